What follows belongs to an exercise in optimizing a design on an open flow for small area, a short achievable clock period and few clock cycles; a production flow would make more cautious choices.
Where RTL was checked, it was by simulation tests only, not by an equivalence proof against the original.
Runs are listed by start time; runs that overlapped did not see each other's results, and the first one shown may already differ from the original design.
Not every run is shown, and edits may drop behaviour that the tests do not exercise.
The RTL of runs 2 to 6, 9, 11, 13, 15, 16 and 18 to 22 was laid out without a check of its function.
No activity file was given, so power comes from the tool's default toggle rates.

--- design.v ---
/*verilator lint_off MULTITOP*/
module std_div_pipe #(
    parameter WIDTH = 32
) (
    input                    reset,
    input                    clk,
    input                    go,
    input        [WIDTH-1:0] left,
    input        [WIDTH-1:0] right,
    output logic [WIDTH-1:0] out_remainder,
    output logic [WIDTH-1:0] out_quotient,
    output logic             done
);
  logic [WIDTH-1:0] dividend;
  logic [(WIDTH-1)*2:0] divisor;
  logic [WIDTH-1:0] quotient;
  logic [WIDTH-1:0] quotient_msk;
  logic start, running, finished, dividend_is_zero;
  assign start = go && !running;
  assign finished = quotient_msk == 0 && running;
  assign dividend_is_zero = start && left == 0;
  always_ff @(posedge clk) begin
    if (finished || dividend_is_zero)
      done <= 1;
    else
      done <= 0;
  end
  always_ff @(posedge clk) begin
    if (reset || finished || dividend_is_zero)
      running <= 0;
    else if (start)
      running <= 1;
    else
      running <= running;
  end
  always_ff @(posedge clk) begin
    if (dividend_is_zero || start) begin
      out_quotient <= 0;
      out_remainder <= 0;
    end else if (finished) begin
      out_quotient <= quotient;
      out_remainder <= dividend;
    end else begin
      out_quotient <= out_quotient;
      out_remainder <= out_remainder;
    end
  end
  always_ff @(posedge clk) begin
    if (start)
      quotient_msk <= 1 << WIDTH - 1;
    else if (running)
      quotient_msk <= quotient_msk >> 1;
    else
      quotient_msk <= quotient_msk;
  end
  always_ff @(posedge clk) begin
    if (start)
      quotient <= 0;
    else if (divisor <= dividend)
      quotient <= quotient | quotient_msk;
    else
      quotient <= quotient;
  end
  always_ff @(posedge clk) begin
    if (start)
      dividend <= left;
    else if (divisor <= dividend)
      dividend <= dividend - divisor;
    else
      dividend <= dividend;
  end
  always_ff @(posedge clk) begin
    if (start) begin
      divisor <= right << WIDTH - 1;
    end else if (finished) begin
      divisor <= 0;
    end else begin
      divisor <= divisor >> 1;
    end
  end
endmodule
/*verilator lint_off WIDTH*/
module std_sdiv_pipe #(
    parameter WIDTH = 32
) (
    input                           reset,
    input                           clk,
    input                           go,
    input  logic signed [WIDTH-1:0] left,
    input  logic signed [WIDTH-1:0] right,
    output logic signed [WIDTH-1:0] out_quotient,
    output logic signed [WIDTH-1:0] out_remainder,
    output logic                    done
);
  logic signed [WIDTH-1:0] left_abs, right_abs, comp_out_q, comp_out_r, right_save, out_rem_intermediate;
  logic different_signs, left_sign, right_sign;
  always_ff @(posedge clk) begin
    if (go) begin
      right_save <= right_abs;
      left_sign <= left[WIDTH-1];
      right_sign <= right[WIDTH-1];
    end else begin
      left_sign <= left_sign;
      right_save <= right_save;
      right_sign <= right_sign;
    end
  end
  assign right_abs = right[WIDTH-1] ? -right : right;
  assign left_abs = left[WIDTH-1] ? -left : left;
  assign different_signs = left_sign ^ right_sign;
  assign out_quotient = different_signs ? -comp_out_q : comp_out_q;
  assign out_rem_intermediate = different_signs & |comp_out_r ? $signed(right_save - comp_out_r) : comp_out_r;
  assign out_remainder = right_sign ? -out_rem_intermediate : out_rem_intermediate;
  std_div_pipe #(
    .WIDTH(WIDTH)
  ) comp (
    .reset(reset),
    .clk(clk),
    .done(done),
    .go(go),
    .left(left_abs),
    .right(right_abs),
    .out_quotient(comp_out_q),
    .out_remainder(comp_out_r)
  );
endmodule
--- run.sh ---
#!/bin/bash
# synth_recipe.tcl (not shown) runs the flow's synth.tcl, then flattens the netlist and writes it again
# the make line also repeats each setting of config.mk as NAME=value (left out here)
make -C /OpenROAD-flow-scripts/flow DESIGN_CONFIG=/design/flow/config.mk WORK_HOME=/design/flow/orfs CLKGATE_MAP_FILE= SYNTH_SCRIPT=/design/flow/synth_recipe.tcl finish
--- config.mk ---
export PLATFORM = sky130hd
export DESIGN_NAME = std_sdiv_pipe
export DESIGN_NICKNAME = std_sdiv_pipe
export VERILOG_FILES = /design/flow/design.v
export SDC_FILE = /design/flow/constraint.sdc
export NUM_CORES = 4
export LEC_CHECK = 0
export CAP_MARGIN = 20
export CORE_MARGIN = 2
export CORE_UTILIZATION = 40
export PLACE_DENSITY = 0.6
export SLEW_MARGIN = 20
--- constraint.sdc ---
create_clock -name core_clock -period 6.0 [get_ports {clk}]
set_input_delay 1.2000 -clock core_clock [delete_from_list [all_inputs] [get_ports {clk}]]
set_output_delay 1.2000 -clock core_clock [all_outputs]
set_load 0.01 [all_outputs]
==> results of run 1 <==
-- critical path, cell delays in order (launching register included) --
cell and delay (ns):
dfxtp_1 0.41, inv_1 0.07, ha_2 0.40, o21a_1 0.16, o31a_1 0.27, o21ai_1 0.11
o211ai_1 0.35, buf_4 0.24, mux2i_1 0.09, o31ai_1 0.38, a21oi_1 0.17, o21ai_1 0.39
buf_4 0.20, o21ai_0 0.10, xor2_1 0.17, clkdlybuf4s50_1 0.55
-- metal layers --
layer	track usage (%)	routed length (um)	up-vias
li1	-	-	7433
met1	30.6	23100	7141
met2	36.9	23100	345
met3	2.86	2420	86
met4	7.24	1570	0
met5	0	0	-
-- path summary, 6_finish.rpt --
kind,startpoint,endpoint,slack [ns]
hold / removal,comp.divisor[52]$_DFF_P_,comp.divisor[51]$_DFF_P_,0.45
setup / recovery,comp.out_remainder[2]$_SDFFE_PP0P_,out_remainder[20],0.20
hold reg to reg,comp.divisor[52]$_DFF_P_,comp.divisor[51]$_DFF_P_,0.45
setup reg to reg,comp.dividend[19]$_DFFE_PP_,comp.dividend[23]$_DFFE_PP_,2.09
-- synth_stat cells, types with 7 or more instances --
cell type | n | area (um2)
inv_1 | 130 | 488
a211oi_1 | 11 | 82.6
a21boi_0 | 8 | 60.1
xor2_1 | 60 | 526
nand2_1 | 316 | 1190
a21oi_1 | 200 | 1000
buf_1 | 9 | 33.8
nand2b_1 | 46 | 288
a31oi_1 | 12 | 75.1
nor2_1 | 134 | 503
o211ai_1 | 13 | 97.6
o31ai_1 | 32 | 240
clkbuf_1 | 80 | 300
nor2b_1 | 13 | 81.3
nor3_1 | 65 | 325
nand3_1 | 49 | 245
o21ai_1 | 11 | 55.1
a22o_1 | 8 | 70.1
o21bai_1 | 9 | 67.6
edfxtp_1 | 66 | 1980
o21a_1 | 26 | 195
or4_1 | 12 | 90.1
or3_1 | 26 | 163
and2_1 | 7 | 43.8
nor4_1 | 34 | 213
xnor2_1 | 95 | 832
dfxtp_1 | 193 | 3860
and3_1 | 11 | 68.8
nand4_1 | 18 | 113
ha_1 | 99 | 1240
o21ai_0 | 126 | 631
a21o_1 | 36 | 270
-- final cells by class --
type / count / area, um2
fillers: 3995 / 21400
multi-input cells: 1578 / 9940
flip-flops and latches: 259 / 5850
repair buffers: 162 / 1560
clock buffers: 36 / 771
well taps: 532 / 666
inverters: 131 / 492
clock inverters: 16 / 171
-- registers in the layout, summed over array words and instances (netlist names) --
register	count
right_sign	1
comp.dividend	32
comp.divisor	63
comp.quotient	32
comp.quotient_msk	32
comp.done	1
right_save	32
comp.running	1
left_sign	1
comp.out_quotient	32
comp.out_remainder	32
-- power breakdown --
part | switching, uW | total (uW) | internal [uW]
Sequential | 124 | 2090 | 1960
Combinational | 1490 | 2550 | 1060
Clock | 712 | 1750 | 1040
-- kinds of logic after synthesis --
group / after synthesis / synth area share, %
AND/OR/NAND/NOR: 756 / 21.4
AO/OA/AOI/OAI: 560 / 21.2
flip-flops: 259 / 35.4
buffers and inverters: 233 / 5.66
XOR/XNOR: 155 / 8.22
adder cells (fa/ha/maj): 101 / 7.74
multiplexers: 6 / 0.363
-- metrics by stage --
| step | std cells | worst slack, ns |
|---|---|---|
| after floorplan | 2070 | 1.33 |
| final | 2714 | 0.199 |
| after global placement | 2656 | 0.415 |
| after global routing | 2714 | 0.0370 |
| after CTS | 2708 | 0.0174 |
| after detailed placement | 2656 | 0.330 |
-- what timing repair did --
item	4_1_cts	5_1_grt
buffers inserted	0	6
hold endpoints to repair	0	0
pin swaps	1	7
endpoints found under the setup margin	12	17
resized for setup	8	39
==> impl_metrics.json, run 1 <==
{
  "status": "complete, no violations",
  "initial_core_util_pct": 40.5,
  "drt.antenna.violating_nets": 0,
  "htree_num_levels": 1,
  "layout_common_cells": "nand2_1, a21oi_1, dfxtp_1, nor2_1, inv_1",
  "powerDensity_nw_per_um2": 328,
  "dp_hpwl_um": 37800,
  "first_global_vias": 14300,
  "via_per_inst": 5.53,
  "core_um2": 40800,
  "syn_avg_cell_area_um2": 7.98,
  "design.die.area_um2": 43000,
  "final_common_cell": "nand2_1",
  "place_area_um2": 18300,
  "hp-class": "reg2reg",
  "synth_nets": 2238,
  "diodes": 0,
  "hold_viol": 0,
  "grt_start_max_net_pins": 101,
  "total_power_uw": 6390,
  "slew_headroom_pct": 29.7,
  "setup_viol": 0,
  "synth-seq-area-share_pct": 35.4,
  "routed_wl_um": 50200,
  "die_w_um": 207,
  "synth-edff-count": 66,
  "rr_worst_depth": 12,
  "vias": 15000,
  "drc": 0,
  "syn_inst": 2070,
  "synth-seq-cells": 259,
  "utilization_pct": 47.6,
  "rows": 74,
  "ys.flop_type": "dfxtp_1",
  "worstSkewPairLatency_ns": 0.55,
  "cp_max_fo": 6,
  "hold_slack_ns": 0.452,
  "cp-start-kind": "register",
  "p_leak_uw": 0.00742,
  "clk_pin_slew_ns": 0.06,
  "yosysWarnings": 2,
  "synth_area_um2": 16500,
  "drive_gt1_share_pct": 6.55,
  "gr-total-overflow": 0,
  "final_max_slew_viol_count": 0,
  "cts_root_buf": "clkbuf_16",
  "numPortBuffers": 131,
  "drt-wirelength-per-cell_um": 18.5,
  "cts_buffer_depth": 3,
  "ctsHoldBuffers": 0,
  "cp-end-kind": "output pin",
  "area.growth.synth_to_final_pct": 17.7,
  "arrival_ns": 4.60,
  "finalInstanceArea_um2": 19400,
  "post-route-period-util_pct": 96.7,
  "gp_congestion": 0.928,
  "dieHeight_um": 207,
  "post-route-min-period_ns": 5.80,
  "clock.fmax_mhz": 172,
  "yosysUniqueCellTypes": 84,
  "cts.sinks": 259,
  "hold_depth": 2,
  "io_pins": 132,
  "setup_tns_ns": 0,
  "numCtsBuffers": 28,
  "ir_worst_vdd_mv": 0.212,
  "drtIter0Drc": 793,
  "cts_tree": "yes",
  "synthArstFlopShare_pct": 0,
  "first_pass_iters": 6,
  "worstPathRequired_ns": 4.80,
  "track_usage_pct": 22.4,
  "fin_nets": 2328,
  "worstMarginPinSlew_ns": 1.05,
  "worstSetupPathType": "reg2out",
  "grt_pass1_wl_um": 78800,
  "maxCapViolCount": 0,
  "rsz0062_at_grt": "false",
  "finalClockSkew_ns": 0.00813,
  "antenna_found_initial": 0
}
Testbench counts, summed over its fixed seeds: cycles 52,758.
==> inputs of run 2 (changes only) <==
==> design.v (replaced) <==
module std_sdiv_pipe #(
    parameter WIDTH = 32
) (
    input                           reset,
    input                           clk,
    input                           go,
    input  logic signed [WIDTH-1:0] left,
    input  logic signed [WIDTH-1:0] right,
    output logic signed [WIDTH-1:0] out_quotient,
    output logic signed [WIDTH-1:0] out_remainder,
    output logic                    done
);
  function automatic [5:0] clz32(input [31:0] x);
    logic [15:0] v1; logic [15:0]      c1;
    logic [7:0]  v2; logic [7:0][1:0]  c2;
    logic [3:0]  v4; logic [3:0][2:0]  c4;
    logic [1:0]  v8; logic [1:0][3:0]  c8;
    logic        v16; logic [4:0]      c16;
    integer i;
    begin
      for (i = 0; i < 16; i = i + 1) begin
        v1[i] = x[2*i+1] | x[2*i];
        c1[i] = ~x[2*i+1];
      end
      for (i = 0; i < 8; i = i + 1) begin
        v2[i] = v1[2*i+1] | v1[2*i];
        c2[i] = v1[2*i+1] ? {1'b0, c1[2*i+1]} : {1'b1, c1[2*i]};
      end
      for (i = 0; i < 4; i = i + 1) begin
        v4[i] = v2[2*i+1] | v2[2*i];
        c4[i] = v2[2*i+1] ? {1'b0, c2[2*i+1]} : {1'b1, c2[2*i]};
      end
      for (i = 0; i < 2; i = i + 1) begin
        v8[i] = v4[2*i+1] | v4[2*i];
        c8[i] = v4[2*i+1] ? {1'b0, c4[2*i+1]} : {1'b1, c4[2*i]};
      end
      v16 = v8[1] | v8[0];
      c16 = v8[1] ? {1'b0, c8[1]} : {1'b1, c8[0]};
      clz32 = v16 ? {1'b0, c16} : 6'd32;
    end
  endfunction
  logic        busy, align;
  logic [31:0] P, D, Q;
  logic [4:0]  cnt;
  logic        s, ls;
  wire start = go & ~busy;
  wire [31:0] abs_l = left[31] ? -left : left;
  wire [31:0] abs_r = right[31] ? -right : right;
  wire        l_nz = |left;
  wire        r_nz = |right;
  wire [5:0] clz_p = clz32(P);
  wire [5:0] clz_d = clz32(D);
  wire [5:0] sh = clz_d - clz_p;
  wire       sh_pos = ~sh[5] & (sh != 0);
  wire [31:0] d_al = D << sh[4:0];
  wire        iter = busy & (~align | ~sh_pos);
  wire        last = align | (cnt == 0);
  wire [32:0] diff = {1'b0, P} - {1'b0, D};
  wire        ge = ~diff[32];
  wire [32:0] diff2 = {1'b0, P} - {D, 1'b0};
  wire        eq_d = (P == D);
  wire        eq_0 = (P == 0);
  wire [31:0] p_ge = (last & s & ~eq_d) ? diff2[31:0] : diff[31:0];
  wire [31:0] p_lt = (last & s & ~eq_0) ? diff[31:0] : P;
  always_ff @(posedge clk) begin
    if (reset) begin
      busy <= 1'b0;
      done <= 1'b0;
    end else if (start) begin
      P <= abs_l;
      D <= abs_r;
      Q <= {32{l_nz & ~r_nz}};
      s <= left[31] ^ right[31];
      ls <= left[31];
      busy <= l_nz & r_nz;
      align <= 1'b1;
      done <= ~(l_nz & r_nz);
    end else if (busy) begin
      if (align & sh_pos) begin
        D <= d_al;
        cnt <= sh[4:0];
        align <= 1'b0;
        done <= 1'b0;
      end else begin
        P <= ge ? p_ge : p_lt;
        Q <= {Q[30:0], ge};
        D <= {1'b0, D[31:1]};
        cnt <= cnt - 5'd1;
        align <= 1'b0;
        busy <= ~last;
        done <= last;
      end
    end else begin
      done <= 1'b0;
    end
  end
  assign out_quotient = s ? -Q : Q;
  assign out_remainder = ls ? -P : P;
endmodule
==> impl_metrics.json, run 2 <==
{
  "grt_start_max_net_pins": 57,
  "yosysTopAreaCell": "edfxtp_1",
  "synth_most_common_cell": "nand2_1",
  "yosysTopAreaCellShare_pct": 24.2,
  "setup_tns_ns": 0,
  "synth-seq-area-share_pct": 24.5,
  "critical_path.cell_chain": "nor4_1 -> and2_1 -> nand4_1 -> a311oi_1 -> nor3_1 -> nor3_1 -> o311ai_0 -> a2111oi_0 -> buf_4 -> fa_2 -> nor2_1 -> nand2_1 -> o31ai_1 -> nor3_2 -> o21bai_1 -> a21oi_4 -> buf_4",
  "final_common_cell": "nand2_1",
  "synth-seq-cells": 106,
  "numPortBuffers": 131,
  "path_depth": 17,
  "dp_hpwl_um": 34400,
  "core_um2": 31600,
  "gr-total-overflow": 0,
  "cp-end-kind": "register",
  "maxCapViolCount": 0,
  "gp_congestion": 0.961,
  "cpLargestDelayFamily": "simple AND/OR/NAND/NOR gates",
  "status": "complete, no violations",
  "design.die.area_um2": 33700,
  "worstSetupPathType": "reg2reg",
  "routed_wl_um": 44500,
  "ctsHoldBuffers": 0,
  "yosysUniqueCellTypes": 74,
  "drt-wirelength-per-cell_um": 21.1,
  "place_area_um2": 14600,
  "area.growth.synth_to_final_pct": 16.0,
  "vias": 12900,
  "post_cts_buffers": 0,
  "synth_area_um2": 12900,
  "hold_viol": 0,
  "utilization_pct": 47.2,
  "drc": 0,
  "arrival_ns": 5.40,
  "stdcell_count": 2110,
  "cp-start-kind": "register",
  "fin_nets": 1845,
  "synthArstFlopShare_pct": 0,
  "worstPathRequired_ns": 6.01,
  "syn_inst": 1612,
  "final_max_slew_viol_count": 0,
  "n_fill_cell": 3117,
  "grt_pass1_wl_um": 68900,
  "numCtsBuffers": 9,
  "synthTopCellsByArea": "edfxtp_1, xnor2_1, ha_1",
  "via_per_inst": 6.14,
  "rsz0062_at_grt": "false",
  "largestRegisters": "D (32), P (32), Q (32)",
  "synth-edff-count": 104,
  "drt.antenna.violating_nets": 0,
  "drtIter0Drc": 1199,
  "hp-class": "reg2reg",
  "first_pass_iters": 5,
  "ir_worst_vdd_mv": 0.233,
  "clock.fmax_mhz": 186,
  "diodes": 0,
  "track_usage_pct": 26.2,
  "p_leak_uw": 0.00572,
  "rr_worst_depth": 17,
  "cts_buffer_depth": 2,
  "cts_tree": "yes",
  "setup_viol": 0,
  "layout_common_cells": "nand2_1, clkdlybuf4s50_1, o21ai_0, nor2_1, xnor2_1",
  "cts_resized": 0,
  "slew_headroom_pct": 25.1,
  "io_pins": 132,
  "clk_pin_slew_ns": 0.10,
  "cpPeakStageDelay_ns": 0.68,
  "post-route-min-period_ns": 5.39,
  "cp_slowest_cell": "fa_2",
  "synth_nets": 1754,
  "dp_cells": 2094,
  "finalClockSkew_ns": 0.0174,
  "yosysWarnings": 1,
  "rows": 65,
  "hold_depth": 2,
  "worstSkewPairLatency_ns": 0.38,
  "die_w_um": 183,
  "antenna_found_initial": 0,
  "seq_area_um2": 3160,
  "dieHeight_um": 183,
  "worstMarginPinSlew_ns": 1.11,
  "drive_gt1_share_pct": 6.09,
  "cts.sinks": 106,
  "multi_input_area_um2": 9160,
  "path_buf_inv": 2,
  "cts_root_buf": "clkbuf_16",
  "synth_common_cells": "nand2_1, o21ai_0, nor2_1",
  "initial_core_util_pct": 40.7,
  "htree_num_levels": 3,
  "syn_avg_cell_area_um2": 7.99,
  "powerDensity_nw_per_um2": 368,
  "post-route-period-util_pct": 89.8,
  "finalInstanceArea_um2": 14900,
  "ys.flop_type": "edfxtp_1",
  "first_global_vias": 12300,
  "r2r_slack_ns": 0.61,
  "cp_max_fo": 31
}
-- run 2: logic make-up after synthesis --
| group | count (synthesis) | share of synthesized area [%] |
|---|---|---|
| AND/OR/NAND/NOR | 565 | 20.7 |
| AO/OA/AOI/OAI | 476 | 24.5 |
| XOR/XNOR | 177 | 12.0 |
| buffers and inverters | 153 | 4.85 |
| flip-flops | 106 | 24.5 |
| adder cells (fa/ha/maj) | 75 | 7.46 |
| multiplexers | 60 | 5.97 |
-- run 2: layout make-up --
type                    count  share of cell area, %
repair buffers            158                   10.2
inverters                  75                   1.88
clock buffers               9                   1.51
well taps                 402                   3.37
flip-flops and latches    106                   21.2
multi-input cells        1353                   61.3
clock inverters             7                  0.594
-- run 2: layer usage --
layer / vias to the layer above / share of wire [%] / GRT usage, %
li1: 6161 / - / -
met2: 531 / 46 / 42.4
met4: 0 / 2.4 / 7.58
met5: - / 0 / 0
met3: 68 / 7.6 / 4.56
met1: 6185 / 44 / 35.9
-- run 2: per-stage QoR --
step	worst slack [ns]	hold slack, ns	total power [uW]
after floorplan	0.414	0.473	3660
after global placement	0.756	0.496	4760
after detailed placement	0.667	0.502	4750
after CTS	0.623	0.514	5430
after global routing	0.0811	0.559	5860
final	0.614	0.511	5500
-- run 2: worst register-to-register path, delay by kind of cell, from the launching register on --
kind / cells / cell delay [ns]
flops: 1 / 0.52
fa+ha+maj: 1 / 0.68
compound gates: 6 / 1.54
buf+inv: 2 / 0.65
simple gates: 8 / 1.63
-- run 2: worst paths after layout --
path,start,end
hold / removal,busy$_SDFF_PP0_,busy$_SDFF_PP0_
setup reg to reg,D[10]$_DFFE_PP_,P[29]$_DFFE_PP_
setup / recovery,D[10]$_DFFE_PP_,P[29]$_DFFE_PP_
hold reg to reg,busy$_SDFF_PP0_,busy$_SDFF_PP0_
-- run 2: power breakdown --
part	switching (uW)	internal, uW	total, uW
combinational	2130	1480	3620
sequential	206	1010	1220
clock	362	306	667
total	2700	2800	5500
==> inputs of run 3 (changes only) <==
==> design.v (replaced) <==
module sdiv_sub32 (
    input  logic [31:0] a,
    input  logic [31:0] b,
    output logic [31:0] diff,
    output logic        ge
);
  logic [32:0] g [0:6];
  logic [32:0] p [0:6];
  logic [31:0] x;
  assign x = a ^ ~b;
  assign g[0][0] = 1'b1;
  assign p[0][0] = 1'b0;
  genvar i, l;
  generate
    for (i = 0; i < 32; i = i + 1) begin : gen_gp
      assign g[0][i+1] = a[i] & ~b[i];
      assign p[0][i+1] = x[i];
    end
    for (l = 0; l < 6; l = l + 1) begin : gen_lvl
      for (i = 0; i < 33; i = i + 1) begin : gen_node
        if (((i >> l) & 1) == 1) begin : gen_op
          localparam integer J = ((i >> l) << l) - 1;
          assign g[l+1][i] = g[l][i] | (p[l][i] & g[l][J]);
          assign p[l+1][i] = p[l][i] & p[l][J];
        end else begin : gen_pass
          assign g[l+1][i] = g[l][i];
          assign p[l+1][i] = p[l][i];
        end
      end
    end
    for (i = 0; i < 32; i = i + 1) begin : gen_sum
      assign diff[i] = x[i] ^ g[6][i];
    end
  endgenerate
  assign ge = g[6][32];
endmodule
module std_sdiv_pipe #(
    parameter WIDTH = 32
) (
    input                           reset,
    input                           clk,
    input                           go,
    input  logic signed [WIDTH-1:0] left,
    input  logic signed [WIDTH-1:0] right,
    output logic signed [WIDTH-1:0] out_quotient,
    output logic signed [WIDTH-1:0] out_remainder,
    output logic                    done
);
  function automatic [5:0] clz32(input [31:0] x);
    logic [15:0] v1; logic [15:0]      c1;
    logic [7:0]  v2; logic [7:0][1:0]  c2;
    logic [3:0]  v4; logic [3:0][2:0]  c4;
    logic [1:0]  v8; logic [1:0][3:0]  c8;
    logic        v16; logic [4:0]      c16;
    integer i;
    begin
      for (i = 0; i < 16; i = i + 1) begin
        v1[i] = x[2*i+1] | x[2*i];
        c1[i] = ~x[2*i+1];
      end
      for (i = 0; i < 8; i = i + 1) begin
        v2[i] = v1[2*i+1] | v1[2*i];
        c2[i] = v1[2*i+1] ? {1'b0, c1[2*i+1]} : {1'b1, c1[2*i]};
      end
      for (i = 0; i < 4; i = i + 1) begin
        v4[i] = v2[2*i+1] | v2[2*i];
        c4[i] = v2[2*i+1] ? {1'b0, c2[2*i+1]} : {1'b1, c2[2*i]};
      end
      for (i = 0; i < 2; i = i + 1) begin
        v8[i] = v4[2*i+1] | v4[2*i];
        c8[i] = v4[2*i+1] ? {1'b0, c4[2*i+1]} : {1'b1, c4[2*i]};
      end
      v16 = v8[1] | v8[0];
      c16 = v8[1] ? {1'b0, c8[1]} : {1'b1, c8[0]};
      clz32 = v16 ? {1'b0, c16} : 6'd32;
    end
  endfunction
  localparam logic [1:0] IDLE = 2'd0, ALIGN = 2'd1, ITER = 2'd2, FIX = 2'd3;
  logic [1:0]  phase;
  logic [31:0] P, D, Q;
  logic [4:0]  cnt;
  logic        last;
  logic        s, ls;
  wire start = go & (phase == IDLE);
  wire [31:0] abs_l = left[31] ? -left : left;
  wire [31:0] abs_r = right[31] ? -right : right;
  wire        l_nz = |left;
  wire        r_nz = |right;
  wire [5:0]  sh = clz32(D) - clz32(P);
  wire        sh_pos = ~sh[5] & (sh[4:0] != 5'd0);
  wire [31:0] diff;
  wire        ge;
  sdiv_sub32 u_sub (.a(P), .b(D), .diff(diff), .ge(ge));
  wire        p_zero = (P == 32'd0);
  always_ff @(posedge clk) begin
    if (reset) begin
      phase <= IDLE;
      done <= 1'b0;
    end else begin
      done <= 1'b0;
      case (phase)
        IDLE: if (go) begin
          if (l_nz & r_nz) phase <= ALIGN;
          else done <= 1'b1;
        end
        ALIGN: phase <= ITER;
        ITER: if (last) begin
          if (s) phase <= FIX;
          else begin
            phase <= IDLE;
            done <= 1'b1;
          end
        end
        FIX: begin
          phase <= IDLE;
          done <= 1'b1;
        end
      endcase
    end
  end
  always_ff @(posedge clk) begin
    case (phase)
      IDLE: if (go) begin
        P <= abs_l;
        D <= abs_r;
        Q <= {32{l_nz & ~r_nz}};
        s <= left[31] ^ right[31];
        ls <= left[31];
      end
      ALIGN: begin
        if (sh_pos) D <= D << sh[4:0];
        cnt <= sh_pos ? sh[4:0] : 5'd0;
        last <= ~sh_pos;
      end
      ITER: begin
        if (ge) P <= diff;
        Q <= {Q[30:0], ge};
        if (!last) D <= {1'b0, D[31:1]};
        cnt <= cnt - 5'd1;
        last <= (cnt == 5'd1);
      end
      FIX: begin
        P <= p_zero ? 32'd0 : diff;
      end
    endcase
  end
  assign out_quotient = s ? -Q : Q;
  assign out_remainder = ls ? -P : P;
endmodule
==> impl_metrics.json, run 3 <==
{
  "status": "complete, no violations",
  "yosysUniqueCellTypes": 73,
  "worstMarginPinSlew_ns": 0.968,
  "ctsHoldBuffers": 0,
  "dieHeight_um": 169,
  "synth_most_common_cell": "nand2_1",
  "cts_buffer_depth": 2,
  "layout_common_cells": "clkdlybuf4s50_1, nand2_1, edfxtp_1, inv_1, xnor2_1",
  "grtUsageMet3_pct": 2.88,
  "cts_root_buf": "clkbuf_16",
  "yosys.area_share.adder_pct": 6.38,
  "post_cts_buffers": 0,
  "yosys.area_share.simple_pct": 15.8,
  "gp_congestion": 0.925,
  "routed_wl_um": 32900,
  "io_pins": 132,
  "hold_viol": 0,
  "rows": 60,
  "initial_core_util_pct": 40.6,
  "grt_pass1_wl_um": 51300,
  "yosysTopAreaCell": "edfxtp_1",
  "final_common_cell": "clkdlybuf4s50_1",
  "synth-edff-count": 104,
  "top_usage_layer": "met2",
  "synth_common_cells": "nand2_1, edfxtp_1, inv_1",
  "worstSetupPathType": "reg2reg",
  "post-route-min-period_ns": 5.25,
  "finalClockSkew_ns": 0.0136,
  "clock.fmax_mhz": 190,
  "gr-total-overflow": 0,
  "arrival_ns": 5.33,
  "largestRegisters": "D (32), P (32), Q (32)",
  "drt-wirelength-per-cell_um": 19.4,
  "synthTopCellsByArea": "edfxtp_1, xnor2_1, ha_1",
  "post-route-period-util_pct": 87.6,
  "synth_nets": 1372,
  "syn_avg_cell_area_um2": 8.70,
  "diodes": 0,
  "cp_max_fo": 25,
  "cp-start-kind": "register",
  "rsz0062_at_grt": "false",
  "antenna_found_initial": 0,
  "min_from": "phase[1]$_SDFFE_PP0P_",
  "grt_start_max_net_pins": 62,
  "synth_xor_area_share_pct": 11.6,
  "worstPathRequired_ns": 6.08,
  "htree_num_levels": 3,
  "cts.sinks": 107,
  "synth_area_um2": 10900,
  "drtIter0Drc": 857,
  "core_um2": 26900,
  "design.die.area_um2": 28600,
  "dp_hpwl_um": 25000,
  "fin_nets": 1468,
  "drt.antenna.violating_nets": 0,
  "synthArstFlopShare_pct": 0,
  "area.growth.synth_to_final_pct": 18.0,
  "ys.flop_type": "edfxtp_1",
  "clk_pin_slew_ns": 0.08,
  "setup_tns_ns": 0,
  "synth-seq-cells": 107,
  "via_per_inst": 5.92,
  "utilization_pct": 47.9,
  "met1_usage_pct": 29.5,
  "r2r-start": "D[21]$_DFFE_PP_",
  "syn_inst": 1253,
  "first_pass_iters": 6,
  "maxCapViolCount": 0,
  "synth-seq-area-share_pct": 29.2,
  "startpoint": "D[21]$_DFFE_PP_",
  "yosysWarnings": 4,
  "cp-end-kind": "register",
  "slew_headroom_pct": 35.5,
  "setup_viol": 0,
  "synth_top_family_by_area": "compound AO/OA/AOI/OAI gates",
  "grt_use_met2_pct": 38.7,
  "synth.mux.area_fraction_pct": 8.11,
  "cts_tree": "yes",
  "drive_gt1_share_pct": 7.09,
  "first_global_vias": 9538,
  "vias": 10000,
  "synth_compound_area_share_pct": 23.1,
  "numPortBuffers": 131,
  "worstSkewPairLatency_ns": 0.36,
  "numCtsBuffers": 9,
  "drc": 0,
  "die_w_um": 169,
  "track_usage_pct": 22.6,
  "yosysTopAreaCellShare_pct": 28.6,
  "hp-class": "reg2reg",
  "cts_resized": 0,
  "final_max_slew_viol_count": 0
}
-- run 3: critical path, stage by stage, from the launching register on --
cell	delay, ns
edfxtp_1	0.50
nor4_1	0.52
and4_1	0.29
nand3_1	0.17
nor2b_1	0.26
o311ai_0	0.20
o41ai_1	0.17
inv_1	0.15
fa_1	0.77
buf_4	0.36
o21ai_0	0.17
o21ai_0	0.41
o21ai_0	0.14
mux4_2	0.50
a221oi_1	0.27
a21oi_1	0.07
-- run 3: final cells by class --
cell class                      instances  area (um2)
Clock inverter                          6        57.6
Fill cell                            2632       14000
Sequential cell                       107        3180
Timing Repair Buffer                  152        1470
Multi-Input combinational cell        979        7120
Clock buffer                           10         229
Tap cell                              341         427
Inverter                              100         375
-- run 3: cells by family (layout without fill, tap and decap cells) --
group | after synthesis | after routing
AO/OA/AOI/OAI | 376 | 376
AND/OR/NAND/NOR | 347 | 347
buffers and inverters | 167 | 268
XOR/XNOR | 144 | 144
flip-flops | 107 | 107
multiplexers | 60 | 60
adder cells (fa/ha/maj) | 52 | 52
-- run 3: per-layer routing --
| layer | wire length (um) | vias up |
|---|---|---|
| li1 | - | 4875 |
| met1 | 14500 | 4764 |
| met2 | 15800 | 340 |
| met3 | 1600 | 59 |
| met4 | 1010 | 0 |
| met5 | 0 | - |
-- run 3: per-stage QoR --
step	area, um2	worst slack (ns)	instances	hold slack (ns)
global route	12900	0.370	1695	0.613
detailed placement	12600	0.732	1679	0.553
floorplan	10900	0.378	1253	0.512
global placement	12600	0.919	1679	0.559
CTS	12900	0.708	1695	0.565
finish	12900	0.747	1695	0.558
-- run 3: path summary, 6_finish.rpt --
path	to	slack, ns	cells past startpoint
worst min register to register	phase[1]$_SDFFE_PP0P_	0.56	2
worst min-delay path	phase[1]$_SDFFE_PP0P_	0.56	2
worst max-delay path	D[25]$_DFFE_PP_	0.75	15
worst max register to register	D[25]$_DFFE_PP_	0.75	15
Power of run 3 is left out: the tool's default activity adds up to more than one toggle a clock period on the data nets, which glitch-free logic cannot reach.
==> inputs of run 4 (changes only) <==
--- a/design.v
+++ b/design.v
@@ -1,6 +1,7 @@
 module sdiv_sub32 (
     input  logic [31:0] a,
     input  logic [31:0] b,
+    input  logic        cin,
     output logic [31:0] diff,
     output logic        ge
 );
@@ -8,7 +9,7 @@
   logic [32:0] p [0:6];
   logic [31:0] x;
   assign x = a ^ ~b;
-  assign g[0][0] = 1'b1;
+  assign g[0][0] = cin;
   assign p[0][0] = 1'b0;
   genvar i, l;
   generate
@@ -79,18 +80,18 @@
   logic [1:0]  phase;
   logic [31:0] P, D, Q;
   logic [4:0]  cnt;
-  logic        last;
+  logic        last, cin;
   logic        s, ls;
-  wire start = go & (phase == IDLE);
   wire [31:0] abs_l = left[31] ? -left : left;
   wire [31:0] abs_r = right[31] ? -right : right;
   wire        l_nz = |left;
   wire        r_nz = |right;
   wire [5:0]  sh = clz32(D) - clz32(P);
   wire        sh_pos = ~sh[5] & (sh[4:0] != 5'd0);
+  wire [4:0]  sh_amt = sh_pos ? sh[4:0] : 5'd0;
   wire [31:0] diff;
   wire        ge;
-  sdiv_sub32 u_sub (.a(P), .b(D), .diff(diff), .ge(ge));
+  sdiv_sub32 u_sub (.a(P), .b(D), .cin(cin), .diff(diff), .ge(ge));
   wire        p_zero = (P == 32'd0);
   always_ff @(posedge clk) begin
     if (reset) begin
@@ -105,7 +106,7 @@
         end
         ALIGN: phase <= ITER;
         ITER: if (last) begin
-          if (s) phase <= FIX;
+          if (ls | s) phase <= FIX;
           else begin
             phase <= IDLE;
             done <= 1'b1;
@@ -121,29 +122,32 @@
   always_ff @(posedge clk) begin
     case (phase)
       IDLE: if (go) begin
-        P <= abs_l;
+        P <= r_nz ? abs_l : left;
         D <= abs_r;
         Q <= {32{l_nz & ~r_nz}};
         s <= left[31] ^ right[31];
         ls <= left[31];
       end
       ALIGN: begin
-        if (sh_pos) D <= D << sh[4:0];
-        cnt <= sh_pos ? sh[4:0] : 5'd0;
+        D <= D << sh_amt;
+        cnt <= sh_amt;
         last <= ~sh_pos;
+        cin <= 1'b1;
       end
       ITER: begin
         if (ge) P <= diff;
         Q <= {Q[30:0], ge};
         if (!last) D <= {1'b0, D[31:1]};
+        else if (!s) D <= 32'd0;
         cnt <= cnt - 5'd1;
         last <= (cnt == 5'd1);
+        cin <= ~(last & ls);
       end
       FIX: begin
-        P <= p_zero ? 32'd0 : diff;
+        P <= (s & p_zero) ? 32'd0 : (ls ? ~diff : diff);
       end
     endcase
   end
   assign out_quotient = s ? -Q : Q;
-  assign out_remainder = ls ? -P : P;
+  assign out_remainder = P;
 endmodule
==> impl_metrics.json, run 4 <==
{
  "cpPeakStageDelay_ns": 0.49,
  "cts_tree": "yes",
  "synth_common_cells": "nand2_1, a21oi_1, nor2_1",
  "drt-wirelength-per-cell_um": 21.0,
  "core_um2": 27000,
  "first_global_vias": 10500,
  "worstSkewPairLatency_ns": 0.37,
  "synth-seq-cells": 108,
  "critical_path.cell_chain": "inv_1 -> o211ai_1 -> a311oi_1 -> nor3_1 -> nor3_1 -> o311ai_0 -> a311oi_1 -> nor3_1 -> o311ai_0 -> a2111oi_2 -> ha_1 -> nand2b_1 -> a21oi_1 -> o22ai_2 -> xor3_2 -> buf_4 -> nor2_1 -> buf_4 -> a221oi_1 -> a31oi_1 -> o21ai_0 -> o32a_1",
  "first_pass_iters": 6,
  "gp_congestion": 0.972,
  "drt.antenna.violating_nets": 0,
  "worstMarginPinSlew_ns": 1.05,
  "status": "complete, no violations",
  "synth_area_um2": 11100,
  "drc": 0,
  "antenna_found_initial": 0,
  "finalClockSkew_ns": 0.0106,
  "syn_avg_cell_area_um2": 8.05,
  "slew_headroom_pct": 29.4,
  "hp-class": "reg2reg",
  "yosysTopAreaCell": "edfxtp_1",
  "htree_num_levels": 3,
  "initial_core_util_pct": 40.9,
  "synth-seq-area-share_pct": 29.1,
  "layout_common_cells": "nand2_1, clkdlybuf4s50_1, a21oi_1, nor2_1, edfxtp_1",
  "setup_tns_ns": 0,
  "r2r-end": "D[28]$_DFFE_PP_",
  "drtIter0Drc": 1136,
  "cts_root_buf": "clkbuf_16",
  "cts.sinks": 108,
  "r2r-start": "D[4]$_DFFE_PP_",
  "largestRegisters": "D (32), P (32), Q (32)",
  "design.die.area_um2": 29000,
  "grt_pass1_wl_um": 59900,
  "holdPathEnd": "phase[1]$_SDFFE_PP0P_",
  "routed_wl_um": 38400,
  "cts_buffer_depth": 2,
  "rr_worst_depth": 22,
  "diodes": 0,
  "cp_max_fo": 20,
  "arrival_ns": 5.80,
  "synthTopCellsByArea": "edfxtp_1, a21oi_1, xnor2_1",
  "yosysUniqueCellTypes": 80,
  "synth-edff-count": 105,
  "post-route-min-period_ns": 5.68,
  "fin_nets": 1602,
  "ys.flop_type": "edfxtp_1",
  "cp-start-kind": "register",
  "synthArstFlopShare_pct": 0,
  "n_fill_cell": 2718,
  "yosysWarnings": 4,
  "gr-total-overflow": 0,
  "crit_path_frequent_cell": "nor3_1",
  "maxCapViolCount": 0,
  "min_from": "phase[1]$_SDFFE_PP0P_",
  "rows": 60,
  "post-route-period-util_pct": 94.6,
  "syn_inst": 1373,
  "dieHeight_um": 170,
  "synth_most_common_cell": "nand2_1",
  "numPortBuffers": 131,
  "die_w_um": 170,
  "worstPathRequired_ns": 6.12,
  "grt_start_max_net_pins": 53,
  "final_max_slew_viol_count": 0,
  "track_usage_pct": 26.4,
  "synth_nets": 1492,
  "via_per_inst": 6.10,
  "hold_depth": 2,
  "final_common_cell": "nand2_1",
  "numCtsBuffers": 9,
  "r2r_slack_ns": 0.32,
  "cp-end-kind": "register",
  "yosysTopAreaCellShare_pct": 28.5,
  "cp_slowest_cell": "edfxtp_1",
  "clock.fmax_mhz": 176,
  "hold_viol": 0,
  "worstSetupPathType": "reg2reg",
  "drive_gt1_share_pct": 7.33,
  "ctsHoldBuffers": 0,
  "area.growth.synth_to_final_pct": 19.6,
  "io_pins": 132,
  "clk_pin_slew_ns": 0.08,
  "setup_viol": 0,
  "rsz0062_at_grt": "false",
  "dp_hpwl_um": 29800,
  "vias": 11200
}
-- run 4: layout make-up --
type | instances | area (um2) | area share, %
sequential | 108 | 3210 | 24.3
timing repair buffer | 182 | 1730 | 13.1
clock buffer | 9 | 225 | 1.70
inverter | 94 | 353 | 2.67
tap | 341 | 427 | 3.23
multi-input combinational | 1088 | 7210 | 54.5
clock inverter | 7 | 66.3 | 0.501
-- run 4: timing repair --
item,in CTS,in global routing
setup endpoints to repair,0,30
hold endpoints to repair,0,0
resized for setup,0,7
buffers inserted,0,0
-- run 4: metrics by stage --
step | std cells | hold slack [ns] | setup slack [ns] | utilization (%) | instance area, um2
after floorplan | 1373 | 0.533 | 0.137 | - | 11100
after global placement | 1812 | 0.567 | 0.198 | 47.7 | 12900
after detailed placement | 1812 | 0.574 | 0.0382 | 47.7 | 12900
after CTS | 1828 | 0.586 | 0.0279 | 48.7 | 13200
after global routing | 1829 | 0.609 | 0.0143 | 48.9 | 13200
final | 1829 | 0.590 | 0.323 | 48.9 | 13200
-- run 4: cell families after synthesis --
logic type	synth area share (%)
compound gates	27.2
xor+xnor	9.86
fa+ha+maj	6.36
buf+inv	6.34
flops	29.1
mux	2.84
simple gates	18.4
-- run 4: layer usage --
metal  GRT usage (%)  vias to the layer above  wire length [um]
met2            43.8                      441             18400
met1            35.9                     5303             16700
met3            3.14                       84              2170
li1                -                     5331                 -
met4            8.51                        0              1140
met5               0                        -                 0
-- run 4: worst max path at each step --
stage | cells past startpoint | startpoint | to | slack [ns]
2_1_floorplan | 14 | D[12]$_DFFE_PP_ | P[0]$_DFFE_PP_ | 0.14
3_3_place_gp | 21 | D[4]$_DFFE_PP_ | D[31]$_DFFE_PP_ | 0.20
3_5_place_dp | 21 | D[4]$_DFFE_PP_ | D[31]$_DFFE_PP_ | 0.04
4_1_cts | 21 | D[4]$_DFFE_PP_ | D[31]$_DFFE_PP_ | 0.03
5_1_grt | 22 | D[4]$_DFFE_PP_ | D[28]$_DFFE_PP_ | 0.01
6_report | 22 | D[4]$_DFFE_PP_ | D[28]$_DFFE_PP_ | 0.32
-- run 4: worst max-delay path, delay by kind of cell, from the launching register on --
family | cells | cell delay (ns)
DFF | 1 | 0.49
buffers and inverters | 3 | 0.68
xor gates and xnor gates | 1 | 0.47
adders and majority gates | 1 | 0.31
and+or+nand+nor | 5 | 0.50
AOI/OAI and AO/OA | 12 | 2.96
Power of run 4 is left out for the same reason.
==> inputs of run 5 (changes only) <==
--- a/config.mk
+++ b/config.mk
@@ -9,4 +9,5 @@
 export CORE_MARGIN = 2
 export CORE_UTILIZATION = 40
 export PLACE_DENSITY = 0.6
+export SETUP_SLACK_MARGIN = 2.0
 export SLEW_MARGIN = 20
==> impl_metrics.json, run 5 <==
{
  "r2r-end": "D[28]$_DFFE_PP_",
  "synth-edff-count": 105,
  "drtIter0Drc": 1457,
  "clk_pin_slew_ns": 0.09,
  "endpoint": "D[28]$_DFFE_PP_",
  "rr_worst_depth": 19,
  "multi_input_area_um2": 8670,
  "clock.fmax_mhz": 194,
  "worstSkewPairLatency_ns": 0.38,
  "first_global_vias": 11500,
  "r2r_slack_ns": 0.85,
  "hold_viol": 0,
  "syn_avg_cell_area_um2": 8.05,
  "drt-wirelength-per-cell_um": 22.5,
  "post-route-period-util_pct": 85.9,
  "setup_viol": 0,
  "routed_wl_um": 44700,
  "finalClockSkew_ns": 0.0100,
  "slew_headroom_pct": 25.2,
  "synth_area_um2": 11100,
  "synth-seq-cells": 108,
  "cts_tree": "yes",
  "die_w_um": 170,
  "maxCapViolCount": 0,
  "design.die.area_um2": 29000,
  "syn_inst": 1373,
  "cts_buffer_depth": 2,
  "path_buf_inv": 5,
  "dp_worst_setup_slack_ns": 0.241,
  "synth-seq-area-share_pct": 29.1,
  "yosysUniqueCellTypes": 80,
  "cts_root_buf": "clkbuf_16",
  "worst_slack_ns": 0.847,
  "cpLargestDelayFamily": "simple AND/OR/NAND/NOR gates",
  "utilization_pct": 60.5,
  "finalInstanceArea_um2": 16400,
  "antenna_found_initial": 1,
  "cp_max_fo": 6,
  "first_pass_iters": 6,
  "grt_pass1_wl_um": 64500,
  "yosysWarnings": 4,
  "gr-total-overflow": 0,
  "crit_path_frequent_cell": "buf_6",
  "seq_area_um2": 3210,
  "hp-class": "reg2reg",
  "critical_path.cell_chain": "nor4_1 -> nand4_1 -> nor4_1 -> a21oi_1 -> ha_2 -> nand2b_1 -> a21oi_2 -> o22ai_4 -> buf_6 -> buf_6 -> xnor3_2 -> buf_6 -> clkbuf_16 -> a22oi_2 -> nand2_1 -> a31oi_1 -> buf_4 -> o21ai_0 -> o32a_1",
  "numPortBuffers": 131,
  "rows": 60,
  "final_max_slew_viol_count": 0,
  "dieHeight_um": 170,
  "grt_start_max_net_pins": 53,
  "diodes": 0,
  "cpPeakStageDelay_ns": 0.60,
  "cp-start-kind": "register",
  "via_per_inst": 6.27,
  "vias": 12500,
  "yosysTopAreaCell": "edfxtp_1",
  "worstSetupPathType": "reg2reg",
  "cp-end-kind": "register",
  "drc": 0,
  "track_usage_pct": 28.4,
  "ys.flop_type": "edfxtp_1",
  "layout_common_cells": "buf_4, nand2_1, a21oi_1, edfxtp_1, clkdlybuf4s50_1",
  "worstPathRequired_ns": 6.14,
  "final_common_cell": "buf_4",
  "cts.sinks": 108,
  "startpoint": "D[31]$_DFFE_PP_",
  "largestRegisters": "D (32), P (32), Q (32)",
  "n_fill_cell": 2277,
  "synth_common_cells": "nand2_1, a21oi_1, nor2_1",
  "setup_tns_ns": 0,
  "synthArstFlopShare_pct": 0,
  "cp_slowest_cell": "nor4_1",
  "status": "complete, no violations",
  "fin_nets": 1763,
  "synthTopCellsByArea": "edfxtp_1, a21oi_1, xnor2_1",
  "worstMarginPinSlew_ns": 1.12,
  "place_area_um2": 13000,
  "gp_congestion": 0.987,
  "yosysTopAreaCellShare_pct": 28.5,
  "path_depth": 19,
  "drive_gt1_share_pct": 28.5,
  "dp_hpwl_um": 29600,
  "initial_core_util_pct": 40.9,
  "htree_num_levels": 3,
  "rsz0062_at_grt": "true",
  "numCtsBuffers": 9,
  "area.growth.synth_to_final_pct": 47.9,
  "synth_nets": 1492,
  "synth_most_common_cell": "nand2_1",
  "drt.antenna.violating_nets": 0,
  "post-route-min-period_ns": 5.15,
  "io_pins": 132,
  "core_um2": 27000,
  "arrival_ns": 5.29,
  "r2r-start": "D[31]$_DFFE_PP_"
}
## run 5: changes by cell type in the layout (fill, tap and decap cells not counted), moves of 17 or more
cell	previous run	this run
buf_4	49	140
buf_6	0	40
clkdlybuf4s50_1	131	102
o21ai_0	98	69
a21oi_1	128	108
nand2_1	142	125
## run 5: metal layers
layer,wire length [um],track usage (%),vias up
met1,17900,36.8,5955
met5,0,0,-
met3,3560,4.53,181
met4,2370,11.1,0
met2,20900,47.6,687
li1,-,-,5660
## run 5: per-stage QoR
stage	std cells	hold slack, ns
floorplan	1373	0.533
global placement	1809	0.566
detailed placement	1809	0.574
CTS	1928	0.586
global route	1990	0.640
finish	1990	0.597
## run 5: cell families after synthesis
group,after synthesis,share of synthesized area [%]
buffers and inverters,177,6.34
adders and majority gates,52,6.36
AOI/OAI and AO/OA,458,27.2
muxes,31,2.84
DFF,108,29.1
xor gates and xnor gates,121,9.86
and+or+nand+nor,426,18.4
## run 5: layout make-up
| class | count | area share, % |
|---|---|---|
| timing repair buffer | 341 | 20.6 |
| clock inverter | 7 | 0.574 |
| tap | 341 | 2.61 |
| inverter | 94 | 2.16 |
| clock buffer | 9 | 1.38 |
| sequential | 108 | 19.6 |
| multi-input combinational | 1090 | 53.0 |
## run 5: how the worst min path moves through the flow
| stage | start | to | slack (ns) | cells past startpoint |
|---|---|---|---|---|
| after floorplan | phase[1]$_SDFFE_PP0P_ | phase[1]$_SDFFE_PP0P_ | 0.53 | 2 |
| after global placement | phase[0]$_SDFFE_PP0P_ | phase[0]$_SDFFE_PP0P_ | 0.57 | 2 |
| after detailed placement | phase[0]$_SDFFE_PP0P_ | phase[0]$_SDFFE_PP0P_ | 0.57 | 2 |
| after CTS | phase[0]$_SDFFE_PP0P_ | phase[0]$_SDFFE_PP0P_ | 0.59 | 2 |
| after global routing | phase[1]$_SDFFE_PP0P_ | phase[1]$_SDFFE_PP0P_ | 0.64 | 2 |
| final | phase[0]$_SDFFE_PP0P_ | phase[0]$_SDFFE_PP0P_ | 0.60 | 2 |
## run 5: worst register-to-register path, delay by kind of cell (launching register included)
kind            cells  cell delay, ns
compound gates      7            1.31
fa+ha+maj           1            0.23
flops               1            0.59
buf+inv             5            0.75
xor+xnor            1            0.29
simple gates        5            1.76
## run 5: repair_timing
item / in CTS / in global routing
pin swaps: 87 / 93
buffers inserted: 99 / 57
cloned: 4 / 5
hold buffers: 0 / 0
setup endpoints to repair: 154 / 152
gates resized for setup: 245 / 176
Power of run 5 is left out for the same reason.
==> inputs of run 6 (changes only) <==
--- a/design.v
+++ b/design.v
@@ -86,9 +86,8 @@
   wire [31:0] abs_r = right[31] ? -right : right;
   wire        l_nz = |left;
   wire        r_nz = |right;
+  wire        sgn = left[31] ^ right[31];
   wire [5:0]  sh = clz32(D) - clz32(P);
-  wire        sh_pos = ~sh[5] & (sh[4:0] != 5'd0);
-  wire [4:0]  sh_amt = sh_pos ? sh[4:0] : 5'd0;
   wire [31:0] diff;
   wire        ge;
   sdiv_sub32 u_sub (.a(P), .b(D), .cin(cin), .diff(diff), .ge(ge));
@@ -104,7 +103,12 @@
           if (l_nz & r_nz) phase <= ALIGN;
           else done <= 1'b1;
         end
-        ALIGN: phase <= ITER;
+        ALIGN: if (!sh[5]) phase <= ITER;
+        else if (ls | s) phase <= FIX;
+        else begin
+          phase <= IDLE;
+          done <= 1'b1;
+        end
         ITER: if (last) begin
           if (ls | s) phase <= FIX;
           else begin
@@ -124,15 +128,17 @@
       IDLE: if (go) begin
         P <= r_nz ? abs_l : left;
         D <= abs_r;
-        Q <= {32{l_nz & ~r_nz}};
-        s <= left[31] ^ right[31];
+        Q <= (l_nz & ~r_nz) ? (sgn ? 32'd1 : 32'hffffffff) : 32'd0;
+        s <= sgn;
         ls <= left[31];
+        cin <= 1'b1;
       end
       ALIGN: begin
-        D <= D << sh_amt;
-        cnt <= sh_amt;
-        last <= ~sh_pos;
-        cin <= 1'b1;
+        if (!sh[5]) D <= D << sh[4:0];
+        else if (!s) D <= 32'd0;
+        cnt <= sh[4:0];
+        last <= (sh[4:0] == 5'd0);
+        cin <= ~(sh[5] & ls);
       end
       ITER: begin
         if (ge) P <= diff;
@@ -145,9 +151,10 @@
       end
       FIX: begin
         P <= (s & p_zero) ? 32'd0 : (ls ? ~diff : diff);
+        if (s) Q <= -Q;
       end
     endcase
   end
-  assign out_quotient = s ? -Q : Q;
+  assign out_quotient = Q;
   assign out_remainder = P;
 endmodule
--- a/config.mk
+++ b/config.mk
@@ -9,5 +9,4 @@
 export CORE_MARGIN = 2
 export CORE_UTILIZATION = 40
 export PLACE_DENSITY = 0.6
-export SETUP_SLACK_MARGIN = 2.0
 export SLEW_MARGIN = 20
==> impl_metrics.json, run 6 <==
{
  "status": "complete, no violations",
  "setup_tns_ns": 0,
  "first_global_vias": 10500,
  "arrival_ns": 5.40,
  "final_common_cell": "nand2_1",
  "drc": 0,
  "post-route-period-util_pct": 87.9,
  "cts_root_buf": "clkbuf_16",
  "r2r_slack_ns": 0.72,
  "layout_common_cells": "nand2_1, clkdlybuf4s50_1, edfxtp_1, o21ai_0, nor2_1",
  "drt.antenna.violating_nets": 0,
  "final_max_slew_viol_count": 0,
  "design.die.area_um2": 30100,
  "rsz0062_at_grt": "false",
  "dp_hpwl_um": 27600,
  "synth-seq-cells": 108,
  "post_cts_buffers": 0,
  "post-route-min-period_ns": 5.28,
  "synthTopCellsByArea": "edfxtp_1, nand2_1, mux2i_1",
  "track_usage_pct": 24.7,
  "synth-edff-count": 105,
  "cts.sinks": 108,
  "core_um2": 28500,
  "holdPathEnd": "phase[0]$_SDFFE_PP0P_",
  "drtIter0Drc": 1145,
  "antenna_found_initial": 0,
  "hold_viol": 0,
  "largestRegisters": "D (32), P (32), Q (32)",
  "worstSetupPathType": "reg2reg",
  "synth_common_cells": "nand2_1, edfxtp_1, o21ai_0",
  "cp-end-kind": "register",
  "rr_worst_depth": 19,
  "numPortBuffers": 131,
  "syn_inst": 1352,
  "yosysTopAreaCellShare_pct": 27.5,
  "ys.flop_type": "edfxtp_1",
  "drive_gt1_share_pct": 8.36,
  "synthArstFlopShare_pct": 0,
  "gr-total-overflow": 0,
  "startpoint": "D[26]$_DFFE_PP_",
  "vias": 11000,
  "cts_resized": 0,
  "grt_pass1_wl_um": 59500,
  "clk_pin_slew_ns": 0.09,
  "setup_viol": 0,
  "synth_area_um2": 11500,
  "dieHeight_um": 173,
  "yosysWarnings": 4,
  "fin_nets": 1551,
  "initial_core_util_pct": 40.3,
  "r2r-start": "D[26]$_DFFE_PP_",
  "htree_num_levels": 3,
  "io_pins": 132,
  "diodes": 0,
  "cp-start-kind": "register",
  "die_w_um": 173,
  "total_power_uw": 6940,
  "via_per_inst": 6.06,
  "routed_wl_um": 37600,
  "syn_avg_cell_area_um2": 8.49,
  "drt-wirelength-per-cell_um": 20.7,
  "worstMarginPinSlew_ns": 0.973,
  "cts_tree": "yes",
  "powerDensity_nw_per_um2": 514,
  "min_from": "phase[0]$_SDFFE_PP0P_",
  "p_leak_uw": 0.00523,
  "gp_congestion": 0.908,
  "ctsHoldBuffers": 0,
  "slew_headroom_pct": 34.9,
  "hp-class": "reg2reg",
  "utilization_pct": 47.5,
  "first_pass_iters": 9,
  "synth-seq-area-share_pct": 28.0,
  "yosysTopAreaCell": "edfxtp_1",
  "hold_depth": 2,
  "numCtsBuffers": 9,
  "area.growth.synth_to_final_pct": 17.7,
  "synth_nets": 1472,
  "cts_buffer_depth": 2,
  "finalClockSkew_ns": 0.0134,
  "maxCapViolCount": 0,
  "synth_most_common_cell": "nand2_1",
  "clock.fmax_mhz": 190,
  "hold_slack_ns": 0.610,
  "cp_max_fo": 37,
  "grt_start_max_net_pins": 54,
  "yosysUniqueCellTypes": 71,
  "rows": 62,
  "r2r-end": "D[30]$_DFFE_PP_",
  "ir_worst_vdd_mv": 0.353,
  "worstPathRequired_ns": 6.12,
  "worstSkewPairLatency_ns": 0.38
}
## run 6: cell types whose count changed after synthesis, sizes merged, moves of 24 or more
cell | before | now
and3 | 5 | 29
nand2 | 145 | 173
inv | 94 | 62
nor2 | 114 | 88
a21oi | 129 | 62
o31ai | 37 | 13
mux2i | 28 | 63
## run 6: per-layer routing
metal,global-route usage [%],vias up,share of wire [%],routed length (um)
met3,3.99,50,7.0,2640
met5,0,-,0,0
met2,40.8,476,47,17700
met4,7.17,0,2.5,930
li1,-,5239,-,-
met1,33.6,5270,44,16400
## run 6: worst max-delay path by stage
stage                     cells after the start  slack (ns)              end
after floorplan                              13        0.50   P[0]$_DFFE_PP_
final                                        19        0.72  D[30]$_DFFE_PP_
after CTS                                    19        0.74  D[30]$_DFFE_PP_
after global routing                         19        0.18  D[30]$_DFFE_PP_
after detailed placement                     19        0.79  D[30]$_DFFE_PP_
after global placement                       19        0.79  D[30]$_DFFE_PP_
## run 6: cell type report
| type | count | area, um2 |
|---|---|---|
| clock buffers | 9 | 225 |
| fillers | 2763 | 15000 |
| clock inverters | 7 | 91.3 |
| well taps | 384 | 480 |
| repair buffers | 164 | 1560 |
| multi-input cells | 1086 | 7710 |
| inverters | 62 | 233 |
| flip-flops and latches | 108 | 3210 |
## run 6: critical path, stage by stage, from the launching register on
cell      delay (ns)
edfxtp_1        0.36
buf_4           0.18
nor4_1          0.77
nand3_1         0.26
nor2_1          0.22
o21a_1          0.20
o311ai_0        0.14
nand2_1         0.14
inv_1           0.07
fa_1            0.53
buf_4           0.42
mux2_2          0.39
nand2_1         0.06
o21ai_0         0.12
mux2i_1         0.33
mux2i_1         0.16
mux2i_1         0.15
mux2i_1         0.08
a222oi_1        0.28
mux2i_1         0.11
## run 6: report_power, final
| group | leakage [uW] | internal (uW) | switching, uW |
|---|---|---|---|
| sequential | 0.00107 | 1130 | 392 |
| clock | 0.000152 | 304 | 357 |
| combinational | 0.00400 | 2030 | 2730 |
| total | 0.00523 | 3470 | 3470 |
## run 6: metrics by stage
stage	worst slack (ns)	std cells	area, um2
after floorplan	0.495	1352	11500
after CTS	0.743	1820	13500
after detailed placement	0.786	1804	13200
final	0.725	1820	13500
after global routing	0.184	1820	13500
after global placement	0.794	1804	13200
## run 6: cells by family after synthesis
kind of cell    synth area share [%]
flops                           28.0
compound gates                  20.5
xor+xnor                        8.00
fa+ha+maj                       6.23
buf+inv                         5.48
mux                             9.80
simple gates                    22.0
==> inputs of run 7 (changes only) <==
--- a/design.v
+++ b/design.v
@@ -92,6 +92,7 @@
   wire        ge;
   sdiv_sub32 u_sub (.a(P), .b(D), .cin(cin), .diff(diff), .ge(ge));
   wire        p_zero = (P == 32'd0);
+  wire        skip = sh[5] | (s & ~ge);
   always_ff @(posedge clk) begin
     if (reset) begin
       phase <= IDLE;
@@ -103,7 +104,7 @@
           if (l_nz & r_nz) phase <= ALIGN;
           else done <= 1'b1;
         end
-        ALIGN: if (!sh[5]) phase <= ITER;
+        ALIGN: if (!skip) phase <= ITER;
         else if (ls | s) phase <= FIX;
         else begin
           phase <= IDLE;
@@ -136,13 +137,15 @@
       ALIGN: begin
         if (!sh[5]) D <= D << sh[4:0];
         else if (!s) D <= 32'd0;
+        if (s & ge) P <= diff;
+        Q <= {32{s & ~skip}};
         cnt <= sh[4:0];
         last <= (sh[4:0] == 5'd0);
-        cin <= ~(sh[5] & ls);
+        cin <= ~(skip & ls);
       end
       ITER: begin
         if (ge) P <= diff;
-        Q <= {Q[30:0], ge};
+        Q <= {Q[30:0], ge ^ s};
         if (!last) D <= {1'b0, D[31:1]};
         else if (!s) D <= 32'd0;
         cnt <= cnt - 5'd1;
@@ -151,7 +154,6 @@
       end
       FIX: begin
         P <= (s & p_zero) ? 32'd0 : (ls ? ~diff : diff);
-        if (s) Q <= -Q;
       end
     endcase
   end
==> impl_metrics.json, run 7 <==
{
  "drt.antenna.violating_nets": 0,
  "post_cts_buffers": 0,
  "gr-total-overflow": 0,
  "min_from": "phase[0]$_SDFFE_PP0P_",
  "rr_worst_depth": 18,
  "synth-edff-count": 105,
  "synth_most_common_cell": "nand2_1",
  "crit_path_frequent_cell": "nand2_1",
  "r2r-start": "P[8]$_DFFE_PP_",
  "utilization_pct": 47.8,
  "layout_common_cells": "nand2_1, clkdlybuf4s50_1, a21oi_1, edfxtp_1, nor2_1",
  "maxCapViolCount": 0,
  "first_global_vias": 9810,
  "syn_inst": 1293,
  "worstSkewPairLatency_ns": 0.37,
  "via_per_inst": 6.02,
  "clock.fmax_mhz": 178,
  "cp-start-kind": "register",
  "htree_num_levels": 3,
  "core_um2": 26800,
  "numPortBuffers": 131,
  "cts_buffer_depth": 2,
  "finalInstanceArea_um2": 12800,
  "initial_core_util_pct": 40.5,
  "first_pass_iters": 6,
  "yosysUniqueCellTypes": 74,
  "ctsHoldBuffers": 0,
  "synth-seq-cells": 108,
  "track_usage_pct": 23.3,
  "design.die.area_um2": 28400,
  "vias": 10300,
  "io_pins": 132,
  "arrival_ns": 5.71,
  "largestRegisters": "D (32), P (32), Q (32)",
  "cpLargestDelayFamily": "compound AO/OA/AOI/OAI gates",
  "setup_tns_ns": 0,
  "routed_wl_um": 33400,
  "die_w_um": 169,
  "critical_path.cell_chain": "nor4_1 -> nand2_1 -> nor4_1 -> o21ai_0 -> a211oi_1 -> nor3_1 -> nor3_1 -> o311ai_0 -> fa_2 -> buf_4 -> mux4_2 -> nand2_1 -> nand2_1 -> o21ai_0 -> a211oi_1 -> a31o_1 -> a222oi_1 -> o21ai_1",
  "dp_hpwl_um": 24600,
  "finalClockSkew_ns": 0.0131,
  "antenna_found_initial": 0,
  "cts_root_buf": "clkbuf_16",
  "numCtsBuffers": 9,
  "grt_pass1_wl_um": 53400,
  "synth_common_cells": "nand2_1, a21oi_1, edfxtp_1",
  "cts.sinks": 108,
  "area.growth.synth_to_final_pct": 18.0,
  "syn_avg_cell_area_um2": 8.39,
  "cp_max_fo": 18,
  "hold_depth": 2,
  "synth-seq-area-share_pct": 29.6,
  "diodes": 0,
  "drt-wirelength-per-cell_um": 19.6,
  "synth_nets": 1413,
  "place_area_um2": 12500,
  "holdPathEnd": "phase[0]$_SDFFE_PP0P_",
  "rsz0062_at_grt": "false",
  "post-route-min-period_ns": 5.60,
  "final_common_cell": "nand2_1",
  "path_buf_inv": 1,
  "post-route-period-util_pct": 93.4,
  "synthArstFlopShare_pct": 0,
  "worstMarginPinSlew_ns": 1.03,
  "status": "complete, no violations",
  "ys.flop_type": "edfxtp_1",
  "cp_slowest_cell": "fa_2",
  "synth_area_um2": 10800,
  "worstSetupPathType": "reg2reg",
  "worstPathRequired_ns": 6.11,
  "gp_congestion": 0.967,
  "clk_pin_slew_ns": 0.09,
  "cpPeakStageDelay_ns": 0.92,
  "drive_gt1_share_pct": 8.49,
  "setup_viol": 0,
  "hold_viol": 0,
  "dieHeight_um": 169,
  "hp-class": "reg2reg",
  "final_max_slew_viol_count": 0,
  "yosysWarnings": 4,
  "drtIter0Drc": 917,
  "drc": 0,
  "n_fill_cell": 2592,
  "grt_start_max_net_pins": 68,
  "cp-end-kind": "register",
  "r2r-end": "D[28]$_DFFE_PP_",
  "cts_tree": "yes",
  "yosysTopAreaCell": "edfxtp_1",
  "fin_nets": 1482,
  "rows": 60,
  "slew_headroom_pct": 31.6,
  "r2r_slack_ns": 0.40,
  "synthTopCellsByArea": "edfxtp_1, a21oi_1, ha_1",
  "yosysTopAreaCellShare_pct": 29.1
}
-- run 7: changes by cell type in the layout (fill, tap and decap cells not counted), sizes merged, moves of 12 or more --
cell / change
a21oi: +55
nand2: -40
a22oi: -27
a211oi: +26
and3: -25
mux2i: -23
a221oi: -22
o221ai: -20
xor2: -20
o31ai: +18
a222oi: +16
o21ai: +15
nor2: +13
nor2b: -12
-- run 7: worst max path at each step --
stage,start,to,slack (ns),depth (start not counted)
after floorplan,D[13]$_DFFE_PP_,P[0]$_DFFE_PP_,0.36,17
after global placement,D[7]$_DFFE_PP_,D[28]$_DFFE_PP_,0.55,18
after detailed placement,D[6]$_DFFE_PP_,D[28]$_DFFE_PP_,0.39,18
after CTS,D[6]$_DFFE_PP_,D[28]$_DFFE_PP_,0.37,18
after global routing,P[12]$_DFFE_PP_,D[30]$_DFFE_PP_,0.02,19
final,P[8]$_DFFE_PP_,D[28]$_DFFE_PP_,0.40,18
-- run 7: metrics by stage --
step | cells | hold WS [ns] | worst slack [ns]
5_1_grt | 1708 | 0.630 | 0.0240
3_5_place_dp | 1692 | 0.571 | 0.387
6_report | 1708 | 0.591 | 0.396
3_3_place_gp | 1692 | 0.558 | 0.555
4_1_cts | 1708 | 0.590 | 0.369
2_1_floorplan | 1293 | 0.516 | 0.364
-- run 7: routing by layer --
metal,global-route usage (%),vias to the layer above,share of wire (%)
met4,6.22,0,2.0
met2,38.6,326,48
li1,-,4947,-
met1,32.2,4962,45
met3,2.99,52,5.4
met5,0,-,0
-- run 7: area by class of cell --
| class | count | area [um2] | share of cell area (%) |
|---|---|---|---|
| clock buffer | 9 | 225 | 1.76 |
| clock inverter | 7 | 83.8 | 0.655 |
| inverter | 62 | 233 | 1.82 |
| multi-input combinational | 1011 | 7010 | 54.8 |
| sequential | 108 | 3210 | 25.1 |
| tap | 341 | 427 | 3.33 |
| timing repair buffer | 170 | 1600 | 12.5 |
-- run 7: logic make-up after synthesis --
kind of cell | Yosys count | share of synthesized area (%)
flip-flops | 108 | 29.6
AO/OA/AOI/OAI | 399 | 23.6
adder cells (fa/ha/maj) | 53 | 6.60
buffers and inverters | 174 | 6.30
XOR/XNOR | 90 | 7.27
AND/OR/NAND/NOR | 404 | 18.0
multiplexers | 65 | 8.61
-- run 7: tightest hold or removal path, stage by stage (launching register included) --
cell and delay [ns]:
dfxtp_1 0.36, nor2_1 0.12, a211oi_1 0.06
-- run 7: what timing repair did --
item                                   4_1_cts  5_1_grt
endpoints found under the hold margin        0        0
setup endpoints to repair                    0        3
resized for setup                            0        1
Testbench counts for the RTL of run 7, summed over its fixed seeds: cycles 12,688.
Power of run 7 is left out: the tool's default activity adds up to more than one toggle a clock period on the data nets, which glitch-free logic cannot reach.
==> inputs of run 8 (changes only) <==
--- a/config.mk
+++ b/config.mk
@@ -5,6 +5,7 @@
 export SDC_FILE = /design/flow/constraint.sdc
 export NUM_CORES = 4
 export LEC_CHECK = 0
+export ABC_AREA = 1
 export CAP_MARGIN = 20
 export CORE_MARGIN = 2
 export CORE_UTILIZATION = 40
==> impl_metrics.json, run 8 <==
{
  "status": "complete, no violations",
  "numPortBuffers": 131,
  "setup_tns_ns": 0,
  "die_w_um": 180,
  "antenna_found_initial": 1,
  "multi_input_area_um2": 8040,
  "syn_avg_cell_area_um2": 6.04,
  "syn_inst": 2047,
  "synth-seq-area-share_pct": 26.0,
  "largestRegisters": "D (32), P (32), Q (32)",
  "drtIter0Drc": 1340,
  "hold_viol": 0,
  "n_fill_cell": 3228,
  "design.die.area_um2": 32400,
  "r2r-end": "D[30]$_DFFE_PP_",
  "cts_tree": "yes",
  "slew_headroom_pct": 36.9,
  "yosysTopAreaCellShare_pct": 25.5,
  "r2r_slack_ns": 1.68,
  "cp-start-kind": "register",
  "ys.flop_type": "edfxtp_1",
  "post-route-min-period_ns": 4.32,
  "track_usage_pct": 27.7,
  "htree_num_levels": 3,
  "first_pass_iters": 6,
  "synth_most_common_cell": "nand2_1",
  "drt.antenna.violating_nets": 0,
  "gp_congestion": 1.04,
  "layout_common_cells": "nand2_1, nand3_1, inv_1, nor2_1, clkdlybuf4s50_1",
  "area.growth.synth_to_final_pct": 15.3,
  "numCtsBuffers": 9,
  "cp-end-kind": "register",
  "yosysTopAreaCell": "edfxtp_1",
  "cts_buffer_depth": 2,
  "synth_common_cells": "nand2_1, nand3_1, inv_1",
  "final_common_cell": "nand2_1",
  "grt_start_max_net_pins": 48,
  "yosysUniqueCellTypes": 46,
  "core_um2": 30500,
  "cp_max_fo": 34,
  "holdPathEnd": "phase[1]$_SDFFE_PP0P_",
  "worstSetupPathType": "reg2reg",
  "worstMarginPinSlew_ns": 0.922,
  "routed_wl_um": 45700,
  "worstSkewPairLatency_ns": 0.38,
  "min_from": "phase[1]$_SDFFE_PP0P_",
  "io_pins": 132,
  "synth_nets": 2167,
  "via_per_inst": 5.59,
  "hp-class": "reg2reg",
  "clock.fmax_mhz": 231,
  "first_global_vias": 13000,
  "initial_core_util_pct": 40.6,
  "arrival_ns": 4.43,
  "clk_pin_slew_ns": 0.10,
  "cts_root_buf": "clkbuf_16",
  "setup_viol": 0,
  "dp_cells": 2501,
  "yosysWarnings": 4,
  "synthArstFlopShare_pct": 0,
  "stdcell_count": 2517,
  "drc": 0,
  "ctsHoldBuffers": 0,
  "worstPathRequired_ns": 6.11,
  "hold_depth": 2,
  "fin_nets": 2236,
  "synth_area_um2": 12400,
  "finalClockSkew_ns": 0.0189,
  "hold_slack_ns": 0.547,
  "final_max_slew_viol_count": 0,
  "seq_area_um2": 3210,
  "cts.sinks": 108,
  "diodes": 0,
  "synth-edff-count": 105,
  "synth-seq-cells": 108,
  "gr-total-overflow": 0,
  "rows": 64,
  "cts_resized": 0,
  "rr_worst_depth": 17,
  "dp_hpwl_um": 34300,
  "drt-wirelength-per-cell_um": 18.1,
  "maxCapViolCount": 0,
  "drive_gt1_share_pct": 4.34,
  "vias": 14100,
  "utilization_pct": 46.8,
  "post_cts_buffers": 0,
  "grt_pass1_wl_um": 72600,
  "synthTopCellsByArea": "edfxtp_1, nand2_1, nand3_1",
  "r2r-start": "D[2]$_DFFE_PP_",
  "rsz0062_at_grt": "false",
  "dieHeight_um": 180,
  "post-route-period-util_pct": 72.1
}
run 8: per-layer routing:
metal  share of wire [%]  global-route usage, %  wire length, um
met5                   0                      0                0
met4                 2.9                   8.94             1310
met3                 7.9                   4.76             3600
met2                  46                   45.8            21000
met1                  43                   36.9            19700
run 8: logic make-up after synthesis:
logic type               share of synthesized area, %
AND/OR/NAND/NOR                                  43.5
AO/OA/AOI/OAI                                    13.5
buffers and inverters                            9.33
flip-flops                                       26.0
adder cells (fa/ha/maj)                          5.78
XOR/XNOR                                         1.91
run 8: layout make-up:
class | count | area share (%)
clock buffer | 9 | 1.58
multi-input combinational | 1651 | 56.4
sequential | 108 | 22.5
timing repair buffer | 153 | 10.3
clock inverter | 7 | 0.640
inverter | 193 | 5.08
tap | 396 | 3.47
run 8: through the flow:
step | instance area (um2) | setup WS, ns
after floorplan | 12400 | 1.51
after global placement | 14000 | 1.73
after detailed placement | 14000 | 1.79
after CTS | 14300 | 1.76
after global routing | 14300 | 1.37
final | 14300 | 1.68
run 8: worst max path at each step:
stage,start,to,slack (ns),cells past startpoint
2_1_floorplan,D[0]$_DFFE_PP_,P[0]$_DFFE_PP_,1.51,16
3_3_place_gp,D[25]$_DFFE_PP_,D[30]$_DFFE_PP_,1.73,21
3_5_place_dp,D[25]$_DFFE_PP_,D[30]$_DFFE_PP_,1.79,21
4_1_cts,D[25]$_DFFE_PP_,D[30]$_DFFE_PP_,1.76,21
5_1_grt,D[25]$_DFFE_PP_,D[30]$_DFFE_PP_,1.37,18
6_report,D[2]$_DFFE_PP_,D[30]$_DFFE_PP_,1.68,17
run 8: worst max-delay path, stage by stage, from the launching register on:
cell and delay (ns):
edfxtp_1 0.53, nor2_1 0.23, o21ai_0 0.13, nand2_1 0.07, o211ai_1 0.12, a2111oi_0 0.81, fa_1 0.40, xnor2_2 0.13
buf_4 0.33, inv_2 0.31, nand3_1 0.15, nand2_1 0.10, o21ai_0 0.34, nand2_1 0.09, nand2_1 0.09, nand2_1 0.05
nand3_1 0.08, a21oi_1 0.08
Power of run 8 is left out for the same reason.
==> inputs of run 9 (changes only) <==
--- a/design.v
+++ b/design.v
@@ -87,7 +87,20 @@
   wire        l_nz = |left;
   wire        r_nz = |right;
   wire        sgn = left[31] ^ right[31];
-  wire [5:0]  sh = clz32(D) - clz32(P);
+  function automatic ones_below(input [31:0] x);
+    integer i;
+    begin
+      ones_below = 1'b1;
+      for (i = 0; i < 31; i = i + 1)
+        if (x[i+1] & ~x[i]) ones_below = 1'b0;
+    end
+  endfunction
+  wire [31:0] l_x = left ^ {32{left[31]}};
+  wire [31:0] r_x = right ^ {32{right[31]}};
+  logic [5:0] cl, cr;
+  logic       zl, zr;
+  wire [6:0]  sh7 = {1'b0, cr} - {1'b0, cl} + {6'd0, zl} - {6'd0, zr};
+  wire [5:0]  sh = sh7[5:0];
   wire [31:0] diff;
   wire        ge;
   sdiv_sub32 u_sub (.a(P), .b(D), .cin(cin), .diff(diff), .ge(ge));
@@ -133,6 +146,10 @@
         s <= sgn;
         ls <= left[31];
         cin <= 1'b1;
+        cl <= clz32(l_x);
+        cr <= clz32(r_x);
+        zl <= left[31] & ones_below(l_x);
+        zr <= right[31] & ones_below(r_x);
       end
       ALIGN: begin
         if (!sh[5]) D <= D << sh[4:0];
==> impl_metrics.json, run 9 <==
{
  "status": "complete, no violations",
  "drtIter0Drc": 1482,
  "path_depth": 15,
  "track_usage_pct": 28.6,
  "maxCapViolCount": 0,
  "ctsHoldBuffers": 0,
  "rsz0062_at_grt": "false",
  "post-route-period-util_pct": 70.3,
  "initial_core_util_pct": 40.6,
  "worst_slack_ns": 1.78,
  "finalClockSkew_ns": 0.0167,
  "clk_pin_slew_ns": 0.07,
  "cpPeakStageDelay_ns": 0.65,
  "synth_most_common_cell": "nand2_1",
  "synthTopCellsByArea": "edfxtp_1, nand2_1, nand3_1",
  "cts_tree": "yes",
  "worstPathRequired_ns": 6.17,
  "synth-seq-area-share_pct": 25.2,
  "ys.flop_type": "edfxtp_1",
  "diodes": 0,
  "clock.fmax_mhz": 237,
  "synthArstFlopShare_pct": 0,
  "seq_area_um2": 3630,
  "cp-end-kind": "register",
  "first_pass_iters": 6,
  "multi_input_area_um2": 9380,
  "antenna_found_initial": 0,
  "cp_max_fo": 23,
  "gp_congestion": 0.942,
  "via_per_inst": 5.52,
  "synth-seq-cells": 122,
  "syn_avg_cell_area_um2": 6.26,
  "synth_area_um2": 14400,
  "vias": 15700,
  "cpLargestDelayFamily": "simple AND/OR/NAND/NOR gates",
  "drt-wirelength-per-cell_um": 19.1,
  "syn_inst": 2306,
  "grt_start_max_net_pins": 74,
  "hold_depth": 2,
  "numPortBuffers": 131,
  "core_um2": 35600,
  "synth-edff-count": 119,
  "cts.sinks": 122,
  "post_cts_buffers": 0,
  "numCtsBuffers": 17,
  "setup_tns_ns": 0,
  "final_common_cell": "nand2_1",
  "rr_worst_depth": 15,
  "critical_path.cell_chain": "fa_1 -> fa_1 -> ha_1 -> inv_1 -> fa_1 -> nor2_1 -> nor2_1 -> nand3_1 -> nand2_2 -> nor2_2 -> nand2_1 -> nand3_1 -> nand2_1 -> nand2_1 -> o21ai_0",
  "drc": 0,
  "cp_slowest_cell": "nor2_2",
  "routed_wl_um": 54400,
  "dieHeight_um": 194,
  "layout_common_cells": "nand2_1, nand3_1, inv_1, nor2_1, clkdlybuf4s50_1",
  "synth_nets": 2435,
  "hold_viol": 0,
  "area.growth.synth_to_final_pct": 14.5,
  "hp-class": "reg2reg",
  "worstSetupPathType": "reg2reg",
  "cp-start-kind": "register",
  "setup_viol": 0,
  "io_pins": 132,
  "post-route-min-period_ns": 4.22,
  "drive_gt1_share_pct": 5.45,
  "worstSkewPairLatency_ns": 0.46,
  "dp_worst_setup_slack_ns": 1.88,
  "first_global_vias": 14600,
  "htree_num_levels": 4,
  "worstMarginPinSlew_ns": 1.06,
  "cts_buffer_depth": 2,
  "final_max_slew_viol_count": 0,
  "rows": 69,
  "die_w_um": 194,
  "yosysTopAreaCellShare_pct": 24.7,
  "design.die.area_um2": 37600,
  "fin_nets": 2501,
  "n_fill_cell": 3778,
  "arrival_ns": 4.39,
  "cts_resized": 0,
  "dp_hpwl_um": 41200,
  "gr-total-overflow": 0,
  "drt.antenna.violating_nets": 0,
  "largestRegisters": "D (32), P (32), Q (32)",
  "cts_root_buf": "clkbuf_16",
  "yosysTopAreaCell": "edfxtp_1",
  "hold_slack_ns": 0.537,
  "yosysUniqueCellTypes": 62,
  "slew_headroom_pct": 29.4,
  "path_buf_inv": 1,
  "yosysWarnings": 4,
  "synth_common_cells": "nand2_1, nand3_1, inv_1",
  "grt_pass1_wl_um": 84500
}
-- run 9: changes by cell type in the layout (fill, tap and decap cells not counted), moves of 20 or more --
| cell | before | now |
|---|---|---|
| nand2_1 | 719 | 845 |
| a21oi_1 | 126 | 95 |
| xor2_1 | 18 | 38 |
| xnor2_1 | 8 | 34 |
| nand3_1 | 276 | 230 |
| inv_1 | 181 | 225 |
-- run 9: cell families after synthesis --
| kind of cell | count (synthesis) | synth area share, % |
|---|---|---|
| muxes | 2 | 0.139 |
| and+or+nand+nor | 1370 | 40.2 |
| adders and majority gates | 62 | 5.84 |
| buffers and inverters | 347 | 10.0 |
| AOI/OAI and AO/OA | 315 | 12.4 |
| DFF | 122 | 25.2 |
| xor gates and xnor gates | 88 | 6.17 |
-- run 9: per-stage QoR --
stage	util, %	cells	cell area [um2]
floorplan	-	2306	14400
global placement	44.9	2814	16000
detailed placement	44.9	2814	16000
CTS	46.5	2846	16500
global route	46.5	2846	16500
finish	46.5	2846	16500
-- run 9: worst paths after layout --
check	start	end	slack [ns]
hold / removal	phase[1]$_SDFFE_PP0P_	phase[1]$_SDFFE_PP0P_	0.54
setup / recovery	cr[0]$_SDFFCE_PP0P_	D[16]$_DFFE_PP_	1.78
hold reg to reg	phase[1]$_SDFFE_PP0P_	phase[1]$_SDFFE_PP0P_	0.54
setup reg to reg	cr[0]$_SDFFCE_PP0P_	D[16]$_DFFE_PP_	1.78
-- run 9: layout make-up --
cell class,instances,area share [%]
clock buffer,18,2.59
clock inverter,14,0.832
inverter,242,5.50
multi-input combinational,1837,56.7
sequential,122,22.0
tap,461,3.49
timing repair buffer,152,8.90
-- run 9: metal layers --
| layer | GRT usage (%) | vias up | wire length (um) | share of wire (%) |
|---|---|---|---|---|
| li1 | - | 7702 | - | - |
| met3 | 4.45 | 96 | 4080 | 7.5 |
| met4 | 10.3 | 0 | 1780 | 3.3 |
| met5 | 0 | - | 0 | 0 |
| met2 | 44.8 | 654 | 23900 | 44 |
| met1 | 39.9 | 7251 | 24600 | 45 |
-- run 9: worst min-delay path, stage by stage, from the launching register on --
cell     delay, ns
dfxtp_1       0.36
nand2_1       0.08
a21oi_1       0.05
Power of run 9 is not shown: the default activity estimate is doubtful for this run.
==> inputs of run 10 (changes only) <==
--- a/design.v
+++ b/design.v
@@ -87,20 +87,7 @@
   wire        l_nz = |left;
   wire        r_nz = |right;
   wire        sgn = left[31] ^ right[31];
-  function automatic ones_below(input [31:0] x);
-    integer i;
-    begin
-      ones_below = 1'b1;
-      for (i = 0; i < 31; i = i + 1)
-        if (x[i+1] & ~x[i]) ones_below = 1'b0;
-    end
-  endfunction
-  wire [31:0] l_x = left ^ {32{left[31]}};
-  wire [31:0] r_x = right ^ {32{right[31]}};
-  logic [5:0] cl, cr;
-  logic       zl, zr;
-  wire [6:0]  sh7 = {1'b0, cr} - {1'b0, cl} + {6'd0, zl} - {6'd0, zr};
-  wire [5:0]  sh = sh7[5:0];
+  wire [5:0]  sh = clz32(D) - clz32(P);
   wire [31:0] diff;
   wire        ge;
   sdiv_sub32 u_sub (.a(P), .b(D), .cin(cin), .diff(diff), .ge(ge));
@@ -146,10 +133,6 @@
         s <= sgn;
         ls <= left[31];
         cin <= 1'b1;
-        cl <= clz32(l_x);
-        cr <= clz32(r_x);
-        zl <= left[31] & ones_below(l_x);
-        zr <= right[31] & ones_below(r_x);
       end
       ALIGN: begin
         if (!sh[5]) D <= D << sh[4:0];
--- a/config.mk
+++ b/config.mk
@@ -8,6 +8,6 @@
 export ABC_AREA = 1
 export CAP_MARGIN = 20
 export CORE_MARGIN = 2
-export CORE_UTILIZATION = 40
-export PLACE_DENSITY = 0.6
+export CORE_UTILIZATION = 65
+export PLACE_DENSITY = 0.75
 export SLEW_MARGIN = 20
==> impl_metrics.json, run 10 <==
{
  "critical_path.cell_chain": "inv_2 -> nand2_1 -> nor2_1 -> nand2_1 -> a21oi_1 -> o21ai_0 -> nand3_1 -> ha_1 -> inv_1 -> fa_1 -> xnor2_2 -> buf_4 -> inv_2 -> nand3_1 -> nand3_1 -> o21ai_0 -> o21ai_0 -> nand3_1 -> a21oi_1",
  "clk_pin_slew_ns": 0.08,
  "cpPeakStageDelay_ns": 0.57,
  "crit_path_frequent_cell": "nand3_1",
  "drt.antenna.violating_nets": 0,
  "cts_resized": 0,
  "cpLargestDelayFamily": "compound AO/OA/AOI/OAI gates",
  "dieHeight_um": 142,
  "post_cts_buffers": 0,
  "first_pass_iters": 7,
  "status": "complete, no violations",
  "yosysTopAreaCell": "edfxtp_1",
  "first_global_vias": 12900,
  "finalInstanceArea_um2": 14100,
  "drtIter0Drc": 2094,
  "initial_core_util_pct": 66.1,
  "cts_root_buf": "clkbuf_16",
  "dp_hpwl_um": 31200,
  "largestRegisters": "D (32), P (32), Q (32)",
  "rows": 50,
  "layout_common_cells": "nand2_1, nand3_1, inv_1, nor2_1, clkdlybuf4s50_1",
  "synth_most_common_cell": "nand2_1",
  "place_area_um2": 13700,
  "grt_pass1_wl_um": 66400,
  "post-route-period-util_pct": 78.0,
  "rsz0062_at_grt": "false",
  "numCtsBuffers": 9,
  "io_pins": 132,
  "arrival_ns": 4.91,
  "cts_tree": "yes",
  "synth_nets": 2167,
  "ctsHoldBuffers": 0,
  "syn_inst": 2047,
  "drt-wirelength-per-cell_um": 18.0,
  "cp-start-kind": "register",
  "synthTopCellsByArea": "edfxtp_1, nand2_1, nand3_1",
  "design.die.area_um2": 20200,
  "syn_avg_cell_area_um2": 6.04,
  "synth-seq-cells": 108,
  "htree_num_levels": 3,
  "slew_headroom_pct": 27.5,
  "synth_area_um2": 12400,
  "track_usage_pct": 41.5,
  "synth_common_cells": "nand2_1, nand3_1, inv_1",
  "cp_max_fo": 34,
  "worstMarginPinSlew_ns": 1.09,
  "cts.sinks": 108,
  "vias": 14800,
  "worstPathRequired_ns": 6.23,
  "drc": 0,
  "synthArstFlopShare_pct": 0,
  "ys.flop_type": "edfxtp_1",
  "die_w_um": 142,
  "final_common_cell": "nand2_1",
  "seq_area_um2": 3210,
  "synth-seq-area-share_pct": 26.0,
  "hold_viol": 0,
  "cts_buffer_depth": 2,
  "clock.fmax_mhz": 214,
  "finalClockSkew_ns": 0.0131,
  "cp-end-kind": "register",
  "yosysTopAreaCellShare_pct": 25.5,
  "drive_gt1_share_pct": 4.34,
  "setup_viol": 0,
  "gr-total-overflow": 0,
  "yosysWarnings": 4,
  "cp_slowest_cell": "edfxtp_1",
  "worstSetupPathType": "reg2reg",
  "final_max_slew_viol_count": 0,
  "antenna_found_initial": 3,
  "post-route-min-period_ns": 4.68,
  "grt_start_max_net_pins": 66,
  "worstSkewPairLatency_ns": 0.38,
  "n_fill_cell": 1554,
  "path_buf_inv": 4,
  "via_per_inst": 6.28,
  "fin_nets": 2236,
  "numPortBuffers": 131,
  "routed_wl_um": 42500,
  "area.growth.synth_to_final_pct": 13.6,
  "hp-class": "reg2reg",
  "gp_congestion": 1.09,
  "maxCapViolCount": 0,
  "multi_input_area_um2": 8040,
  "synth-edff-count": 105,
  "yosysUniqueCellTypes": 46,
  "setup_tns_ns": 0,
  "core_um2": 18700
}
==> run 10: cell types whose count changed after synthesis, sizes merged, moves of 9 or more <==
cell | previous run | this run
o211ai | 27 | 10
buf | 59 | 45
edfxtp | 119 | 105
a21oi | 97 | 127
xnor2 | 48 | 9
o21ai | 137 | 117
inv | 237 | 192
nand3b | 14 | 5
nor2 | 191 | 177
nand3 | 234 | 277
xor2 | 40 | 18
nand2 | 854 | 733
==> run 10: path summary, 6_finish.rpt <==
path | startpoint | end | slack (ns) | cells past startpoint
min | phase[1]$_SDFFE_PP0P_ | phase[1]$_SDFFE_PP0P_ | 0.56 | 2
max | D[9]$_DFFE_PP_ | D[10]$_DFFE_PP_ | 1.32 | 19
min reg2reg | phase[1]$_SDFFE_PP0P_ | phase[1]$_SDFFE_PP0P_ | 0.56 | 2
max reg2reg | D[9]$_DFFE_PP_ | D[10]$_DFFE_PP_ | 1.32 | 19
==> run 10: worst reg2reg max path, delay by kind of cell, from the launching register on <==
kind / cells / cell delay (ns)
fa+ha+maj: 2 / 0.61
flops: 1 / 0.57
buf+inv: 4 / 0.97
compound gates: 5 / 1.21
xor+xnor: 1 / 0.16
simple gates: 7 / 1.01
==> run 10: logic make-up (layout without fill, tap and decap cells) <==
logic type	Yosys count	count (layout)	share of synthesized area, %
adders and majority gates	53	53	5.78
and+or+nand+nor	1268	1268	43.5
DFF	108	108	26.0
xor gates and xnor gates	27	27	1.91
AOI/OAI and AO/OA	303	303	13.5
other	0	1	0
buffers and inverters	288	362	9.33
==> run 10: metal layers <==
layer  GRT usage, %  share of wire [%]  up-vias
met3           11.6                 14      183
li1               -                  -     6938
met2           63.8                 43     1064
met5              0              0.026        -
met1           56.2                 39     6617
met4           15.0                4.3        2
==> run 10: per-stage QoR <==
step	utilization [%]	cells	worst slack (ns)	hold WS [ns]
floorplan	-	2047	1.51	0.486
global placement	73.5	2339	1.81	0.524
detailed placement	73.5	2339	1.60	0.547
CTS	75.2	2355	1.58	0.562
global route	75.2	2355	1.05	0.596
finish	75.2	2356	1.32	0.562
==> run 10: cell type report <==
class / count / share of cell area [%]
clock inverters: 7 / 0.614
clock buffers: 9 / 1.60
multi-input cells: 1651 / 57.2
diodes: 1 / 0.0178
well taps: 234 / 2.08
inverters: 193 / 5.15
flip-flops and latches: 108 / 22.9
repair buffers: 153 / 10.5
Testbench counts for the RTL of run 10, summed over its fixed seeds: cycles 12,688.
Power of run 10 is not shown: default switching activity piles up to over one toggle a cycle in this logic, so the estimate is an artifact.
==> inputs of run 11 (changes only) <==
--- a/design.v
+++ b/design.v
@@ -77,17 +77,31 @@
     end
   endfunction
   localparam logic [1:0] IDLE = 2'd0, ALIGN = 2'd1, ITER = 2'd2, FIX = 2'd3;
+  function automatic [31:0] shl_fill(input [31:0] x, input [4:0] amt, input f);
+    logic [31:0] y;
+    begin
+      y = x;
+      if (amt[0]) y = {y[30:0], f};
+      if (amt[1]) y = {y[29:0], {2{f}}};
+      if (amt[2]) y = {y[27:0], {4{f}}};
+      if (amt[3]) y = {y[23:0], {8{f}}};
+      if (amt[4]) y = {y[15:0], {16{f}}};
+      shl_fill = y;
+    end
+  endfunction
   logic [1:0]  phase;
   logic [31:0] P, D, Q;
   logic [4:0]  cnt;
   logic        last, cin;
   logic        s, ls;
+  wire        rs = s ^ ls;
   wire [31:0] abs_l = left[31] ? -left : left;
-  wire [31:0] abs_r = right[31] ? -right : right;
+  wire [31:0] r_x = right ^ {32{right[31]}};
   wire        l_nz = |left;
   wire        r_nz = |right;
   wire        sgn = left[31] ^ right[31];
-  wire [5:0]  sh = clz32(D) - clz32(P);
+  wire [5:0]  clz_d = clz32(D);
+  wire [5:0]  sh = (clz_d[5] ? 6'd31 : clz_d) - clz32(P);
   wire [31:0] diff;
   wire        ge;
   sdiv_sub32 u_sub (.a(P), .b(D), .cin(cin), .diff(diff), .ge(ge));
@@ -128,20 +142,20 @@
     case (phase)
       IDLE: if (go) begin
         P <= r_nz ? abs_l : left;
-        D <= abs_r;
+        D <= r_x;
         Q <= (l_nz & ~r_nz) ? (sgn ? 32'd1 : 32'hffffffff) : 32'd0;
         s <= sgn;
         ls <= left[31];
-        cin <= 1'b1;
+        cin <= ~right[31];
       end
       ALIGN: begin
-        if (!sh[5]) D <= D << sh[4:0];
+        if (!sh[5]) D <= shl_fill(D, sh[4:0], rs);
         else if (!s) D <= 32'd0;
         if (s & ge) P <= diff;
         Q <= {32{s & ~skip}};
         cnt <= sh[4:0];
         last <= (sh[4:0] == 5'd0);
-        cin <= ~(skip & ls);
+        cin <= ~(skip | rs);
       end
       ITER: begin
         if (ge) P <= diff;
@@ -150,10 +164,10 @@
         else if (!s) D <= 32'd0;
         cnt <= cnt - 5'd1;
         last <= (cnt == 5'd1);
-        cin <= ~(last & ls);
+        cin <= ~(last | rs);
       end
       FIX: begin
-        P <= (s & p_zero) ? 32'd0 : (ls ? ~diff : diff);
+        if (!(s & p_zero)) P <= ls ? ~diff : diff;
       end
     endcase
   end
--- a/config.mk
+++ b/config.mk
@@ -8,6 +8,6 @@
 export ABC_AREA = 1
 export CAP_MARGIN = 20
 export CORE_MARGIN = 2
-export CORE_UTILIZATION = 65
-export PLACE_DENSITY = 0.75
+export CORE_UTILIZATION = 40
+export PLACE_DENSITY = 0.6
 export SLEW_MARGIN = 20
==> impl_metrics.json, run 11 <==
{
  "dieHeight_um": 178,
  "synth_most_common_cell": "nand2_1",
  "cts_buffer_depth": 2,
  "arrival_ns": 5.12,
  "yosysWarnings": 4,
  "yosysTopAreaCellShare_pct": 26.0,
  "cp_max_fo": 33,
  "core_um2": 29700,
  "syn_avg_cell_area_um2": 6.01,
  "final_common_cell": "nand2_1",
  "layout_common_cells": "nand2_1, nand3_1, inv_1, nor2_1, clkdlybuf4s50_1",
  "post-route-min-period_ns": 4.90,
  "synth-seq-area-share_pct": 26.5,
  "design.die.area_um2": 31700,
  "io_pins": 132,
  "numPortBuffers": 131,
  "htree_num_levels": 3,
  "hold_viol": 0,
  "die_w_um": 178,
  "cp-start-kind": "register",
  "rows": 63,
  "worstMarginPinSlew_ns": 1.02,
  "cts.sinks": 108,
  "drt.antenna.violating_nets": 0,
  "worstSkewPairLatency_ns": 0.38,
  "grt_pass1_wl_um": 68800,
  "drtIter0Drc": 1331,
  "yosysTopAreaCell": "edfxtp_1",
  "post_cts_buffers": 0,
  "slew_headroom_pct": 31.7,
  "syn_inst": 2019,
  "first_global_vias": 12700,
  "via_per_inst": 5.48,
  "drc": 0,
  "yosysUniqueCellTypes": 47,
  "antenna_found_initial": 1,
  "maxCapViolCount": 0,
  "cts_root_buf": "clkbuf_16",
  "initial_core_util_pct": 40.8,
  "worstSetupPathType": "reg2reg",
  "numCtsBuffers": 9,
  "gp_congestion": 0.980,
  "synthArstFlopShare_pct": 0,
  "clock.fmax_mhz": 204,
  "setup_viol": 0,
  "ys.flop_type": "edfxtp_1",
  "vias": 13600,
  "first_pass_iters": 6,
  "n_fill_cell": 3126,
  "cts_resized": 0,
  "largestRegisters": "D (32), P (32), Q (32)",
  "synth_common_cells": "nand2_1, nand3_1, inv_1",
  "cts_tree": "yes",
  "synth_area_um2": 12100,
  "final_max_slew_viol_count": 0,
  "ctsHoldBuffers": 0,
  "finalClockSkew_ns": 0.0117,
  "clk_pin_slew_ns": 0.09,
  "rsz0062_at_grt": "false",
  "cp-end-kind": "register",
  "synth_nets": 2140,
  "drive_gt1_share_pct": 3.49,
  "setup_tns_ns": 0,
  "status": "complete, no violations",
  "routed_wl_um": 43600,
  "dp_hpwl_um": 32000,
  "area.growth.synth_to_final_pct": 16.2,
  "drt-wirelength-per-cell_um": 17.6,
  "fin_nets": 2210,
  "gr-total-overflow": 0,
  "synth-seq-cells": 108,
  "worstPathRequired_ns": 6.22,
  "post-route-period-util_pct": 81.6,
  "track_usage_pct": 27.7,
  "grt_start_max_net_pins": 46,
  "synthTopCellsByArea": "edfxtp_1, nand2_1, nand3_1",
  "synth-edff-count": 105,
  "hp-class": "reg2reg"
}
-- run 11: cell count changes after synthesis, moves of 13 or more --
| cell | previous run | this run |
|---|---|---|
| clkbuf_1 | 50 | 63 |
| nor3_1 | 37 | 24 |
| o21ai_0 | 104 | 73 |
| nor2_1 | 163 | 143 |
| nand2_1 | 719 | 767 |
| nand3_1 | 276 | 303 |
| nand4_1 | 26 | 11 |
-- run 11: final timing paths --
check	start	endpoint	slack, ns	cells past startpoint
max	D[27]$_DFFE_PP_	D[13]$_DFFE_PP_	1.10	22
min	phase[1]$_SDFFE_PP0P_	phase[1]$_SDFFE_PP0P_	0.56	2
max reg2reg	D[27]$_DFFE_PP_	D[13]$_DFFE_PP_	1.10	22
min reg2reg	phase[1]$_SDFFE_PP0P_	phase[1]$_SDFFE_PP0P_	0.56	2
-- run 11: layer usage --
metal	GRT usage [%]	vias to the layer above	share of wire, %
met5	0	-	0
met4	9.32	0	3.0
met3	3.84	78	6.9
met2	44.7	512	46
met1	38.0	6250	44
li1	-	6783	-
-- run 11: worst max-delay path, cell delays in order, from the launching register on --
cell	delay [ns]
edfxtp_1	0.54
inv_1	0.20
nand2_1	0.10
nor3_1	0.26
inv_1	0.08
nor2_1	0.14
nand2_1	0.13
inv_1	0.12
nor2_1	0.05
a22oi_1	0.20
ha_1	0.19
inv_1	0.07
fa_1	0.54
clkinv_1	0.81
nand3_1	0.43
nand3_1	0.13
nand2_1	0.10
nand2_1	0.07
nand3_1	0.16
nand2_1	0.08
nand2_1	0.09
nand3_1	0.06
a21oi_1	0.18
-- run 11: cells by family (layout without fill, tap and decap cells) --
group / Yosys count / after routing / synth area share, %
and+or+nand+nor: 1281 / 1281 / 44.2
buffers and inverters: 290 / 365 / 9.39
AOI/OAI and AO/OA: 256 / 256 / 11.7
DFF: 108 / 108 / 26.5
adders and majority gates: 54 / 54 / 6.00
xor gates and xnor gates: 30 / 30 / 2.23
other: 0 / 1 / 0
-- run 11: final cells by class --
cell class / count / area (um2) / share of cell area, %
Clock buffer: 9 / 225 / 1.60
Timing Repair Buffer: 158 / 1510 / 10.7
Inverter: 191 / 717 / 5.09
Sequential cell: 108 / 3210 / 22.8
Tap cell: 390 / 488 / 3.46
Clock inverter: 7 / 111 / 0.790
Antenna cell: 1 / 2.50 / 0.0178
Multi-Input combinational cell: 1621 / 7830 / 55.5
-- run 11: stage by stage --
| stage | cells | setup WS (ns) | utilization (%) | hold WS [ns] | instance area (um2) |
|---|---|---|---|---|---|
| after floorplan | 2019 | 0.623 | - | 0.486 | 12100 |
| after global placement | 2468 | 1.40 | 46.3 | 0.530 | 13800 |
| after detailed placement | 2468 | 1.37 | 46.3 | 0.538 | 13800 |
| after CTS | 2484 | 1.36 | 47.4 | 0.554 | 14100 |
| after global routing | 2484 | 0.566 | 47.4 | 0.596 | 14100 |
| final | 2485 | 1.10 | 47.4 | 0.563 | 14100 |
Power of run 11 is left out for the same reason.
==> inputs of run 12 (changes only) <==
--- a/design.v
+++ b/design.v
@@ -77,31 +77,17 @@
     end
   endfunction
   localparam logic [1:0] IDLE = 2'd0, ALIGN = 2'd1, ITER = 2'd2, FIX = 2'd3;
-  function automatic [31:0] shl_fill(input [31:0] x, input [4:0] amt, input f);
-    logic [31:0] y;
-    begin
-      y = x;
-      if (amt[0]) y = {y[30:0], f};
-      if (amt[1]) y = {y[29:0], {2{f}}};
-      if (amt[2]) y = {y[27:0], {4{f}}};
-      if (amt[3]) y = {y[23:0], {8{f}}};
-      if (amt[4]) y = {y[15:0], {16{f}}};
-      shl_fill = y;
-    end
-  endfunction
   logic [1:0]  phase;
   logic [31:0] P, D, Q;
   logic [4:0]  cnt;
   logic        last, cin;
   logic        s, ls;
-  wire        rs = s ^ ls;
   wire [31:0] abs_l = left[31] ? -left : left;
-  wire [31:0] r_x = right ^ {32{right[31]}};
+  wire [31:0] abs_r = right[31] ? -right : right;
   wire        l_nz = |left;
   wire        r_nz = |right;
   wire        sgn = left[31] ^ right[31];
-  wire [5:0]  clz_d = clz32(D);
-  wire [5:0]  sh = (clz_d[5] ? 6'd31 : clz_d) - clz32(P);
+  wire [5:0]  sh = clz32(D) - clz32(P);
   wire [31:0] diff;
   wire        ge;
   sdiv_sub32 u_sub (.a(P), .b(D), .cin(cin), .diff(diff), .ge(ge));
@@ -142,20 +128,20 @@
     case (phase)
       IDLE: if (go) begin
         P <= r_nz ? abs_l : left;
-        D <= r_x;
+        D <= abs_r;
         Q <= (l_nz & ~r_nz) ? (sgn ? 32'd1 : 32'hffffffff) : 32'd0;
         s <= sgn;
         ls <= left[31];
-        cin <= ~right[31];
+        cin <= 1'b1;
       end
       ALIGN: begin
-        if (!sh[5]) D <= shl_fill(D, sh[4:0], rs);
+        if (!sh[5]) D <= D << sh[4:0];
         else if (!s) D <= 32'd0;
         if (s & ge) P <= diff;
         Q <= {32{s & ~skip}};
         cnt <= sh[4:0];
         last <= (sh[4:0] == 5'd0);
-        cin <= ~(skip | rs);
+        cin <= ~(skip & ls);
       end
       ITER: begin
         if (ge) P <= diff;
@@ -164,10 +150,10 @@
         else if (!s) D <= 32'd0;
         cnt <= cnt - 5'd1;
         last <= (cnt == 5'd1);
-        cin <= ~(last | rs);
+        cin <= ~(last & ls);
       end
       FIX: begin
-        if (!(s & p_zero)) P <= ls ? ~diff : diff;
+        P <= (s & p_zero) ? 32'd0 : (ls ? ~diff : diff);
       end
     endcase
   end
--- a/config.mk
+++ b/config.mk
@@ -10,4 +10,5 @@
 export CORE_MARGIN = 2
 export CORE_UTILIZATION = 40
 export PLACE_DENSITY = 0.6
+export SETUP_SLACK_MARGIN = 1.0
 export SLEW_MARGIN = 20
==> impl_metrics.json, run 12 <==
{
  "status": "complete, no violations",
  "layout_common_cells": "nand2_1, nand3_1, inv_1, nor2_1, clkdlybuf4s50_1",
  "synth_common_cells": "nand2_1, nand3_1, inv_1",
  "grt_pass1_wl_um": 72600,
  "yosysWarnings": 4,
  "worstSkewPairLatency_ns": 0.38,
  "track_usage_pct": 27.7,
  "diodes": 0,
  "hold_depth": 2,
  "synth-seq-cells": 108,
  "min_from": "phase[1]$_SDFFE_PP0P_",
  "synth_nets": 2167,
  "yosysTopAreaCell": "edfxtp_1",
  "rsz0062_at_grt": "false",
  "via_per_inst": 5.59,
  "r2r_slack_ns": 1.68,
  "cp-start-kind": "register",
  "ys.flop_type": "edfxtp_1",
  "drt-wirelength-per-cell_um": 18.1,
  "syn_inst": 2047,
  "numCtsBuffers": 9,
  "area.growth.synth_to_final_pct": 15.3,
  "yosysTopAreaCellShare_pct": 25.5,
  "yosysUniqueCellTypes": 46,
  "synth-seq-area-share_pct": 26.0,
  "core_um2": 30500,
  "finalClockSkew_ns": 0.0189,
  "htree_num_levels": 3,
  "dp_hpwl_um": 34300,
  "design.die.area_um2": 32400,
  "cts_tree": "yes",
  "die_w_um": 180,
  "holdPathEnd": "phase[1]$_SDFFE_PP0P_",
  "cp_max_fo": 34,
  "numPortBuffers": 131,
  "setup_tns_ns": 0,
  "cts_root_buf": "clkbuf_16",
  "first_pass_iters": 6,
  "rows": 64,
  "worstMarginPinSlew_ns": 0.922,
  "gr-total-overflow": 0,
  "drc": 0,
  "hold_viol": 0,
  "synthArstFlopShare_pct": 0,
  "rr_worst_depth": 17,
  "syn_avg_cell_area_um2": 6.04,
  "routed_wl_um": 45700,
  "gp_congestion": 1.04,
  "synth-edff-count": 105,
  "synthTopCellsByArea": "edfxtp_1, nand2_1, nand3_1",
  "post_cts_buffers": 0,
  "post-route-period-util_pct": 72.1,
  "largestRegisters": "D (32), P (32), Q (32)",
  "clk_pin_slew_ns": 0.10,
  "antenna_found_initial": 1,
  "setup_viol": 0,
  "cts.sinks": 108,
  "clock.fmax_mhz": 231,
  "fin_nets": 2236,
  "worstSetupPathType": "reg2reg",
  "maxCapViolCount": 0,
  "initial_core_util_pct": 40.6,
  "drtIter0Drc": 1340,
  "r2r-end": "D[30]$_DFFE_PP_",
  "vias": 14100,
  "cp-end-kind": "register",
  "arrival_ns": 4.43,
  "r2r-start": "D[2]$_DFFE_PP_",
  "worstPathRequired_ns": 6.11,
  "synth_most_common_cell": "nand2_1",
  "drive_gt1_share_pct": 4.34,
  "slew_headroom_pct": 36.9,
  "final_max_slew_viol_count": 0,
  "io_pins": 132,
  "cts_resized": 0,
  "dieHeight_um": 180,
  "grt_start_max_net_pins": 48,
  "ctsHoldBuffers": 0,
  "synth_area_um2": 12400,
  "first_global_vias": 13000,
  "drt.antenna.violating_nets": 0,
  "cts_buffer_depth": 2,
  "post-route-min-period_ns": 4.32,
  "final_common_cell": "nand2_1",
  "hp-class": "reg2reg"
}
## run 12: logic make-up (layout without fill, tap and decap cells)
family | Yosys count | in the layout | share of synthesized area [%]
and+or+nand+nor | 1268 | 1268 | 43.5
AOI/OAI and AO/OA | 303 | 303 | 13.5
buffers and inverters | 288 | 362 | 9.33
DFF | 108 | 108 | 26.0
adders and majority gates | 53 | 53 | 5.78
xor gates and xnor gates | 27 | 27 | 1.91
## run 12: worst max path at each step
stage / start / to / slack (ns)
after detailed placement: D[25]$_DFFE_PP_ / D[30]$_DFFE_PP_ / 1.79
after global routing: D[25]$_DFFE_PP_ / D[30]$_DFFE_PP_ / 1.37
after floorplan: D[0]$_DFFE_PP_ / P[0]$_DFFE_PP_ / 1.51
after global placement: D[25]$_DFFE_PP_ / D[30]$_DFFE_PP_ / 1.73
after CTS: D[25]$_DFFE_PP_ / D[30]$_DFFE_PP_ / 1.76
final: D[2]$_DFFE_PP_ / D[30]$_DFFE_PP_ / 1.68
## run 12: per-stage QoR
step | hold slack, ns | std cells | setup slack, ns | utilization (%) | area (um2)
after floorplan | 0.486 | 2047 | 1.51 | - | 12400
after global placement | 0.521 | 2501 | 1.73 | 45.7 | 14000
after detailed placement | 0.526 | 2501 | 1.79 | 45.7 | 14000
after CTS | 0.539 | 2517 | 1.76 | 46.8 | 14300
after global routing | 0.581 | 2517 | 1.37 | 46.8 | 14300
final | 0.547 | 2517 | 1.68 | 46.8 | 14300
## run 12: layout make-up
class | instances | area [um2]
inverters | 193 | 724
fillers | 3228 | 16200
multi-input cells | 1651 | 8040
clock inverters | 7 | 91.3
repair buffers | 153 | 1480
clock buffers | 9 | 225
flip-flops and latches | 108 | 3210
well taps | 396 | 495
## run 12: critical path, stage by stage, from the launching register on
cell	delay, ns
edfxtp_1	0.53
nor2_1	0.23
o21ai_0	0.13
nand2_1	0.07
o211ai_1	0.12
a2111oi_0	0.81
fa_1	0.40
xnor2_2	0.13
buf_4	0.33
inv_2	0.31
nand3_1	0.15
nand2_1	0.10
o21ai_0	0.34
nand2_1	0.09
nand2_1	0.09
nand2_1	0.05
nand3_1	0.08
a21oi_1	0.08
## run 12: layer usage
layer	global-route usage [%]	up-vias	wire length [um]
li1	-	6922	-
met1	36.9	6527	19700
met2	45.8	546	21000
met3	4.76	78	3600
met4	8.94	0	1310
met5	0	-	0
Testbench counts for the RTL of run 12, summed over its fixed seeds: cycles 12,688.
Power of run 12 is left out for the same reason.
==> inputs of run 13 (changes only) <==
--- a/design.v
+++ b/design.v
@@ -77,17 +77,31 @@
     end
   endfunction
   localparam logic [1:0] IDLE = 2'd0, ALIGN = 2'd1, ITER = 2'd2, FIX = 2'd3;
+  function automatic [31:0] shl_fill(input [31:0] x, input [4:0] amt, input f);
+    logic [31:0] y;
+    begin
+      y = x;
+      if (amt[0]) y = {y[30:0], f};
+      if (amt[1]) y = {y[29:0], {2{f}}};
+      if (amt[2]) y = {y[27:0], {4{f}}};
+      if (amt[3]) y = {y[23:0], {8{f}}};
+      if (amt[4]) y = {y[15:0], {16{f}}};
+      shl_fill = y;
+    end
+  endfunction
   logic [1:0]  phase;
   logic [31:0] P, D, Q;
   logic [4:0]  cnt;
   logic        last, cin;
   logic        s, ls;
+  wire        rs = s ^ ls;
   wire [31:0] abs_l = left[31] ? -left : left;
-  wire [31:0] abs_r = right[31] ? -right : right;
+  wire [31:0] r_x = right ^ {32{right[31]}};
   wire        l_nz = |left;
   wire        r_nz = |right;
   wire        sgn = left[31] ^ right[31];
-  wire [5:0]  sh = clz32(D) - clz32(P);
+  wire [5:0]  clz_d = clz32(D);
+  wire [5:0]  sh = (clz_d[5] ? 6'd31 : clz_d) - clz32(P);
   wire [31:0] diff;
   wire        ge;
   sdiv_sub32 u_sub (.a(P), .b(D), .cin(cin), .diff(diff), .ge(ge));
@@ -128,20 +142,20 @@
     case (phase)
       IDLE: if (go) begin
         P <= r_nz ? abs_l : left;
-        D <= abs_r;
+        D <= r_x;
         Q <= (l_nz & ~r_nz) ? (sgn ? 32'd1 : 32'hffffffff) : 32'd0;
         s <= sgn;
         ls <= left[31];
-        cin <= 1'b1;
+        cin <= ~right[31];
       end
       ALIGN: begin
-        if (!sh[5]) D <= D << sh[4:0];
+        if (!sh[5]) D <= shl_fill(D, sh[4:0], rs);
         else if (!s) D <= 32'd0;
         if (s & ge) P <= diff;
         Q <= {32{s & ~skip}};
         cnt <= sh[4:0];
         last <= (sh[4:0] == 5'd0);
-        cin <= ~(skip & ls);
+        cin <= ~(skip | rs);
       end
       ITER: begin
         if (ge) P <= diff;
@@ -150,10 +164,10 @@
         else if (!s) D <= 32'd0;
         cnt <= cnt - 5'd1;
         last <= (cnt == 5'd1);
-        cin <= ~(last & ls);
+        cin <= ~(last | rs);
       end
       FIX: begin
-        P <= (s & p_zero) ? 32'd0 : (ls ? ~diff : diff);
+        if (!(s & p_zero)) P <= ls ? ~diff : diff;
       end
     endcase
   end
--- a/config.mk
+++ b/config.mk
@@ -10,5 +10,5 @@
 export CORE_MARGIN = 2
 export CORE_UTILIZATION = 40
 export PLACE_DENSITY = 0.6
-export SETUP_SLACK_MARGIN = 1.0
+export SETUP_SLACK_MARGIN = 2.0
 export SLEW_MARGIN = 20
==> impl_metrics.json, run 13 <==
{
  "syn_inst": 2019,
  "endpoint": "D[31]$_DFFE_PP_",
  "worstSetupPathType": "reg2reg",
  "initial_core_util_pct": 40.8,
  "layout_common_cells": "nand2_1, nand3_1, inv_1, nor2_1, clkdlybuf4s50_1",
  "numPortBuffers": 131,
  "drive_gt1_share_pct": 8.33,
  "yosysTopAreaCell": "edfxtp_1",
  "cp-end-kind": "register",
  "design.die.area_um2": 31700,
  "core_um2": 29700,
  "post-route-period-util_pct": 64.9,
  "die_w_um": 178,
  "first_global_vias": 12600,
  "synthArstFlopShare_pct": 0,
  "setup_viol": 0,
  "synth_most_common_cell": "nand2_1",
  "rows": 63,
  "fin_nets": 2264,
  "hold_slack_ns": 0.547,
  "path_buf_inv": 5,
  "r2r-start": "D[21]$_DFFE_PP_",
  "yosysWarnings": 4,
  "hp-class": "reg2reg",
  "r2r_slack_ns": 2.10,
  "worstMarginPinSlew_ns": 0.995,
  "cts.sinks": 108,
  "final_max_slew_viol_count": 0,
  "synth-edff-count": 105,
  "final_common_cell": "nand2_1",
  "diodes": 0,
  "largestRegisters": "D (32), P (32), Q (32)",
  "r2r-end": "D[31]$_DFFE_PP_",
  "ys.flop_type": "edfxtp_1",
  "rr_worst_depth": 22,
  "grt_start_max_net_pins": 82,
  "cts_buffer_depth": 2,
  "post-route-min-period_ns": 3.90,
  "utilization_pct": 49.7,
  "dieHeight_um": 178,
  "cts_root_buf": "clkbuf_16",
  "vias": 14100,
  "cpPeakStageDelay_ns": 0.60,
  "antenna_found_initial": 0,
  "clk_pin_slew_ns": 0.09,
  "cp_max_fo": 8,
  "slew_headroom_pct": 33.5,
  "worstPathRequired_ns": 6.14,
  "cp_slowest_cell": "fa_2",
  "yosysTopAreaCellShare_pct": 26.0,
  "crit_path_frequent_cell": "nand2_1",
  "htree_num_levels": 3,
  "path_depth": 22,
  "gr-total-overflow": 0,
  "numCtsBuffers": 9,
  "cp-start-kind": "register",
  "hold_viol": 0,
  "synth_nets": 2140,
  "setup_tns_ns": 0,
  "cpLargestDelayFamily": "simple AND/OR/NAND/NOR gates",
  "routed_wl_um": 45300,
  "cts_tree": "yes",
  "synth-seq-area-share_pct": 26.5,
  "status": "complete, no violations",
  "clock.fmax_mhz": 257,
  "critical_path.cell_chain": "nor2_1 -> nand2_1 -> o21ai_1 -> nand2_1 -> a21oi_2 -> o21ai_2 -> a22oi_1 -> ha_2 -> inv_2 -> fa_2 -> buf_12 -> buf_4 -> clkinvlp_4 -> buf_4 -> nand3_1 -> nand3_1 -> nand3_1 -> nand2_1 -> o21ai_2 -> nand2_1 -> nand2_1 -> a21oi_1",
  "rsz0062_at_grt": "true",
  "drt.antenna.violating_nets": 0,
  "track_usage_pct": 27.8,
  "syn_avg_cell_area_um2": 6.01,
  "startpoint": "D[21]$_DFFE_PP_",
  "grt_pass1_wl_um": 68800,
  "worstSkewPairLatency_ns": 0.38,
  "synthTopCellsByArea": "edfxtp_1, nand2_1, nand3_1",
  "area.growth.synth_to_final_pct": 21.7,
  "synth_common_cells": "nand2_1, nand3_1, inv_1",
  "arrival_ns": 4.04,
  "io_pins": 132,
  "finalClockSkew_ns": 0.0132,
  "gp_congestion": 0.935,
  "drtIter0Drc": 1456,
  "maxCapViolCount": 0,
  "drc": 0,
  "ctsHoldBuffers": 0,
  "dp_hpwl_um": 31800,
  "synth_area_um2": 12100,
  "synth-seq-cells": 108,
  "via_per_inst": 5.54,
  "first_pass_iters": 6,
  "yosysUniqueCellTypes": 47,
  "drt-wirelength-per-cell_um": 17.9
}
run 13: worst min-delay path by stage:
stage                     cells after the start                   from  slack (ns)               endpoint
final                                         2  phase[1]$_SDFFE_PP0P_        0.55  phase[1]$_SDFFE_PP0P_
after global routing                          2  phase[1]$_SDFFE_PP0P_        0.59  phase[1]$_SDFFE_PP0P_
after CTS                                     2  phase[1]$_SDFFE_PP0P_        0.54  phase[1]$_SDFFE_PP0P_
after detailed placement                      2  phase[1]$_SDFFE_PP0P_        0.53  phase[1]$_SDFFE_PP0P_
after floorplan                               2  phase[1]$_SDFFE_PP0P_        0.49  phase[1]$_SDFFE_PP0P_
after global placement                        2  phase[1]$_SDFFE_PP0P_        0.53  phase[1]$_SDFFE_PP0P_
run 13: kinds of logic (layout without fill, tap and decap cells):
kind of cell / after synthesis / count (layout) / synth area share [%]
AOI/OAI and AO/OA: 256 / 256 / 11.7
and+or+nand+nor: 1281 / 1281 / 44.2
buffers and inverters: 290 / 419 / 9.39
xor gates and xnor gates: 30 / 30 / 2.23
adders and majority gates: 54 / 54 / 6.00
DFF: 108 / 108 / 26.5
run 13: timing repair:
item	in CTS	in global routing
gates cloned	1	4
resized for setup	10	69
buffers inserted	10	38
endpoints found under the setup margin	67	100
pin swaps	0	22
run 13: final cells by class:
cell class	instances	area, um2
Sequential cell	108	3210
Timing Repair inverter	2	12.5
Timing Repair Buffer	210	2030
Fill cell	3100	15000
Multi-Input combinational cell	1621	8000
Inverter	191	724
Clock inverter	7	60.1
Tap cell	390	488
Clock buffer	9	225
run 13: layer usage:
layer  track usage, %  part of all wire [%]  up-vias
li1                 -                     -     6899
met1             38.3                    43     6437
met2             44.6                    46      642
met3             3.79                   7.4       91
met4             9.60                   3.4        0
met5                0                     0        -
run 13: worst min-delay path: cells and delay by family (launching register included):
kind	cells	cell delay (ns)
DFF	1	0.36
and+or+nand+nor	1	0.09
AOI/OAI and AO/OA	1	0.06
run 13: metrics by stage:
step                setup slack [ns]  cells  instance area (um2)
global route                    1.94   2538                14800
CTS                             2.02   2496                14200
finish                          2.10   2538                14800
global placement                1.21   2469                13800
detailed placement              1.16   2469                13800
floorplan                       2.20   2019                12100
Power of run 13 is left out for the same reason.
==> inputs of run 14 (changes only) <==
--- a/design.v
+++ b/design.v
@@ -77,31 +77,17 @@
     end
   endfunction
   localparam logic [1:0] IDLE = 2'd0, ALIGN = 2'd1, ITER = 2'd2, FIX = 2'd3;
-  function automatic [31:0] shl_fill(input [31:0] x, input [4:0] amt, input f);
-    logic [31:0] y;
-    begin
-      y = x;
-      if (amt[0]) y = {y[30:0], f};
-      if (amt[1]) y = {y[29:0], {2{f}}};
-      if (amt[2]) y = {y[27:0], {4{f}}};
-      if (amt[3]) y = {y[23:0], {8{f}}};
-      if (amt[4]) y = {y[15:0], {16{f}}};
-      shl_fill = y;
-    end
-  endfunction
   logic [1:0]  phase;
   logic [31:0] P, D, Q;
   logic [4:0]  cnt;
   logic        last, cin;
   logic        s, ls;
-  wire        rs = s ^ ls;
   wire [31:0] abs_l = left[31] ? -left : left;
-  wire [31:0] r_x = right ^ {32{right[31]}};
+  wire [31:0] abs_r = right[31] ? -right : right;
   wire        l_nz = |left;
   wire        r_nz = |right;
   wire        sgn = left[31] ^ right[31];
-  wire [5:0]  clz_d = clz32(D);
-  wire [5:0]  sh = (clz_d[5] ? 6'd31 : clz_d) - clz32(P);
+  wire [5:0]  sh = clz32(D) - clz32(P);
   wire [31:0] diff;
   wire        ge;
   sdiv_sub32 u_sub (.a(P), .b(D), .cin(cin), .diff(diff), .ge(ge));
@@ -142,20 +128,20 @@
     case (phase)
       IDLE: if (go) begin
         P <= r_nz ? abs_l : left;
-        D <= r_x;
+        D <= abs_r;
         Q <= (l_nz & ~r_nz) ? (sgn ? 32'd1 : 32'hffffffff) : 32'd0;
         s <= sgn;
         ls <= left[31];
-        cin <= ~right[31];
+        cin <= 1'b1;
       end
       ALIGN: begin
-        if (!sh[5]) D <= shl_fill(D, sh[4:0], rs);
+        if (!sh[5]) D <= D << sh[4:0];
         else if (!s) D <= 32'd0;
         if (s & ge) P <= diff;
         Q <= {32{s & ~skip}};
         cnt <= sh[4:0];
         last <= (sh[4:0] == 5'd0);
-        cin <= ~(skip | rs);
+        cin <= ~(skip & ls);
       end
       ITER: begin
         if (ge) P <= diff;
@@ -164,10 +150,10 @@
         else if (!s) D <= 32'd0;
         cnt <= cnt - 5'd1;
         last <= (cnt == 5'd1);
-        cin <= ~(last | rs);
+        cin <= ~(last & ls);
       end
       FIX: begin
-        if (!(s & p_zero)) P <= ls ? ~diff : diff;
+        P <= (s & p_zero) ? 32'd0 : (ls ? ~diff : diff);
       end
     endcase
   end
--- a/config.mk
+++ b/config.mk
@@ -10,5 +10,5 @@
 export CORE_MARGIN = 2
 export CORE_UTILIZATION = 40
 export PLACE_DENSITY = 0.6
-export SETUP_SLACK_MARGIN = 2.0
+export SETUP_SLACK_MARGIN = 2.5
 export SLEW_MARGIN = 20
==> impl_metrics.json, run 14 <==
{
  "cts_tree": "yes",
  "routed_wl_um": 51900,
  "htree_num_levels": 3,
  "drt.antenna.violating_nets": 0,
  "clk_pin_slew_ns": 0.10,
  "worstSkewPairLatency_ns": 0.39,
  "n_fill_cell": 3014,
  "synth_area_um2": 12400,
  "yosysUniqueCellTypes": 46,
  "first_global_vias": 13900,
  "largestRegisters": "D (32), P (32), Q (32)",
  "maxCapViolCount": 0,
  "dp_hpwl_um": 34700,
  "layout_common_cells": "nand2_1, nand3_1, inv_1, buf_4, nor2_1",
  "dieHeight_um": 180,
  "numCtsBuffers": 9,
  "synth-seq-cells": 108,
  "worstSetupPathType": "reg2reg",
  "cts_root_buf": "clkbuf_16",
  "dr_wl_met3_um": 4130,
  "setup_tns_ns": 0,
  "fin_nets": 2391,
  "hp-class": "reg2reg",
  "grt_pass1_wl_um": 77400,
  "setup_viol": 0,
  "vias": 15300,
  "ys.flop_type": "edfxtp_1",
  "area.growth.synth_to_final_pct": 35.7,
  "post-route-min-period_ns": 3.63,
  "syn_inst": 2047,
  "cts.sinks": 108,
  "worstMarginPinSlew_ns": 1.04,
  "grt_start_max_net_pins": 47,
  "synth_top_family_by_area": "simple AND/OR/NAND/NOR gates",
  "via_per_inst": 5.71,
  "yosysWarnings": 4,
  "yosysTopAreaCellShare_pct": 25.5,
  "status": "complete, no violations",
  "final_max_slew_viol_count": 0,
  "gp_congestion": 0.951,
  "core_um2": 30500,
  "final_common_cell": "nand2_1",
  "track_usage_pct": 29.8,
  "rows": 64,
  "synth_nets": 2167,
  "arrival_ns": 3.86,
  "synth_common_cells": "nand2_1, nand3_1, inv_1",
  "drtIter0Drc": 1727,
  "yosys.area_share.adder_pct": 5.78,
  "gr-total-overflow": 0,
  "first_pass_iters": 9,
  "clock.fmax_mhz": 276,
  "synthTopCellsByArea": "edfxtp_1, nand2_1, nand3_1",
  "initial_core_util_pct": 40.6,
  "synth.mux.area_fraction_pct": 0,
  "antenna_found_initial": 0,
  "design.die.area_um2": 32400,
  "io_pins": 132,
  "ctsHoldBuffers": 0,
  "post-route-period-util_pct": 60.5,
  "synth_xor_area_share_pct": 1.91,
  "dr.max_layer_used": "met4",
  "slew_headroom_pct": 30.9,
  "yosysTopAreaCell": "edfxtp_1",
  "drive_gt1_share_pct": 19.5,
  "rsz0062_at_grt": "true",
  "finalClockSkew_ns": 0.0224,
  "cp-start-kind": "register",
  "die_w_um": 180,
  "wl_met1_um": 21300,
  "synthArstFlopShare_pct": 0,
  "cp_max_fo": 8,
  "synth_compound_area_share_pct": 13.5,
  "cts_buffer_depth": 2,
  "drt-wirelength-per-cell_um": 19.4,
  "hold_viol": 0,
  "multi_input_area_um2": 9100,
  "synth-seq-area-share_pct": 26.0,
  "synth_most_common_cell": "nand2_1",
  "numPortBuffers": 131,
  "synth-edff-count": 105,
  "cp-end-kind": "register",
  "syn_avg_cell_area_um2": 6.04,
  "seq_area_um2": 3210,
  "worstPathRequired_ns": 6.23,
  "yosys.area_share.simple_pct": 43.5,
  "drc": 0,
  "wl_met2_um": 24200,
  "diodes": 0
}
-- run 14: changes by cell type after synthesis, moves of 8 or more --
cell / change
nand2_1: -48
o21ai_0: +31
nand3_1: -27
nor2_1: +20
nand4_1: +15
clkbuf_1: -13
nor3_1: +13
o21ai_1: +9
nor2_2: +8
-- run 14: final timing paths --
path	from	end	slack (ns)	cells after the start
worst max-delay path	P[11]$_DFFE_PP_	D[19]$_DFFE_PP_	2.37	19
worst min-delay path	phase[1]$_SDFFE_PP0P_	phase[1]$_SDFFE_PP0P_	0.55	2
worst max register to register	P[11]$_DFFE_PP_	D[19]$_DFFE_PP_	2.37	19
worst min register to register	phase[1]$_SDFFE_PP0P_	phase[1]$_SDFFE_PP0P_	0.55	2
-- run 14: per-layer routing --
| metal | vias up | track usage (%) |
|---|---|---|
| met5 | - | 0 |
| met4 | 0 | 11.6 |
| met3 | 138 | 5.17 |
| met2 | 698 | 49.4 |
| met1 | 7158 | 38.8 |
| li1 | 7266 | - |
-- run 14: cell families (layout without fill, tap and decap cells) --
logic type	Yosys count	count (layout)
fa+ha+maj	53	53
simple gates	1268	1273
flops	108	108
compound gates	303	303
xor+xnor	27	27
buf+inv	288	512
-- run 14: repair_timing --
action	CTS	global route
pin swaps	39	83
buffers inserted	98	44
gates resized for setup	125	189
setup endpoints to repair	116	154
cloned	7	5
-- run 14: final cells by class --
class | count | share of cell area, %
Multi-Input combinational cell | 1656 | 54.2
Sequential cell | 108 | 19.1
Timing Repair Buffer | 303 | 17.3
Inverter | 193 | 4.49
Tap cell | 396 | 2.95
Clock buffer | 9 | 1.34
Clock inverter | 7 | 0.559
-- run 14: worst max-delay path: stages, from the launching register on --
cell and delay (ns):
edfxtp_1 0.46, nor2_1 0.08, nand3_1 0.09, nor2_2 0.06, buf_4 0.13, buf_4 0.13, a221oi_2 0.27, o211ai_1 0.12
buf_4 0.17, fa_2 0.61, inv_4 0.08, buf_12 0.13, buf_16 0.15, nand3_4 0.08, nand3_1 0.11, a21oi_1 0.20
nor2_2 0.05, o21ai_2 0.21, nand3_1 0.14, a21oi_2 0.19
-- run 14: metrics by stage --
stage	util, %	setup WS (ns)	instances	hold WS (ns)	instance area [um2]
3_5_place_dp	45.8	1.64	2502	0.533	14000
3_3_place_gp	45.8	1.51	2502	0.525	14000
2_1_floorplan	-	2.52	2047	0.486	12400
5_1_grt	55.1	2.28	2672	0.576	16800
6_report	55.1	2.37	2672	0.549	16800
4_1_cts	51.2	2.45	2623	0.549	15600
Testbench counts for the RTL of run 14, summed over its fixed seeds: cycles 12,688.
Power of run 14 is left out for the same reason.
==> inputs of run 15 (changes only) <==
--- a/design.v
+++ b/design.v
@@ -31,6 +31,37 @@
     end
     for (i = 0; i < 32; i = i + 1) begin : gen_sum
       assign diff[i] = x[i] ^ g[6][i];
+    end
+  endgenerate
+  assign ge = g[6][32];
+endmodule
+module sdiv_ge32 (
+    input  logic [31:0] a,
+    input  logic [31:0] b,
+    input  logic        cin,
+    output logic        ge
+);
+  logic [32:0] g [0:6];
+  logic [32:0] t [0:6];
+  assign g[0][0] = cin;
+  assign t[0][0] = 1'b0;
+  genvar i, l;
+  generate
+    for (i = 0; i < 32; i = i + 1) begin : gen_gt
+      assign g[0][i+1] = a[i] & ~b[i];
+      assign t[0][i+1] = a[i] | ~b[i];
+    end
+    for (l = 0; l < 6; l = l + 1) begin : gen_lvl
+      for (i = 0; i < 33; i = i + 1) begin : gen_node
+        if (((i >> l) & 1) == 1) begin : gen_op
+          localparam integer J = ((i >> l) << l) - 1;
+          assign g[l+1][i] = g[l][i] | (t[l][i] & g[l][J]);
+          assign t[l+1][i] = t[l][i] & t[l][J];
+        end else begin : gen_pass
+          assign g[l+1][i] = g[l][i];
+          assign t[l+1][i] = t[l][i];
+        end
+      end
     end
   endgenerate
   assign ge = g[6][32];
@@ -77,20 +108,37 @@
     end
   endfunction
   localparam logic [1:0] IDLE = 2'd0, ALIGN = 2'd1, ITER = 2'd2, FIX = 2'd3;
+  function automatic [31:0] shl_fill(input [31:0] x, input [4:0] amt, input f);
+    logic [31:0] y;
+    begin
+      y = x;
+      if (amt[0]) y = {y[30:0], f};
+      if (amt[1]) y = {y[29:0], {2{f}}};
+      if (amt[2]) y = {y[27:0], {4{f}}};
+      if (amt[3]) y = {y[23:0], {8{f}}};
+      if (amt[4]) y = {y[15:0], {16{f}}};
+      shl_fill = y;
+    end
+  endfunction
   logic [1:0]  phase;
   logic [31:0] P, D, Q;
   logic [4:0]  cnt;
-  logic        last, cin;
+  wire         last = (cnt == 5'd0);
+  logic        cin, skp;
   logic        s, ls;
+  wire        rs = s ^ ls;
   wire [31:0] abs_l = left[31] ? -left : left;
-  wire [31:0] abs_r = right[31] ? -right : right;
+  wire [31:0] r_x = right ^ {32{right[31]}};
   wire        l_nz = |left;
   wire        r_nz = |right;
   wire        sgn = left[31] ^ right[31];
-  wire [5:0]  sh = clz32(D) - clz32(P);
+  wire [5:0]  clz_d = clz32(D);
+  wire [5:0]  sh = (clz_d[5] ? 6'd31 : clz_d) - clz32(P);
   wire [31:0] diff;
   wire        ge;
-  sdiv_sub32 u_sub (.a(P), .b(D), .cin(cin), .diff(diff), .ge(ge));
+  wire        ge_unused;
+  sdiv_sub32 u_sub (.a(P), .b(D), .cin(cin), .diff(diff), .ge(ge_unused));
+  sdiv_ge32 u_ge (.a(P), .b(D), .cin(cin), .ge(ge));
   wire        p_zero = (P == 32'd0);
   wire        skip = sh[5] | (s & ~ge);
   always_ff @(posedge clk) begin
@@ -128,20 +176,20 @@
     case (phase)
       IDLE: if (go) begin
         P <= r_nz ? abs_l : left;
-        D <= abs_r;
+        D <= r_x;
         Q <= (l_nz & ~r_nz) ? (sgn ? 32'd1 : 32'hffffffff) : 32'd0;
         s <= sgn;
         ls <= left[31];
-        cin <= 1'b1;
+        cin <= ~right[31];
       end
       ALIGN: begin
-        if (!sh[5]) D <= D << sh[4:0];
+        if (!sh[5]) D <= shl_fill(D, sh[4:0], rs);
         else if (!s) D <= 32'd0;
         if (s & ge) P <= diff;
-        Q <= {32{s & ~skip}};
+        Q <= {32{s}};
+        skp <= skip;
         cnt <= sh[4:0];
-        last <= (sh[4:0] == 5'd0);
-        cin <= ~(skip & ls);
+        cin <= ~(skip | rs);
       end
       ITER: begin
         if (ge) P <= diff;
@@ -149,11 +197,12 @@
         if (!last) D <= {1'b0, D[31:1]};
         else if (!s) D <= 32'd0;
         cnt <= cnt - 5'd1;
-        last <= (cnt == 5'd1);
-        cin <= ~(last & ls);
+        cin <= ~(last | rs);
+        skp <= 1'b0;
       end
       FIX: begin
-        P <= (s & p_zero) ? 32'd0 : (ls ? ~diff : diff);
+        if (!(s & p_zero)) P <= ls ? ~diff : diff;
+        if (skp) Q <= 32'd0;
       end
     endcase
   end
--- a/config.mk
+++ b/config.mk
@@ -10,5 +10,5 @@
 export CORE_MARGIN = 2
 export CORE_UTILIZATION = 40
 export PLACE_DENSITY = 0.6
-export SETUP_SLACK_MARGIN = 2.5
+export SETUP_SLACK_MARGIN = 2.0
 export SLEW_MARGIN = 20
==> impl_metrics.json, run 15 <==
{
  "worstSkewPairLatency_ns": 0.38,
  "antenna_found_initial": 1,
  "yosysTopAreaCellShare_pct": 24.4,
  "cp-start-kind": "register",
  "place_area_um2": 14500,
  "gp_congestion": 0.970,
  "worstSetupPathType": "reg2reg",
  "cp-end-kind": "register",
  "slew_headroom_pct": 30.2,
  "htree_num_levels": 3,
  "first_pass_iters": 7,
  "synth_xor_area_share_pct": 2.63,
  "clock.fmax_mhz": 259,
  "post-route-period-util_pct": 64.3,
  "yosysTopAreaCell": "edfxtp_1",
  "synth_most_common_cell": "nand2_1",
  "clk_pin_slew_ns": 0.09,
  "post-route-min-period_ns": 3.86,
  "ys.flop_type": "edfxtp_1",
  "arrival_ns": 4.01,
  "seq_area_um2": 3210,
  "yosysUniqueCellTypes": 45,
  "synth-edff-count": 105,
  "synthArstFlopShare_pct": 0,
  "grt_pass1_wl_um": 73400,
  "drtIter0Drc": 1625,
  "design.die.area_um2": 33700,
  "cts_tree": "yes",
  "cts_root_buf": "clkbuf_16",
  "dieHeight_um": 184,
  "setup_viol": 0,
  "synth.mux.area_fraction_pct": 0,
  "dp_hpwl_um": 35400,
  "finalInstanceArea_um2": 15400,
  "grt_start_max_net_pins": 71,
  "maxCapViolCount": 0,
  "area.growth.synth_to_final_pct": 19.5,
  "drt.antenna.violating_nets": 0,
  "worstPathRequired_ns": 6.15,
  "syn_avg_cell_area_um2": 6.05,
  "r2r_slack_ns": 2.14,
  "track_usage_pct": 27.6,
  "synth_top_family_by_area": "simple AND/OR/NAND/NOR gates",
  "status": "complete, no violations",
  "drt-wirelength-per-cell_um": 17.9,
  "initial_core_util_pct": 40.8,
  "final_common_cell": "nand2_1",
  "drc": 0,
  "hold_viol": 0,
  "cts_buffer_depth": 2,
  "finalClockSkew_ns": 0.0151,
  "via_per_inst": 5.51,
  "synthTopCellsByArea": "edfxtp_1, nand2_1, nand3_1",
  "synth_compound_area_share_pct": 10.9,
  "rsz0062_at_grt": "true",
  "die_w_um": 184,
  "yosys.area_share.adder_pct": 8.49,
  "yosysWarnings": 7,
  "fin_nets": 2405,
  "hp-class": "reg2reg",
  "stdcell_count": 2661,
  "synth_common_cells": "nand2_1, nand3_1, inv_1",
  "routed_wl_um": 47600,
  "numCtsBuffers": 9,
  "first_global_vias": 13300,
  "largestRegisters": "D (32), P (32), Q (32)",
  "numPortBuffers": 131,
  "synth_nets": 2283,
  "final_max_slew_viol_count": 0,
  "io_pins": 132,
  "drive_gt1_share_pct": 6.46,
  "layout_common_cells": "nand2_1, nand3_1, inv_1, nor2_1, clkdlybuf4s50_1",
  "vias": 14700,
  "setup_tns_ns": 0,
  "synth-seq-area-share_pct": 24.9,
  "worstMarginPinSlew_ns": 1.05,
  "rows": 65,
  "n_fill_cell": 3306,
  "yosys.area_share.simple_pct": 42.4,
  "synth-seq-cells": 108,
  "core_um2": 31600,
  "cts.sinks": 108,
  "syn_inst": 2132,
  "synth_area_um2": 12900,
  "gr-total-overflow": 0,
  "diodes": 0,
  "multi_input_area_um2": 8470,
  "cp_max_fo": 16,
  "dp_cells": 2601
}
## run 15: layout make-up
type / instances / share of cell area, %
timing repair buffer: 195 / 12.3
clock buffer: 9 / 1.46
multi-input combinational: 1666 / 54.9
sequential: 108 / 20.8
inverter: 273 / 6.67
clock inverter: 7 / 0.487
tap: 402 / 3.26
timing repair inverter: 1 / 0.0487
## run 15: critical path: stages (launching register included)
cell,delay [ns]
edfxtp_1,0.44
inv_2,0.11
nand2_1,0.11
nor3_4,0.20
nand4_1,0.16
inv_1,0.10
nand2_1,0.10
nor2_4,0.14
inv_1,0.09
nand4_1,0.10
nand2_1,0.06
inv_1,0.05
ha_2,0.19
fa_2,0.53
clkinvlp_4,0.13
buf_12,0.15
nand3_1,0.11
nand3_1,0.10
nand2_1,0.08
o21ai_1,0.26
nand2_1,0.11
nand3_1,0.11
nand3_1,0.09
nand2_1,0.07
inv_1,0.03
## run 15: layer usage
| layer | track usage, % | part of all wire (%) | up-vias |
|---|---|---|---|
| met2 | 44.8 | 45 | 652 |
| li1 | - | - | 7203 |
| met5 | 0 | 0 | - |
| met1 | 38.3 | 44 | 6719 |
| met3 | 4.02 | 7.8 | 82 |
| met4 | 7.78 | 2.6 | 0 |
## run 15: timing repair
action	in CTS	in global routing
hold buffers	0	0
gates cloned	1	2
endpoints found under the setup margin	34	37
buffers inserted	1	40
gates resized for setup	18	28
pin swaps	1	5
## run 15: kinds of logic (layout without fill, tap and decap cells)
kind of cell | count (synthesis) | after routing
DFF | 108 | 108
adders and majority gates | 84 | 84
xor gates and xnor gates | 37 | 37
AOI/OAI and AO/OA | 254 | 254
and+or+nand+nor | 1290 | 1291
buffers and inverters | 359 | 485
## run 15: per-stage QoR
stage / worst slack, ns / hold WS [ns] / utilization (%)
6_report: 2.14 / 0.546 / 48.7
5_1_grt: 1.94 / 0.580 / 48.7
4_1_cts: 2.00 / 0.539 / 47.2
3_5_place_dp: 1.26 / 0.526 / 46.0
3_3_place_gp: 1.36 / 0.510 / 46.0
2_1_floorplan: 2.33 / 0.482 / -
## run 15: path summary, 6_finish.rpt
check | startpoint | depth (start not counted) | to
setup / recovery | D[30]$_DFFE_PP_ | 24 | D[6]$_DFFE_PP_
hold / removal | phase[1]$_SDFFE_PP0P_ | 2 | phase[1]$_SDFFE_PP0P_
setup reg to reg | D[30]$_DFFE_PP_ | 24 | D[6]$_DFFE_PP_
hold reg to reg | phase[1]$_SDFFE_PP0P_ | 2 | phase[1]$_SDFFE_PP0P_
Power of run 15 is left out for the same reason.
==> inputs of run 16 (changes only) <==
--- a/config.mk
+++ b/config.mk
@@ -10,5 +10,5 @@
 export CORE_MARGIN = 2
 export CORE_UTILIZATION = 40
 export PLACE_DENSITY = 0.6
-export SETUP_SLACK_MARGIN = 2.0
+export SETUP_SLACK_MARGIN = 2.5
 export SLEW_MARGIN = 20
==> impl_metrics.json, run 16 <==
{
  "drt-wirelength-per-cell_um": 19.0,
  "cts_root_buf": "clkbuf_16",
  "hp-class": "reg2reg",
  "place_area_um2": 14600,
  "worstSetupPathType": "reg2reg",
  "synthArstFlopShare_pct": 0,
  "cp-end-kind": "register",
  "setup_tns_ns": 0,
  "finalInstanceArea_um2": 17500,
  "yosysWarnings": 7,
  "yosysTopAreaCellShare_pct": 24.4,
  "finalClockSkew_ns": 0.0169,
  "dieHeight_um": 184,
  "worstSkewPairLatency_ns": 0.38,
  "maxCapViolCount": 0,
  "largestRegisters": "D (32), P (32), Q (32)",
  "drtIter0Drc": 1780,
  "hold_slack_ns": 0.546,
  "via_per_inst": 5.65,
  "cp-start-kind": "register",
  "antenna_found_initial": 0,
  "rsz0062_at_grt": "true",
  "cts_buffer_depth": 2,
  "syn_avg_cell_area_um2": 6.05,
  "core_um2": 31600,
  "cts_tree": "yes",
  "dp_hpwl_um": 35500,
  "diodes": 0,
  "gr-total-overflow": 0,
  "clk_pin_slew_ns": 0.10,
  "syn_inst": 2132,
  "design.die.area_um2": 33700,
  "slew_headroom_pct": 26.2,
  "worstMarginPinSlew_ns": 1.11,
  "rows": 65,
  "die_w_um": 184,
  "drive_gt1_share_pct": 18.6,
  "grt_start_max_net_pins": 71,
  "setup_viol": 0,
  "worstPathRequired_ns": 6.25,
  "final_max_slew_viol_count": 0,
  "cts.sinks": 108,
  "synth_common_cells": "nand2_1, nand3_1, inv_1",
  "layout_common_cells": "nand2_1, inv_1, nand3_1, nor2_1, clkdlybuf4s50_1",
  "utilization_pct": 55.2,
  "io_pins": 132,
  "grt_pass1_wl_um": 77900,
  "first_global_vias": 14100,
  "post-route-period-util_pct": 61.4,
  "synth-seq-area-share_pct": 24.9,
  "track_usage_pct": 29.6,
  "clock.fmax_mhz": 271,
  "synth_nets": 2283,
  "synthTopCellsByArea": "edfxtp_1, nand2_1, nand3_1",
  "final_common_cell": "nand2_1",
  "numCtsBuffers": 9,
  "routed_wl_um": 52500,
  "hold_viol": 0,
  "ctsHoldBuffers": 0,
  "drc": 0,
  "yosysTopAreaCell": "edfxtp_1",
  "synth-seq-cells": 108,
  "status": "complete, no violations",
  "synth-edff-count": 105,
  "yosysUniqueCellTypes": 45,
  "ys.flop_type": "edfxtp_1",
  "synth_most_common_cell": "nand2_1",
  "first_pass_iters": 6,
  "area.growth.synth_to_final_pct": 35.3,
  "initial_core_util_pct": 40.8,
  "fin_nets": 2499,
  "numPortBuffers": 131,
  "synth_area_um2": 12900,
  "drt.antenna.violating_nets": 0,
  "arrival_ns": 3.94,
  "vias": 15600,
  "post-route-min-period_ns": 3.69,
  "htree_num_levels": 3,
  "cp_max_fo": 7,
  "gp_congestion": 0.950
}
## run 16: path summary, 6_finish.rpt
| check | start | endpoint | slack, ns | depth (start not counted) |
|---|---|---|---|---|
| max | D[25]$_DFFE_PP_ | D[29]$_DFFE_PP_ | 2.31 | 22 |
| min | phase[1]$_SDFFE_PP0P_ | phase[1]$_SDFFE_PP0P_ | 0.55 | 2 |
| max reg2reg | D[25]$_DFFE_PP_ | D[29]$_DFFE_PP_ | 2.31 | 22 |
| min reg2reg | phase[1]$_SDFFE_PP0P_ | phase[1]$_SDFFE_PP0P_ | 0.55 | 2 |
## run 16: worst max-delay path, cell delays in order (launching register included)
cell and delay, ns:
edfxtp_1 0.59, inv_1 0.18, nand4_1 0.16, inv_1 0.07, nand2_2 0.09, nor2_4 0.05, inv_2 0.07, nand4_1 0.14
nand2_1 0.11, inv_2 0.05, ha_4 0.15, fa_2 0.58, buf_8 0.17, buf_6 0.12, clkinvlp_4 0.12, buf_8 0.18
nand3_1 0.08, nand3_1 0.12, nand3_2 0.11, nand3_2 0.09, nand3_2 0.08, nand3_2 0.06, a21oi_2 0.16
## run 16: cell families after synthesis
family	count (synthesis)	synth area share [%]
buf+inv	359	10.7
xor+xnor	37	2.63
simple gates	1290	42.4
flops	108	24.9
compound gates	254	10.9
fa+ha+maj	84	8.50
## run 16: area by class of cell
cell class                      instances  area, um2
Tap cell                              402        503
Clock inverter                          7       72.6
Clock buffer                            9        225
Multi-Input combinational cell       1667       9540
Fill cell                            3041      14200
Timing Repair Buffer                  288       2860
Inverter                              273       1030
Timing Repair inverter                  1       7.51
Sequential cell                       108       3210
## run 16: per-layer routing
layer | global-route usage, % | part of all wire (%) | vias up
met4 | 9.57 | 3.8 | 0
met1 | 40.5 | 42 | 7205
li1 | - | - | 7387
met2 | 47.7 | 45 | 832
met3 | 4.75 | 9.5 | 154
met5 | 0 | 0 | -
## run 16: timing repair
| action | in CTS | in global routing |
|---|---|---|
| endpoints found under the setup margin | 59 | 88 |
| gates cloned | 6 | 5 |
| endpoints found under the hold margin | 0 | 0 |
| buffers inserted | 65 | 63 |
| resized for setup | 116 | 187 |
| pin swaps | 46 | 89 |
## run 16: metrics by stage
stage	setup WS, ns	std cells
final	2.31	2755
after detailed placement	1.22	2600
after floorplan	2.55	2132
after global routing	2.20	2755
after global placement	1.24	2600
after CTS	2.34	2687
Power of run 16 is left out for the same reason.
==> inputs of run 17 (changes only) <==
==> design.v: back to that of run 7 <==
--- a/config.mk
+++ b/config.mk
@@ -10,5 +10,5 @@
 export CORE_MARGIN = 2
 export CORE_UTILIZATION = 40
 export PLACE_DENSITY = 0.6
-export SETUP_SLACK_MARGIN = 2.5
+export SETUP_SLACK_MARGIN = 2.0
 export SLEW_MARGIN = 20
==> impl_metrics.json, run 17 <==
{
  "status": "complete, no violations",
  "fin_nets": 2293,
  "yosysTopAreaCellShare_pct": 25.5,
  "maxCapViolCount": 0,
  "diodes": 0,
  "post-route-min-period_ns": 3.81,
  "cp-end-kind": "register",
  "dp_cells": 2503,
  "via_per_inst": 5.57,
  "rsz0062_at_grt": "false",
  "synth_nets": 2167,
  "synth-edff-count": 105,
  "clock.fmax_mhz": 262,
  "layout_common_cells": "nand2_1, nand3_1, inv_1, nor2_1, clkdlybuf4s50_1",
  "dieHeight_um": 180,
  "setup_viol": 0,
  "cts_root_buf": "clkbuf_16",
  "ctsHoldBuffers": 0,
  "htree_num_levels": 3,
  "core_um2": 30500,
  "track_usage_pct": 27.9,
  "final_max_slew_viol_count": 0,
  "worstPathRequired_ns": 6.13,
  "vias": 14300,
  "hold_viol": 0,
  "finalClockSkew_ns": 0.0211,
  "slew_headroom_pct": 32.7,
  "initial_core_util_pct": 40.6,
  "routed_wl_um": 46200,
  "stdcell_count": 2574,
  "synth_most_common_cell": "nand2_1",
  "rows": 64,
  "grt_pass1_wl_um": 72700,
  "drt-wirelength-per-cell_um": 17.9,
  "area.growth.synth_to_final_pct": 20.0,
  "synth-seq-area-share_pct": 26.0,
  "synthArstFlopShare_pct": 0,
  "setup_tns_ns": 0,
  "cp-start-kind": "register",
  "synth_area_um2": 12400,
  "syn_inst": 2047,
  "gp_congestion": 0.987,
  "numPortBuffers": 131,
  "syn_avg_cell_area_um2": 6.04,
  "cts_buffer_depth": 2,
  "ys.flop_type": "edfxtp_1",
  "yosysWarnings": 4,
  "yosysUniqueCellTypes": 46,
  "hp-class": "reg2reg",
  "dp_hpwl_um": 34100,
  "worstMarginPinSlew_ns": 0.999,
  "yosysTopAreaCell": "edfxtp_1",
  "die_w_um": 180,
  "worstSkewPairLatency_ns": 0.38,
  "antenna_found_initial": 0,
  "drc": 0,
  "clk_pin_slew_ns": 0.09,
  "rr_worst_depth": 23,
  "arrival_ns": 3.95,
  "gr-total-overflow": 0,
  "first_pass_iters": 8,
  "hold_depth": 2,
  "n_fill_cell": 3201,
  "post-route-period-util_pct": 63.5,
  "design.die.area_um2": 32400,
  "first_global_vias": 13100,
  "synth-seq-cells": 108,
  "cp_max_fo": 34,
  "synthTopCellsByArea": "edfxtp_1, nand2_1, nand3_1",
  "cts.sinks": 108,
  "worstSetupPathType": "reg2reg",
  "numCtsBuffers": 9,
  "cts_tree": "yes",
  "r2r-start": "D[10]$_DFFE_PP_",
  "drtIter0Drc": 1351,
  "final_common_cell": "nand2_1",
  "io_pins": 132,
  "min_from": "phase[1]$_SDFFE_PP0P_",
  "r2r-end": "D[31]$_DFFE_PP_",
  "largestRegisters": "D (32), P (32), Q (32)",
  "r2r_slack_ns": 2.19,
  "holdPathEnd": "phase[1]$_SDFFE_PP0P_",
  "grt_start_max_net_pins": 74,
  "drt.antenna.violating_nets": 0,
  "drive_gt1_share_pct": 7.76,
  "synth_common_cells": "nand2_1, nand3_1, inv_1"
}
-- run 17: cell count changes after synthesis, moves of 15 or more --
| cell | previous run | this run |
|---|---|---|
| a211oi_1 | 0 | 17 |
| a21oi_1 | 96 | 127 |
| clkbuf_1 | 65 | 50 |
| ha_1 | 78 | 46 |
| inv_1 | 267 | 181 |
| nand3_1 | 345 | 276 |
| nor3_1 | 18 | 37 |
-- run 17: through the flow --
step	hold slack (ns)	setup slack [ns]	util [%]	area, um2
after detailed placement	0.521	1.81	45.8	14000
after global placement	0.512	1.88	45.8	14000
after CTS	0.535	1.97	46.9	14300
after global routing	0.571	2.00	48.7	14900
final	0.534	2.19	48.7	14900
after floorplan	0.486	2.19	-	12400
-- run 17: timing repair --
action                                  in CTS  in global routing
setup buffers                                0                 54
endpoints found under the setup margin      84                 99
gates cloned                                 1                  0
resized for setup                            5                 36
pin swaps                                    0                  6
-- run 17: cell families after synthesis --
kind of cell	count (synthesis)	share of synthesized area (%)
AO/OA/AOI/OAI	303	13.5
XOR/XNOR	27	1.91
adder cells (fa/ha/maj)	53	5.78
buffers and inverters	288	9.33
flip-flops	108	26.0
AND/OR/NAND/NOR	1268	43.5
-- run 17: per-layer routing --
| layer | global-route usage [%] | vias up | routed length, um |
|---|---|---|---|
| li1 | - | 7041 | - |
| met1 | 36.8 | 6605 | 19400 |
| met5 | 0 | - | 0 |
| met3 | 4.84 | 97 | 3840 |
| met2 | 45.6 | 602 | 21300 |
| met4 | 10.8 | 0 | 1570 |
-- run 17: critical path: stages, from the launching register on --
cell and delay, ns:
edfxtp_1 0.49, inv_2 0.13, nand2_1 0.06, nor2_1 0.15, nand2_1 0.17, a21oi_2 0.18, o21ai_0 0.12, nand3_1 0.10
ha_1 0.17, inv_1 0.07, fa_1 0.43, xnor2_2 0.21, buf_8 0.25, inv_6 0.14, nand3_1 0.12, nand2_1 0.09
nand2_1 0.09, nand3_1 0.13, nand2_1 0.09, nand2_1 0.06, nand2_1 0.07, o21ai_0 0.10, nand2_1 0.09, nand2_1 0.05
-- run 17: how the worst max path moves through the flow --
stage,startpoint,depth (start not counted),slack (ns),endpoint
6_report,D[10]$_DFFE_PP_,23,2.19,D[31]$_DFFE_PP_
5_1_grt,D[10]$_DFFE_PP_,23,2.00,D[31]$_DFFE_PP_
4_1_cts,D[0]$_DFFE_PP_,18,1.97,Q[0]$_DFFE_PP_
3_5_place_dp,D[17]$_DFFE_PP_,15,1.81,P[12]$_DFFE_PP_
3_3_place_gp,D[23]$_DFFE_PP_,18,1.88,D[19]$_DFFE_PP_
2_1_floorplan,D[0]$_DFFE_PP_,16,2.19,P[0]$_DFFE_PP_
-- run 17: cell type report --
class / count / area, um2 / share of cell area, %
tap: 396 / 495 / 3.34
inverter: 193 / 737 / 4.96
clock inverter: 7 / 81.3 / 0.548
sequential: 108 / 3210 / 21.6
timing repair buffer: 209 / 1970 / 13.3
clock buffer: 9 / 225 / 1.52
multi-input combinational: 1652 / 8130 / 54.7
Testbench counts for the RTL of run 17, summed over its fixed seeds: cycles 12,688.
Power of run 17 is left out for the same reason.
==> inputs of run 18 (changes only) <==
--- a/design.v
+++ b/design.v
@@ -87,6 +87,19 @@
   wire        l_nz = |left;
   wire        r_nz = |right;
   wire        sgn = left[31] ^ right[31];
+  wire [31:0] l_x = left ^ {32{left[31]}};
+  wire [31:0] r_x = right ^ {32{right[31]}};
+  wire [31:0] u = left[31] ? {l_x[30:0], 1'b1} : l_x;
+  function automatic [31:0] ones_at_or_above(input [31:0] x);
+    integer k;
+    begin
+      ones_at_or_above[31] = x[31];
+      for (k = 30; k >= 0; k = k - 1)
+        ones_at_or_above[k] = ones_at_or_above[k+1] | x[k];
+    end
+  endfunction
+  wire [31:0] u_above = ones_at_or_above(u);
+  wire        lt = |(r_x & ~u_above);
   wire [5:0]  sh = clz32(D) - clz32(P);
   wire [31:0] diff;
   wire        ge;
@@ -101,7 +114,8 @@
       done <= 1'b0;
       case (phase)
         IDLE: if (go) begin
-          if (l_nz & r_nz) phase <= ALIGN;
+          if (l_nz & r_nz & ~lt) phase <= ALIGN;
+          else if (l_nz & r_nz & (left[31] | right[31])) phase <= FIX;
           else done <= 1'b1;
         end
         ALIGN: if (!skip) phase <= ITER;
@@ -128,11 +142,11 @@
     case (phase)
       IDLE: if (go) begin
         P <= r_nz ? abs_l : left;
-        D <= abs_r;
+        D <= (lt & ~sgn) ? 32'd0 : abs_r;
         Q <= (l_nz & ~r_nz) ? (sgn ? 32'd1 : 32'hffffffff) : 32'd0;
         s <= sgn;
         ls <= left[31];
-        cin <= 1'b1;
+        cin <= ~(lt & left[31]);
       end
       ALIGN: begin
         if (!sh[5]) D <= D << sh[4:0];
==> impl_metrics.json, run 18 <==
{
  "post-route-period-util_pct": 72.2,
  "synth-edff-count": 105,
  "synth-seq-cells": 108,
  "synth_common_cells": "nand2_1, o21ai_0, inv_1",
  "layout_common_cells": "nand2_1, inv_1, o21ai_0, buf_4, nor2_1",
  "cpPeakStageDelay_ns": 0.43,
  "arrival_ns": 4.45,
  "drtIter0Drc": 2079,
  "synth-seq-area-share_pct": 26.2,
  "cts_buffer_depth": 2,
  "htree_num_levels": 3,
  "worstMarginPinSlew_ns": 0.996,
  "drive_gt1_share_pct": 23.7,
  "dp_hpwl_um": 36500,
  "cp_slowest_cell": "edfxtp_1",
  "gp_congestion": 0.989,
  "numPortBuffers": 131,
  "startpoint": "P[26]$_DFFE_PP_",
  "status": "complete, no violations",
  "post-route-min-period_ns": 4.33,
  "cp-end-kind": "register",
  "area.growth.synth_to_final_pct": 41.7,
  "dieHeight_um": 179,
  "worstSetupPathType": "reg2reg",
  "first_pass_iters": 7,
  "largestRegisters": "D (32), P (32), Q (32)",
  "grt_pass1_wl_um": 77300,
  "cts.sinks": 108,
  "cp-start-kind": "register",
  "gr-total-overflow": 0,
  "setup_viol": 0,
  "track_usage_pct": 31.7,
  "diodes": 0,
  "hp-class": "reg2reg",
  "dp_worst_setup_slack_ns": 0.758,
  "cts_tree": "yes",
  "synth_area_um2": 12300,
  "syn_inst": 1916,
  "via_per_inst": 5.94,
  "final_max_slew_viol_count": 0,
  "final_common_cell": "nand2_1",
  "initial_core_util_pct": 40.3,
  "synth_nets": 2038,
  "syn_avg_cell_area_um2": 6.41,
  "worstSkewPairLatency_ns": 0.39,
  "drt-wirelength-per-cell_um": 20.9,
  "design.die.area_um2": 32100,
  "clk_pin_slew_ns": 0.09,
  "worstPathRequired_ns": 6.12,
  "yosysTopAreaCell": "edfxtp_1",
  "synthArstFlopShare_pct": 0,
  "yosysUniqueCellTypes": 60,
  "antenna_found_initial": 2,
  "die_w_um": 179,
  "io_pins": 132,
  "cp_max_fo": 10,
  "yosysTopAreaCellShare_pct": 25.7,
  "worst_slack_ns": 1.67,
  "synthTopCellsByArea": "edfxtp_1, nand2_1, o21ai_0",
  "drt.antenna.violating_nets": 0,
  "ys.flop_type": "edfxtp_1",
  "setup_tns_ns": 0,
  "slew_headroom_pct": 33.4,
  "grt_start_max_net_pins": 75,
  "ctsHoldBuffers": 0,
  "vias": 15300,
  "core_um2": 30400,
  "clock.fmax_mhz": 231,
  "critical_path.cell_chain": "nor2_2 -> inv_2 -> nor3_4 -> nand2_2 -> nor2_2 -> nand3_2 -> buf_4 -> a22oi_2 -> ha_4 -> a21oi_2 -> inv_1 -> a31oi_2 -> or2_4 -> nand2_2 -> a21oi_2 -> xnor2_1 -> or2_1 -> nand2_4 -> bufbuf_16 -> a21oi_1 -> a211oi_1 -> o21ai_0 -> o31ai_1",
  "fin_nets": 2294,
  "min_from": "phase[1]$_SDFFE_PP0P_",
  "rows": 64,
  "routed_wl_um": 53900,
  "first_global_vias": 13400,
  "synth_most_common_cell": "nand2_1",
  "maxCapViolCount": 0,
  "cts_root_buf": "clkbuf_16",
  "numCtsBuffers": 9,
  "rsz0062_at_grt": "true",
  "r2r-start": "P[26]$_DFFE_PP_",
  "drc": 0,
  "hold_viol": 0,
  "yosysWarnings": 4,
  "finalClockSkew_ns": 0.0189
}
[run 18: cell count changes after synthesis, moves of 15 or more]
| cell | delta |
|---|---|
| o221ai_1 | +18 |
| nand2_1 | -168 |
| xnor2_1 | +21 |
| clkbuf_1 | +25 |
| o21ai_0 | +114 |
| nand3_1 | -170 |
| o22ai_1 | +29 |
| mux2i_1 | +18 |
| o31ai_1 | +15 |
[run 18: cells by family (layout without fill, tap and decap cells)]
family,count (synthesis),in the layout,share of synthesized area [%]
and+or+nand+nor,905,906,30.7
buffers and inverters,298,558,9.62
adders and majority gates,55,55,6.03
xor gates and xnor gates,54,54,3.85
muxes,18,18,1.47
DFF,108,108,26.2
AOI/OAI and AO/OA,478,478,22.2
[run 18: per-layer routing]
metal	global-route usage [%]	part of all wire, %	up-vias
li1	-	-	7048
met1	43.7	41	7033
met2	48.3	44	998
met3	5.51	9.7	204
met4	14.1	5.4	0
met5	0	0	-
[run 18: area by class of cell]
class / instances / area (um2)
multi-input combinational: 1511 / 9150
clock inverter: 7 / 104
timing repair buffer: 340 / 3400
fill: 2838 / 13000
timing repair inverter: 3 / 27.5
tap: 396 / 495
inverter: 199 / 782
sequential: 108 / 3210
clock buffer: 9 / 225
[run 18: what timing repair did]
| action | CTS | global route |
|---|---|---|
| buffers inserted | 119 | 45 |
| resized for setup | 242 | 225 |
| pin swaps | 63 | 117 |
| gates cloned | 12 | 6 |
| endpoints found under the setup margin | 115 | 124 |
[run 18: critical path, delay by kind of cell, from the launching register on]
family	cells	cell delay, ns
flops	1	0.43
fa+ha+maj	1	0.25
xor+xnor	1	0.16
simple gates	9	1.19
compound gates	8	1.41
buf+inv	4	0.61
[run 18: final timing paths]
kind                                              end  slack, ns  cells after the start
worst max register to register        D[11]$_DFFE_PP_       1.67                     23
worst min register to register  phase[1]$_SDFFE_PP0P_       0.58                      2
worst max-delay path                  D[11]$_DFFE_PP_       1.67                     23
worst min-delay path            phase[1]$_SDFFE_PP0P_       0.58                      2
[run 18: through the flow]
stage | cell area (um2) | hold slack, ns | util (%) | instances
floorplan | 12300 | 0.526 | - | 1916
global placement | 13900 | 0.555 | 45.7 | 2375
detailed placement | 13900 | 0.567 | 45.7 | 2375
CTS | 16100 | 0.576 | 53.0 | 2522
global route | 17400 | 0.638 | 57.2 | 2573
finish | 17400 | 0.584 | 57.2 | 2573
Power of run 18 is left out for the same reason.
==> inputs of run 19 (changes only) <==
--- a/config.mk
+++ b/config.mk
@@ -10,5 +10,5 @@
 export CORE_MARGIN = 2
 export CORE_UTILIZATION = 40
 export PLACE_DENSITY = 0.6
-export SETUP_SLACK_MARGIN = 2.0
+export SETUP_SLACK_MARGIN = 1.8
 export SLEW_MARGIN = 20
==> impl_metrics.json, run 19 <==
{
  "status": "complete, no violations",
  "cts_tree": "yes",
  "clock.fmax_mhz": 227,
  "yosysUniqueCellTypes": 60,
  "synth_area_um2": 12300,
  "cp-start-kind": "register",
  "htree_num_levels": 3,
  "fin_nets": 2235,
  "cp_slowest_cell": "edfxtp_1",
  "arrival_ns": 4.54,
  "post-route-min-period_ns": 4.41,
  "maxCapViolCount": 0,
  "rr_worst_depth": 28,
  "worstMarginPinSlew_ns": 1.10,
  "track_usage_pct": 31.2,
  "syn_inst": 1916,
  "synth_nets": 2038,
  "gr-total-overflow": 0,
  "drt.antenna.violating_nets": 0,
  "diodes": 0,
  "yosysWarnings": 4,
  "first_pass_iters": 6,
  "yosysTopAreaCellShare_pct": 25.7,
  "synth-edff-count": 105,
  "clk_pin_slew_ns": 0.10,
  "gp_congestion": 0.942,
  "dieHeight_um": 179,
  "area.growth.synth_to_final_pct": 30.4,
  "first_global_vias": 13200,
  "slew_headroom_pct": 26.5,
  "numPortBuffers": 131,
  "drt-wirelength-per-cell_um": 20.7,
  "multi_input_area_um2": 8590,
  "cp-end-kind": "register",
  "grt_start_max_net_pins": 75,
  "initial_core_util_pct": 40.3,
  "antenna_found_initial": 0,
  "seq_area_um2": 3210,
  "hold_viol": 0,
  "via_per_inst": 5.83,
  "worstSetupPathType": "reg2reg",
  "setup_viol": 0,
  "routed_wl_um": 51900,
  "final_max_slew_viol_count": 0,
  "min_from": "phase[0]$_SDFFE_PP0P_",
  "synthArstFlopShare_pct": 0,
  "cts_root_buf": "clkbuf_16",
  "drive_gt1_share_pct": 16.2,
  "startpoint": "D[30]$_DFFE_PP_",
  "design.die.area_um2": 32100,
  "rows": 64,
  "vias": 14700,
  "synthTopCellsByArea": "edfxtp_1, nand2_1, o21ai_0",
  "cpPeakStageDelay_ns": 0.41,
  "synth_most_common_cell": "nand2_1",
  "hp-class": "reg2reg",
  "synth_common_cells": "nand2_1, o21ai_0, inv_1",
  "hold_depth": 2,
  "finalClockSkew_ns": 0.0167,
  "drtIter0Drc": 1696,
  "crit_path_frequent_cell": "nor2_4",
  "die_w_um": 179,
  "r2r-start": "D[30]$_DFFE_PP_",
  "n_fill_cell": 3034,
  "ys.flop_type": "edfxtp_1",
  "final_common_cell": "nand2_1",
  "layout_common_cells": "nand2_1, inv_1, o21ai_0, nor2_1, buf_4",
  "cts.sinks": 108,
  "ctsHoldBuffers": 0,
  "yosysTopAreaCell": "edfxtp_1",
  "grt_pass1_wl_um": 76000,
  "cp_max_fo": 4,
  "worstPathRequired_ns": 6.13,
  "numCtsBuffers": 9,
  "drc": 0,
  "syn_avg_cell_area_um2": 6.41,
  "synth-seq-cells": 108,
  "post-route-period-util_pct": 73.5,
  "worstSkewPairLatency_ns": 0.38,
  "cts_buffer_depth": 2,
  "io_pins": 132,
  "synth-seq-area-share_pct": 26.2,
  "core_um2": 30400,
  "largestRegisters": "D (32), P (32), Q (32)",
  "rsz0062_at_grt": "true",
  "setup_tns_ns": 0,
  "dp_hpwl_um": 37300
}
[run 19: cell type report]
type | instances | share of cell area, %
multi-input combinational | 1510 | 53.6
sequential | 108 | 20.1
timing repair buffer | 283 | 16.4
inverter | 199 | 4.90
tap | 396 | 3.09
clock buffer | 9 | 1.41
clock inverter | 7 | 0.461
timing repair inverter | 2 | 0.0781
[run 19: kinds of logic (layout without fill, tap and decap cells)]
family	after synthesis	after routing	synth area share, %
simple gates	905	905	30.7
mux	18	18	1.47
compound gates	478	478	22.2
flops	108	108	26.2
fa+ha+maj	55	55	6.03
buf+inv	298	500	9.62
xor+xnor	54	54	3.85
[run 19: layer usage]
| metal | up-vias | track usage [%] | part of all wire [%] |
|---|---|---|---|
| met5 | - | 0 | 0 |
| met2 | 761 | 49.1 | 45 |
| met1 | 6862 | 43.3 | 42 |
| met4 | 0 | 11.7 | 3.8 |
| li1 | 6898 | - | - |
| met3 | 140 | 4.58 | 9.1 |
[run 19: path summary, 6_finish.rpt]
kind | end | slack (ns)
worst max register to register | Q[0]$_DFFE_PP_ | 1.59
worst min-delay path | phase[0]$_SDFFE_PP0P_ | 0.58
worst min register to register | phase[0]$_SDFFE_PP0P_ | 0.58
worst max-delay path | Q[0]$_DFFE_PP_ | 1.59
[run 19: timing repair]
action,CTS,global route
pin swaps,22,67
gates cloned,4,3
buffers inserted,68,44
resized for setup,89,176
setup endpoints to repair,107,118
[run 19: per-stage QoR]
stage | util [%] | hold slack [ns] | worst slack, ns | std cells | instance area (um2)
4_1_cts | 49.6 | 0.583 | 1.75 | 2467 | 15100
3_5_place_dp | 45.8 | 0.572 | 0.931 | 2379 | 13900
2_1_floorplan | - | 0.526 | 1.81 | 1916 | 12300
5_1_grt | 52.6 | 0.602 | 1.45 | 2514 | 16000
6_report | 52.6 | 0.581 | 1.59 | 2514 | 16000
3_3_place_gp | 45.8 | 0.558 | 0.993 | 2379 | 13900
[run 19: critical path, delay by kind of cell, from the launching register on]
kind | cells | cell delay, ns
and+or+nand+nor | 14 | 1.97
buffers and inverters | 7 | 0.83
AOI/OAI and AO/OA | 5 | 0.63
DFF | 1 | 0.41
adders and majority gates | 1 | 0.20
xor gates and xnor gates | 1 | 0.10
Power of run 19 is left out for the same reason.
==> inputs of run 20 (changes only) <==
--- a/design.v
+++ b/design.v
@@ -115,7 +115,7 @@
       case (phase)
         IDLE: if (go) begin
           if (l_nz & r_nz & ~lt) phase <= ALIGN;
-          else if (l_nz & r_nz & (left[31] | right[31])) phase <= FIX;
+          else if (l_nz & (left[31] | right[31])) phase <= FIX;
           else done <= 1'b1;
         end
         ALIGN: if (!skip) phase <= ITER;
@@ -141,12 +141,12 @@
   always_ff @(posedge clk) begin
     case (phase)
       IDLE: if (go) begin
-        P <= r_nz ? abs_l : left;
+        P <= abs_l;
         D <= (lt & ~sgn) ? 32'd0 : abs_r;
         Q <= (l_nz & ~r_nz) ? (sgn ? 32'd1 : 32'hffffffff) : 32'd0;
         s <= sgn;
         ls <= left[31];
-        cin <= ~(lt & left[31]);
+        cin <= ~((lt | ~r_nz) & left[31]);
       end
       ALIGN: begin
         if (!sh[5]) D <= D << sh[4:0];
@@ -167,7 +167,7 @@
         cin <= ~(last & ls);
       end
       FIX: begin
-        P <= (s & p_zero) ? 32'd0 : (ls ? ~diff : diff);
+        if (!(s & p_zero)) P <= ls ? ~diff : diff;
       end
     endcase
   end
--- a/config.mk
+++ b/config.mk
@@ -10,5 +10,5 @@
 export CORE_MARGIN = 2
 export CORE_UTILIZATION = 40
 export PLACE_DENSITY = 0.6
-export SETUP_SLACK_MARGIN = 1.8
+export SETUP_SLACK_MARGIN = 2.0
 export SLEW_MARGIN = 20
==> impl_metrics.json, run 20 <==
{
  "synthArstFlopShare_pct": 0,
  "ctsHoldBuffers": 0,
  "grt_pass1_wl_um": 79800,
  "final_max_slew_viol_count": 0,
  "worstSetupPathType": "reg2reg",
  "first_pass_iters": 8,
  "status": "complete, no violations",
  "diodes": 0,
  "fin_nets": 2299,
  "rows": 64,
  "via_per_inst": 5.96,
  "stdcell_count": 2578,
  "worstPathRequired_ns": 6.14,
  "gr-total-overflow": 0,
  "drive_gt1_share_pct": 25.1,
  "cts_buffer_depth": 2,
  "largestRegisters": "D (32), P (32), Q (32)",
  "cts_root_buf": "clkbuf_16",
  "routed_wl_um": 55400,
  "syn_inst": 1913,
  "final_common_cell": "nand2_1",
  "synth-edff-count": 105,
  "drt-wirelength-per-cell_um": 21.5,
  "design.die.area_um2": 32800,
  "antenna_found_initial": 2,
  "track_usage_pct": 31.2,
  "dp_hpwl_um": 35500,
  "dieHeight_um": 181,
  "clk_pin_slew_ns": 0.10,
  "post-route-min-period_ns": 4.56,
  "die_w_um": 181,
  "cts.sinks": 108,
  "synth_most_common_cell": "nand2_1",
  "cp_max_fo": 15,
  "yosysWarnings": 4,
  "area.growth.synth_to_final_pct": 41.1,
  "gp_congestion": 0.977,
  "syn_avg_cell_area_um2": 6.56,
  "yosysTopAreaCell": "edfxtp_1",
  "dp_cells": 2360,
  "synth_common_cells": "nand2_1, o21ai_0, inv_1",
  "post-route-period-util_pct": 76.0,
  "yosysUniqueCellTypes": 66,
  "slew_headroom_pct": 29.3,
  "setup_viol": 0,
  "synth_area_um2": 12600,
  "finalClockSkew_ns": 0.0161,
  "drtIter0Drc": 1993,
  "ys.flop_type": "edfxtp_1",
  "synth-seq-cells": 108,
  "worstMarginPinSlew_ns": 1.05,
  "vias": 15400,
  "numPortBuffers": 131,
  "synth_nets": 2035,
  "arrival_ns": 4.70,
  "htree_num_levels": 3,
  "layout_common_cells": "nand2_1, buf_4, inv_1, nor2_1, o21ai_0",
  "drc": 0,
  "synthTopCellsByArea": "edfxtp_1, nand2_1, o21ai_0",
  "grt_start_max_net_pins": 66,
  "initial_core_util_pct": 40.8,
  "worstSkewPairLatency_ns": 0.39,
  "io_pins": 132,
  "hp-class": "reg2reg",
  "clock.fmax_mhz": 219,
  "r2r_slack_ns": 1.44,
  "cp-end-kind": "register",
  "first_global_vias": 13700,
  "cp-start-kind": "register",
  "rsz0062_at_grt": "true",
  "setup_tns_ns": 0,
  "numCtsBuffers": 9,
  "hold_viol": 0,
  "maxCapViolCount": 0,
  "yosysTopAreaCellShare_pct": 25.1,
  "core_um2": 30700,
  "cts_tree": "yes",
  "synth-seq-area-share_pct": 25.6,
  "drt.antenna.violating_nets": 0
}
==> run 20: cell count changes in the layout (fill, tap and decap cells not counted), sizes merged, moves of 9 or more <==
cell / previous run / this run
nor3: 37 / 27
nand2: 554 / 569
nand3: 107 / 98
o22ai: 31 / 16
o221ai: 19 / 35
buf: 149 / 213
a21oi: 117 / 108
==> run 20: layout make-up <==
| cell class | count | area, um2 |
|---|---|---|
| fillers | 2814 | 13000 |
| multi-input cells | 1504 | 9360 |
| repair buffers | 349 | 3480 |
| flip-flops and latches | 108 | 3210 |
| inverters | 198 | 787 |
| well taps | 396 | 495 |
| clock buffers | 9 | 225 |
| clock inverters | 7 | 73.8 |
| repair inverters | 7 | 65.1 |
==> run 20: routing by layer <==
layer / up-vias / global-route usage [%] / routed length [um]
li1: 7041 / - / -
met4: 4 / 12.8 / 2790
met1: 7105 / 42.3 / 22200
met3: 201 / 8.14 / 6400
met5: - / 0 / 24
met2: 1010 / 47.0 / 24000
==> run 20: timing repair <==
item | CTS | global route
endpoints found under the setup margin | 106 | 113
resized for setup | 234 | 229
cloned | 14 | 7
buffers inserted | 137 | 44
pin swaps | 93 | 98
==> run 20: through the flow <==
stage	cell area, um2	hold WS [ns]	worst slack (ns)	utilization [%]
floorplan	12600	0.513	1.80	-
global placement	14100	0.605	0.624	45.9
detailed placement	14100	0.607	0.592	45.9
CTS	16400	0.622	1.74	53.3
global route	17700	0.659	1.35	57.6
finish	17700	0.633	1.44	57.6
==> run 20: cell families (layout without fill, tap and decap cells) <==
logic type / after synthesis / in the layout / share of synthesized area [%]
fa+ha+maj: 55 / 55 / 5.90
flops: 108 / 108 / 25.6
compound gates: 473 / 473 / 23.5
simple gates: 909 / 910 / 30.5
mux: 15 / 15 / 1.20
xor+xnor: 51 / 51 / 3.56
buf+inv: 302 / 570 / 9.79
==> run 20: final timing paths <==
kind         cells past startpoint                   from                    end
min reg2reg                      2  phase[0]$_SDFFE_PP0P_  phase[0]$_SDFFE_PP0P_
min                              2  phase[0]$_SDFFE_PP0P_  phase[0]$_SDFFE_PP0P_
max reg2reg                     23        D[14]$_DFFE_PP_        D[31]$_DFFE_PP_
max                             23        D[14]$_DFFE_PP_        D[31]$_DFFE_PP_
==> run 20: worst max-delay path: stages, from the launching register on <==
cell        delay [ns]
edfxtp_1          0.53
nor2_4            0.19
nand3_2           0.11
nor2_4            0.14
inv_2             0.06
nor2_4            0.11
nand4_1           0.20
inv_2             0.17
buf_6             0.11
buf_6             0.09
buf_6             0.08
buf_6             0.09
a21oi_4           0.07
fa_2              0.46
a21oi_1           0.17
o21ai_0           0.15
xnor2_2           0.33
clkinvlp_4        0.51
nand2_1           0.25
o21ai_1           0.10
o21ai_1           0.12
o21ai_1           0.07
nand2_1           0.13
o31ai_4           0.08
Power of run 20 is left out for the same reason.
==> inputs of run 21 (changes only) <==
--- a/design.v
+++ b/design.v
@@ -80,8 +80,9 @@
   logic [1:0]  phase;
   logic [31:0] P, D, Q;
   logic [4:0]  cnt;
-  logic        last, cin;
-  logic        s, ls;
+  logic        s, ls, skp;
+  wire         last = (cnt == 5'd0);
+  wire         cin = ~((phase == FIX) & ls);
   wire [31:0] abs_l = left[31] ? -left : left;
   wire [31:0] abs_r = right[31] ? -right : right;
   wire        l_nz = |left;
@@ -118,12 +119,7 @@
           else if (l_nz & (left[31] | right[31])) phase <= FIX;
           else done <= 1'b1;
         end
-        ALIGN: if (!skip) phase <= ITER;
-        else if (ls | s) phase <= FIX;
-        else begin
-          phase <= IDLE;
-          done <= 1'b1;
-        end
+        ALIGN: phase <= ITER;
         ITER: if (last) begin
           if (ls | s) phase <= FIX;
           else begin
@@ -146,16 +142,14 @@
         Q <= (l_nz & ~r_nz) ? (sgn ? 32'd1 : 32'hffffffff) : 32'd0;
         s <= sgn;
         ls <= left[31];
-        cin <= ~((lt | ~r_nz) & left[31]);
+        skp <= 1'b0;
       end
       ALIGN: begin
         if (!sh[5]) D <= D << sh[4:0];
-        else if (!s) D <= 32'd0;
         if (s & ge) P <= diff;
-        Q <= {32{s & ~skip}};
-        cnt <= sh[4:0];
-        last <= (sh[4:0] == 5'd0);
-        cin <= ~(skip & ls);
+        Q <= {32{s}};
+        skp <= skip;
+        cnt <= sh[5] ? 5'd0 : sh[4:0];
       end
       ITER: begin
         if (ge) P <= diff;
@@ -163,11 +157,10 @@
         if (!last) D <= {1'b0, D[31:1]};
         else if (!s) D <= 32'd0;
         cnt <= cnt - 5'd1;
-        last <= (cnt == 5'd1);
-        cin <= ~(last & ls);
       end
       FIX: begin
         if (!(s & p_zero)) P <= ls ? ~diff : diff;
+        if (skp) Q <= 32'd0;
       end
     endcase
   end
==> impl_metrics.json, run 21 <==
{
  "status": "complete, no violations",
  "largestRegisters": "D (32), P (32), Q (32)",
  "r2r_slack_ns": 1.83,
  "hold_depth": 3,
  "drtIter0Drc": 1446,
  "rows": 62,
  "grt_start_max_net_pins": 52,
  "numCtsBuffers": 9,
  "syn_inst": 1706,
  "routed_wl_um": 47600,
  "dieHeight_um": 174,
  "maxCapViolCount": 0,
  "via_per_inst": 5.71,
  "ys.flop_type": "edfxtp_1",
  "utilization_pct": 54.4,
  "first_pass_iters": 6,
  "gr-total-overflow": 0,
  "cts_buffer_depth": 2,
  "fin_nets": 2045,
  "io_pins": 132,
  "startpoint": "phase[1]$_SDFFE_PP0P_",
  "worstSetupPathType": "reg2reg",
  "dp_hpwl_um": 35100,
  "hp-class": "reg2reg",
  "drt.antenna.violating_nets": 0,
  "grt_pass1_wl_um": 71400,
  "cts_root_buf": "clkbuf_16",
  "synth_nets": 1827,
  "r2r-end": "P[1]$_DFFE_PP_",
  "synth_common_cells": "nand2_1, inv_1, o21ai_0",
  "gp_congestion": 0.945,
  "drc": 0,
  "yosysTopAreaCell": "edfxtp_1",
  "drive_gt1_share_pct": 19.8,
  "yosysWarnings": 4,
  "diodes": 0,
  "hold_slack_ns": 0.646,
  "min_from": "phase[1]$_SDFFE_PP0P_",
  "yosys.area_share.simple_pct": 28.0,
  "final_max_slew_viol_count": 0,
  "numPortBuffers": 131,
  "synth_compound_area_share_pct": 22.8,
  "synth_most_common_cell": "nand2_1",
  "holdPathEnd": "phase[1]$_SDFFE_PP0P_",
  "synthTopCellsByArea": "edfxtp_1, nand2_1, o21ai_0",
  "post-route-period-util_pct": 69.5,
  "synth_top_family_by_area": "simple AND/OR/NAND/NOR gates",
  "arrival_ns": 4.31,
  "layout_common_cells": "nand2_1, inv_1, o21ai_0, nor2_1, buf_4",
  "yosysUniqueCellTypes": 63,
  "finalClockSkew_ns": 0.0168,
  "area.growth.synth_to_final_pct": 34.6,
  "synth_xor_area_share_pct": 3.20,
  "place_area_um2": 13200,
  "synth_area_um2": 11500,
  "worstMarginPinSlew_ns": 1.04,
  "first_global_vias": 12200,
  "cp-end-kind": "register",
  "slew_headroom_pct": 30.0,
  "die_w_um": 174,
  "yosys.area_share.adder_pct": 6.33,
  "n_fill_cell": 2767,
  "cts.sinks": 107,
  "rsz0062_at_grt": "true",
  "syn_avg_cell_area_um2": 6.74,
  "worstSkewPairLatency_ns": 0.38,
  "cp-start-kind": "register",
  "rr_worst_depth": 26,
  "vias": 13200,
  "yosysTopAreaCellShare_pct": 27.2,
  "r2r-start": "phase[1]$_SDFFE_PP0P_",
  "track_usage_pct": 30.6,
  "setup_viol": 0,
  "hold_viol": 0,
  "cts_tree": "yes",
  "synthArstFlopShare_pct": 0,
  "worstPathRequired_ns": 6.14,
  "synth.mux.area_fraction_pct": 2.26,
  "finalInstanceArea_um2": 15500,
  "synth-seq-cells": 107,
  "ctsHoldBuffers": 0,
  "initial_core_util_pct": 40.4,
  "cp_max_fo": 8,
  "clock.fmax_mhz": 240,
  "drt-wirelength-per-cell_um": 20.6,
  "post-route-min-period_ns": 4.17,
  "final_common_cell": "nand2_1",
  "synth-edff-count": 104,
  "htree_num_levels": 3,
  "setup_tns_ns": 0,
  "design.die.area_um2": 30100,
  "synth-seq-area-share_pct": 27.7,
  "clk_pin_slew_ns": 0.08,
  "core_um2": 28500,
  "antenna_found_initial": 2
}
## run 21: cell type report
class                           instances  area [um2]  area share [%]
Timing Repair inverter                  2        16.3           0.105
Sequential cell                       107        3190            20.6
Clock inverter                          6        48.8           0.315
Multi-Input combinational cell       1318        7950            51.4
Clock buffer                           10         229            1.48
Timing Repair Buffer                  284        2770            17.9
Tap cell                              384         480            3.11
Inverter                              202         797            5.15
## run 21: routing by layer
layer / up-vias / routed length, um / GRT usage, %
met4: 0 / 1340 / 10.1
met2: 648 / 20700 / 46.0
met1: 6202 / 20800 / 43.4
li1: 6281 / - / -
met3: 78 / 4800 / 7.08
met5: - / 0 / 0
## run 21: through the flow
| step | worst slack [ns] | instances |
|---|---|---|
| 2_1_floorplan | 1.86 | 1706 |
| 3_3_place_gp | 0.887 | 2163 |
| 3_5_place_dp | 0.933 | 2163 |
| 4_1_cts | 1.80 | 2288 |
| 5_1_grt | 1.70 | 2313 |
| 6_report | 1.83 | 2313 |
## run 21: worst max-delay path, cell delays in order, from the launching register on
cell and delay (ns):
dfxtp_4 0.36, ha_4 0.15, nand2_4 0.08, fa_2 0.35
a21o_1 0.17, a21oi_2 0.18, o21ai_2 0.09, nand2_1 0.08
nand2_2 0.08, a21oi_4 0.18, o21ai_2 0.08, nand2_1 0.08
nand2_2 0.06, nand2_2 0.06, nand2_2 0.06, nand2_2 0.08
nand2_4 0.06, a21oi_4 0.22, inv_4 0.07, nand3_4 0.07
nand3_2 0.07, a21o_1 0.19, fa_2 0.38, ha_4 0.18
o221ai_4 0.15, a31oi_4 0.13, buf_12 0.24
## run 21: kinds of logic (layout without fill, tap and decap cells)
group,after synthesis,in the layout
simple gates,747,747
flops,107,107
compound gates,449,449
mux,26,26
fa+ha+maj,54,54
buf+inv,281,504
xor+xnor,42,42
## run 21: how the worst max path moves through the flow
stage / slack [ns] / to / depth (start not counted)
finish: 1.83 / P[1]$_DFFE_PP_ / 26
global route: 1.70 / D[30]$_DFFE_PP_ / 25
CTS: 1.80 / P[1]$_DFFE_PP_ / 26
detailed placement: 0.93 / D[16]$_DFFE_PP_ / 19
global placement: 0.89 / D[20]$_DFFE_PP_ / 19
floorplan: 1.86 / P[0]$_DFFE_PP_ / 26
## run 21: timing repair
action	4_1_cts	5_1_grt
gates cloned	9	1
endpoints found under the hold margin	0	0
pin swaps	72	59
buffers inserted	100	24
endpoints found under the setup margin	144	149
gates resized for setup	165	88
Power of run 21 is left out for the same reason.
==> inputs of run 22 (changes only) <==
--- a/design.v
+++ b/design.v
@@ -31,6 +31,37 @@
     end
     for (i = 0; i < 32; i = i + 1) begin : gen_sum
       assign diff[i] = x[i] ^ g[6][i];
+    end
+  endgenerate
+  assign ge = g[6][32];
+endmodule
+module sdiv_ge32 (
+    input  logic [31:0] a,
+    input  logic [31:0] b,
+    input  logic        cin,
+    output logic        ge
+);
+  logic [32:0] g [0:6];
+  logic [32:0] t [0:6];
+  assign g[0][0] = cin;
+  assign t[0][0] = 1'b0;
+  genvar i, l;
+  generate
+    for (i = 0; i < 32; i = i + 1) begin : gen_gt
+      assign g[0][i+1] = a[i] & ~b[i];
+      assign t[0][i+1] = a[i] | ~b[i];
+    end
+    for (l = 0; l < 6; l = l + 1) begin : gen_lvl
+      for (i = 0; i < 33; i = i + 1) begin : gen_node
+        if (((i >> l) & 1) == 1) begin : gen_op
+          localparam integer J = ((i >> l) << l) - 1;
+          assign g[l+1][i] = g[l][i] | (t[l][i] & g[l][J]);
+          assign t[l+1][i] = t[l][i] & t[l][J];
+        end else begin : gen_pass
+          assign g[l+1][i] = g[l][i];
+          assign t[l+1][i] = t[l][i];
+        end
+      end
     end
   endgenerate
   assign ge = g[6][32];
@@ -104,7 +135,9 @@
   wire [5:0]  sh = clz32(D) - clz32(P);
   wire [31:0] diff;
   wire        ge;
-  sdiv_sub32 u_sub (.a(P), .b(D), .cin(cin), .diff(diff), .ge(ge));
+  wire        ge_unused;
+  sdiv_sub32 u_sub (.a(P), .b(D), .cin(cin), .diff(diff), .ge(ge_unused));
+  sdiv_ge32 u_ge (.a(P), .b(D), .cin(cin), .ge(ge));
   wire        p_zero = (P == 32'd0);
   wire        skip = sh[5] | (s & ~ge);
   always_ff @(posedge clk) begin
==> impl_metrics.json, run 22 <==
{
  "status": "complete, no violations",
  "cts_root_buf": "clkbuf_16",
  "crit_path_frequent_cell": "inv_1",
  "dieHeight_um": 180,
  "core_um2": 30500,
  "synthTopCellsByArea": "edfxtp_1, nand2_1, ha_1",
  "synth_top_family_by_area": "simple AND/OR/NAND/NOR gates",
  "fin_nets": 2151,
  "routed_wl_um": 48700,
  "hold_viol": 0,
  "slew_headroom_pct": 25.6,
  "clk_pin_slew_ns": 0.09,
  "synth_area_um2": 12400,
  "holdPathEnd": "phase[1]$_SDFFE_PP0P_",
  "rows": 64,
  "numCtsBuffers": 9,
  "yosys.area_share.adder_pct": 8.95,
  "synth-seq-area-share_pct": 25.7,
  "synth_common_cells": "nand2_1, inv_1, o21ai_0",
  "utilization_pct": 51.8,
  "rsz0062_at_grt": "true",
  "synthArstFlopShare_pct": 0,
  "diodes": 0,
  "cp_slowest_cell": "fa_2",
  "post-route-period-util_pct": 67.2,
  "drtIter0Drc": 1410,
  "yosysTopAreaCell": "edfxtp_1",
  "post-route-min-period_ns": 4.03,
  "drt.antenna.violating_nets": 0,
  "vias": 13600,
  "setup_tns_ns": 0,
  "r2r-start": "P[22]$_DFFE_PP_",
  "worstPathRequired_ns": 6.10,
  "dp_hpwl_um": 36600,
  "hp-class": "reg2reg",
  "synth_most_common_cell": "nand2_1",
  "cts_buffer_depth": 2,
  "first_global_vias": 12500,
  "drt-wirelength-per-cell_um": 20.3,
  "layout_common_cells": "nand2_1, inv_1, o21ai_0, nor2_1, clkdlybuf4s50_1",
  "rr_worst_depth": 24,
  "grt_start_max_net_pins": 58,
  "yosysTopAreaCellShare_pct": 25.2,
  "cts_tree": "yes",
  "gp_congestion": 1.05,
  "synth.mux.area_fraction_pct": 2.02,
  "htree_num_levels": 3,
  "final_max_slew_viol_count": 0,
  "drive_gt1_share_pct": 16.9,
  "synth_nets": 1968,
  "io_pins": 132,
  "track_usage_pct": 29.1,
  "worstSkewPairLatency_ns": 0.38,
  "cp-start-kind": "register",
  "yosysUniqueCellTypes": 69,
  "cp_max_fo": 7,
  "maxCapViolCount": 0,
  "arrival_ns": 4.13,
  "ys.flop_type": "edfxtp_1",
  "numPortBuffers": 131,
  "synth-edff-count": 104,
  "cts.sinks": 107,
  "via_per_inst": 5.67,
  "yosys.area_share.simple_pct": 26.5,
  "setup_viol": 0,
  "min_from": "phase[1]$_SDFFE_PP0P_",
  "r2r-end": "D[14]$_DFFE_PP_",
  "yosysWarnings": 7,
  "first_pass_iters": 5,
  "drc": 0,
  "synth-seq-cells": 107,
  "cpPeakStageDelay_ns": 0.64,
  "worstMarginPinSlew_ns": 1.11,
  "n_fill_cell": 3038,
  "final_common_cell": "nand2_1",
  "initial_core_util_pct": 40.6,
  "clock.fmax_mhz": 248,
  "cp-end-kind": "register",
  "synth_compound_area_share_pct": 22.9,
  "syn_avg_cell_area_um2": 6.82,
  "finalClockSkew_ns": 0.0154,
  "ctsHoldBuffers": 0,
  "antenna_found_initial": 0,
  "grt_pass1_wl_um": 73800,
  "gr-total-overflow": 0,
  "design.die.area_um2": 32400,
  "die_w_um": 180,
  "area.growth.synth_to_final_pct": 27.5,
  "synth_xor_area_share_pct": 3.68,
  "syn_inst": 1816,
  "hold_depth": 2,
  "r2r_slack_ns": 1.97,
  "worstSetupPathType": "reg2reg",
  "critical_path.cell_chain": "nor2_1 -> inv_1 -> nor3_2 -> nand2_1 -> nor2_1 -> inv_2 -> nor2_2 -> inv_1 -> o21ai_2 -> ha_4 -> inv_2 -> fa_2 -> clkinvlp_4 -> buf_12 -> buf_6 -> mux2i_1 -> inv_1 -> nand2_2 -> o21ai_2 -> mux2i_1 -> buf_4 -> o22ai_4 -> nand2_2 -> o31ai_4",
  "largestRegisters": "D (32), P (32), Q (32)"
}
run 22: cell count changes in the layout (fill, tap and decap cells not counted), moves of 8 or more:
cell and change:
o31ai_4 +9, nand2_1 +20, xor2_1 +8, o21ai_0 +13, nand4_1 +8, clkdlybuf4s50_1 +14, o221ai_1 -9, buf_4 -12
buf_6 -8, ha_1 +34, nor2_1 +27, nand2_2 -29, a21oi_1 -8, inv_1 +32
run 22: critical path, delay by kind of cell, from the launching register on:
| kind | cells | cell delay, ns |
|---|---|---|
| compound gates | 4 | 0.40 |
| fa+ha+maj | 2 | 0.79 |
| mux | 2 | 0.28 |
| flops | 1 | 0.44 |
| buf+inv | 9 | 0.98 |
| simple gates | 7 | 0.86 |
run 22: repair_timing:
action	CTS	global route
buffers inserted	52	49
pin swaps	20	54
hold endpoints to repair	0	0
setup endpoints to repair	137	136
gates resized for setup	92	117
gates cloned	2	3
run 22: worst max-delay path by stage:
stage                     from              end  slack [ns]  cells after the start
6_report       P[22]$_DFFE_PP_  D[14]$_DFFE_PP_        1.97                     24
5_1_grt         D[6]$_DFFE_PP_  D[14]$_DFFE_PP_        1.78                     22
4_1_cts        D[27]$_DFFE_PP_  D[25]$_DFFE_PP_        1.94                     20
3_5_place_dp   P[15]$_DFFE_PP_  D[25]$_DFFE_PP_        0.72                     22
3_3_place_gp   P[15]$_DFFE_PP_  D[25]$_DFFE_PP_        0.75                     22
2_1_floorplan  P[15]$_DFFE_PP_  D[25]$_DFFE_PP_        2.03                     24
run 22: cell type report:
| type | count | area, um2 | share of cell area [%] |
|---|---|---|---|
| multi-input combinational | 1385 | 8470 | 53.7 |
| sequential | 107 | 3190 | 20.2 |
| timing repair buffer | 255 | 2370 | 15.0 |
| inverter | 237 | 932 | 5.90 |
| tap | 396 | 495 | 3.14 |
| clock buffer | 9 | 225 | 1.43 |
| clock inverter | 7 | 76.3 | 0.483 |
| timing repair inverter | 4 | 30.0 | 0.190 |
run 22: per-layer routing:
layer / vias up / global-route usage, % / part of all wire [%]
met3: 70 / 4.60 / 8.9
met2: 577 / 43.5 / 43
met5: - / 0 / 0
met1: 6426 / 43.1 / 46
met4: 0 / 8.10 / 2.6
li1: 6524 / - / -
run 22: kinds of logic after synthesis:
group	count (synthesis)
AND/OR/NAND/NOR	767
AO/OA/AOI/OAI	456
buffers and inverters	324
flip-flops	107
adder cells (fa/ha/maj)	85
XOR/XNOR	52
multiplexers	25
run 22: through the flow:
stage | worst slack, ns | instance area, um2 | cells | hold WS [ns]
final | 1.97 | 15800 | 2400 | 0.566
after global routing | 1.78 | 15800 | 2400 | 0.595
after CTS | 1.94 | 15000 | 2347 | 0.566
after detailed placement | 0.717 | 14000 | 2277 | 0.568
after global placement | 0.747 | 14000 | 2277 | 0.554
after floorplan | 2.03 | 12400 | 1816 | 0.513
Power of run 22 is left out for the same reason.
==> inputs of run 23 (changes only) <==
==> design.v: back to that of run 7 <==
==> flow/run.sh (new file) <==
#!/bin/bash
# The standard layout, with the port buffers made of the platform's
# smallest buffer (sky130_fd_sc_hd__buf_1) instead of the cell buffer_ports
# picks by itself. Every port still gets its own buffer.
set -euo pipefail
export BUFFER_PORTS_ARGS="-buffer_cell sky130_fd_sc_hd__buf_1"
bash standard.sh > standard.log 2>&1
==> standard.sh (new file) <==
#!/bin/bash
# synth_recipe.tcl (not shown) runs the flow's synth.tcl, then flattens the netlist and writes it again
# the make line also repeats each setting of config.mk as NAME=value (left out here)
make -C /OpenROAD-flow-scripts/flow DESIGN_CONFIG=/design/flow/config.mk WORK_HOME=/design/flow/orfs CLKGATE_MAP_FILE= SYNTH_SCRIPT=/design/flow/synth_recipe.tcl "${@:-finish}"
removed: run.sh
==> impl_metrics.json, run 23 <==
{
  "status": "complete, no violations",
  "diodes": 0,
  "drc": 0,
  "maxCapViolCount": 0,
  "finalInstanceArea_um2": 14400,
  "drt.antenna.violating_nets": 0,
  "rows": 64,
  "routed_wl_um": 47800,
  "holdPathEnd": "phase[1]$_SDFFE_PP0P_",
  "design.die.area_um2": 32400,
  "synth_nets": 2167,
  "cpLargestDelayFamily": "simple AND/OR/NAND/NOR gates",
  "synth-edff-count": 105,
  "post-route-period-util_pct": 64.7,
  "cts.sinks": 108,
  "worstSkewPairLatency_ns": 0.39,
  "yosysWarnings": 4,
  "fin_nets": 2329,
  "track_usage_pct": 28.3,
  "min_from": "phase[1]$_SDFFE_PP0P_",
  "yosysUniqueCellTypes": 46,
  "drt-wirelength-per-cell_um": 18.3,
  "setup_tns_ns": 0,
  "utilization_pct": 47.3,
  "initial_core_util_pct": 40.6,
  "dp_hpwl_um": 33900,
  "syn_avg_cell_area_um2": 6.04,
  "gp_congestion": 0.966,
  "gr-total-overflow": 0,
  "r2r_slack_ns": 2.12,
  "r2r-start": "D[28]$_DFFE_PP_",
  "first_global_vias": 13200,
  "place_area_um2": 13100,
  "clock.fmax_mhz": 258,
  "slew_headroom_pct": 33.5,
  "cpPeakStageDelay_ns": 0.68,
  "synthTopCellsByArea": "edfxtp_1, nand2_1, nand3_1",
  "synthArstFlopShare_pct": 0,
  "drtIter0Drc": 1594,
  "worstSetupPathType": "reg2reg",
  "syn_inst": 2047,
  "arrival_ns": 4.10,
  "cp_slowest_cell": "fa_2",
  "yosysTopAreaCellShare_pct": 25.5,
  "cts_buffer_depth": 2,
  "cp-end-kind": "register",
  "final_common_cell": "nand2_1",
  "core_um2": 30500,
  "final_max_slew_viol_count": 0,
  "cp-start-kind": "register",
  "vias": 14500,
  "cts_tree": "yes",
  "synth-seq-cells": 108,
  "post-route-min-period_ns": 3.88,
  "die_w_um": 180,
  "hold_slack_ns": 0.545,
  "synth-seq-area-share_pct": 26.0,
  "dieHeight_um": 180,
  "rr_worst_depth": 21,
  "path_buf_inv": 4,
  "worstMarginPinSlew_ns": 0.995,
  "clk_pin_slew_ns": 0.10,
  "ys.flop_type": "edfxtp_1",
  "synth_most_common_cell": "nand2_1",
  "cts_root_buf": "clkbuf_16",
  "hold_depth": 2,
  "first_pass_iters": 7,
  "layout_common_cells": "nand2_1, nand3_1, inv_1, nor2_1, buf_1",
  "grt_pass1_wl_um": 73200,
  "antenna_found_initial": 0,
  "worstPathRequired_ns": 6.22,
  "critical_path.cell_chain": "nor2_1 -> nand2_2 -> nor2_4 -> inv_1 -> a21oi_2 -> a2111oi_2 -> nand3_1 -> ha_2 -> inv_1 -> fa_2 -> clkinvlp_4 -> buf_12 -> nand3_1 -> nand3_1 -> nand2_1 -> nand2_1 -> nand2_1 -> nor2_1 -> o21ai_1 -> nand3_1 -> a21oi_1",
  "grt_start_max_net_pins": 74,
  "hold_viol": 0,
  "io_pins": 132,
  "synth_common_cells": "nand2_1, nand3_1, inv_1",
  "finalClockSkew_ns": 0.0188,
  "htree_num_levels": 3,
  "largestRegisters": "D (32), P (32), Q (32)",
  "r2r-end": "D[17]$_DFFE_PP_",
  "cp_max_fo": 7,
  "numPortBuffers": 131,
  "ctsHoldBuffers": 0,
  "rsz0062_at_grt": "true",
  "drive_gt1_share_pct": 10.1,
  "area.growth.synth_to_final_pct": 16.6,
  "numCtsBuffers": 9,
  "setup_viol": 0,
  "via_per_inst": 5.57,
  "yosysTopAreaCell": "edfxtp_1",
  "crit_path_frequent_cell": "nand3_1",
  "hp-class": "reg2reg",
  "synth_area_um2": 12400
}
run 23: through the flow:
| stage | std cells | setup slack (ns) |
|---|---|---|
| 6_report | 2610 | 2.12 |
| 4_1_cts | 2535 | 2.00 |
| 5_1_grt | 2610 | 1.91 |
| 3_5_place_dp | 2499 | 1.24 |
| 2_1_floorplan | 2047 | 2.19 |
| 3_3_place_gp | 2499 | 1.26 |
run 23: repair_timing:
action	4_1_cts	5_1_grt
resized for setup	14	52
pin swaps	0	17
hold endpoints to repair	0	0
setup buffers	18	71
endpoints found under the setup margin	96	99
gates cloned	2	3
run 23: cells by family after synthesis:
logic type / after synthesis / synth area share, %
compound gates: 303 / 13.5
xor+xnor: 27 / 1.91
fa+ha+maj: 53 / 5.78
buf+inv: 288 / 9.33
flops: 108 / 26.0
simple gates: 1268 / 43.5
run 23: layout make-up:
class / count / area, um2
Clock buffer: 9 / 225
Clock inverter: 7 / 91.3
Fill cell: 3251 / 16100
Inverter: 193 / 737
Multi-Input combinational cell: 1652 / 8210
Sequential cell: 108 / 3210
Tap cell: 396 / 495
Timing Repair Buffer: 243 / 1450
Timing Repair inverter: 2 / 15.0
run 23: how the worst max path moves through the flow:
stage                      end            start  cells after the start  slack, ns
3_3_place_gp   D[15]$_DFFE_PP_  D[24]$_DFFE_PP_                     22       1.26
6_report       D[17]$_DFFE_PP_  D[28]$_DFFE_PP_                     21       2.12
4_1_cts        D[14]$_DFFE_PP_  D[21]$_DFFE_PP_                     18       2.00
5_1_grt        D[22]$_DFFE_PP_  D[10]$_DFFE_PP_                     22       1.91
3_5_place_dp   D[14]$_DFFE_PP_  D[15]$_DFFE_PP_                     15       1.24
2_1_floorplan   P[0]$_DFFE_PP_   D[0]$_DFFE_PP_                     16       2.19
run 23: worst register-to-register path, stage by stage (launching register included):
cell and delay, ns:
edfxtp_1 0.52, nor2_1 0.16, nand2_2 0.12, nor2_4 0.13
inv_1 0.10, a21oi_2 0.16, a2111oi_2 0.06, nand3_1 0.09
ha_2 0.18, inv_1 0.07, fa_2 0.68, clkinvlp_4 0.26
buf_12 0.21, nand3_1 0.09, nand3_1 0.09, nand2_1 0.09
nand2_1 0.05, nand2_1 0.08, nor2_1 0.05, o21ai_1 0.26
nand3_1 0.11, a21oi_1 0.18
run 23: per-layer routing:
layer	part of all wire [%]	track usage, %	vias to the layer above
li1	-	-	7118
met3	8.2	5.04	114
met5	0	0	-
met4	4.2	11.6	0
met1	43	37.1	6659
met2	45	46.2	645
Testbench counts for the RTL of run 23, summed over its fixed seeds: cycles 12,688.
Power of run 23 is left out for the same reason.
==> inputs of run 24 (changes only) <==
--- a/config.mk
+++ b/config.mk
@@ -10,5 +10,5 @@
 export CORE_MARGIN = 2
 export CORE_UTILIZATION = 40
 export PLACE_DENSITY = 0.6
-export SETUP_SLACK_MARGIN = 2.0
+export SETUP_SLACK_MARGIN = 2.1
 export SLEW_MARGIN = 20
==> impl_metrics.json, run 24 <==
{
  "status": "complete, no violations",
  "synth-seq-area-share_pct": 26.0,
  "drive_gt1_share_pct": 12.8,
  "cts_tree": "yes",
  "synth-seq-cells": 108,
  "layout_common_cells": "nand2_1, nand3_1, inv_1, nor2_1, buf_1",
  "drtIter0Drc": 1495,
  "multi_input_area_um2": 8420,
  "io_pins": 132,
  "slew_headroom_pct": 30.4,
  "worstPathRequired_ns": 6.23,
  "wl_met2_um": 22300,
  "syn_avg_cell_area_um2": 6.04,
  "synth_nets": 2167,
  "final_max_slew_viol_count": 0,
  "clock.fmax_mhz": 257,
  "synth_area_um2": 12400,
  "synth_most_common_cell": "nand2_1",
  "dr_wl_met3_um": 4140,
  "seq_area_um2": 3210,
  "grt_start_max_net_pins": 74,
  "gp_congestion": 0.966,
  "dr.max_layer_used": "met4",
  "syn_inst": 2047,
  "synth_common_cells": "nand2_1, nand3_1, inv_1",
  "synthArstFlopShare_pct": 0,
  "cp_max_fo": 6,
  "cts_root_buf": "clkbuf_16",
  "yosysTopAreaCellShare_pct": 25.5,
  "synthTopCellsByArea": "edfxtp_1, nand2_1, nand3_1",
  "setup_viol": 0,
  "vias": 14700,
  "post-route-min-period_ns": 3.88,
  "first_pass_iters": 6,
  "fin_nets": 2353,
  "initial_core_util_pct": 40.6,
  "dp_worst_setup_slack_ns": 1.24,
  "post-route-period-util_pct": 64.7,
  "track_usage_pct": 28.7,
  "drt-wirelength-per-cell_um": 18.6,
  "numCtsBuffers": 9,
  "gr-total-overflow": 0,
  "die_w_um": 180,
  "first_global_vias": 13300,
  "worstMarginPinSlew_ns": 1.04,
  "cp-start-kind": "register",
  "cp-end-kind": "register",
  "numPortBuffers": 131,
  "antenna_found_initial": 0,
  "ys.flop_type": "edfxtp_1",
  "synth-edff-count": 105,
  "routed_wl_um": 48900,
  "setup_tns_ns": 0,
  "design.die.area_um2": 32400,
  "arrival_ns": 4.11,
  "hp-class": "reg2reg",
  "dieHeight_um": 180,
  "drc": 0,
  "cts_buffer_depth": 2,
  "rows": 64,
  "grt_pass1_wl_um": 74000,
  "area.growth.synth_to_final_pct": 20.4,
  "maxCapViolCount": 0,
  "wl_met1_um": 20400,
  "yosysUniqueCellTypes": 46,
  "finalClockSkew_ns": 0.0150,
  "rsz0062_at_grt": "true",
  "via_per_inst": 5.59,
  "clk_pin_slew_ns": 0.10,
  "yosysWarnings": 4,
  "core_um2": 30500,
  "dp_hpwl_um": 33900,
  "yosysTopAreaCell": "edfxtp_1",
  "drt.antenna.violating_nets": 0,
  "htree_num_levels": 3,
  "hold_viol": 0,
  "diodes": 0,
  "worstSkewPairLatency_ns": 0.38,
  "worst_slack_ns": 2.12,
  "largestRegisters": "D (32), P (32), Q (32)",
  "final_common_cell": "nand2_1",
  "n_fill_cell": 3218,
  "cts.sinks": 108,
  "worstSetupPathType": "reg2reg"
}
run 24: what timing repair did:
item	CTS	global route
hold buffers	0	0
hold endpoints to repair	0	0
pin swaps	3	29
gates cloned	3	5
resized for setup	23	107
setup buffers	38	72
setup endpoints to repair	97	99
run 24: routing by layer:
layer,vias to the layer above,global-route usage [%]
met3,118,5.47
li1,7169,-
met5,-,0
met4,0,11.3
met2,658,46.8
met1,6783,37.5
run 24: area by class of cell:
| class | instances | area share [%] |
|---|---|---|
| repair buffers | 266 | 11.4 |
| multi-input cells | 1652 | 56.5 |
| flip-flops and latches | 108 | 21.6 |
| clock buffers | 9 | 1.51 |
| inverters | 193 | 4.97 |
| clock inverters | 7 | 0.613 |
| repair inverters | 3 | 0.151 |
| well taps | 396 | 3.32 |
run 24: final timing paths:
| path | slack (ns) | from | endpoint | cells after the start |
|---|---|---|---|---|
| setup / recovery | 2.12 | D[25]$_DFFE_PP_ | D[14]$_DFFE_PP_ | 18 |
| hold / removal | 0.54 | phase[1]$_SDFFE_PP0P_ | phase[1]$_SDFFE_PP0P_ | 2 |
| setup reg to reg | 2.12 | D[25]$_DFFE_PP_ | D[14]$_DFFE_PP_ | 18 |
| hold reg to reg | 0.54 | phase[1]$_SDFFE_PP0P_ | phase[1]$_SDFFE_PP0P_ | 2 |
run 24: metrics by stage:
stage               instances  area [um2]  utilization [%]  hold WS, ns
floorplan                2047       12400                -        0.486
global placement         2499       13100             43.0        0.524
detailed placement       2499       13100             43.0        0.526
CTS                      2556       13900             45.4        0.540
global route             2634       14900             48.8        0.571
finish                   2634       14900             48.8        0.544
run 24: kinds of logic (layout without fill, tap and decap cells):
family	Yosys count	count (layout)	share of synthesized area, %
AO/OA/AOI/OAI	303	303	13.5
adder cells (fa/ha/maj)	53	53	5.78
flip-flops	108	108	26.0
AND/OR/NAND/NOR	1268	1269	43.5
buffers and inverters	288	478	9.33
XOR/XNOR	27	27	1.91
run 24: critical path, cell delays in order, from the launching register on:
cell and delay (ns):
edfxtp_1 0.53, nor2_2 0.16, nand2_2 0.09, nor2_4 0.11
inv_2 0.07, a21oi_2 0.19, a2111oi_4 0.07, nand3_1 0.10
ha_2 0.19, inv_2 0.05, fa_2 0.69, clkinvlp_4 0.27
nand3_1 0.18, nand3_1 0.16, nand3_1 0.15, o21ai_1 0.11
o21ai_0 0.26, nand3_1 0.16, a21oi_1 0.20
Power of run 24 is left out for the same reason.
==> inputs of run 25 (changes only) <==
--- a/config.mk
+++ b/config.mk
@@ -10,5 +10,5 @@
 export CORE_MARGIN = 2
 export CORE_UTILIZATION = 40
 export PLACE_DENSITY = 0.6
-export SETUP_SLACK_MARGIN = 2.1
+export SETUP_SLACK_MARGIN = 1.8
 export SLEW_MARGIN = 20
==> impl_metrics.json, run 25 <==
{
  "status": "complete, no violations",
  "cp_max_fo": 7,
  "setup_tns_ns": 0,
  "synth_most_common_cell": "nand2_1",
  "drive_gt1_share_pct": 6.88,
  "multi_input_area_um2": 8120,
  "gp_congestion": 0.966,
  "first_pass_iters": 5,
  "worstMarginPinSlew_ns": 0.982,
  "final_max_slew_viol_count": 0,
  "cts_tree": "yes",
  "cts_root_buf": "clkbuf_16",
  "finalClockSkew_ns": 0.0168,
  "rows": 64,
  "dieHeight_um": 180,
  "post-route-min-period_ns": 4.04,
  "cts.sinks": 108,
  "maxCapViolCount": 0,
  "synthArstFlopShare_pct": 0,
  "rsz0062_at_grt": "false",
  "numCtsBuffers": 9,
  "design.die.area_um2": 32400,
  "arrival_ns": 4.18,
  "worstSkewPairLatency_ns": 0.38,
  "hp-class": "reg2reg",
  "yosysUniqueCellTypes": 46,
  "n_fill_cell": 3260,
  "synth_nets": 2167,
  "clock.fmax_mhz": 248,
  "drtIter0Drc": 1400,
  "worstSetupPathType": "reg2reg",
  "drt.antenna.violating_nets": 0,
  "synth_xor_area_share_pct": 1.91,
  "gr-total-overflow": 0,
  "synth-edff-count": 105,
  "diodes": 0,
  "area.growth.synth_to_final_pct": 12.7,
  "cp-end-kind": "register",
  "synth-seq-cells": 108,
  "clk_pin_slew_ns": 0.10,
  "drt-wirelength-per-cell_um": 18.3,
  "grt_pass1_wl_um": 72300,
  "numPortBuffers": 131,
  "cp-start-kind": "register",
  "core_um2": 30500,
  "synth_area_um2": 12400,
  "dp_hpwl_um": 33900,
  "via_per_inst": 5.58,
  "seq_area_um2": 3210,
  "ys.flop_type": "edfxtp_1",
  "ctsHoldBuffers": 0,
  "vias": 14300,
  "synth_common_cells": "nand2_1, nand3_1, inv_1",
  "syn_avg_cell_area_um2": 6.04,
  "synth-seq-area-share_pct": 26.0,
  "r2r_slack_ns": 1.96,
  "cts_buffer_depth": 2,
  "antenna_found_initial": 0,
  "fin_nets": 2280,
  "routed_wl_um": 46800,
  "grt_start_max_net_pins": 74,
  "yosys.area_share.adder_pct": 5.78,
  "synth_compound_area_share_pct": 13.5,
  "yosysTopAreaCell": "edfxtp_1",
  "drc": 0,
  "hold_viol": 0,
  "post-route-period-util_pct": 67.3,
  "io_pins": 132,
  "layout_common_cells": "nand2_1, nand3_1, inv_1, nor2_1, buf_1",
  "track_usage_pct": 27.9,
  "die_w_um": 180,
  "yosysWarnings": 4,
  "yosys.area_share.simple_pct": 43.5,
  "final_common_cell": "nand2_1",
  "synthTopCellsByArea": "edfxtp_1, nand2_1, nand3_1",
  "largestRegisters": "D (32), P (32), Q (32)",
  "worstPathRequired_ns": 6.14,
  "setup_viol": 0,
  "synth.mux.area_fraction_pct": 0,
  "yosysTopAreaCellShare_pct": 25.5,
  "slew_headroom_pct": 34.4,
  "first_global_vias": 13100,
  "htree_num_levels": 3,
  "syn_inst": 2047,
  "initial_core_util_pct": 40.6,
  "synth_top_family_by_area": "simple AND/OR/NAND/NOR gates"
}
[run 25: cell counts after synthesis]
Identical to the previous run, type by type.
[run 25: per-stage QoR]
step	setup WS, ns	hold WS [ns]	utilization [%]	area [um2]	instances
2_1_floorplan	2.19	0.486	-	12400	2047
3_3_place_gp	1.26	0.524	43.0	13100	2499
3_5_place_dp	1.24	0.526	43.0	13100	2499
4_1_cts	1.77	0.540	44.2	13500	2519
5_1_grt	1.76	0.571	45.7	13900	2561
6_report	1.96	0.539	45.7	13900	2561
[run 25: metal layers]
metal / track usage (%) / wire, um / up-vias
met4: 11.0 / 1830 / 0
met5: 0 / 0 / -
met3: 4.78 / 3460 / 96
met2: 45.5 / 21300 / 613
li1: - / - / 7021
met1: 36.7 / 20200 / 6571
[run 25: critical path: stages (launching register included)]
cell and delay, ns:
edfxtp_1 0.56, nor2_1 0.18, nand2_2 0.12, nor2_4 0.13, inv_1 0.10, a21oi_2 0.21, a2111oi_4 0.07, nand3_1 0.10
ha_1 0.17, inv_1 0.08, fa_2 0.67, clkinvlp_4 0.25, or2_2 0.35, nand3_1 0.07, nand2_1 0.10, nand2_1 0.09
nand2_1 0.06, nand2_1 0.06, nand2_1 0.11, nand3_1 0.13, nand2_1 0.07, nand2_1 0.05, nand2_1 0.07
[run 25: layout make-up]
cell class / instances / area share (%)
Tap cell: 396 / 3.55
Timing Repair Buffer: 194 / 7.50
Timing Repair inverter: 2 / 0.108
Clock buffer: 9 / 1.62
Clock inverter: 7 / 0.655
Sequential cell: 108 / 23.0
Inverter: 193 / 5.29
Multi-Input combinational cell: 1652 / 58.2
[run 25: kinds of logic after synthesis]
| group | Yosys count |
|---|---|
| AO/OA/AOI/OAI | 303 |
| adder cells (fa/ha/maj) | 53 |
| buffers and inverters | 288 |
| AND/OR/NAND/NOR | 1268 |
| flip-flops | 108 |
| XOR/XNOR | 27 |
[run 25: path summary, 6_finish.rpt]
path | from | end | cells past startpoint
max reg2reg | D[29]$_DFFE_PP_ | D[15]$_DFFE_PP_ | 22
min | phase[1]$_SDFFE_PP0P_ | phase[1]$_SDFFE_PP0P_ | 2
max | D[29]$_DFFE_PP_ | D[15]$_DFFE_PP_ | 22
min reg2reg | phase[1]$_SDFFE_PP0P_ | phase[1]$_SDFFE_PP0P_ | 2
[run 25: timing repair]
action,CTS,global route
setup buffers,3,39
gates resized for setup,5,27
cloned,1,2
setup endpoints to repair,34,95
pin swaps,0,2
Power of run 25 is left out for the same reason.
==> inputs of run 26 (changes only) <==
--- a/config.mk
+++ b/config.mk
@@ -10,5 +10,5 @@
 export CORE_MARGIN = 2
 export CORE_UTILIZATION = 40
 export PLACE_DENSITY = 0.6
-export SETUP_SLACK_MARGIN = 1.8
+export SETUP_SLACK_MARGIN = 1.9
 export SLEW_MARGIN = 20
==> impl_metrics.json, run 26 <==
{
  "dr.max_layer_used": "met4",
  "synth_most_common_cell": "nand2_1",
  "gp_congestion": 0.966,
  "antenna_found_initial": 0,
  "diodes": 0,
  "ys.flop_type": "edfxtp_1",
  "vias": 14300,
  "synth-seq-area-share_pct": 26.0,
  "n_fill_cell": 3253,
  "syn_inst": 2047,
  "drtIter0Drc": 1516,
  "maxCapViolCount": 0,
  "ctsHoldBuffers": 0,
  "wl_met1_um": 20200,
  "rows": 64,
  "hp-class": "reg2reg",
  "cts_tree": "yes",
  "fin_nets": 2285,
  "critical_path.cell_chain": "nor2_1 -> nand2_2 -> nor2_4 -> inv_1 -> a21oi_2 -> a2111oi_4 -> nand3_1 -> ha_1 -> inv_1 -> fa_2 -> clkinvlp_4 -> nand3_1 -> nand3_1 -> nand3_1 -> o21ai_0 -> o21ai_0 -> nand3_1 -> a21oi_1",
  "finalClockSkew_ns": 0.0156,
  "synthArstFlopShare_pct": 0,
  "gr-total-overflow": 0,
  "cp-end-kind": "register",
  "design.die.area_um2": 32400,
  "yosysWarnings": 4,
  "syn_avg_cell_area_um2": 6.04,
  "clock.fmax_mhz": 253,
  "synthTopCellsByArea": "edfxtp_1, nand2_1, nand3_1",
  "drt-wirelength-per-cell_um": 18.4,
  "area.growth.synth_to_final_pct": 13.8,
  "setup_viol": 0,
  "final_common_cell": "nand2_1",
  "cts_root_buf": "clkbuf_16",
  "drive_gt1_share_pct": 7.65,
  "core_um2": 30500,
  "clk_pin_slew_ns": 0.10,
  "arrival_ns": 4.20,
  "setup_tns_ns": 0,
  "layout_common_cells": "nand2_1, nand3_1, inv_1, nor2_1, buf_1",
  "dieHeight_um": 180,
  "synth-edff-count": 105,
  "first_global_vias": 13100,
  "post-route-period-util_pct": 65.9,
  "routed_wl_um": 47200,
  "largestRegisters": "D (32), P (32), Q (32)",
  "first_pass_iters": 7,
  "cp_max_fo": 7,
  "drt.antenna.violating_nets": 0,
  "worstSkewPairLatency_ns": 0.39,
  "worstMarginPinSlew_ns": 1.01,
  "cp_slowest_cell": "fa_2",
  "hold_viol": 0,
  "cts_buffer_depth": 2,
  "synth_area_um2": 12400,
  "path_buf_inv": 3,
  "die_w_um": 180,
  "drc": 0,
  "status": "complete, no violations",
  "post-route-min-period_ns": 3.95,
  "yosysUniqueCellTypes": 46,
  "dr_wl_met3_um": 3580,
  "numPortBuffers": 131,
  "worstSetupPathType": "reg2reg",
  "yosysTopAreaCell": "edfxtp_1",
  "final_max_slew_viol_count": 0,
  "place_area_um2": 13100,
  "initial_core_util_pct": 40.6,
  "numCtsBuffers": 9,
  "synth_nets": 2167,
  "worstPathRequired_ns": 6.24,
  "slew_headroom_pct": 32.6,
  "cp-start-kind": "register",
  "grt_pass1_wl_um": 72700,
  "utilization_pct": 46.2,
  "via_per_inst": 5.56,
  "cpLargestDelayFamily": "simple AND/OR/NAND/NOR gates",
  "hold_slack_ns": 0.544,
  "dp_hpwl_um": 33900,
  "synth_common_cells": "nand2_1, nand3_1, inv_1",
  "track_usage_pct": 28.1,
  "finalInstanceArea_um2": 14100,
  "yosysTopAreaCellShare_pct": 25.5,
  "crit_path_frequent_cell": "nand3_1",
  "wl_met2_um": 21400,
  "cpPeakStageDelay_ns": 0.65,
  "grt_start_max_net_pins": 74,
  "synth-seq-cells": 108,
  "cts.sinks": 108,
  "htree_num_levels": 3,
  "io_pins": 132,
  "rsz0062_at_grt": "true"
}
==> run 26: changes by cell type in the layout (fill, tap and decap cells not counted), sizes merged <==
| cell | before | now |
|---|---|---|
| clkbuf | 9 | 10 |
| buf | 194 | 197 |
| clkinvlp | 4 | 5 |
==> run 26: area by class of cell <==
class / count / area (um2) / area share (%)
Multi-Input combinational cell: 1652 / 8160 / 57.9
Inverter: 193 / 737 / 5.23
Timing Repair inverter: 3 / 22.5 / 0.160
Clock inverter: 7 / 91.3 / 0.649
Sequential cell: 108 / 3210 / 22.8
Tap cell: 396 / 495 / 3.52
Clock buffer: 9 / 225 / 1.60
Timing Repair Buffer: 198 / 1140 / 8.10
==> run 26: final timing paths <==
path	startpoint	end	slack [ns]	cells past startpoint
max	D[29]$_DFFE_PP_	D[10]$_DFFE_PP_	2.05	18
min	phase[1]$_SDFFE_PP0P_	phase[1]$_SDFFE_PP0P_	0.54	2
min reg2reg	phase[1]$_SDFFE_PP0P_	phase[1]$_SDFFE_PP0P_	0.54	2
max reg2reg	D[29]$_DFFE_PP_	D[10]$_DFFE_PP_	2.05	18
==> run 26: kinds of logic (layout without fill, tap and decap cells) <==
kind of cell	count (synthesis)	in the layout	synth area share, %
AOI/OAI and AO/OA	303	303	13.5
xor gates and xnor gates	27	27	1.91
DFF	108	108	26.0
buffers and inverters	288	410	9.33
and+or+nand+nor	1268	1269	43.5
adders and majority gates	53	53	5.78
==> run 26: worst register-to-register path, stage by stage, from the launching register on <==
cell and delay (ns):
edfxtp_1 0.56, nor2_1 0.18, nand2_2 0.12, nor2_4 0.13
inv_1 0.09, a21oi_2 0.20, a2111oi_4 0.07, nand3_1 0.10
ha_1 0.17, inv_1 0.08, fa_2 0.65, clkinvlp_4 0.24
nand3_1 0.18, nand3_1 0.11, nand3_1 0.10, o21ai_0 0.13
o21ai_0 0.40, nand3_1 0.14, a21oi_1 0.17
==> run 26: routing by layer <==
layer	track usage, %	vias to the layer above
met5	0	-
met4	10.9	0
met3	4.62	118
met2	46.0	580
met1	37.1	6551
li1	-	7027
==> run 26: repair_timing <==
item                       CTS  global route
setup endpoints to repair   96            98
setup buffers                5            40
resized for setup           10            43
hold endpoints to repair     0             0
cloned                       2             3
pin swaps                    0             4
==> run 26: stage by stage <==
| stage | setup slack [ns] | cells |
|---|---|---|
| final | 2.05 | 2566 |
| after global routing | 1.85 | 2566 |
| after CTS | 1.89 | 2522 |
| after detailed placement | 1.24 | 2499 |
| after global placement | 1.26 | 2499 |
| after floorplan | 2.19 | 2047 |
Power of run 26 is left out for the same reason.

[port drivers added, routing unchanged]
The results above use ideal ports. As a check the final layouts listed here were re-extracted and re-timed, cells and wires unchanged. Step 1 assumes that a clkbuf_16 drives the clock port and a buf_2 every other input. Step 2, shift: input delay + t, output delay - t, t = (earliest + latest rising clock arrival at the registers) / 2. This alone moves slack from input paths to output paths. Slacks: ideal / step 1 / step 2; pairs: ideal / step 1.
run	t, ns	setup WS [ns]	worst data-port slew with drivers (ns)
run 1	0.596	0.199 / 0.148 / 0.744	0.05
run 2	0.420	0.614 / 0.614 / 0.614	0.06
run 3	0.407	0.747 / 0.747 / 0.747	0.05
run 4	0.410	0.323 / 0.323 / 0.323	0.05
run 5	0.424	0.847 / 0.847 / 0.847	0.05
run 6	0.418	0.725 / 0.725 / 0.725	0.06
run 7	0.411	0.396 / 0.396 / 0.396	0.05
run 8	0.421	1.676 / 1.676 / 1.676	0.05
run 9	0.499	1.782 / 1.782 / 1.782	0.05
run 10	0.418	1.319 / 1.319 / 1.319	0.05
run 11	0.424	1.102 / 1.102 / 1.102	0.07
run 12	0.421	1.676 / 1.676 / 1.676	0.05
run 13	0.424	2.103 / 2.103 / 1.960	0.07
run 14	0.429	2.371 / 2.371 / 2.127	0.05
run 15	0.424	2.139 / 2.139 / 2.061	0.05
run 16	0.428	2.314 / 2.314 / 2.219	0.04
run 17	0.414	2.189 / 2.189 / 1.950	0.05
run 18	0.436	1.667 / 1.667 / 1.620	0.06
run 19	0.428	1.591 / 1.591 / 1.544	0.05
run 20	0.430	1.440 / 1.440 / 1.440	0.04
run 21	0.418	1.832 / 1.832 / 1.715	0.04
run 22	0.421	1.969 / 1.969 / 1.731	0.05
run 23	0.428	2.121 / 2.121 / 2.121	0.05
run 24	0.423	2.116 / 2.116 / 2.116	0.05
run 25	0.428	1.962 / 1.962 / 1.962	0.05
run 26	0.430	2.046 / 2.046 / 2.046	0.05
After both steps every run listed still meets setup and hold. The setup slack of run 14, which loses most, moves by 0.000 ns with the drivers and by -0.244 ns with both steps.
